What follows belongs to an exercise in optimizing a design on an open flow for small area, a short achievable clock period and few clock cycles per item; a production flow would make more cautious choices.
At most, simulation tests tie the RTL to the original design; equivalence was not proved.
Order is by start time. A run may have started before the one above it ended, and the first run may already hold edits.
Some runs may be left out. An edit can pass the tests and still lose a function that they never use.
No functional check of the RTL was part of runs 3 to 6, 9 to 13, 17 and 23.
Power figures rest on the tool's default switching activity, not on a simulated workload.

`design/flow/constraint.sdc`:
```
create_clock -name core_clock -period 6.0 [get_ports {clk}]
set_input_delay 1.2000 -clock core_clock [delete_from_list [all_inputs] [get_ports {clk}]]
set_output_delay 1.2000 -clock core_clock [all_outputs]
set_load 0.01 [all_outputs]
```
`design/flow/design.v`:
```
module riscv_alu_div
#(
   parameter C_WIDTH     = 32,
   parameter C_LOG_WIDTH = 6
)
(
    input  logic                    Clk_CI,
    input  logic                    Rst_RBI,
    input  logic [C_WIDTH-1:0]      OpA_DI,
    input  logic [C_WIDTH-1:0]      OpB_DI,
    input  logic [C_LOG_WIDTH-1:0]  OpBShift_DI,
    input  logic                    OpBIsZero_SI,  
    input  logic                    OpBSign_SI,  
    input  logic [1:0]              OpCode_SI,   
    input  logic                    InVld_SI,
    input  logic                    OutRdy_SI,
    output logic                    OutVld_SO,
    output logic [C_WIDTH-1:0]      Res_DO
  );
  logic [C_WIDTH-1:0] ResReg_DP, ResReg_DN;
  logic [C_WIDTH-1:0] ResReg_DP_rev;
  logic [C_WIDTH-1:0] AReg_DP, AReg_DN;
  logic [C_WIDTH-1:0] BReg_DP, BReg_DN;
  logic RemSel_SN, RemSel_SP;
  logic BZero_SN, BZero_SP;
  logic OpBIsZero_S;
  logic CompInv_SN, CompInv_SP;
  logic ResInv_SN, ResInv_SP;
  logic [C_WIDTH-1:0] AddMux_D;
  logic [C_WIDTH-1:0] AddOut_D;
  logic [C_WIDTH-1:0] AddTmp_D;
  logic [C_WIDTH-1:0] BMux_D;
  logic [C_WIDTH-1:0] OutMux_D;
  logic [C_LOG_WIDTH-1:0] Cnt_DP, Cnt_DN;
  logic CntZero_S;
  logic ARegEn_S, BRegEn_S, ResRegEn_S, ABComp_S, PmSel_S, LoadEn_S;
  enum logic [1:0] {IDLE, DIVIDE, FINISH} State_SN, State_SP;
  assign PmSel_S     = LoadEn_S & ~(OpCode_SI[0] & (OpA_DI[$high(OpA_DI)] ^ OpBSign_SI));
  assign AddMux_D    = (LoadEn_S) ? OpA_DI  : BReg_DP;
  assign BMux_D      = (LoadEn_S) ? OpB_DI : {CompInv_SP, (BReg_DP[$high(BReg_DP):1])};
  always_comb begin : p_rev
    for (int i = 0; i < C_WIDTH; i++)
      ResReg_DP_rev[i] = ResReg_DP[C_WIDTH-1-i];
  end
  assign OutMux_D    = (RemSel_SP) ? AReg_DP : ResReg_DP_rev;
  assign Res_DO      = (ResInv_SP) ? -$signed(OutMux_D) : OutMux_D;
  assign OpBIsZero_S = (LoadEn_S) ? OpBIsZero_SI : BZero_SP;
  assign ABComp_S    = ((AReg_DP == BReg_DP) | ((AReg_DP > BReg_DP) ^ CompInv_SP)) & ((|AReg_DP) | OpBIsZero_S);
  assign AddTmp_D    = (LoadEn_S) ? 0 : AReg_DP;
  assign AddOut_D    = (PmSel_S)  ? AddTmp_D + AddMux_D : AddTmp_D - $signed(AddMux_D);
  assign Cnt_DN      = (LoadEn_S)   ? OpBShift_DI :
                       (~CntZero_S) ? Cnt_DP - 1  : Cnt_DP;
  assign CntZero_S   = ~(|Cnt_DP);
  always_comb
  begin : p_fsm
    State_SN       = State_SP;
    OutVld_SO      = 1'b0;
    LoadEn_S       = 1'b0;
    ARegEn_S       = 1'b0;
    BRegEn_S       = 1'b0;
    ResRegEn_S     = 1'b0;
    case (State_SP)
      IDLE: begin
        OutVld_SO    = 1'b1;
        if(InVld_SI) begin
          OutVld_SO  = 1'b0;
          ARegEn_S   = 1'b1;
          BRegEn_S   = 1'b1;
          LoadEn_S   = 1'b1;
          State_SN   = DIVIDE;
        end
      end
      DIVIDE: begin
        ARegEn_S     = ABComp_S;
        BRegEn_S     = 1'b1;
        ResRegEn_S   = 1'b1;
        if (CntZero_S) begin
          State_SN   = FINISH;
        end
      end
      FINISH: begin
        OutVld_SO = 1'b1;
        if(OutRdy_SI) begin
          State_SN  = IDLE;
        end
      end
      default :   ;
    endcase
  end
  assign RemSel_SN  = (LoadEn_S) ? OpCode_SI[1] : RemSel_SP;
  assign CompInv_SN = (LoadEn_S) ? OpBSign_SI   : CompInv_SP;
  assign BZero_SN   = OpBIsZero_S;
  assign ResInv_SN  = (LoadEn_S) ? (~OpBIsZero_SI | OpCode_SI[1]) & OpCode_SI[0] & (OpA_DI[$high(OpA_DI)] ^ OpBSign_SI) : ResInv_SP;
  assign AReg_DN   = (ARegEn_S)   ? AddOut_D : AReg_DP;
  assign BReg_DN   = (BRegEn_S)   ? BMux_D   : BReg_DP;
  assign ResReg_DN = (LoadEn_S)   ? '0       :
                     (ResRegEn_S) ? {ABComp_S, ResReg_DP[$high(ResReg_DP):1]} : ResReg_DP;
  always_ff @(posedge Clk_CI or negedge Rst_RBI) begin : p_regs
    if(~Rst_RBI) begin
       State_SP   <= IDLE;
       AReg_DP    <= '0;
       BReg_DP    <= '0;
       ResReg_DP  <= '0;
       Cnt_DP     <= '0;
       RemSel_SP  <= 1'b0;
       CompInv_SP <= 1'b0;
       ResInv_SP  <= 1'b0;
       BZero_SP   <= 1'b0;
    end else begin
       State_SP   <= State_SN;
       AReg_DP    <= AReg_DN;
       BReg_DP    <= BReg_DN;
       ResReg_DP  <= ResReg_DN;
       Cnt_DP     <= Cnt_DN;
       RemSel_SP  <= RemSel_SN;
       CompInv_SP <= CompInv_SN;
       ResInv_SP  <= ResInv_SN;
       BZero_SP   <= BZero_SN;
    end
  end
endmodule  
module riscv_div (
    input  logic        clk,
    input  logic        rst_n,
    input  logic        in_valid,
    input  logic [31:0] op_a,       
    input  logic [31:0] op_b,       
    input  logic [1:0]  opcode,     
    input  logic        out_ready,
    output logic        out_valid,
    output logic [31:0] result
  );
  logic        b_neg;
  logic [5:0]  lead;
  logic [5:0]  b_shift;
  logic [31:0] b_shifted;
  assign b_neg = opcode[0] & op_b[31];
  always_comb begin : p_lead
    lead = 6'd32;
    for (int i = 0; i < 32; i++)
      if (op_b[i] ^ b_neg)
        lead = 6'(31 - i);
  end
  assign b_shift   = lead - {5'd0, b_neg};
  assign b_shifted = op_b << b_shift[4:0];
  riscv_alu_div #(
    .C_WIDTH     ( 32 ),
    .C_LOG_WIDTH ( 6  )
  ) div_i (
    .Clk_CI       ( clk              ),
    .Rst_RBI      ( rst_n            ),
    .OpA_DI       ( op_a             ),
    .OpB_DI       ( b_shifted        ),
    .OpBShift_DI  ( b_shift          ),
    .OpBIsZero_SI ( op_b == 32'd0    ),
    .OpBSign_SI   ( b_neg            ),
    .OpCode_SI    ( opcode           ),
    .InVld_SI     ( in_valid         ),
    .OutRdy_SI    ( out_ready        ),
    .OutVld_SO    ( out_valid        ),
    .Res_DO       ( result           )
  );
endmodule
```
`design/flow/run.sh`:
```
#!/bin/bash
# synth_recipe.tcl (not shown) runs the flow's synth.tcl, then flattens the netlist and writes it again
# the make line also repeats each setting of config.mk as NAME=value (left out here)
make -C /OpenROAD-flow-scripts/flow DESIGN_CONFIG=/design/flow/config.mk WORK_HOME=/design/flow/orfs CLKGATE_MAP_FILE= SYNTH_SCRIPT=/design/flow/synth_recipe.tcl finish
```
`design/flow/config.mk`:
```
export PLATFORM = sky130hd
export DESIGN_NAME = riscv_div
export DESIGN_NICKNAME = riscv_div
export VERILOG_FILES = /design/flow/design.v
export SDC_FILE = /design/flow/constraint.sdc
export NUM_CORES = 4
export LEC_CHECK = 0
export CAP_MARGIN = 20
export CORE_MARGIN = 2
export CORE_UTILIZATION = 40
export PLACE_DENSITY = 0.6
export SLEW_MARGIN = 20
```
==> reports/results.tsv, run 1 <==
metric	value	unit
crit_path_max_fanout	6	
synth_common_cells	mux2i_1 (168), nor2_1 (115), dfrtp_1 (108), nand2_1 (105), a21oi_1 (83)	
status	finished clean	
portBuffers	102	
synth_edf_count	0	
initial_core_util	40.43	%
hold_buffers	0	
first_iter_violations	744	
ant_nets	0	
die_area	31280	µm²
min_period	5.567	ns
finalClockSkew	0.01232	ns
area_growth	15.99	%
maxCapViolations	0	
setup_viol	0	
tightest_slew	1.030	ns
yosysWarnings	2	
syn_inst	1421	
via_per_inst	5.727	
grt_pass1_wl	56.76	mm
finalMaxSlewViolations	0	
yosysTopAreaCellShare	22.61	%
fin_crit_sh	92.78	%
n_fill_cell	2927	
die-height	176.9	µm
max_stage_delay	0.58	ns
placed_cells	1877	
synthFlopType	dfrtp_1	
wl	35.02	mm
cp-start-kind	input pin	
irDropWorstVdd	0.0002479	V
worst_path_max_delay_cell	clkdlybuf4s50_1	
grt_max_degree	67	
vias	10840	
ys_seq_area_share	22.61	%
min_path_type	flop to flop	
track_usage	22.71	%
firstDrtPassIters	7	
clkTransAtPathRegs	0.07	ns
dp_slack	-0.05803	ns
io_pins	103	
synthTopCellsByArea	dfrtp_1 (23%), mux2i_1 (14%), ha_1 (7.6%)	
grt_pass1_vias	10670	
async_flop_share	100.0	%
gp_congestion	0.8838	
hold_violations	0	
cts_tree	built	
final_net_count	1642	
leakagePower	5.994	nW
num_rows	63	
hpwl	27.34	mm
cts_inserted_buffers	9	
overflow	0	
core_area	29560	µm²
syn_nets	1565	
worstSetupPathType	input pin to flop	
maxSlewHeadroom	31.33	%
seqCellArea	2704	µm²
htree_levels	3	
yosysMostFrequentCell	mux2i_1	
stdcell_count	1893	
layout_setup_ws	0.4334	ns
antenna_cells	0	
p_per_area	629.9	nW/µm²
netlist_area	11950	µm²
clockBufferDepth	2	
multiInputGateArea	8731	µm²
rsz0062_at_grt	false	
ys_ff_latch	108	
clk-insertion-delay-late	0.36	ns
required	6.25	ns
syn_avg_cell_area	8.411	µm²
drcViolationCount	0	
wl_per_cell	18.50	µm
antenna_found_initial	0	
fp.dieW	176.9	µm
crit_arrival	5.81	ns
fmax	179.6	MHz
clock-sinks	108	
synth.distinct_cells	76	
yosysTopAreaCell	dfrtp_1	
cts-root-buf	clkbuf_16	
crit_chain	clkdlybuf4s50_1 > and2_4 > mux2i_1 > ha_1 > o211a_1 > o2111ai_1 > or2_2 > o21ai_0 > xor2_1 > ha_1 > nand3_1 > or2_2 > o221a_2 > o21ai_0 > buf_4 > o211ai_1 > a21oi_1 > a41oi_1 > xnor2_1 > mux2_2	
drive_gt1_share	10.71	%
endpoint_kind	flop	
-- metrics by stage --
stage	util [%]	hold slack (ns)	setup TNS, ns	area [µm²]	power, mW
finish	46.90	0.4820	0	13860	8.732
global route	46.90	0.4964	0	13860	9.554
CTS	46.87	0.4811	0	13850	8.739
detailed placement	45.88	0.4648	-0.05803	13560	8.094
global placement	45.88	0.4531	0	13560	7.999
floorplan	-	0.4350	0	11970	6.086
-- report_power, final --
group / internal, mW / leakage (nW) / total, mW / switching, mW
sequential: 1.03 / 1.36 / 1.55 / 0.517
combinational: 3.29 / 4.50 / 6.57 / 3.29
clock: 0.325 / 0.139 / 0.610 / 0.286
total: 4.64 / 5.99 / 8.73 / 4.09
-- repair_timing --
item / CTS / global route
endpoints found under the setup margin: 0 / 3
buffers inserted: 0 / 0
resized for setup: 0 / 2
-- worst max-delay path: cells and delay by family --
kind / cells / cell delay [ns]
AND/OR/NAND/NOR: 4 / 0.98
AO/OA/AOI/OAI: 8 / 1.65
buffers and inverters: 2 / 0.78
multiplexers: 2 / 0.45
adder cells (fa/ha/maj): 2 / 0.50
XOR/XNOR: 2 / 0.26
-- per-layer routing --
| layer | vias to the layer above | track usage (%) | part of all wire, % |
|---|---|---|---|
| met4 | 0 | 7.713 | 2.7 |
| met2 | 264 | 39.13 | 48 |
| met1 | 5191 | 29.67 | 45 |
| met5 | - | 0 | 0 |
| li1 | 5336 | - | - |
| met3 | 51 | 2.320 | 3.8 |
-- cells in the final DEF, fill, tap and decap left out, types with 6 or more instances in the layout --
| master | count |
|---|---|
| a211o_1 | 6 |
| a211oi_1 | 6 |
| a21o_1 | 30 |
| a21oi_1 | 83 |
| a31oi_1 | 21 |
| and2_1 | 39 |
| and3_1 | 13 |
| buf_4 | 48 |
| clkbuf_16 | 9 |
| clkdlybuf4s50_1 | 101 |
| dfrtp_1 | 107 |
| ha_1 | 72 |
| inv_1 | 56 |
| mux2_2 | 40 |
| mux2i_1 | 168 |
| mux4_2 | 20 |
| nand2_1 | 104 |
| nand2b_1 | 10 |
| nand3_1 | 31 |
| nand4_1 | 18 |
| nor2_1 | 114 |
| nor2b_1 | 16 |
| nor3_1 | 56 |
| nor4_1 | 11 |
| o211a_1 | 9 |
| o211ai_1 | 11 |
| o21ai_0 | 66 |
| o22ai_1 | 12 |
| o31ai_1 | 12 |
| or2_2 | 12 |
| or3_1 | 9 |
| xnor2_1 | 44 |
| xor2_1 | 52 |
-- registers in the layout (all words and copies together), names as in the netlist --
register / flops
div_i.ResReg_DP: 32
div_i.BReg_DP: 32
div_i.BZero_SP: 1
div_i.Cnt_DP: 6
div_i.CompInv_SP: 1
div_i.AReg_DP: 32
div_i.State_SP: 2
div_i.ResInv_SP: 1
div_i.RemSel_SP: 1
-- path summary, 6_finish.rpt --
path	to	startpoint	slack, ns	cells after the start
setup / recovery	div_i.AReg_DP[29]	in_valid	0.43	20
hold / removal	div_i.BZero_SP	div_i.BZero_SP	0.48	2
setup reg to reg	div_i.AReg_DP[29]	div_i.State_SP[1]	0.92	21
hold reg to reg	div_i.BZero_SP	div_i.BZero_SP	0.48	2
max in group asynchronous	div_i.BReg_DP[15]	rst_n	3.92	2
min in group asynchronous	div_i.AReg_DP[2]	rst_n	0.91	1
-- layout make-up --
type,instances,share of cell area (%)
repair buffers,152,10.33
inverters,57,1.552
flip-flops and latches,108,19.51
well taps,390,3.520
clock inverters,6,0.4603
clock buffers,10,1.652
multi-input cells,1170,62.98
-- kinds of logic after synthesis --
group                      after synthesis  share of synthesized area, %
and+or+nand+nor                        457                         18.91
muxes                                  228                         21.61
xor gates and xnor gates                97                         7.109
buffers and inverters                  143                         4.753
AOI/OAI and AO/OA                      314                         17.20
DFF                                    108                         22.61
adders and majority gates               74                         7.810
Testbench counts, summed over its fixed seeds: cycles 46,537, items 3,200.
==> run 2: changes to the inputs <==
==> design/flow/design.v (replaced) <==
module riscv_alu_div (
    input  logic        clk,
    input  logic        rst_n,
    input  logic        in_valid,
    input  logic [31:0] op_a,
    input  logic [31:0] op_b,
    input  logic [1:0]  opcode,    
    input  logic        out_ready,
    output logic        out_valid,
    output logic [31:0] result
  );
  logic st_idle, st_prep, st_step, st_fix, st_done;
  logic [31:0] A, B, Q;
  logic [4:0]  cnt;
  logic [5:0]  lzA;
  logic [4:0]  lzB;
  logic        a_neg, b_neg, rem_op, b_zero, neg_res;
  function automatic logic [5:0] lzc(input logic [31:0] x);
    lzc = 6'd32;
    for (int i = 0; i < 32; i++)
      if (x[i]) lzc = 6'(31 - i);
  endfunction
  logic        in_an, in_bn;
  logic [31:0] in_ax, in_bx;
  logic [5:0]  in_lzb;
  assign in_an  = opcode[0] & op_a[31];
  assign in_bn  = opcode[0] & op_b[31];
  assign in_ax  = op_a ^ {32{in_an}};
  assign in_bx  = op_b ^ {32{in_bn}};
  assign in_lzb = lzc({in_bx[31:1], 1'b1});
  logic signed [6:0] algn;
  logic              quick;
  assign algn  = $signed({2'b0, lzB}) - $signed({1'b0, lzA}) + $signed({6'b0, a_neg});
  assign quick = b_zero | algn[6];
  logic [31:0] neg_in, neg_out;
  assign neg_in  = st_fix ? Q : A;
  assign neg_out = -neg_in;
  logic [31:0] b_al;
  assign b_al = (B << algn[4:0]) | ({32{~b_neg}} & ~({32{1'b1}} << algn[4:0]));
  logic [32:0] sum;
  logic        qbit, last;
  logic [31:0] a_step;
  assign sum    = {1'b0, A} + {1'b0, B} + {32'b0, ~b_neg};
  assign qbit   = sum[32];
  assign a_step = qbit ? sum[31:0] : A;
  assign last   = (cnt == 5'd0);
  always_ff @(posedge clk or negedge rst_n) begin
    if (!rst_n) begin
      st_idle <= 1'b1;
      st_prep <= 1'b0;
      st_step <= 1'b0;
      st_fix  <= 1'b0;
      st_done <= 1'b0;
    end else begin
      st_idle <= (st_idle & ~in_valid) | (st_done & out_ready);
      st_prep <= st_idle & in_valid;
      st_step <= (st_prep & ~quick) | (st_step & ~last);
      st_fix  <= st_step & last & neg_res;
      st_done <= (st_prep & quick) | (st_step & last & ~neg_res) | st_fix | (st_done & ~out_ready);
    end
  end
  always_ff @(posedge clk) begin
    if (st_idle) begin
      A       <= op_a;
      B       <= op_b ^ {32{~in_bn}};
      lzA     <= lzc(in_ax);
      lzB     <= in_lzb[4:0];
      a_neg   <= in_an;
      b_neg   <= in_bn;
      rem_op  <= opcode[1];
      b_zero  <= (op_b == 32'd0);
      neg_res <= opcode[0] & (opcode[1] ? in_an : (in_an ^ in_bn)) & (op_b != 32'd0);
    end
    if (st_prep) begin
      if (quick) begin
        Q <= rem_op ? A : {32{b_zero}};
      end else begin
        A   <= a_neg ? neg_out : A;
        B   <= b_al;
        Q   <= 32'd0;
        cnt <= algn[4:0];
      end
    end
    if (st_step) begin
      A   <= a_step;
      B   <= {1'b1, B[31:1]};
      Q   <= (last & rem_op) ? a_step : {Q[30:0], qbit};
      cnt <= cnt - 5'd1;
    end
    if (st_fix)
      Q <= neg_out;
  end
  assign out_valid = st_done;
  assign result    = Q;
endmodule
module riscv_div (
    input  logic        clk,
    input  logic        rst_n,
    input  logic        in_valid,
    input  logic [31:0] op_a,       
    input  logic [31:0] op_b,       
    input  logic [1:0]  opcode,     
    input  logic        out_ready,
    output logic        out_valid,
    output logic [31:0] result
  );
  riscv_alu_div div_i (
    .clk       ( clk       ),
    .rst_n     ( rst_n     ),
    .in_valid  ( in_valid  ),
    .op_a      ( op_a      ),
    .op_b      ( op_b      ),
    .opcode    ( opcode    ),
    .out_ready ( out_ready ),
    .out_valid ( out_valid ),
    .result    ( result    )
  );
endmodule
==> run 2 against run 1 <==
Effect of this change: power grew 27%; global-route usage rose by 5.0 points; clock skew rose by 0.0021 ns; die area increased by 15%; synthesized cell count grew 27%; worst setup slack improved by 0.95 ns; non-clock buffer count is 27 lower; critical path depth down 6; count of clock-buffer cells in the layout grew 9; register-to-register slack gained 0.46 ns; routed wire length up 45%; combinational power grew 18%.
==> reports/results.tsv, run 2 <==
metric	value	unit
synthTopCellsByArea	edfxtp_1 (18%), mux2i_1 (8.2%), o21ai_0 (6.1%)	
grt_pass1_wl	77.40	mm
async_flop_share	4.098	%
holdWs	0.5262	ns
antenna_cells	0	
crit_family	compound AO/OA/AOI/OAI gates	
yosysWarnings	1	
htree_levels	4	
finalMaxSlewViolations	0	
rsz0062_at_grt	false	
cts_tree	built	
status	finished clean	
syn_nets	1925	
synth.distinct_cells	91	
synthFlopType	edfxtp_1	
fp.dieW	190.1	µm
initial_core_util	40.39	%
netlist_area	13850	µm²
setup_viol	0	
postCtsSetupRepairBufs	0	
area_growth	13.16	%
crit_arrival	4.80	ns
regToRegSetupSlack	1.38	ns
maxCapViolations	0	
yosysTopAreaCellShare	18.43	%
via_per_inst	6.299	
vias	14310	
tightest_slew	1.071	ns
portBuffers	102	
syn_inst	1807	
track_usage	27.68	%
ys_ff_latch	122	
num_rows	68	
min_path_type	flop to flop	
grt_max_degree	84	
synth_common_cells	nand2_1 (225), o21ai_0 (170), a21oi_1 (157), nor2_1 (134), clkbuf_1 (117)	
endpoint_kind	flop	
wl_per_cell	22.35	µm
crit_path_max_fanout	28	
ant_nets	0	
antenna_found_initial	2	
reg.largest.list	div_i.A (32), div_i.B (32), div_i.Q (32)	
firstDrtPassIters	6	
min_period	4.621	ns
max_stage_delay	0.51	ns
placed_cells	2239	
maxSlewHeadroom	28.36	%
stdcell_count	2271	
die_area	36120	µm²
ys_seq_area_share	23.97	%
irDropWorstVdd	0.0004577	V
worstSetupPathType	flop to flop	
fmax	216.4	MHz
die-height	190.1	µm
clock-sinks	122	
drcViolationCount	0	
hold_buffers	0	
path_buf_inv	3	
fin_crit_sh	77.02	%
required	6.17	ns
gp_congestion	0.9429	
drive_gt1_share	7.434	%
final_net_count	1921	
fin_util	45.71	%
clk-insertion-delay-late	0.44	ns
grt_pass1_vias	13120	
core_area	34290	µm²
yosysTopAreaCell	edfxtp_1	
wl	50.76	mm
synth_edf_count	85	
cts_resized	0	
clkTransAtPathRegs	0.06	ns
final_cell_mix	nand2_1 (224), o21ai_0 (169), a21oi_1 (157)	
overflow	0	
finalClockSkew	0.01446	ns
crit_chain	buf_4 > inv_1 > fa_1 > fa_1 > a211o_1 > a2111oi_2 > nor3_2 > o2111ai_2 > a211o_1 > nand3b_1 > buf_4 > mux2i_1 > o21ai_0 > a221o_1	
finalSetupTns	0	ns
p_per_area	706.9	nW/µm²
cts_inserted_buffers	17	
leakagePower	5.782	nW
syn_avg_cell_area	7.664	µm²
cp-start-kind	flop	
clockBufferDepth	2	
first_iter_violations	1769	
hold_violations	0	
io_pins	103	
worst_path_max_delay_cell	fa_1	
cts-root-buf	clkbuf_16	
hpwl	35.95	mm
yosysMostFrequentCell	nand2_1	
mostFrequentLayoutCell	nand2_1	
==> run 2: per-layer routing <==
| layer | share of wire [%] | vias up | global-route usage, % |
|---|---|---|---|
| li1 | - | 6716 | - |
| met1 | 43 | 6782 | 37.80 |
| met2 | 44 | 697 | 42.01 |
| met3 | 10 | 109 | 7.157 |
| met4 | 3.2 | 2 | 10.20 |
| met5 | 0.026 | - | 0 |
==> run 2: tightest hold or removal path: stages, from the launching register on <==
cell and delay [ns]:
dfxtp_1 0.34, nand2_1 0.07, o21ai_0 0.07
==> run 2: cell families (layout without fill, tap and decap cells) <==
kind of cell             after synthesis  count (layout)  share of synthesized area (%)
AND/OR/NAND/NOR                      622             622                          21.09
buffers and inverters                192             201                          5.593
adder cells (fa/ha/maj)               48              48                          4.499
AO/OA/AOI/OAI                        575             575                          25.81
flip-flops                           122             122                          23.97
XOR/XNOR                              91              91                          5.755
multiplexers                         157             157                          13.28
==> run 2: final cells by class <==
type,instances,area (µm²)
Timing Repair Buffer,125,1206
Clock inverter,13,143.9
Sequential cell,122,3328
Tap cell,455,569.3
Multi-Input combinational cell,1493,9816
Fill cell,3442,18620
Inverter,44,165.2
Clock buffer,19,442.9
==> run 2: final timing paths <==
kind | from | endpoint | cells past startpoint
max | div_i.b_neg | div_i.Q[2] | 14
min | div_i.B[30] | div_i.B[29] | 2
max reg2reg | div_i.b_neg | div_i.Q[2] | 14
min reg2reg | div_i.B[30] | div_i.B[29] | 2
max in group asynchronous | rst_n | div_i.st_idle | 1
min in group asynchronous | rst_n | div_i.st_done | 1
==> run 2: through the flow <==
step	total power [mW]	setup slack [ns]	cell area, µm²
floorplan	7.526	1.940	13850
global placement	9.739	1.536	15080
detailed placement	9.799	1.438	15080
CTS	10.90	1.425	15670
global route	11.85	1.114	15670
finish	11.08	1.379	15670
==> run 2: power breakdown <==
part           internal (mW)  total, mW  switching, mW
combinational           3.07       7.72           4.65
clock                  0.625       1.05          0.426
sequential              1.51       2.30          0.793
total                   5.21       11.1           5.87
Testbench counts for the RTL of run 2, summed over its fixed seeds: cycles 28,479, items 3,200.
==> run 3: changes to the inputs <==
==> design/flow/design.v (replaced) <==
module riscv_alu_div (
    input  logic        clk,
    input  logic        rst_n,
    input  logic        in_valid,
    input  logic [31:0] op_a,
    input  logic [31:0] op_b,
    input  logic [1:0]  opcode,    
    input  logic        out_ready,
    output logic        out_valid,
    output logic [31:0] result
  );
  logic st_idle, st_algn, st_step, st_done;
  logic [31:0] A, B, Q;
  logic [4:0]  cnt;
  logic        neg_res, cin, sel_a, n_inv, n_inc, a_inc;
  function automatic logic [5:0] lzc32(input logic [31:0] x);
    logic [15:0] v0; logic [15:0] c0;
    logic [7:0] v1; logic [1:0] c1 [8];
    logic [3:0] v2; logic [2:0] c2 [4];
    logic [1:0] v3; logic [3:0] c3 [2];
    logic v4; logic [4:0] c4;
    for (int i = 0; i < 16; i++) begin
      v0[i] = x[2*i+1] | x[2*i];
      c0[i] = ~x[2*i+1];
    end
    for (int i = 0; i < 8; i++) begin
      v1[i] = v0[2*i+1] | v0[2*i];
      c1[i] = v0[2*i+1] ? {1'b0, c0[2*i+1]} : {1'b1, c0[2*i]};
    end
    for (int i = 0; i < 4; i++) begin
      v2[i] = v1[2*i+1] | v1[2*i];
      c2[i] = v1[2*i+1] ? {1'b0, c1[2*i+1]} : {1'b1, c1[2*i]};
    end
    for (int i = 0; i < 2; i++) begin
      v3[i] = v2[2*i+1] | v2[2*i];
      c3[i] = v2[2*i+1] ? {1'b0, c2[2*i+1]} : {1'b1, c2[2*i]};
    end
    v4 = v3[1] | v3[0];
    c4 = v3[1] ? {1'b0, c3[1]} : {1'b1, c3[0]};
    lzc32 = {~v4, c4 & {5{v4}}};
  endfunction
  logic        in_an, in_bn, in_bz, quick;
  logic [31:0] in_ax, in_bx;
  logic [5:0]  in_lza, in_lzb;
  logic [6:0]  algn;
  assign in_an  = opcode[0] & op_a[31];
  assign in_bn  = opcode[0] & op_b[31];
  assign in_bz  = (op_b == 32'd0);
  assign in_ax  = op_a ^ {32{in_an}};    
  assign in_bx  = op_b ^ {32{in_bn}};    
  assign in_lza = lzc32(in_ax);
  assign in_lzb = lzc32({in_bx[31:1], 1'b1});
  assign algn   = {1'b0, in_lzb} - {1'b0, in_lza} + {6'b0, in_an};
  assign quick  = in_bz | algn[6];
  logic [31:0] n_in, n_out;
  assign n_in  = sel_a ? A : Q;
  logic [31:0] n_x, n_c;
  logic [7:0]  n_g;
  assign n_x = n_in ^ {32{n_inv}};
  always_comb begin : p_inc
    for (int g = 0; g < 8; g++) n_g[g] = &n_x[4*g+3 -: 4];
    for (int k = 0; k < 32; k++) begin
      n_c[k] = n_inc;
      for (int g = 0; g < k/4; g++) n_c[k] = n_c[k] & n_g[g];
      for (int j = (k/4)*4; j < k; j++) n_c[k] = n_c[k] & n_x[j];
    end
  end
  assign n_out = n_x ^ n_c;
  logic [31:0] sum;
  logic        qbit, last;
  wire [31:0] ad_g = A & B;
  wire [31:0] ad_p = A ^ B;
  wire ad_bg0_1 = ad_g[1] | (ad_p[1] & ad_g[0]);
  wire ad_bp0_1 = ad_p[1] & ad_p[0];
  wire ad_bg1_3 = ad_g[3] | (ad_p[3] & ad_g[2]);
  wire ad_bp1_3 = ad_p[3] & ad_p[2];
  wire ad_bg2_5 = ad_g[5] | (ad_p[5] & ad_g[4]);
  wire ad_bp2_5 = ad_p[5] & ad_p[4];
  wire ad_bg3_7 = ad_g[7] | (ad_p[7] & ad_g[6]);
  wire ad_bp3_7 = ad_p[7] & ad_p[6];
  wire ad_bg4_9 = ad_g[9] | (ad_p[9] & ad_g[8]);
  wire ad_bp4_9 = ad_p[9] & ad_p[8];
  wire ad_bg5_11 = ad_g[11] | (ad_p[11] & ad_g[10]);
  wire ad_bp5_11 = ad_p[11] & ad_p[10];
  wire ad_bg6_13 = ad_g[13] | (ad_p[13] & ad_g[12]);
  wire ad_bp6_13 = ad_p[13] & ad_p[12];
  wire ad_bg7_15 = ad_g[15] | (ad_p[15] & ad_g[14]);
  wire ad_bp7_15 = ad_p[15] & ad_p[14];
  wire ad_bg8_17 = ad_g[17] | (ad_p[17] & ad_g[16]);
  wire ad_bp8_17 = ad_p[17] & ad_p[16];
  wire ad_bg9_19 = ad_g[19] | (ad_p[19] & ad_g[18]);
  wire ad_bp9_19 = ad_p[19] & ad_p[18];
  wire ad_bg10_21 = ad_g[21] | (ad_p[21] & ad_g[20]);
  wire ad_bp10_21 = ad_p[21] & ad_p[20];
  wire ad_bg11_23 = ad_g[23] | (ad_p[23] & ad_g[22]);
  wire ad_bp11_23 = ad_p[23] & ad_p[22];
  wire ad_bg12_25 = ad_g[25] | (ad_p[25] & ad_g[24]);
  wire ad_bp12_25 = ad_p[25] & ad_p[24];
  wire ad_bg13_27 = ad_g[27] | (ad_p[27] & ad_g[26]);
  wire ad_bp13_27 = ad_p[27] & ad_p[26];
  wire ad_bg14_29 = ad_g[29] | (ad_p[29] & ad_g[28]);
  wire ad_bp14_29 = ad_p[29] & ad_p[28];
  wire ad_bg15_31 = ad_g[31] | (ad_p[31] & ad_g[30]);
  wire ad_bp15_31 = ad_p[31] & ad_p[30];
  wire adxg0 = ad_bg0_1 | (ad_bp0_1 & cin);
  wire adxp0 = ad_bp0_1 & 1'b0;
  wire adxg1 = ad_bg2_5 | (ad_bp2_5 & ad_bg1_3);
  wire adxp1 = ad_bp2_5 & ad_bp1_3;
  wire adxg2 = ad_bg4_9 | (ad_bp4_9 & ad_bg3_7);
  wire adxp2 = ad_bp4_9 & ad_bp3_7;
  wire adxg3 = ad_bg6_13 | (ad_bp6_13 & ad_bg5_11);
  wire adxp3 = ad_bp6_13 & ad_bp5_11;
  wire adxg4 = ad_bg8_17 | (ad_bp8_17 & ad_bg7_15);
  wire adxp4 = ad_bp8_17 & ad_bp7_15;
  wire adxg5 = ad_bg10_21 | (ad_bp10_21 & ad_bg9_19);
  wire adxp5 = ad_bp10_21 & ad_bp9_19;
  wire adxg6 = ad_bg12_25 | (ad_bp12_25 & ad_bg11_23);
  wire adxp6 = ad_bp12_25 & ad_bp11_23;
  wire adxg7 = ad_bg14_29 | (ad_bp14_29 & ad_bg13_27);
  wire adxp7 = ad_bp14_29 & ad_bp13_27;
  wire adxg8 = adxg1 | (adxp1 & adxg0);
  wire adxp8 = adxp1 & adxp0;
  wire adxg9 = adxg3 | (adxp3 & adxg2);
  wire adxp9 = adxp3 & adxp2;
  wire adxg10 = adxg5 | (adxp5 & adxg4);
  wire adxp10 = adxp5 & adxp4;
  wire adxg11 = adxg7 | (adxp7 & adxg6);
  wire adxp11 = adxp7 & adxp6;
  wire adxg12 = adxg9 | (adxp9 & adxg8);
  wire adxp12 = adxp9 & adxp8;
  wire adxg13 = adxg11 | (adxp11 & adxg10);
  wire adxp13 = adxp11 & adxp10;
  wire adxg14 = adxg13 | (adxp13 & adxg12);
  wire adxp14 = adxp13 & adxp12;
  wire adxg15 = adxg10 | (adxp10 & adxg12);
  wire adxp15 = adxp10 & adxp12;
  wire adxg16 = adxg2 | (adxp2 & adxg8);
  wire adxp16 = adxp2 & adxp8;
  wire adxg17 = adxg4 | (adxp4 & adxg12);
  wire adxp17 = adxp4 & adxp12;
  wire adxg18 = adxg6 | (adxp6 & adxg15);
  wire adxp18 = adxp6 & adxp15;
  wire adxg19 = ad_bg1_3 | (ad_bp1_3 & adxg0);
  wire adxp19 = ad_bp1_3 & adxp0;
  wire adxg20 = ad_bg3_7 | (ad_bp3_7 & adxg8);
  wire adxp20 = ad_bp3_7 & adxp8;
  wire adxg21 = ad_bg5_11 | (ad_bp5_11 & adxg16);
  wire adxp21 = ad_bp5_11 & adxp16;
  wire adxg22 = ad_bg7_15 | (ad_bp7_15 & adxg12);
  wire adxp22 = ad_bp7_15 & adxp12;
  wire adxg23 = ad_bg9_19 | (ad_bp9_19 & adxg17);
  wire adxp23 = ad_bp9_19 & adxp17;
  wire adxg24 = ad_bg11_23 | (ad_bp11_23 & adxg15);
  wire adxp24 = ad_bp11_23 & adxp15;
  wire adxg25 = ad_bg13_27 | (ad_bp13_27 & adxg18);
  wire adxp25 = ad_bp13_27 & adxp18;
  wire adxg26 = ad_bg15_31 | (ad_bp15_31 & adxg14);
  wire adxp26 = ad_bp15_31 & adxp14;
  wire ad_c1 = ad_g[0] | (ad_p[0] & cin);
  wire ad_c3 = ad_g[2] | (ad_p[2] & adxg0);
  wire ad_c5 = ad_g[4] | (ad_p[4] & adxg19);
  wire ad_c7 = ad_g[6] | (ad_p[6] & adxg8);
  wire ad_c9 = ad_g[8] | (ad_p[8] & adxg20);
  wire ad_c11 = ad_g[10] | (ad_p[10] & adxg16);
  wire ad_c13 = ad_g[12] | (ad_p[12] & adxg21);
  wire ad_c15 = ad_g[14] | (ad_p[14] & adxg12);
  wire ad_c17 = ad_g[16] | (ad_p[16] & adxg22);
  wire ad_c19 = ad_g[18] | (ad_p[18] & adxg17);
  wire ad_c21 = ad_g[20] | (ad_p[20] & adxg23);
  wire ad_c23 = ad_g[22] | (ad_p[22] & adxg15);
  wire ad_c25 = ad_g[24] | (ad_p[24] & adxg24);
  wire ad_c27 = ad_g[26] | (ad_p[26] & adxg18);
  wire ad_c29 = ad_g[28] | (ad_p[28] & adxg25);
  wire ad_c31 = ad_g[30] | (ad_p[30] & adxg14);
  assign sum = {ad_p[31] ^ ad_c31, ad_p[30] ^ adxg14, ad_p[29] ^ ad_c29, ad_p[28] ^ adxg25, ad_p[27] ^ ad_c27, ad_p[26] ^ adxg18, ad_p[25] ^ ad_c25, ad_p[24] ^ adxg24, ad_p[23] ^ ad_c23, ad_p[22] ^ adxg15, ad_p[21] ^ ad_c21, ad_p[20] ^ adxg23, ad_p[19] ^ ad_c19, ad_p[18] ^ adxg17, ad_p[17] ^ ad_c17, ad_p[16] ^ adxg22, ad_p[15] ^ ad_c15, ad_p[14] ^ adxg12, ad_p[13] ^ ad_c13, ad_p[12] ^ adxg21, ad_p[11] ^ ad_c11, ad_p[10] ^ adxg16, ad_p[9] ^ ad_c9, ad_p[8] ^ adxg20, ad_p[7] ^ ad_c7, ad_p[6] ^ adxg8, ad_p[5] ^ ad_c5, ad_p[4] ^ adxg19, ad_p[3] ^ ad_c3, ad_p[2] ^ adxg0, ad_p[1] ^ ad_c1, ad_p[0] ^ cin};
  assign qbit = adxg26;
  assign last = (cnt == 5'd0);
  always_ff @(posedge clk or negedge rst_n) begin
    if (!rst_n) begin
      st_idle <= 1'b1;
      st_algn <= 1'b0;
      st_step <= 1'b0;
      st_done <= 1'b0;
    end else begin
      st_idle <= (st_idle & ~in_valid) | (st_done & out_ready);
      st_algn <= st_idle & in_valid & ~quick;
      st_step <= st_algn | (st_step & ~last);
      st_done <= (st_idle & in_valid & quick) | (st_step & last) | (st_done & ~out_ready);
    end
  end
  always_ff @(posedge clk) begin
    if (st_idle) begin
      A       <= in_ax;
      B       <= ~in_bx;
      Q       <= {32{in_bz}};
      cnt     <= algn[4:0];
      neg_res <= opcode[0] & (opcode[1] ? in_an : (in_an ^ in_bn) & ~in_bz);
      cin     <= ~in_bn;
      sel_a   <= opcode[1] | ~quick;
      n_inv   <= quick & opcode[1] & in_an;
      n_inc   <= ~quick & in_an;
      a_inc   <= opcode[1];
    end else if (st_algn) begin
      A       <= n_out;
      B       <= (B << cnt) | ({32{cin}} & ~({32{1'b1}} << cnt));
      sel_a   <= a_inc;
      n_inv   <= neg_res;
      n_inc   <= neg_res;
    end else if (st_step) begin
      if (qbit) A <= sum;
      B   <= {1'b1, B[31:1]};
      Q   <= {Q[30:0], qbit};
      cnt <= cnt - 5'd1;
    end
  end
  assign result    = n_out;
  assign out_valid = st_done;
endmodule
module riscv_div (
    input  logic        clk,
    input  logic        rst_n,
    input  logic        in_valid,
    input  logic [31:0] op_a,       
    input  logic [31:0] op_b,       
    input  logic [1:0]  opcode,     
    input  logic        out_ready,
    output logic        out_valid,
    output logic [31:0] result
  );
  riscv_alu_div div_i (
    .clk       ( clk       ),
    .rst_n     ( rst_n     ),
    .in_valid  ( in_valid  ),
    .op_a      ( op_a      ),
    .op_b      ( op_b      ),
    .opcode    ( opcode    ),
    .out_ready ( out_ready ),
    .out_valid ( out_valid ),
    .result    ( result    )
  );
endmodule
--- a/design/flow/config.mk
+++ b/design/flow/config.mk
@@ -9,4 +9,5 @@
 export CORE_MARGIN = 2
-export CORE_UTILIZATION = 40
-export PLACE_DENSITY = 0.6
+export CORE_UTILIZATION = 65
+export PLACE_DENSITY = 0.75
+export SETUP_SLACK_MARGIN = 1.5
 export SLEW_MARGIN = 20
==> run 3 against run 2 <==
Effect of this change: final area is 11% lower; register-to-register slack better by 0.52 ns; routed wire length is 21% lower; die area is 47% lower; via count is 21% lower; sequential cell count is 11 lower; area after synthesis is 16% lower; hold slack better by 0.073 ns; first-iteration DRC count is 17% lower; sequential share of layout area is 2.5 points higher; power is 17% lower.
==> reports/results.tsv, run 3 <==
metric	value	unit
status	finished clean	
met1Wirelength	15.39	mm
firstDrtPassIters	6	
mostFrequentLayoutCell	edfxtp_1	
synth_xor_area_share	8.919	%
min_path_cells	2	
initial_core_util	65.64	%
netlist_area	11670	µm²
ant_nets	0	
clock-sinks	111	
syn_inst	1290	
synthAdderAreaFrac	10.53	%
min_path_type	flop to flop	
synthFlopType	edfxtp_1	
fin_crit_sh	79.91	%
cts_inserted_buffers	9	
finalMaxSlewViolations	0	
synth_top_family_by_area	compound AO/OA/AOI/OAI gates	
syn_avg_cell_area	9.047	µm²
fmax	208.6	MHz
fp.dieW	138	µm
required	4.80	ns
clockBufferDepth	2	
crit_path_max_fanout	4	
multiInputGateArea	8170	µm²
maxSlewHeadroom	43.27	%
portBuffers	102	
tightest_slew	0.8478	ns
dr.max_layer_used	met4	
synthTopCellsByArea	edfxtp_1 (28%), ha_1 (7.6%), xnor2_1 (7.6%)	
finalSetupTns	0	ns
area_growth	19.93	%
drive_gt1_share	17.17	%
grt_pass1_vias	10580	
grt_max_degree	83	
async_flop_share	3.604	%
die-height	138	µm
maxCapViolations	0	
synth_common_cells	edfxtp_1 (107), xnor2_1 (101), nand2_1 (97), a21oi_1 (82), inv_1 (81)	
num_rows	49	
crit_arrival	3.59	ns
clkTransAtPathRegs	0.08	ns
layout_setup_ws	1.205	ns
clk-insertion-delay-late	0.38	ns
whs_endpoint	div_i.st_idle	
wl	40.11	mm
reg2reg_from	div_i.B[1]	
met2_length	17.49	mm
yosysMostFrequentCell	edfxtp_1	
n_fill_cell	1218	
rr_worst_depth	12	
ys_seq_area_share	28.40	%
vias	11330	
io_pins	103	
route.met3.wl	5.215	mm
antenna_found_initial	1	
syn_nets	1448	
yosysWarnings	7	
ys_ff_latch	111	
die_area	19040	µm²
antenna_cells	0	
yosysTopAreaCell	edfxtp_1	
track_usage	40.58	%
htree_levels	3	
reg.largest.list	div_i.A (32), div_i.B (32), div_i.Q (32)	
cts_tree	built	
endpoint_kind	output pin	
synth_compound_area_share	19.61	%
leakagePower	5.573	nW
seqCellArea	3319	µm²
synth_edf_count	107	
synth.distinct_cells	78	
gp_congestion	1.041	
hold_violations	0	
finalClockSkew	0.01023	ns
cts-root-buf	clkbuf_16	
p_per_area	658.2	nW/µm²
grt_pass1_wl	60.41	mm
worstSetupPathType	flop to output pin	
yosys.area_share.simple	13.46	%
fin_util	78.73	%
muxShareOfSynthArea	13.06	%
rsz0062_at_grt	true	
min_period	4.795	ns
drcViolationCount	0	
via_per_inst	7.017	
cp-start-kind	flop	
wl_per_cell	24.84	µm
core_area	17780	µm²
final_cell_mix	edfxtp_1 (107), xnor2_1 (98), nand2_1 (93)	
hpwl	27.72	mm
worstHoldStart	div_i.st_done	
rr_endpoint	div_i.A[25]	
first_iter_violations	1477	
final_net_count	1539	
power.total	9.213	mW
dp_slack	0.4355	ns
irDropWorstVdd	0.0004866	V
yosysTopAreaCellShare	27.53	%
regToRegSetupSlack	1.90	ns
setup_viol	0	
overflow	0	
run 3: layer usage:
metal / up-vias / GRT usage, %
li1: 4967 / -
met1: 5393 / 56.02
met2: 817 / 60.40
met3: 156 / 10.74
met4: 0 / 18.31
met5: - / 0
run 3: worst max-delay path by stage:
stage                 from           to  slack, ns  depth (start not counted)
2_1_floorplan    opcode[0]  div_i.n_inv       1.51                         19
5_1_grt        div_i.sel_a   result[31]       1.11                         14
3_3_place_gp      op_a[23]  div_i.n_inv       0.58                         18
4_1_cts        div_i.sel_a   result[31]       1.32                         14
6_report       div_i.sel_a   result[11]       1.21                         12
3_5_place_dp     opcode[0]  div_i.n_inv       0.44                         18
run 3: area by class of cell:
type	count	share of cell area, %
multi-input cells	1006	58.37
flip-flops and latches	111	23.71
repair buffers	166	11.31
inverters	87	2.360
well taps	229	2.047
clock buffers	9	1.609
clock inverters	7	0.5900
run 3: kinds of logic (layout without fill, tap and decap cells):
logic type	Yosys count	in the layout
flops	111	111
mux	115	115
buf+inv	175	269
xor+xnor	118	118
fa+ha+maj	88	88
simple gates	318	320
compound gates	365	365
run 3: what timing repair did:
action / 4_1_cts / 5_1_grt
pin swaps: 21 / 24
cloned: 2 / 1
hold buffers: 0 / 0
buffers inserted: 20 / 17
setup endpoints to repair: 30 / 25
gates resized for setup: 102 / 125
run 3: power by group:
part / switching, mW / total [mW] / internal [mW]
Sequential: 0.595 / 2.25 / 1.65
Combinational: 3.55 / 6.31 / 2.76
Clock: 0.320 / 0.650 / 0.331
run 3: worst max-delay path: stages, from the launching register on:
cell             delay, ns
edfxtp_1              0.40
buf_6                 0.16
buf_6                 0.11
mux2i_1               0.12
xor2_1                0.17
or4b_4                0.56
buf_4                 0.16
nor3_1                0.18
ha_1                  0.19
ha_1                  0.15
ha_1                  0.16
xor2_1                0.26
clkdlybuf4s50_1       0.59
run 3: per-stage QoR:
step	hold slack [ns]	instance area [µm²]	cells
2_1_floorplan	0.5345	11680	1290
3_3_place_gp	0.5501	12830	1558
3_5_place_dp	0.5469	12860	1559
4_1_cts	0.5789	13560	1597
5_1_grt	0.5979	14000	1615
6_report	0.5989	14000	1615
==> run 4: changes to the inputs <==
--- a/design/flow/config.mk
+++ b/design/flow/config.mk
@@ -9,4 +9,4 @@
 export CORE_MARGIN = 2
-export CORE_UTILIZATION = 65
-export PLACE_DENSITY = 0.75
+export CORE_UTILIZATION = 40
+export PLACE_DENSITY = 0.6
 export SETUP_SLACK_MARGIN = 1.5
==> run 4 against run 3 <==
Effect of this change: clock skew grew 0.011 ns; largest cell class unchanged; critical endpoint is now result[31]; non-clock buffer count up 11; area after synthesis is the same; global-route usage shrank 15 points.
==> reports/results.tsv, run 4 <==
metric	value	unit
crit_arrival	3.53	ns
final_cell_mix	edfxtp_1 (107), xnor2_1 (97), nand2_1 (92)	
min_path_cells	2	
die-height	174.8	µm
grt_pass1_wl	60.20	mm
endpoint_kind	output pin	
grtUsageMet1	36.20	%
grt_max_degree	73	
clkTransAtPathRegs	0.08	ns
finalSetupTns	0	ns
min_path_type	flop to flop	
seq_power_share	25.2	%
yosysTopAreaCellShare	27.53	%
fmax	211.5	MHz
wl	39.21	mm
rr_worst_depth	16	
netlist_area	11670	µm²
wl_per_cell	22.04	µm
core_area	28700	µm²
ant_nets	0	
cp-start-kind	flop	
portBuffers	102	
clk-insertion-delay-late	0.38	ns
max_stage_delay	0.52	ns
hpwl	28.50	mm
worst_path_max_delay_cell	or4b_4	
hold_violations	0	
finalClockSkew	0.02115	ns
maxSlewHeadroom	25.83	%
clock-sinks	111	
grt_pass1_vias	10310	
first_iter_violations	1122	
setup_viol	0	
crit_path_max_fanout	4	
p_comb_share	67.3	%
finalMaxSlewViolations	0	
overflow	0	
mostFrequentLayoutCell	edfxtp_1	
required	4.80	ns
busiest_layer	met2	
cts-root-buf	clkbuf_16	
reg.largest.list	div_i.A (32), div_i.B (32), div_i.Q (32)	
cts_inserted_buffers	9	
gp_congestion	0.9483	
drcViolationCount	0	
clockBufferDepth	2	
leakagePower	5.565	nW
async_flop_share	3.604	%
swShare	47.47	%
syn_avg_cell_area	9.047	µm²
synth_edf_count	107	
firstDrtPassIters	6	
pwr-share-clk	7.5	%
fp.dieW	174.8	µm
ys_seq_area_share	28.40	%
p_int	4.694	mW
hold_buffers	0	
syn_nets	1448	
drive_gt1_share	17.42	%
track_usage	25.31	%
synth_common_cells	edfxtp_1 (107), xnor2_1 (101), nand2_1 (97), a21oi_1 (82), inv_1 (81)	
area_growth	21.91	%
holdWs	0.5892	ns
fin_util	49.57	%
antenna_cells	0	
worstSetupPathType	flop to output pin	
fin_crit_sh	78.79	%
power.switching	4.241	mW
tightest_slew	1.113	ns
p_per_area	627.9	nW/µm²
initial_core_util	40.66	%
antenna_found_initial	0	
placed_cells	1714	
num_rows	62	
irDropWorstVdd	0.0002652	V
use_met3	3.046	%
yosysWarnings	7	
yosysTopAreaCell	edfxtp_1	
crit_top_cell	ha_4	
vias	10730	
die_area	30560	µm²
synth.distinct_cells	78	
via_per_inst	6.029	
synthFlopType	edfxtp_1	
io_pins	103	
final_net_count	1548	
cts_tree	built	
min_period	4.728	ns
use_met2	40.53	%
stdcell_count	1779	
syn_inst	1290	
rsz0062_at_grt	true	
synthTopCellsByArea	edfxtp_1 (28%), ha_1 (7.6%), xnor2_1 (7.6%)	
ys_ff_latch	111	
status	finished clean	
crit_chain	buf_6 > mux2i_4 > xnor2_2 > or4b_4 > nor4_4 > nand2_2 > nor4_4 > ha_4 > ha_4 > ha_4 > xor2_4 > xnor2_2 > buf_2	
maxCapViolations	0	
htree_levels	3	
yosysMostFrequentCell	edfxtp_1	
-- run 4: layout make-up --
| type | count | area [µm²] |
|---|---|---|
| clock buffers | 9 | 225.2 |
| clock inverters | 7 | 90.09 |
| fillers | 2741 | 14470 |
| inverters | 87 | 332.8 |
| multi-input cells | 1004 | 8165 |
| flip-flops and latches | 111 | 3319 |
| well taps | 384 | 480.5 |
| repair buffers | 177 | 1615 |
-- run 4: per-layer routing --
| layer | up-vias | part of all wire [%] |
|---|---|---|
| met1 | 5190 | 45 |
| li1 | 4984 | - |
| met5 | - | 0 |
| met4 | 0 | 2.0 |
| met3 | 63 | 7.0 |
| met2 | 488 | 46 |
-- run 4: logic make-up after synthesis --
family                     Yosys count  synth area share [%]
AOI/OAI and AO/OA                  365                 19.61
xor gates and xnor gates           118                 8.919
adders and majority gates           88                 10.53
buffers and inverters              175                 6.025
DFF                                111                 28.40
muxes                              115                 13.06
and+or+nand+nor                    318                 13.46
-- run 4: worst paths after layout --
path | slack [ns] | end | startpoint
setup / recovery | 1.27 | result[31] | div_i.sel_a
hold reg to reg | 0.59 | div_i.st_done | div_i.st_done
setup reg to reg | 2.08 | div_i.A[31] | div_i.sel_a
hold / removal | 0.59 | div_i.st_done | div_i.st_done
max in group asynchronous | 4.64 | div_i.st_idle | rst_n
min in group asynchronous | 1.08 | div_i.st_done | rst_n
-- run 4: power groups by stage --
| stage | clock network (mW) | registers, mW | logic (mW) |
|---|---|---|---|
| 2_1_floorplan | 0 | 1.94 | 4.25 |
| 3_3_place_gp | 0 | 2.26 | 5.67 |
| 3_5_place_dp | 0 | 2.26 | 5.76 |
| 4_1_cts | 0.673 | 2.24 | 5.90 |
| 5_1_grt | 0.700 | 2.30 | 6.63 |
| 6_report | 0.668 | 2.25 | 6.01 |
-- run 4: through the flow --
| step | instance area, µm² | setup slack [ns] | total power, mW |
|---|---|---|---|
| 2_1_floorplan | 11680 | 1.507 | 6.192 |
| 3_3_place_gp | 13030 | 0.5493 | 7.928 |
| 3_5_place_dp | 13030 | 0.3329 | 8.018 |
| 4_1_cts | 13940 | 1.264 | 8.817 |
| 5_1_grt | 14230 | 1.134 | 9.633 |
| 6_report | 14230 | 1.272 | 8.934 |
-- run 4: what timing repair did --
action | 4_1_cts | 5_1_grt
buffers inserted | 36 | 11
endpoints found under the setup margin | 30 | 27
resized for setup | 125 | 87
gates cloned | 2 | 0
pin swaps | 27 | 23
-- run 4: critical path, delay by kind of cell, from the launching register on --
| family | cells | cell delay, ns |
|---|---|---|
| simple gates | 4 | 1.18 |
| fa+ha+maj | 3 | 0.49 |
| mux | 1 | 0.18 |
| buf+inv | 2 | 0.35 |
| xor+xnor | 3 | 0.50 |
| flops | 1 | 0.48 |
==> run 5: changes to the inputs <==
--- a/design/flow/design.v
+++ b/design/flow/design.v
@@ -57,11 +57,10 @@
   logic [31:0] n_x, n_c;
-  logic [7:0]  n_g;
+  logic [31:0] n_p [6];
   assign n_x = n_in ^ {32{n_inv}};
   always_comb begin : p_inc
-    for (int g = 0; g < 8; g++) n_g[g] = &n_x[4*g+3 -: 4];
-    for (int k = 0; k < 32; k++) begin
-      n_c[k] = n_inc;
-      for (int g = 0; g < k/4; g++) n_c[k] = n_c[k] & n_g[g];
-      for (int j = (k/4)*4; j < k; j++) n_c[k] = n_c[k] & n_x[j];
-    end
+    n_p[0] = {n_x[30:0], n_inc};
+    for (int l = 0; l < 5; l++)
+      for (int k = 0; k < 32; k++)
+        n_p[l+1][k] = ((k >> l) & 1) ? (n_p[l][k] & n_p[l][((k >> l) << l) - 1]) : n_p[l][k];
+    n_c = n_p[5];
   end
--- a/design/flow/config.mk
+++ b/design/flow/config.mk
@@ -11,3 +11,3 @@
 export PLACE_DENSITY = 0.6
-export SETUP_SLACK_MARGIN = 1.5
+export SETUP_SLACK_MARGIN = 2.0
 export SLEW_MARGIN = 20
==> run 5 against run 4 <==
Effect of this change: still clean; cell count up 10%; non-clock buffer count up 48; clock skew up 0.0018 ns; sequential cell count unchanged; via count up 12%; clock power up 6.9%; worst setup slack better by 0.24 ns; final area up 12%; sequential share of layout area down 2.5 points; critical endpoint is now result[25].
==> reports/results.tsv, run 5 <==
metric	value	unit
min_path_cells	2	
leakagePower	6.223	nW
irDropWorstVdd	0.0002606	V
core_area	30350	µm²
first_iter_violations	1150	
ys_seq_area_share	27.04	%
area_growth	29.95	%
rsz0062_at_grt	true	
reg.largest.list	div_i.A (32), div_i.B (32), div_i.Q (32)	
vias	12040	
required	4.80	ns
maxCapViolations	0	
crit_path_max_fanout	5	
yosysMostFrequentCell	o21ai_0	
portBuffers	102	
synthTopCellsByArea	edfxtp_1 (26%), xnor2_1 (7.8%), o21ai_0 (5.9%)	
clock-sinks	111	
wl	44.66	mm
htree_levels	3	
synth.distinct_cells	84	
mostFrequentLayoutCell	o21ai_0	
p_per_area	583.7	nW/µm²
fmax	222.7	MHz
yosysTopAreaCellShare	26.21	%
syn_avg_cell_area	8.639	µm²
regToRegSetupSlack	2.26	ns
post_dp_cell_area	13690	µm²
whs_endpoint	div_i.st_step	
seq_power_share	24.0	%
worstSetupPathType	flop to output pin	
drcViolationCount	0	
async_flop_share	3.604	%
hold_violations	0	
fp.dieW	179.1	µm
via_per_inst	6.131	
firstDrtPassIters	5	
die-height	179.1	µm
antenna_found_initial	0	
ant_nets	0	
grt_pass1_wl	67.08	mm
clockBufferDepth	2	
hpwl	30.42	mm
hold_buffers	0	
swShare	47.13	%
yosysTopAreaCell	edfxtp_1	
rr_endpoint	div_i.A[31]	
synth_edf_count	107	
endpoint_kind	output pin	
antenna_cells	0	
syn_nets	1558	
clk-insertion-delay-late	0.39	ns
final_cell_mix	o21ai_0 (132), nand2_1 (110), edfxtp_1 (107)	
overflow	0	
status	finished clean	
setup_viol	0	
min_period	4.491	ns
reg2reg_from	div_i.B[2]	
clkTransAtPathRegs	0.08	ns
startpoint	div_i.sel_a	
synth_common_cells	o21ai_0 (145), nand2_1 (119), xnor2_1 (109), edfxtp_1 (107), nor2_1 (101)	
final_net_count	1701	
initial_core_util	40.39	%
wl_per_cell	22.75	µm
crit_arrival	3.29	ns
grt_max_degree	77	
power.switching	4.383	mW
finalClockSkew	0.02296	ns
worstHoldStart	div_i.st_step	
die_area	32060	µm²
cp-start-kind	flop	
yosysWarnings	8	
track_usage	27.46	%
syn_inst	1419	
finalMaxSlewViolations	0	
grt_pass1_vias	11380	
maxSlewHeadroom	36.39	%
synthFlopType	edfxtp_1	
cts_tree	built	
fin_crit_sh	74.85	%
p_comb_share	68.3	%
layout_setup_ws	1.509	ns
netlist_area	12260	µm²
finalSetupTns	0	ns
io_pins	103	
p_int	4.916	mW
gp_congestion	0.9192	
tightest_slew	0.9507	ns
ys_ff_latch	111	
rr_worst_depth	14	
cts_inserted_buffers	9	
design_area	15930	µm²
drive_gt1_share	24.57	%
dp_slack	0.3738	ns
num_rows	64	
min_path_type	flop to flop	
pwr-share-clk	7.7	%
cts-root-buf	clkbuf_16	
-- run 5: cell count changes in the layout (fill, tap and decap cells not counted), moves of 17 or more --
cell / delta
buf_4: +22
buf_2: +17
dlymetal6s2s_1: -18
o21ai_0: +68
nand2_1: +18
o21ai_1: -45
clkdlybuf4s50_1: -27
buf_6: +21
nor2_1: +20
-- run 5: power groups by stage --
stage / Combinational [mW] / Sequential [mW] / Clock, mW
2_1_floorplan: 4.15 / 1.94 / 0
5_1_grt: 6.90 / 2.28 / 0.743
4_1_cts: 6.00 / 2.22 / 0.721
6_report: 6.35 / 2.23 / 0.714
3_3_place_gp: 5.53 / 2.23 / 0
3_5_place_dp: 5.63 / 2.24 / 0
-- run 5: how the worst max path moves through the flow --
stage                       end  slack, ns
global route         result[22]       1.38
CTS                  result[25]       1.49
finish               result[25]       1.51
floorplan           div_i.n_inv       1.51
detailed placement  div_i.n_inv       0.37
global placement    div_i.n_inv       0.45
-- run 5: area by class of cell --
type	instances	area (µm²)
Multi-Input combinational cell	1121	9238
Clock inverter	7	111.4
Sequential cell	111	3319
Tap cell	396	495.5
Inverter	93	391.6
Timing Repair Buffer	225	2141
Clock buffer	9	225.2
Timing Repair inverter	1	8.758
Fill cell	2782	14420
-- run 5: routing by layer --
layer	share of wire (%)	up-vias	global-route usage, %
met4	2.9	0	7.588
met3	7.1	104	3.414
li1	-	5517	-
met2	47	571	44.25
met1	43	5843	38.73
met5	0	-	0
-- run 5: worst max-delay path, stage by stage (launching register included) --
cell	delay, ns
edfxtp_1	0.53
buf_12	0.20
buf_12	0.12
mux2i_1	0.38
o211a_1	0.31
o21ai_2	0.19
or2_4	0.36
or4_4	0.53
xnor2_4	0.15
buf_6	0.14
-- run 5: kinds of logic (layout without fill, tap and decap cells) --
family          count (synthesis)  after routing  synth area share [%]
buf+inv                       189            335                 6.226
mux                            98             98                 10.78
xor+xnor                      135            135                 9.767
compound gates                433            433                 22.91
fa+ha+maj                      69             69                 8.083
flops                         111            111                 27.04
simple gates                  384            386                 15.20
-- run 5: stage by stage --
step	instances	power, mW	hold slack, ns	util [%]
2_1_floorplan	1419	6.092	0.4470	-
3_3_place_gp	1842	7.756	0.4598	45.09
3_5_place_dp	1842	7.871	0.4766	45.10
4_1_cts	1933	8.947	0.4931	50.54
5_1_grt	1963	9.923	0.5138	52.49
6_report	1963	9.299	0.4963	52.49
-- run 5: repair_timing --
item / in CTS / in global routing
pin swaps: 75 / 55
setup buffers: 67 / 29
gates cloned: 8 / 0
setup endpoints to repair: 39 / 35
resized for setup: 354 / 86
endpoints found under the hold margin: 0 / 0
==> run 6: changes to the inputs <==
--- a/design/flow/config.mk
+++ b/design/flow/config.mk
@@ -11,3 +11,3 @@
 export PLACE_DENSITY = 0.6
-export SETUP_SLACK_MARGIN = 2.0
+export SETUP_SLACK_MARGIN = 2.5
 export SLEW_MARGIN = 20
==> run 6 against run 5 <==
Effect of this change: still clean on timing, DRC and antenna; combinational power grew 3.3%; synthesized cell count is the same; register-to-register slack gained 0.28 ns; via count grew 0.47%; maximum frequency grew 0.81%; critical path type unchanged; critical endpoint unchanged; highest routed layer is now met5.
==> reports/results.tsv, run 6 <==
metric	value	unit
holdWs	0.4833	ns
synth_edf_count	107	
synthTopCellsByArea	edfxtp_1 (26%), xnor2_1 (7.8%), o21ai_0 (5.9%)	
worstHoldStart	div_i.st_step	
htree_levels	3	
yosysTopAreaCell	edfxtp_1	
fin_crit_sh	74.25	%
clockBufferDepth	2	
via_per_inst	6.116	
die-height	179.1	µm
syn_avg_cell_area	8.639	µm²
clock-sinks	111	
overflow	0	
reg2reg_from	div_i.A[2]	
num_rows	64	
worst_path_max_delay_cell	or4_4	
hold_buffers	0	
yosysMostFrequentCell	o21ai_0	
ys_ff_latch	111	
netlist_area	12260	µm²
regToRegSetupSlack	2.54	ns
drive_gt1_share	26.94	%
vias	12090	
wl	44.43	mm
cp-start-kind	flop	
io_pins	103	
setup_viol	0	
crit_chain	buf_4 > buf_4 > nand4b_1 > a21oi_1 > o21ai_2 > or2_4 > or4_4 > xnor2_4 > buf_6	
leakagePower	6.226	nW
finalMaxSlewViolations	0	
status	finished clean	
final_net_count	1715	
synthFlopType	edfxtp_1	
maxCapViolations	0	
async_flop_share	3.604	%
whs_endpoint	div_i.st_step	
wl_per_cell	22.47	µm
rr_worst_depth	15	
portBuffers	102	
crit_arrival	3.25	ns
grt_max_degree	78	
clk-insertion-delay-late	0.38	ns
rr_endpoint	div_i.A[29]	
maxSlewHeadroom	34.84	%
endpoint_kind	output pin	
irDropWorstVdd	0.0002877	V
min_path_type	flop to flop	
clkTransAtPathRegs	0.08	ns
ys_seq_area_share	27.04	%
cts_tree	built	
die_area	32060	µm²
yosysWarnings	8	
crit_top_cell	buf_4	
initial_core_util	40.39	%
yosys.area_share.simple	15.20	%
synth_xor_area_share	9.767	%
max_stage_delay	0.53	ns
grt_pass1_vias	11610	
fmax	224.5	MHz
yosysTopAreaCellShare	26.21	%
drcViolationCount	0	
synth.distinct_cells	84	
synth_common_cells	o21ai_0 (145), nand2_1 (119), xnor2_1 (109), edfxtp_1 (107), nor2_1 (101)	
gp_congestion	0.9386	
fp.dieW	179.1	µm
cts_inserted_buffers	9	
min_period	4.455	ns
first_iter_violations	1139	
hold_violations	0	
p_per_area	588.7	nW/µm²
muxShareOfSynthArea	10.78	%
area_growth	30.80	%
ant_nets	0	
synth_top_family_by_area	compound AO/OA/AOI/OAI gates	
rsz0062_at_grt	true	
worstSetupPathType	flop to output pin	
finalSetupTns	0	ns
syn_inst	1419	
grt_pass1_wl	68.19	mm
antenna_cells	0	
reg.largest.list	div_i.A (32), div_i.B (32), div_i.Q (32)	
synth_compound_area_share	22.91	%
firstDrtPassIters	5	
syn_nets	1558	
antenna_found_initial	1	
cts-root-buf	clkbuf_16	
hpwl	30.66	mm
core_area	30350	µm²
required	4.80	ns
track_usage	27.95	%
crit_path_max_fanout	22	
synthAdderAreaFrac	8.083	%
finalClockSkew	0.01443	ns
min_path_cells	2	
mostFrequentLayoutCell	o21ai_0	
final_cell_mix	o21ai_0 (131), nand2_1 (112), edfxtp_1 (107)	
tightest_slew	0.9738	ns
-- run 6: changes by cell type in the layout (fill, tap and decap cells not counted), sizes merged, moves of 3 or more --
cell           before  now
dlymetal6s2s        3    0
clkdlybuf4s15      10   16
clkinv              4    7
inv                93   90
buf               155  169
dlygate4sd2        31   35
clkdlybuf4s50      17   11
-- run 6: area by class of cell --
| type | instances | area [µm²] |
|---|---|---|
| well taps | 396 | 495.5 |
| repair inverters | 1 | 8.758 |
| flip-flops and latches | 111 | 3319 |
| repair buffers | 238 | 2187 |
| multi-input cells | 1122 | 9335 |
| clock inverters | 6 | 68.82 |
| fillers | 2768 | 14310 |
| clock buffers | 10 | 229.0 |
| inverters | 93 | 391.6 |
-- run 6: stage by stage --
stage | std cells | util (%) | area (µm²) | power, mW | worst slack, ns
6_report | 1977 | 52.84 | 16040 | 9.440 | 1.545
5_1_grt | 1977 | 52.84 | 16040 | 10.11 | 1.440
4_1_cts | 1954 | 51.16 | 15530 | 9.030 | 1.517
3_5_place_dp | 1841 | 45.90 | 13930 | 7.932 | 0.3637
3_3_place_gp | 1841 | 45.90 | 13930 | 7.848 | 0.4429
2_1_floorplan | 1419 | - | 12750 | 6.177 | 1.532
-- run 6: power by group --
part / internal (mW) / switching, mW / total [mW]
sequential: 1.62 / 0.609 / 2.23
clock: 0.327 / 0.321 / 0.648
combinational: 3.07 / 3.50 / 6.56
-- run 6: kinds of logic (layout without fill, tap and decap cells) --
kind of cell               Yosys count  count (layout)
AOI/OAI and AO/OA                  433             433
and+or+nand+nor                    384             387
buffers and inverters              189             348
xor gates and xnor gates           135             135
DFF                                111             111
muxes                               98              98
adders and majority gates           69              69
-- run 6: critical path: cells and delay by family (launching register included) --
family          cells  cell delay, ns
simple gates        3            1.17
flops               1            0.50
compound gates      2            0.48
xor+xnor            1            0.15
buf+inv             3            0.58
-- run 6: how the worst max path moves through the flow --
| stage | from | to | slack [ns] |
|---|---|---|---|
| after floorplan | opcode[0] | div_i.n_inv | 1.53 |
| after global placement | opcode[0] | div_i.n_inv | 0.44 |
| after detailed placement | opcode[0] | div_i.n_inv | 0.36 |
| after CTS | div_i.sel_a | result[22] | 1.52 |
| after global routing | div_i.n_inv | result[25] | 1.44 |
| final | div_i.n_inv | result[25] | 1.55 |
-- run 6: what timing repair did --
item,in CTS,in global routing
gates cloned,8,0
setup buffers,89,21
setup endpoints to repair,48,54
pin swaps,76,53
gates resized for setup,353,90
-- run 6: routing by layer --
layer | track usage, % | share of wire [%]
met1 | 38.47 | 43
met2 | 43.89 | 46
met3 | 5.322 | 8.2
met4 | 9.587 | 3.1
met5 | 0 | 0.027
==> run 7: changes to the inputs <==
--- a/design/flow/design.v
+++ b/design/flow/design.v
@@ -11,6 +11,6 @@
   );
-  logic st_idle, st_algn, st_step, st_done;
+  logic st_idle, st_algn, st_step, st_fix, st_done;
   logic [31:0] A, B, Q;
   logic [4:0]  cnt;
-  logic        neg_res, cin, sel_a, n_inv, n_inc, a_inc;
+  logic        neg_res, cin, sel_a, sel_o, n_inv, n_inc, a_inc, q_fix;
   function automatic logic [5:0] lzc32(input logic [31:0] x);
@@ -42,2 +42,3 @@
   logic        in_an, in_bn, in_bz, quick;
+  assign q_fix = opcode[1] & in_an;
   logic [31:0] in_ax, in_bx;
@@ -57,10 +58,11 @@
   logic [31:0] n_x, n_c;
-  logic [31:0] n_p [6];
+  logic [7:0]  n_g;
   assign n_x = n_in ^ {32{n_inv}};
   always_comb begin : p_inc
-    n_p[0] = {n_x[30:0], n_inc};
-    for (int l = 0; l < 5; l++)
-      for (int k = 0; k < 32; k++)
-        n_p[l+1][k] = ((k >> l) & 1) ? (n_p[l][k] & n_p[l][((k >> l) << l) - 1]) : n_p[l][k];
-    n_c = n_p[5];
+    for (int g = 0; g < 8; g++) n_g[g] = &n_x[4*g+3 -: 4];
+    for (int k = 0; k < 32; k++) begin
+      n_c[k] = n_inc;
+      for (int g = 0; g < k/4; g++) n_c[k] = n_c[k] & n_g[g];
+      for (int j = (k/4)*4; j < k; j++) n_c[k] = n_c[k] & n_x[j];
+    end
   end
@@ -181,2 +183,3 @@
       st_step <= 1'b0;
+      st_fix  <= 1'b0;
       st_done <= 1'b0;
@@ -186,3 +189,4 @@
       st_step <= st_algn | (st_step & ~last);
-      st_done <= (st_idle & in_valid & quick) | (st_step & last) | (st_done & ~out_ready);
+      st_fix  <= (st_idle & in_valid & quick & q_fix) | (st_step & last & neg_res);
+      st_done <= (st_idle & in_valid & quick & ~q_fix) | (st_step & last & ~neg_res) | st_fix | (st_done & ~out_ready);
     end
@@ -192,3 +196,2 @@
       A       <= in_ax;
-      B       <= ~in_bx;
       Q       <= {32{in_bz}};
@@ -197,5 +200,6 @@
       cin     <= ~in_bn;
-      sel_a   <= opcode[1] | ~quick;
-      n_inv   <= quick & opcode[1] & in_an;
+      sel_a   <= 1'b1;
+      n_inv   <= quick;
       n_inc   <= ~quick & in_an;
+      sel_o   <= opcode[1];
       a_inc   <= opcode[1];
@@ -203,3 +207,2 @@
       A       <= n_out;
-      B       <= (B << cnt) | ({32{cin}} & ~({32{1'b1}} << cnt));
       sel_a   <= a_inc;
@@ -209,8 +212,18 @@
       if (qbit) A <= sum;
-      B   <= {1'b1, B[31:1]};
       Q   <= {Q[30:0], qbit};
       cnt <= cnt - 5'd1;
-    end
-  end
-  assign result    = n_out;
+    end else if (st_fix) begin
+      Q     <= n_out;
+      sel_o <= 1'b0;
+    end
+  end
+  always_ff @(posedge clk) begin
+    if (st_idle)
+      B <= ~in_bx;
+    else if (st_algn)
+      B <= (B << cnt) | ({32{cin}} & ~({32{1'b1}} << cnt));
+    else
+      B <= {1'b1, B[31:1]};
+  end
+  assign result    = sel_o ? A : Q;
   assign out_valid = st_done;
--- a/design/flow/config.mk
+++ b/design/flow/config.mk
@@ -11,3 +11,3 @@
 export PLACE_DENSITY = 0.6
-export SETUP_SLACK_MARGIN = 2.5
+export SETUP_SLACK_MARGIN = 2.0
 export SLEW_MARGIN = 20
==> run 7 against run 6 <==
Effect of this change: still clean on timing, DRC and antenna; sequential share of layout area shrank 0.23 points; global-route usage fell by 0.25 points; hold slack gained 0.027 ns; critical path type is now input pin to flop.
==> reports/results.tsv, run 7 <==
metric	value	unit
irDropWorstVdd	0.0003285	V
track_usage	27.70	%
clockBufferDepth	2	
synth.distinct_cells	85	
required	6.37	ns
core_area	30430	µm²
worst-path-stages	17	
p_comb_share	65.0	%
clkTransAtPathRegs	0.06	ns
area_growth	21.58	%
grt_max_degree	68	
grt_pass1_wl	67.30	mm
crit_family	compound AO/OA/AOI/OAI gates	
cts-root-buf	clkbuf_16	
cts_tree	built	
synthTopCellsByArea	edfxtp_1 (19%), mux2i_1 (7.9%), xnor2_1 (7.4%)	
n_fill_cell	2932	
pwr-share-clk	11.7	%
status	finished clean	
fin_crit_sh	67.92	%
p_per_area	637.9	nW/µm²
leakagePower	5.894	nW
maxCapViolations	0	
p_int	4.993	mW
swShare	47.62	%
rr_worst_depth	14	
finalSetupTns	0	ns
drcViolationCount	0	
syn_inst	1414	
overflow	0	
worstSetupPathType	input pin to flop	
worst_path_max_delay_cell	clkdlybuf4s50_1	
ys_ff_latch	113	
hpwl	30.97	mm
wl_per_cell	23.01	µm
drive_gt1_share	18.59	%
via_per_inst	6.162	
wl	44.38	mm
power.switching	4.539	mW
tightest_slew	1.102	ns
io_pins	103	
fp.dieW	179.3	µm
finalMaxSlewViolations	0	
power.total	9.532	mW
setup_viol	0	
crit_top_cell	o21ai_1	
max_stage_delay	0.54	ns
layout_setup_ws	1.925	ns
maxSlewHeadroom	26.27	%
reg2reg_from	div_i.n_inv	
placed_cells	1838	
syn_nets	1572	
yosysWarnings	7	
synthFlopType	edfxtp_1	
first_iter_violations	1163	
final_net_count	1678	
gp_congestion	0.9790	
htree_levels	4	
die_area	32140	µm²
syn_avg_cell_area	8.692	µm²
synth_edf_count	76	
endpoint_kind	flop	
async_flop_share	4.425	%
path_buf_inv	3	
vias	11890	
antenna_found_initial	0	
dp_slack	0.5796	ns
seq_power_share	23.4	%
mostFrequentLayoutCell	nand2_1	
fmax	245.4	MHz
hold_violations	0	
stdcell_count	1929	
die-height	179.3	µm
min_path_cells	2	
netlist_area	12290	µm²
ys_seq_area_share	24.81	%
regToRegSetupSlack	2.19	ns
synth_common_cells	nand2_1 (138), a21oi_1 (116), xnor2_1 (104), mux2i_1 (97), o21ai_0 (84)	
initial_core_util	40.39	%
reg.largest.list	div_i.A (32), div_i.B (32), div_i.Q (32)	
yosysTopAreaCell	edfxtp_1	
crit_chain	clkdlybuf4s50_1 > nor2_1 > o311ai_1 > o21a_1 > o22ai_2 > a211oi_2 > nor4_2 > ha_1 > inv_2 > fa_2 > nor2b_1 > o21ai_1 > a21oi_1 > o21ai_1 > a21oi_2 > buf_4 > and3_4	
ant_nets	0	
rsz0062_at_grt	true	
fin_util	49.11	%
num_rows	64	
grt_pass1_vias	11060	
firstDrtPassIters	6	
finalClockSkew	0.01822	ns
clock-sinks	113	
worstHoldStart	div_i.a_inc	
min_period	4.075	ns
crit_arrival	4.44	ns
rr_endpoint	div_i.A[31]	
portBuffers	102	
whs_endpoint	div_i.sel_a	
clk-insertion-delay-late	0.44	ns
final_cell_mix	nand2_1 (132), a21oi_1 (112), xnor2_1 (103)	
min_path_type	flop to flop	
antenna_cells	0	
cp-start-kind	input pin	
crit_path_max_fanout	4	
cts_inserted_buffers	17	
yosysMostFrequentCell	nand2_1	
yosysTopAreaCellShare	18.57	%
==> run 7: cell types whose count changed in the layout (fill, tap and decap cells not counted), moves of 31 or more <==
cell	change
a21oi_1	+33
buf_6	-35
clkdlybuf4s50_1	+33
dfxtp_1	+31
edfxtp_1	-31
inv_1	-37
mux2i_1	+38
o21ai_0	-52
==> run 7: final cells by class <==
cell class | instances | area [µm²] | area share [%]
tap | 396 | 495.5 | 3.316
timing repair buffer | 185 | 1600 | 10.71
clock inverter | 14 | 190.2 | 1.273
inverter | 52 | 197.7 | 1.323
multi-input combinational | 1151 | 8971 | 60.04
clock buffer | 18 | 429.2 | 2.872
sequential | 113 | 3059 | 20.47
==> run 7: how the worst max path moves through the flow <==
stage / from / slack, ns / to
floorplan: opcode[0] / 1.84 / div_i.n_inv
detailed placement: opcode[0] / 0.58 / div_i.n_inv
finish: op_b[2] / 1.92 / div_i.st_algn
global placement: opcode[0] / 0.69 / div_i.n_inv
CTS: op_a[31] / 1.92 / div_i.st_algn
global route: op_b[9] / 1.73 / div_i.st_algn
==> run 7: what timing repair did <==
action                     4_1_cts  5_1_grt
hold buffers                     0        0
cloned                           0        0
setup endpoints to repair       11       17
buffers inserted                51        8
resized for setup              158       53
pin swaps                       38       36
==> run 7: worst register-to-register path: cells and delay by family, from the launching register on <==
kind            cells  cell delay, ns
buf+inv             1            0.47
xor+xnor            3            0.58
fa+ha+maj           3            0.53
simple gates        5            1.18
flops               1            0.56
compound gates      2            0.21
==> run 7: logic make-up (layout without fill, tap and decap cells) <==
family	count (synthesis)	after routing	synth area share, %
AO/OA/AOI/OAI	401	401	20.41
XOR/XNOR	118	118	8.470
adder cells (fa/ha/maj)	88	88	9.997
buffers and inverters	150	269	5.334
flip-flops	113	113	24.81
multiplexers	160	160	15.78
AND/OR/NAND/NOR	384	384	15.20
==> run 7: power groups by stage <==
stage,Clock (mW),Combinational (mW),Sequential [mW]
after floorplan,0,4.56,1.91
after global placement,0,5.95,2.21
after detailed placement,0,6.03,2.23
after CTS,1.12,6.11,2.21
after global routing,1.14,6.82,2.28
final,1.11,6.19,2.23
==> run 7: per-layer routing <==
metal / GRT usage [%] / routed length, µm / vias up / share of wire (%)
met5: 0 / 0 / - / 0
met4: 11.46 / 1646 / 0 / 3.7
li1: - / - / 5467 / -
met1: 39.27 / 19570 / 5786 / 44
met2: 41.67 / 19650 / 536 / 44
met3: 4.411 / 3521 / 98 / 7.9
==> run 7: through the flow <==
| step | hold WS (ns) | instance area [µm²] |
|---|---|---|
| floorplan | 0.4377 | 12350 |
| global placement | 0.4455 | 13590 |
| detailed placement | 0.4966 | 13590 |
| CTS | 0.5115 | 14770 |
| global route | 0.5403 | 14940 |
| finish | 0.5106 | 14940 |
Testbench counts for the RTL of run 7, summed over its fixed seeds: cycles 27,308, items 3,200.
==> run 8: changes to the inputs <==
--- a/design/flow/config.mk
+++ b/design/flow/config.mk
@@ -11,3 +11,3 @@
 export PLACE_DENSITY = 0.6
-export SETUP_SLACK_MARGIN = 2.0
+export SETUP_SLACK_MARGIN = 1.5
 export SLEW_MARGIN = 20
==> run 8 against run 7 <==
Effect of this change: clock skew decreased by 0.0037 ns; global-route usage down 1.1 points; worst setup slack got worse by 0.31 ns; synthesized cell count stayed put; first-iteration DRC count shrank 1.3%; register-to-register slack got worse by 0.30 ns; final area down 3.1%; power is 1.7% lower; critical path type unchanged; critical endpoint is now div_i.n_inv.
==> reports/results.tsv, run 8 <==
metric	value	unit
antenna_cells	0	
maxCapViolations	0	
clkTransAtPathRegs	0.06	ns
crit_path_max_fanout	4	
finalClockSkew	0.01449	ns
synthTopCellsByArea	edfxtp_1 (19%), mux2i_1 (7.9%), xnor2_1 (7.4%)	
die_area	32140	µm²
first_iter_violations	1148	
setup_viol	0	
status	finished clean	
antenna_found_initial	0	
cts_inserted_buffers	17	
synth_common_cells	nand2_1 (138), a21oi_1 (116), xnor2_1 (104), mux2i_1 (97), o21ai_0 (84)	
wl_per_cell	22.56	µm
yosysTopAreaCell	edfxtp_1	
irDropWorstVdd	0.0002900	V
clock-sinks	113	
hpwl	30.42	mm
yosysMostFrequentCell	nand2_1	
required	6.15	ns
firstDrtPassIters	6	
htree_levels	4	
min_period	4.385	ns
reg.largest.list	div_i.A (32), div_i.B (32), div_i.Q (32)	
overflow	0	
stdcell_count	1882	
grt_pass1_vias	10850	
initial_core_util	40.39	%
fmax	228.1	MHz
syn_nets	1572	
placed_cells	1839	
final_net_count	1631	
hold_violations	0	
syn_inst	1414	
mostFrequentLayoutCell	nand2_1	
fin_util	47.59	%
vias	11620	
synth.distinct_cells	85	
synth_edf_count	76	
tightest_slew	1.085	ns
area_growth	17.84	%
netlist_area	12290	µm²
maxSlewHeadroom	27.37	%
yosysTopAreaCellShare	18.57	%
final_cell_mix	nand2_1 (133), a21oi_1 (114), xnor2_1 (104)	
wl	42.45	mm
p_per_area	647.1	nW/µm²
synthFlopType	edfxtp_1	
via_per_inst	6.175	
cp-start-kind	input pin	
fp.dieW	179.3	µm
async_flop_share	4.425	%
ys_seq_area_share	24.81	%
core_area	30430	µm²
cts-root-buf	clkbuf_16	
cts_tree	built	
drive_gt1_share	13.26	%
crit_arrival	4.54	ns
fin_crit_sh	73.08	%
endpoint_kind	flop	
grt_pass1_wl	65.19	mm
io_pins	103	
finalMaxSlewViolations	0	
ys_ff_latch	113	
layout_setup_ws	1.615	ns
clockBufferDepth	2	
drcViolationCount	0	
syn_avg_cell_area	8.692	µm²
track_usage	26.59	%
worstSetupPathType	input pin to flop	
dp_slack	0.5706	ns
clk-insertion-delay-late	0.43	ns
min_path_type	flop to flop	
die-height	179.3	µm
gp_congestion	0.9609	
grt_max_degree	80	
num_rows	64	
ant_nets	0	
leakagePower	5.633	nW
rsz0062_at_grt	false	
finalSetupTns	0	ns
portBuffers	102	
hold_buffers	0	
yosysWarnings	7	
## run 8: cell counts after synthesis
Identical to the previous run, type by type.
## run 8: cell type report
class,instances,area [µm²]
inverter,52,195.2
clock buffer,24,524.3
fill,2923,15950
timing repair buffer,138,1301
multi-input combinational,1151,8836
tap,396,495.5
clock inverter,8,73.82
sequential,113,3057
## run 8: worst paths after layout
kind / from / to / slack [ns] / depth (start not counted)
min: div_i.a_inc / div_i.sel_a / 0.47 / 2
min in group asynchronous: rst_n / div_i.st_done / 1.02 / 1
max in group asynchronous: rst_n / div_i.st_idle / 4.71 / 1
max: op_a[4] / div_i.n_inv / 1.62 / 17
max reg2reg: div_i.n_inv / div_i.A[31] / 1.89 / 14
min reg2reg: div_i.a_inc / div_i.sel_a / 0.47 / 2
## run 8: worst max-delay path, stage by stage
cell	delay, ns
clkdlybuf4s50_1	0.54
nand2_1	0.15
o32ai_4	0.40
o311ai_2	0.17
a21oi_2	0.21
o31ai_2	0.09
ha_1	0.27
inv_1	0.07
ha_2	0.18
inv_2	0.04
fa_2	0.39
nor2b_1	0.12
o21ai_1	0.10
a21oi_1	0.18
o21ai_1	0.11
a21oi_2	0.22
o21bai_1	0.08
## run 8: per-stage QoR
step                power (mW)  instance area (µm²)  hold WS (ns)
floorplan                6.461                12290        0.4377
global placement         8.122                13550        0.4444
detailed placement       8.197                13550        0.4533
CTS                      9.288                14300        0.4672
global route             10.12                14480        0.5101
finish                   9.371                14480        0.4662
## run 8: timing repair
item,in CTS,in global routing
resized for setup,43,62
endpoints found under the setup margin,6,6
cloned,1,0
endpoints found under the hold margin,0,0
setup buffers,6,4
pin swaps,7,19
## run 8: where the power goes
group	internal (mW)	switching, mW	leakage [nW]
Sequential	1.59	0.692	1.07
Combinational	2.67	3.37	4.28
Clock	0.650	0.395	0.282
Total	4.91	4.46	5.63
## run 8: metal layers
layer / GRT usage (%) / up-vias / routed length, µm
met5: 0 / - / 0
met4: 9.341 / 0 / 1431
met3: 5.598 / 100 / 3761
met2: 39.78 / 578 / 18540
met1: 37.69 / 5556 / 18720
li1: - / 5387 / -
## run 8: cells by family after synthesis
logic type	share of synthesized area, %
mux	15.78
compound gates	20.41
simple gates	15.20
fa+ha+maj	9.997
flops	24.81
buf+inv	5.334
xor+xnor	8.470
==> run 9: changes to the inputs <==
--- a/design/flow/design.v
+++ b/design/flow/design.v
@@ -14,3 +14,3 @@
   logic [4:0]  cnt;
-  logic        neg_res, cin, sel_a, sel_o, n_inv, n_inc, a_inc, q_fix;
+  logic        neg_res, cin, sel_a, sel_o, n_inv, n_inc, a_inc;
   function automatic logic [5:0] lzc32(input logic [31:0] x);
@@ -42,6 +42,6 @@
   logic        in_an, in_bn, in_bz, quick;
-  assign q_fix = opcode[1] & in_an;
-  logic [31:0] in_ax, in_bx;
+  logic [31:0] in_bx;
   logic [5:0]  in_lza, in_lzb;
-  logic [6:0]  algn;
+  logic [31:0] in_as;
+  logic [4:0]  algn;
   assign in_an  = opcode[0] & op_a[31];
@@ -49,8 +49,8 @@
   assign in_bz  = (op_b == 32'd0);
-  assign in_ax  = op_a ^ {32{in_an}};    
   assign in_bx  = op_b ^ {32{in_bn}};    
-  assign in_lza = lzc32(in_ax);
+  assign in_as  = in_an ? {~op_a[30:0], 1'b1} : op_a;
+  assign in_lza = lzc32(in_as);
   assign in_lzb = lzc32({in_bx[31:1], 1'b1});
-  assign algn   = {1'b0, in_lzb} - {1'b0, in_lza} + {6'b0, in_an};
-  assign quick  = in_bz | algn[6];
+  assign algn   = in_lzb[4:0] - in_lza[4:0];
+  assign quick  = in_bz | (in_lza > in_lzb);
   logic [31:0] n_in, n_out;
@@ -189,4 +189,4 @@
       st_step <= st_algn | (st_step & ~last);
-      st_fix  <= (st_idle & in_valid & quick & q_fix) | (st_step & last & neg_res);
-      st_done <= (st_idle & in_valid & quick & ~q_fix) | (st_step & last & ~neg_res) | st_fix | (st_done & ~out_ready);
+      st_fix  <= st_step & last & neg_res;
+      st_done <= (st_idle & in_valid & quick) | (st_step & last & ~neg_res) | st_fix | (st_done & ~out_ready);
     end
@@ -195,5 +195,5 @@
     if (st_idle) begin
-      A       <= in_ax;
+      A       <= op_a;
       Q       <= {32{in_bz}};
-      cnt     <= algn[4:0];
+      cnt     <= algn;
       neg_res <= opcode[0] & (opcode[1] ? in_an : (in_an ^ in_bn) & ~in_bz);
@@ -201,4 +201,4 @@
       sel_a   <= 1'b1;
-      n_inv   <= quick;
-      n_inc   <= ~quick & in_an;
+      n_inv   <= in_an;
+      n_inc   <= in_an;
       sel_o   <= opcode[1];
==> run 9 against run 8 <==
Effect of this change: critical path depth shrank 3; area after synthesis down 1.3%; sequential power barely moved; global-route usage down 0.66 points; hold slack gained 0.014 ns; count of clock-buffer cells in the layout shrank 15; clock skew up 0.0010 ns; worst setup slack better by 0.023 ns; synthesized cell count down 2.0%; clock power decreased by 35%; power decreased by 6.4%; sequential share of layout area rose by 0.87 points; largest power group unchanged.
==> reports/results.tsv, run 9 <==
metric	value	unit
synthFlopType	edfxtp_1	
p_int	4.562	mW
rr_endpoint	div_i.Q[31]	
finalMaxSlewViolations	0	
p_per_area	637.1	nW/µm²
async_flop_share	4.464	%
portBuffers	102	
yosysMostFrequentCell	nand2_1	
crit_arrival	4.46	ns
min_period	4.362	ns
holdWs	0.4807	ns
gp_congestion	0.9703	
placed_cells	1806	
clk-insertion-delay-late	0.38	ns
drive_gt1_share	10.59	%
pwr-share-clk	7.8	%
final_cell_mix	nand2_1 (137), a21oi_1 (119), mux2i_1 (109)	
synth_common_cells	nand2_1 (137), a21oi_1 (119), mux2i_1 (109), nor2_1 (93), o21ai_0 (83)	
synth.distinct_cells	87	
synthTopCellsByArea	edfxtp_1 (19%), mux2i_1 (9.0%), ha_1 (7.1%)	
fin_crit_sh	72.69	%
finalClockSkew	0.01550	ns
core_area	29720	µm²
yosysWarnings	7	
cts_tree	built	
htree_levels	3	
hold_violations	0	
clkTransAtPathRegs	0.07	ns
syn_inst	1386	
grt_max_degree	72	
reg.largest.list	div_i.A (32), div_i.B (32), div_i.Q (32)	
final_net_count	1586	
yosysTopAreaCell	edfxtp_1	
ys_ff_latch	112	
netlist_area	12130	µm²
synth_edf_count	75	
num_rows	63	
fin_util	46.34	%
ant_nets	0	
mostFrequentLayoutCell	nand2_1	
tightest_slew	0.8581	ns
grt_pass1_wl	62.97	mm
ys_seq_area_share	24.89	%
via_per_inst	6.209	
io_pins	103	
area_growth	13.53	%
dp_slack	0.8725	ns
required	6.09	ns
cp-start-kind	input pin	
stdcell_count	1825	
first_iter_violations	1275	
syn_nets	1542	
hold_buffers	0	
post_dp_cell_area	13380	µm²
swShare	48.00	%
rr_worst_depth	14	
setup_viol	0	
hpwl	30.67	mm
track_usage	25.93	%
yosysTopAreaCellShare	18.57	%
rsz0062_at_grt	true	
seq_power_share	25.6	%
finalSetupTns	0	ns
min_path_cells	2	
reg2reg_from	div_i.sel_a	
layout_setup_ws	1.638	ns
fmax	229.3	MHz
drcViolationCount	0	
vias	11330	
max_stage_delay	0.57	ns
antenna_found_initial	0	
initial_core_util	40.82	%
n_fill_cell	2885	
wl	41.23	mm
wl_per_cell	22.59	µm
design_area	13770	µm²
regToRegSetupSlack	1.83	ns
power.switching	4.211	mW
clock-sinks	112	
whs_endpoint	div_i.sel_a	
worstHoldStart	div_i.a_inc	
firstDrtPassIters	6	
crit_chain	clkdlybuf4s50_1 > or4_4 > o22ai_4 > nand2_2 > a211o_1 > a211o_1 > o32ai_1 > ha_2 > fa_1 > inv_1 > a21o_1 > a21oi_1 > xor2_1 > a21oi_1	
syn_avg_cell_area	8.751	µm²
clockBufferDepth	2	
min_path_type	flop to flop	
cts-root-buf	clkbuf_16	
overflow	0	
cts_inserted_buffers	9	
startpoint	op_a[26]	
antenna_cells	0	
fp.dieW	178.1	µm
endpoint_kind	flop	
grt_pass1_vias	10490	
leakagePower	5.293	nW
die-height	178.1	µm
worst_path_max_delay_cell	or4_4	
maxSlewHeadroom	42.79	%
p_comb_share	66.6	%
power.total	8.773	mW
irDropWorstVdd	0.0002573	V
worstSetupPathType	input pin to flop	
maxCapViolations	0	
status	finished clean	
die_area	31730	µm²
crit_path_max_fanout	6	
run 9: logic make-up after synthesis:
| family | synth area share [%] |
|---|---|
| AO/OA/AOI/OAI | 20.92 |
| AND/OR/NAND/NOR | 14.20 |
| multiplexers | 18.28 |
| buffers and inverters | 5.426 |
| flip-flops | 24.89 |
| XOR/XNOR | 6.354 |
| adder cells (fa/ha/maj) | 9.924 |
run 9: worst max-delay path by stage:
stage	end	cells after the start
after floorplan	div_i.A[0]	7
after detailed placement	div_i.st_done	14
after CTS	div_i.st_done	14
after global placement	div_i.st_done	13
after global routing	div_i.st_done	14
final	div_i.cnt[4]	14
run 9: repair_timing:
action                                  4_1_cts  5_1_grt
buffers inserted                              0        3
pin swaps                                     0        0
endpoints found under the hold margin         0        0
gates cloned                                  0        0
resized for setup                             5       10
endpoints found under the setup margin        3        5
run 9: critical path: cells and delay by family:
family	cells	cell delay, ns
AND/OR/NAND/NOR	2	0.67
AO/OA/AOI/OAI	7	1.41
buffers and inverters	2	0.55
XOR/XNOR	1	0.16
adder cells (fa/ha/maj)	2	0.47
run 9: per-layer routing:
layer	GRT usage [%]	wire length [µm]	vias up
met1	37.26	18610	5517
met3	3.687	2962	72
li1	-	-	5248
met5	0	0	-
met2	40.25	18470	494
met4	7.787	1190	0
run 9: layout make-up:
cell class / instances / area [µm²] / area share (%)
Multi-Input combinational cell: 1121 / 8493 / 61.68
Sequential cell: 112 / 3027 / 21.98
Timing Repair Buffer: 128 / 1227 / 8.913
Tap cell: 390 / 488.0 / 3.544
Clock buffer: 9 / 225.2 / 1.635
Inverter: 58 / 217.7 / 1.581
Clock inverter: 7 / 92.59 / 0.6724
run 9: power by group through the flow:
| stage | Sequential [mW] | Combinational [mW] | Clock (mW) |
|---|---|---|---|
| final | 2.25 | 5.84 | 0.682 |
| after global routing | 2.29 | 6.46 | 0.716 |
| after CTS | 2.23 | 5.78 | 0.693 |
| after detailed placement | 2.25 | 5.73 | 0 |
| after global placement | 2.24 | 5.67 | 0 |
| after floorplan | 1.88 | 4.40 | 0 |
==> run 10: changes to the inputs <==
--- a/design/flow/design.v
+++ b/design/flow/design.v
@@ -14,3 +14,3 @@
   logic [4:0]  cnt;
-  logic        neg_res, cin, sel_a, sel_o, n_inv, n_inc, a_inc;
+  logic        neg_res, cin, sel_a, n_neg, rem_op;
   function automatic logic [5:0] lzc32(input logic [31:0] x);
@@ -53,18 +53,34 @@
   assign in_lzb = lzc32({in_bx[31:1], 1'b1});
-  assign algn   = in_lzb[4:0] - in_lza[4:0];
-  assign quick  = in_bz | (in_lza > in_lzb);
-  logic [31:0] n_in, n_out;
-  assign n_in  = sel_a ? A : Q;
-  logic [31:0] n_x, n_c;
+  logic [5:0] cp_g [4], cp_p [4];
+  logic [5:0] cp_c;
+  always_comb begin : p_cmp
+    cp_g[0] = in_lzb & ~in_lza;
+    cp_p[0] = in_lzb ^ ~in_lza;
+    for (int l = 0; l < 3; l++)
+      for (int k = 0; k < 6; k++)
+        if (k >= (1 << l)) begin
+          cp_g[l+1][k] = cp_g[l][k] | (cp_p[l][k] & cp_g[l][k - (1 << l)]);
+          cp_p[l+1][k] = cp_p[l][k] & cp_p[l][k - (1 << l)];
+        end else begin
+          cp_g[l+1][k] = cp_g[l][k];
+          cp_p[l+1][k] = cp_p[l][k];
+        end
+    cp_c[0] = 1'b1;
+    for (int k = 1; k < 6; k++) cp_c[k] = cp_g[3][k-1] | cp_p[3][k-1];
+  end
+  assign algn   = cp_p[0][4:0] ^ cp_c[4:0];
+  assign quick  = in_bz | ~(cp_g[3][5] | cp_p[3][5]);
+  logic [31:0] n_in, n_out, n_c;
   logic [7:0]  n_g;
-  assign n_x = n_in ^ {32{n_inv}};
-  always_comb begin : p_inc
-    for (int g = 0; g < 8; g++) n_g[g] = &n_x[4*g+3 -: 4];
+  assign n_in = sel_a ? A : Q;
+  always_comb begin : p_neg
+    for (int g = 0; g < 8; g++) n_g[g] = |n_in[4*g+3 -: 4];
     for (int k = 0; k < 32; k++) begin
-      n_c[k] = n_inc;
-      for (int g = 0; g < k/4; g++) n_c[k] = n_c[k] & n_g[g];
-      for (int j = (k/4)*4; j < k; j++) n_c[k] = n_c[k] & n_x[j];
-    end
-  end
-  assign n_out = n_x ^ n_c;
+      n_c[k] = 1'b0;
+      for (int g = 0; g < k/4; g++) n_c[k] = n_c[k] | n_g[g];
+      for (int j = (k/4)*4; j < k; j++) n_c[k] = n_c[k] | n_in[j];
+      n_c[k] = n_c[k] & n_neg;
+    end
+  end
+  assign n_out = n_in ^ n_c;
   logic [31:0] sum;
@@ -200,12 +216,9 @@
       cin     <= ~in_bn;
-      sel_a   <= 1'b1;
-      n_inv   <= in_an;
-      n_inc   <= in_an;
-      sel_o   <= opcode[1];
-      a_inc   <= opcode[1];
+      rem_op  <= opcode[1];
+      sel_a   <= opcode[1] | ~quick;
+      n_neg   <= in_an;
     end else if (st_algn) begin
       A       <= n_out;
-      sel_a   <= a_inc;
-      n_inv   <= neg_res;
-      n_inc   <= neg_res;
+      sel_a   <= rem_op;
+      n_neg   <= neg_res;
     end else if (st_step) begin
@@ -215,4 +228,4 @@
     end else if (st_fix) begin
-      Q     <= n_out;
-      sel_o <= 1'b0;
+      A     <= n_out;
+      sel_a <= 1'b1;
     end
@@ -227,3 +240,3 @@
   end
-  assign result    = sel_o ? A : Q;
+  assign result    = n_in;
   assign out_valid = st_done;
==> run 10 against run 9 <==
Effect of this change: sequential power fell by 9%; final area decreased by 3.8%; synthesized cell count fell by 2.7%; sequential share of layout area increased by 0.68 points; power is 13% lower; global-route usage increased by 1.3 points; combinational power is 14% lower; critical endpoint is now div_i.sel_a; via count down 2.4%; largest power group unchanged.
==> reports/results.tsv, run 10 <==
metric	value	unit
status	finished clean	
io_pins	103	
regToRegSetupSlack	2.06	ns
design_area	13250	µm²
cts-root-buf	clkbuf_16	
finalSetupTns	0	ns
layout_setup_ws	1.561	ns
worstSetupPathType	input pin to flop	
rr_endpoint	div_i.A[27]	
worstHoldStart	div_i.neg_res	
min_path_type	flop to flop	
mostFrequentLayoutCell	o21ai_0	
syn_inst	1349	
grt_pass1_vias	10260	
drcViolationCount	0	
rsz0062_at_grt	true	
die_area	29040	µm²
synth.distinct_cells	87	
synth_edf_count	75	
yosysTopAreaCellShare	20.33	%
netlist_area	11080	µm²
cp-start-kind	input pin	
dp_slack	0.4661	ns
num_rows	60	
seqCellArea	3003	µm²
leakagePower	5.266	nW
firstDrtPassIters	6	
yosysMostFrequentCell	o21ai_0	
irDropWorstVdd	0.0003383	V
initial_core_util	40.87	%
synthAdderAreaFrac	7.523	%
final_net_count	1563	
hold_buffers	0	
vias	11060	
syn_nets	1476	
reg2reg_from	div_i.A[11]	
final_cell_mix	o21ai_0 (176), nand2_1 (147), inv_1 (96)	
maxCapViolations	0	
synthTopCellsByArea	edfxtp_1 (20%), o21ai_0 (8.1%), dfxtp_1 (5.6%)	
wl_per_cell	21.85	µm
whs_endpoint	div_i.st_done	
rr_worst_depth	11	
track_usage	27.25	%
synth_top_family_by_area	compound AO/OA/AOI/OAI gates	
p_per_area	578.7	nW/µm²
synth_common_cells	o21ai_0 (180), nand2_1 (149), nor2_1 (98), inv_1 (96), a21oi_1 (90)	
grt_pass1_wl	60.55	mm
area_growth	19.65	%
endpoint_kind	flop	
drive_gt1_share	14.24	%
antenna_cells	0	
yosys.area_share.simple	16.30	%
ys_ff_latch	111	
fin_crit_sh	73.98	%
fp.dieW	170.4	µm
ant_nets	0	
multiInputGateArea	7611	µm²
synthFlopType	edfxtp_1	
min_path_cells	1	
clock-sinks	111	
synth_compound_area_share	25.84	%
first_iter_violations	1237	
crit_arrival	4.56	ns
antenna_found_initial	1	
synth_xor_area_share	6.167	%
cts_inserted_buffers	9	
min_period	4.439	ns
required	6.12	ns
clockBufferDepth	2	
finalMaxSlewViolations	0	
stdcell_count	1812	
cts_tree	built	
muxShareOfSynthArea	10.20	%
tightest_slew	1.161	ns
finalClockSkew	0.02516	ns
yosysWarnings	9	
async_flop_share	4.505	%
wl	39.60	mm
clk-insertion-delay-late	0.38	ns
hpwl	29.49	mm
setup_viol	0	
die-height	170.4	µm
crit_path_max_fanout	7	
n_fill_cell	2637	
core_area	27100	µm²
overflow	0	
syn_avg_cell_area	8.211	µm²
fmax	225.3	MHz
gp_congestion	0.9542	
via_per_inst	6.102	
ys_seq_area_share	27.08	%
clkTransAtPathRegs	0.08	ns
grt_max_degree	82	
yosysTopAreaCell	edfxtp_1	
hold_violations	0	
portBuffers	102	
htree_levels	3	
maxSlewHeadroom	22.31	%
placed_cells	1761	
post_dp_cell_area	12470	µm²
reg.largest.list	div_i.A (32), div_i.B (32), div_i.Q (32)	
-- run 10: cell types whose count changed after synthesis, sizes merged, moves of 14 or more --
cell and delta:
buf -22, ha -28, mux2 -35, inv +42
nor3 +17, a21oi -30, o21ai +82, mux2i -74
clkbuf +14
-- run 10: critical path, stage by stage --
cell	delay [ns]
buf_8	0.10
buf_6	0.13
buf_12	0.12
a211o_1	0.33
o32ai_4	0.33
and2_4	0.21
nand4_1	0.13
o41a_1	0.46
ha_1	0.32
o21a_1	0.18
o21a_1	0.21
o21ai_2	0.18
nand3_1	0.10
a22oi_2	0.22
nor2_2	0.06
o32a_1	0.29
-- run 10: layout make-up --
| class | count | share of cell area (%) |
|---|---|---|
| inverter | 102 | 2.898 |
| clock buffer | 9 | 1.699 |
| timing repair buffer | 162 | 11.41 |
| multi-input combinational | 1050 | 57.42 |
| clock inverter | 6 | 0.3965 |
| tap | 372 | 3.512 |
| sequential | 111 | 22.66 |
-- run 10: report_power, final --
group / internal, mW / switching [mW] / leakage, nW / total [mW]
clock network: 0.287 / 0.320 / 0.131 / 0.607
logic: 2.12 / 2.89 / 4.08 / 5.01
registers: 1.46 / 0.594 / 1.06 / 2.05
total: 3.87 / 3.80 / 5.27 / 7.67
-- run 10: metrics by stage --
step                utilization [%]  total power [mW]  hold slack [ns]
floorplan                         -             5.412           0.4677
global placement              46.01             6.909           0.4860
detailed placement            46.01             6.966           0.5195
CTS                           48.25             7.619           0.5175
global route                  48.91             8.284           0.5567
finish                        48.91             7.670           0.5098
-- run 10: cell families (layout without fill, tap and decap cells) --
group | Yosys count | after routing
mux | 75 | 75
xor+xnor | 78 | 78
fa+ha+maj | 57 | 57
compound gates | 452 | 452
flops | 111 | 111
buf+inv | 189 | 279
simple gates | 387 | 388
-- run 10: repair_timing --
action	CTS	global route
endpoints found under the hold margin	0	0
cloned	3	0
gates resized for setup	60	83
buffers inserted	22	11
pin swaps	17	27
endpoints found under the setup margin	6	4
-- run 10: routing by layer --
layer,track usage [%],wire length [µm],vias up
li1,-,-,5132
met1,38.39,17580,5414
met2,43.34,18160,461
met3,3.930,2962,50
met4,8.101,901,0
met5,0,0,-
-- run 10: how the worst max path moves through the flow --
stage,from,endpoint,slack (ns)
finish,opcode[0],div_i.sel_a,1.56
global route,opcode[0],div_i.sel_a,1.41
CTS,opcode[0],div_i.sel_a,1.44
detailed placement,opcode[0],div_i.sel_a,0.47
global placement,opcode[0],div_i.sel_a,0.54
floorplan,op_b[20],div_i.sel_a,1.41
==> run 11: changes to the inputs <==
==> design/flow/flow/run.sh (new file) <==
#!/bin/bash
# Standard layout, with the port buffers made from the smallest buffer cell
# instead of the one buffer_ports picks by default.
set -e
export BUFFER_PORTS_ARGS="-buffer_cell sky130_fd_sc_hd__buf_1"
bash standard.sh > standard.log 2>&1
==> design/flow/standard.sh (new file) <==
#!/bin/bash
# synth_recipe.tcl (not shown) runs the flow's synth.tcl, then flattens the netlist and writes it again
# the make line also repeats each setting of config.mk as NAME=value (left out here)
make -C /OpenROAD-flow-scripts/flow DESIGN_CONFIG=/design/flow/config.mk WORK_HOME=/design/flow/orfs CLKGATE_MAP_FILE= SYNTH_SCRIPT=/design/flow/synth_recipe.tcl "${@:-finish}"
removed: design/flow/run.sh
==> run 11 against run 10 <==
Effect of this change: still clean on timing, DRC and antenna; register-to-register slack better by 0.10 ns; non-clock buffer count decreased by 17; final area is 5.2% lower; count of clock-buffer cells in the layout up 1; routed wire length is 3.8% lower; largest cell class unchanged.
==> reports/results.tsv, run 11 <==
metric	value	unit
yosysTopAreaCellShare	20.33	%
finalSetupTns	0	ns
syn_avg_cell_area	8.211	µm²
yosysMostFrequentCell	o21ai_0	
syn_nets	1476	
p_per_area	600.1	nW/µm²
max_stage_delay	0.64	ns
clock-sinks	111	
crit_family	compound AO/OA/AOI/OAI gates	
worst_path_max_delay_cell	or4_1	
rr_worst_depth	11	
grt_max_degree	80	
met2_length	17.88	mm
yosysWarnings	9	
endpoint_kind	flop	
hold_buffers	0	
num_rows	60	
overflow	0	
die_area	29040	µm²
synthFlopType	edfxtp_1	
worstHoldStart	div_i.neg_res	
required	6.12	ns
dr.max_layer_used	met4	
crit_arrival	4.60	ns
maxCapViolations	0	
worstSetupPathType	input pin to flop	
finalMaxSlewViolations	0	
final_cell_mix	o21ai_0 (176), nand2_1 (147), nor2_1 (97)	
syn_inst	1349	
reg.largest.list	div_i.A (32), div_i.B (32), div_i.Q (32)	
reg2reg_from	div_i.B[13]	
hold_violations	0	
crit_chain	buf_1 > or4_1 > o22ai_4 > nand4b_1 > nor2b_2 > a222oi_1 > ha_1 > o21a_1 > o21a_1 > o21ai_2 > nand3_1 > a22oi_2 > nor2_1 > o32a_1	
min_period	4.485	ns
mostFrequentLayoutCell	o21ai_0	
synth_common_cells	o21ai_0 (180), nand2_1 (149), nor2_1 (98), inv_1 (96), a21oi_1 (90)	
track_usage	26.03	%
die-height	170.4	µm
ant_nets	0	
antenna_found_initial	0	
fin_crit_sh	74.75	%
clk-insertion-delay-late	0.38	ns
final_net_count	1546	
synth.distinct_cells	87	
grt_pass1_wl	58.31	mm
wl	38.11	mm
crit_path_max_fanout	6	
crit_top_cell	o21a_1	
via_per_inst	6.051	
htree_levels	3	
tightest_slew	0.9626	ns
portBuffers	102	
core_area	27100	µm²
area_growth	13.48	%
min_path_cells	1	
clockBufferDepth	2	
synth_edf_count	75	
setup_viol	0	
cp-start-kind	input pin	
whs_endpoint	div_i.st_done	
netlist_area	11080	µm²
rr_endpoint	div_i.A[27]	
grt_pass1_vias	10130	
first_iter_violations	1216	
ys_ff_latch	111	
gp_congestion	0.9404	
regToRegSetupSlack	2.16	ns
async_flop_share	4.505	%
cts-root-buf	clkbuf_16	
synthTopCellsByArea	edfxtp_1 (20%), o21ai_0 (8.1%), dfxtp_1 (5.6%)	
path_buf_inv	1	
cts_tree	built	
io_pins	103	
rsz0062_at_grt	true	
maxSlewHeadroom	35.59	%
vias	10870	
status	finished clean	
clkTransAtPathRegs	0.07	ns
yosysTopAreaCell	edfxtp_1	
met1Wirelength	16.59	mm
fmax	223.0	MHz
route.met3.wl	2.697	mm
drcViolationCount	0	
initial_core_util	40.87	%
wl_per_cell	21.21	µm
cts_inserted_buffers	9	
firstDrtPassIters	5	
ys_seq_area_share	27.08	%
leakagePower	4.761	nW
finalClockSkew	0.01176	ns
drive_gt1_share	11.94	%
fp.dieW	170.4	µm
min_path_type	flop to flop	
irDropWorstVdd	0.0003315	V
hpwl	28.10	mm
fin_util	46.38	%
## run 11: cell counts after synthesis
Identical to the previous run, type by type.
## run 11: repair_timing
| action | CTS | global route |
|---|---|---|
| pin swaps | 14 | 15 |
| gates cloned | 2 | 3 |
| setup buffers | 9 | 14 |
| endpoints found under the setup margin | 5 | 3 |
| gates resized for setup | 17 | 39 |
## run 11: area by class of cell
type | instances | area (µm²)
inverters | 102 | 395.4
repair buffers | 145 | 844.6
fillers | 2691 | 14530
well taps | 372 | 465.4
diodes | 1 | 2.502
clock buffers | 10 | 229.0
clock inverters | 6 | 91.34
multi-input cells | 1050 | 7538
flip-flops and latches | 111 | 3003
## run 11: cell families (layout without fill, tap and decap cells)
group | after synthesis | after routing | share of synthesized area [%]
AOI/OAI and AO/OA | 452 | 452 | 25.84
and+or+nand+nor | 387 | 388 | 16.30
buffers and inverters | 189 | 263 | 6.890
DFF | 111 | 111 | 27.08
xor gates and xnor gates | 78 | 78 | 6.167
muxes | 75 | 75 | 10.20
adders and majority gates | 57 | 57 | 7.523
other | 0 | 1 | 0
## run 11: layer usage
metal	vias to the layer above	track usage [%]
li1	5097	-
met1	5299	35.97
met2	418	41.99
met3	59	4.279
met4	0	7.432
met5	-	0
## run 11: metrics by stage
step                      total power [mW]  area, µm²  hold WS [ns]  std cells  setup slack, ns
final                                7.542      12570        0.5153       1797            1.515
after floorplan                      5.412      11180        0.4677       1349            1.415
after CTS                            7.464      12270        0.5167       1779            1.501
after global placement               6.702      11760        0.4889       1752           0.6145
after global routing                 8.179      12570        0.5790       1796            1.374
after detailed placement             6.737      11760        0.4936       1752           0.5237
## run 11: power breakdown
part / total [mW] / internal [mW] / switching (mW)
clock: 0.680 / 0.370 / 0.310
combinational: 4.82 / 1.96 / 2.86
sequential: 2.04 / 1.46 / 0.581
## run 11: how the worst max path moves through the flow
stage	from	end	slack [ns]	cells past startpoint
6_report	op_a[11]	div_i.sel_a	1.52	14
3_5_place_dp	opcode[0]	div_i.sel_a	0.52	16
3_3_place_gp	opcode[0]	div_i.sel_a	0.61	16
4_1_cts	opcode[0]	div_i.sel_a	1.50	15
5_1_grt	op_a[31]	div_i.sel_a	1.37	14
2_1_floorplan	op_b[20]	div_i.sel_a	1.41	15
==> run 12: changes to the inputs <==
--- a/design/flow/design.v
+++ b/design/flow/design.v
@@ -73,12 +73,10 @@
   logic [31:0] n_in, n_out, n_c;
-  logic [7:0]  n_g;
+  logic [31:0] n_p [6];
   assign n_in = sel_a ? A : Q;
   always_comb begin : p_neg
-    for (int g = 0; g < 8; g++) n_g[g] = |n_in[4*g+3 -: 4];
-    for (int k = 0; k < 32; k++) begin
-      n_c[k] = 1'b0;
-      for (int g = 0; g < k/4; g++) n_c[k] = n_c[k] | n_g[g];
-      for (int j = (k/4)*4; j < k; j++) n_c[k] = n_c[k] | n_in[j];
-      n_c[k] = n_c[k] & n_neg;
-    end
+    n_p[0] = {n_in[30:0], 1'b0};
+    for (int l = 0; l < 5; l++)
+      for (int k = 0; k < 32; k++)
+        n_p[l+1][k] = ((k >> l) & 1) ? (n_p[l][k] | n_p[l][((k >> l) << l) - 1]) : n_p[l][k];
+    n_c = n_p[5] & {32{n_neg}};
   end
==> design/flow/run.sh (new file) <==
#!/bin/bash
# synth_recipe.tcl (not shown) runs the flow's synth.tcl, then flattens the netlist and writes it again
# the make line also repeats each setting of config.mk as NAME=value (left out here)
make -C /OpenROAD-flow-scripts/flow DESIGN_CONFIG=/design/flow/config.mk WORK_HOME=/design/flow/orfs CLKGATE_MAP_FILE= SYNTH_SCRIPT=/design/flow/synth_recipe.tcl finish
removed: design/flow/flow/run.sh
removed: design/flow/standard.sh
==> run 12 against run 11 <==
Effect of this change: die area shrank 2.3%; synthesized cell count grew 0.44%; first-iteration DRC count shrank 9.8%; cell count shrank 1.5%; core utilization grew 1.6 points; hold slack gained 0.035 ns; count of clock-buffer cells in the layout is the same; maximum frequency grew 0.64%; routed wire length shrank 2.9%; area after synthesis shrank 2.4%; register-to-register slack lost 0.29 ns; power shrank 1.8%; critical path type unchanged.
==> reports/results.tsv, run 12 <==
metric	value	unit
fin_crit_sh	74.27	%
cts_inserted_buffers	9	
vias	10650	
cts_tree	built	
initial_core_util	40.46	%
min_period	4.456	ns
num_rows	60	
synth_edf_count	75	
tightest_slew	1.025	ns
irDropWorstVdd	0.0003505	V
fin_util	47.98	%
fmax	224.4	MHz
required	6.08	ns
yosysTopAreaCellShare	20.83	%
grt_pass1_vias	9776	
ys_seq_area_share	27.73	%
wl	37.01	mm
n_fill_cell	2641	
design_area	12820	µm²
holdWs	0.5504	ns
mostFrequentLayoutCell	o21ai_0	
hpwl	26.96	mm
drive_gt1_share	10.93	%
synth_common_cells	o21ai_0 (187), nand2_1 (164), inv_1 (98), a21oi_1 (95), nor2_1 (80)	
portBuffers	102	
gp_congestion	0.9134	
maxSlewHeadroom	31.56	%
syn_inst	1355	
final_net_count	1549	
clk-insertion-delay-late	0.37	ns
post_dp_cell_area	12110	µm²
rsz0062_at_grt	true	
die-height	168.4	µm
core_area	26730	µm²
crit_arrival	4.53	ns
synthTopCellsByArea	edfxtp_1 (21%), o21ai_0 (8.7%), dfxtp_1 (5.7%)	
clkTransAtPathRegs	0.08	ns
setup_viol	0	
seqCellArea	3003	µm²
io_pins	103	
clock-sinks	111	
syn_nets	1482	
ys_ff_latch	111	
maxCapViolations	0	
grt_max_degree	103	
leakagePower	5.061	nW
track_usage	25.68	%
stdcell_count	1770	
netlist_area	10810	µm²
area_growth	18.57	%
overflow	0	
endpoint_kind	flop	
async_flop_share	4.505	%
drcViolationCount	0	
hold_violations	0	
antenna_found_initial	3	
fp.dieW	168.4	µm
final_cell_mix	o21ai_0 (184), nand2_1 (162), inv_1 (96)	
first_iter_violations	1097	
wl_per_cell	20.91	µm
worstSetupPathType	input pin to flop	
min_path_type	flop to flop	
syn_avg_cell_area	7.981	µm²
die_area	28370	µm²
synth.distinct_cells	79	
grt_pass1_wl	57.16	mm
yosysMostFrequentCell	o21ai_0	
yosysTopAreaCell	edfxtp_1	
finalMaxSlewViolations	0	
synthFlopType	edfxtp_1	
cts-root-buf	clkbuf_16	
finalSetupTns	0	ns
crit_path_max_fanout	3	
p_per_area	577.8	nW/µm²
ant_nets	0	
firstDrtPassIters	5	
status	finished clean	
multiInputGateArea	7310	µm²
clockBufferDepth	2	
finalClockSkew	0.01141	ns
via_per_inst	6.015	
cp-start-kind	input pin	
htree_levels	3	
reg.largest.list	div_i.A (32), div_i.B (32), div_i.Q (32)	
yosysWarnings	10	
placed_cells	1726	
## run 12: kinds of logic (layout without fill, tap and decap cells)
kind of cell,Yosys count,count (layout),synth area share (%)
flops,111,111,27.73
mux,73,73,9.025
buf+inv,199,271,7.092
compound gates,459,459,26.08
fa+ha+maj,57,57,7.706
simple gates,379,379,16.13
xor+xnor,77,77,6.236
other cells,0,2,0
## run 12: cell type report
cell class	instances	share of cell area [%]
diodes	2	0.03903
clock buffers	10	1.864
clock inverters	6	0.4294
inverters	103	3.035
multi-input cells	1045	57.01
flip-flops and latches	111	23.42
well taps	341	3.327
repair buffers	152	10.88
## run 12: timing repair
action                                  CTS  global route
resized for setup                        92            35
setup buffers                            22             4
endpoints found under the setup margin    6             6
hold buffers                              0             0
pin swaps                                23            24
## run 12: where the power goes
| group | total [mW] | leakage [nW] | internal [mW] | switching (mW) |
|---|---|---|---|---|
| registers | 1.99 | 1.05 | 1.46 | 0.526 |
| logic | 4.79 | 3.86 | 2.01 | 2.77 |
| clock network | 0.633 | 0.148 | 0.306 | 0.328 |
| total | 7.41 | 5.06 | 3.78 | 3.63 |
## run 12: worst paths after layout
path                          startpoint             to  slack [ns]  cells after the start
min reg2reg                div_i.st_done  div_i.st_idle        0.55                      2
max in group asynchronous          rst_n  div_i.st_idle        4.69                      1
min in group asynchronous          rst_n   div_i.st_fix        1.05                      1
max reg2reg                    div_i.cin    div_i.A[28]        1.87                     12
min                        div_i.st_done  div_i.st_idle        0.55                      2
max                            opcode[0]   div_i.cnt[4]        1.54                     18
## run 12: layer usage
layer / part of all wire, % / track usage, % / vias up
li1: - / - / 5084
met1: 46 / 36.31 / 5120
met2: 45 / 40.04 / 380
met3: 6.1 / 4.419 / 61
met4: 2.7 / 8.021 / 2
met5: 0.035 / 0 / -
## run 12: metrics by stage
stage | worst slack (ns) | total power [mW]
6_report | 1.544 | 7.408
4_1_cts | 1.500 | 7.361
2_1_floorplan | 1.508 | 5.217
3_3_place_gp | 0.5167 | 6.619
5_1_grt | 1.369 | 8.062
3_5_place_dp | 0.4299 | 6.664
## run 12: worst max-delay path, cell delays in order
cell and delay (ns):
buf_6 0.10, and2_4 0.16, or3_4 0.33, o32a_1 0.33, o211ai_1 0.23, a21oi_2 0.10, a211oi_2 0.20, nor2_1 0.09
o41a_1 0.45, ha_4 0.23, o21a_1 0.20, o21a_1 0.21, o21ai_2 0.16, nand2b_1 0.10, xnor2_1 0.14, xnor2_1 0.13
nor2_1 0.11, a31oi_1 0.06
==> run 13: changes to the inputs <==
==> design/flow/flow/run.sh (new file) <==
#!/bin/bash
# Standard layout, with the port buffers made from the smallest buffer cell
# instead of the one buffer_ports picks by default.
set -e
export BUFFER_PORTS_ARGS="-buffer_cell sky130_fd_sc_hd__buf_1"
bash standard.sh > standard.log 2>&1
==> design/flow/standard.sh (new file) <==
#!/bin/bash
# synth_recipe.tcl (not shown) runs the flow's synth.tcl, then flattens the netlist and writes it again
# the make line also repeats each setting of config.mk as NAME=value (left out here)
make -C /OpenROAD-flow-scripts/flow DESIGN_CONFIG=/design/flow/config.mk WORK_HOME=/design/flow/orfs CLKGATE_MAP_FILE= SYNTH_SCRIPT=/design/flow/synth_recipe.tcl "${@:-finish}"
removed: design/flow/run.sh
==> run 13 against run 12 <==
Effect of this change: sequential power increased by 2%; highest routed layer is now met4; via count about the same; die area unchanged; core utilization decreased by 2.9 points; sequential share of layout area increased by 1.5 points; synthesized cell count unchanged; sequential cell count unchanged; combinational power decreased by 4%; first-iteration DRC count decreased by 3.7%.
==> reports/results.tsv, run 13 <==
metric	value	unit
status	finished clean	
pwr-share-clk	9.1	%
fmax	219.2	MHz
cp-start-kind	input pin	
finalMaxSlewViolations	0	
overflow	0	
layout_setup_ws	1.437	ns
reg.largest.list	div_i.A (32), div_i.B (32), div_i.Q (32)	
drive_gt1_share	8.763	%
fin_util	45.13	%
mostFrequentLayoutCell	o21ai_0	
irDropWorstVdd	0.0002970	V
drcViolationCount	0	
syn_inst	1355	
required	6.08	ns
seq_power_share	27.8	%
gp_congestion	0.9149	
antenna_found_initial	0	
grt_pass1_wl	56.59	mm
yosysMostFrequentCell	o21ai_0	
hold_violations	0	
die-height	168.4	µm
yosysWarnings	10	
first_iter_violations	1056	
synth_edf_count	75	
endpoint_kind	flop	
portBuffers	102	
tightest_slew	0.9961	ns
grt_max_degree	74	
hold_buffers	0	
via_per_inst	6.063	
maxCapViolations	0	
clk-insertion-delay-late	0.37	ns
core_area	26730	µm²
leakagePower	4.583	nW
p_comb_share	63.1	%
firstDrtPassIters	8	
synthTopCellsByArea	edfxtp_1 (21%), o21ai_0 (8.7%), dfxtp_1 (5.7%)	
syn_avg_cell_area	7.981	µm²
cts_inserted_buffers	9	
ys_seq_area_share	27.73	%
finalSetupTns	0	ns
worstSetupPathType	input pin to flop	
clock-sinks	111	
wl	36.39	mm
io_pins	103	
netlist_area	10810	µm²
n_fill_cell	2705	
maxSlewHeadroom	33.52	%
cts-root-buf	clkbuf_16	
track_usage	25.30	%
wl_per_cell	20.71	µm
power.total	7.283	mW
synth.distinct_cells	79	
final_cell_mix	o21ai_0 (185), nand2_1 (162), buf_1 (98)	
dp_slack	0.6166	ns
async_flop_share	4.505	%
cts_tree	built	
grt_pass1_vias	10020	
vias	10650	
htree_levels	3	
fin_crit_sh	76.04	%
fp.dieW	168.4	µm
finalClockSkew	0.01127	ns
num_rows	60	
yosysTopAreaCell	edfxtp_1	
rsz0062_at_grt	true	
clkTransAtPathRegs	0.08	ns
ant_nets	0	
min_path_type	flop to flop	
crit_arrival	4.64	ns
initial_core_util	40.46	%
synthFlopType	edfxtp_1	
p_per_area	603.9	nW/µm²
swShare	49.72	%
crit_path_max_fanout	6	
hpwl	26.77	mm
clockBufferDepth	2	
p_int	3.662	mW
area_growth	11.52	%
synth_common_cells	o21ai_0 (187), nand2_1 (164), inv_1 (98), a21oi_1 (95), nor2_1 (80)	
min_period	4.563	ns
yosysTopAreaCellShare	20.83	%
die_area	28370	µm²
final_net_count	1537	
syn_nets	1482	
setup_viol	0	
power.switching	3.621	mW
ys_ff_latch	111	
==> run 13: cell types whose count changed in the layout (fill, tap and decap cells not counted), sizes merged <==
| cell | delta |
|---|---|
| buf | +83 |
| clkbuf | -3 |
| clkdlybuf4s50 | -56 |
| bufinv | +1 |
| dlygate4sd2 | -23 |
| clkinv | -1 |
| clkdlybuf4s15 | -1 |
| diode | -1 |
| dlymetal6s2s | -12 |
==> run 13: final timing paths <==
check | slack, ns | cells past startpoint | endpoint | start
min in group asynchronous | 0.68 | 1 | div_i.st_done | rst_n
setup / recovery | 1.44 | 17 | div_i.cnt[4] | op_a[31]
hold / removal | 0.53 | 2 | div_i.st_idle | div_i.st_done
max in group asynchronous | 5.05 | 1 | div_i.st_idle | rst_n
setup reg to reg | 1.76 | 9 | div_i.A[14] | div_i.cin
hold reg to reg | 0.53 | 2 | div_i.st_idle | div_i.st_done
==> run 13: cell families after synthesis <==
logic type / Yosys count / share of synthesized area, %
AO/OA/AOI/OAI: 459 / 26.08
XOR/XNOR: 77 / 6.236
adder cells (fa/ha/maj): 57 / 7.706
buffers and inverters: 199 / 7.092
flip-flops: 111 / 27.73
multiplexers: 73 / 9.025
AND/OR/NAND/NOR: 379 / 16.13
==> run 13: what timing repair did <==
action	CTS	global route
setup buffers	5	10
endpoints found under the setup margin	5	4
pin swaps	9	21
gates resized for setup	15	24
==> run 13: layer usage <==
| metal | vias up | track usage [%] | part of all wire (%) |
|---|---|---|---|
| li1 | 5065 | - | - |
| met1 | 5071 | 34.92 | 45 |
| met2 | 450 | 40.08 | 45 |
| met3 | 66 | 4.278 | 6.7 |
| met4 | 0 | 8.846 | 3.3 |
| met5 | - | 0 | 0 |
==> run 13: final cells by class <==
type                    count  area (µm²)  area share, %
repair buffers            140       738.2          6.121
inverters                 103       386.6          3.206
flip-flops and latches    111        3003          24.90
clock inverters             6       73.82         0.6121
multi-input cells        1045        7201          59.71
well taps                 341       426.7          3.538
clock buffers              10       229.0          1.899
diodes                      1       2.502        0.02075
==> run 13: through the flow <==
stage / instances / hold slack (ns) / cell area [µm²]
after floorplan: 1355 / 0.4720 / 10830
after global placement: 1723 / 0.5210 / 11430
after detailed placement: 1723 / 0.5207 / 11430
after CTS: 1744 / 0.5365 / 11840
after global routing: 1756 / 0.5604 / 12060
final: 1757 / 0.5305 / 12060
==> run 13: power groups by stage <==
stage	Sequential [mW]	Combinational, mW	Clock, mW
6_report	2.03	4.60	0.661
3_5_place_dp	2.04	4.43	0
4_1_cts	2.03	4.47	0.666
3_3_place_gp	2.04	4.37	0
2_1_floorplan	1.73	3.49	0
5_1_grt	2.07	5.16	0.688
==> run 13: critical path, stage by stage <==
cell      delay (ns)
buf_6           0.10
and2_4          0.17
or3_1           0.38
o32ai_4         0.32
nand2_2         0.14
nor3b_4         0.25
inv_1           0.09
o41a_1          0.44
ha_1            0.32
o21a_1          0.22
o21a_1          0.23
o21ai_2         0.19
nand2b_1        0.16
xnor2_2         0.18
xnor2_1         0.13
nor2_1          0.08
a31oi_1         0.05
==> run 14: changes to the inputs <==
--- a/design/flow/design.v
+++ b/design/flow/design.v
@@ -13,3 +13,4 @@
   logic [31:0] A, B, Q;
-  logic [4:0]  cnt;
+  logic [4:0]  cnt, lzb_r;
+  logic [5:0]  lza_r;
   logic        neg_res, cin, sel_a, n_neg, rem_op;
@@ -53,21 +54,13 @@
   assign in_lzb = lzc32({in_bx[31:1], 1'b1});
-  logic [5:0] cp_g [4], cp_p [4];
-  logic [5:0] cp_c;
-  always_comb begin : p_cmp
-    cp_g[0] = in_lzb & ~in_lza;
-    cp_p[0] = in_lzb ^ ~in_lza;
-    for (int l = 0; l < 3; l++)
-      for (int k = 0; k < 6; k++)
-        if (k >= (1 << l)) begin
-          cp_g[l+1][k] = cp_g[l][k] | (cp_p[l][k] & cp_g[l][k - (1 << l)]);
-          cp_p[l+1][k] = cp_p[l][k] & cp_p[l][k - (1 << l)];
-        end else begin
-          cp_g[l+1][k] = cp_g[l][k];
-          cp_p[l+1][k] = cp_p[l][k];
-        end
-    cp_c[0] = 1'b1;
-    for (int k = 1; k < 6; k++) cp_c[k] = cp_g[3][k-1] | cp_p[3][k-1];
-  end
-  assign algn   = cp_p[0][4:0] ^ cp_c[4:0];
-  assign quick  = in_bz | ~(cp_g[3][5] | cp_p[3][5]);
+  logic [31:0] m_r [6];
+  logic [31:0] m_b;
+  always_comb begin : p_msk
+    for (int k = 0; k < 32; k++) m_r[0][k] = (k == 31) ? 1'b1 : in_bx[31 - k];
+    for (int l = 0; l < 5; l++)
+      for (int k = 0; k < 32; k++)
+        m_r[l+1][k] = ((k >> l) & 1) ? (m_r[l][k] | m_r[l][((k >> l) << l) - 1]) : m_r[l][k];
+    for (int k = 0; k < 32; k++) m_b[k] = m_r[5][31 - k];
+  end
+  assign quick  = in_bz | ((in_as & ~{1'b0, m_b[31:1]}) == 32'd0);
+  assign algn   = lzb_r - lza_r[4:0];
   logic [31:0] n_in, n_out, n_c;
@@ -211,3 +204,4 @@
       Q       <= {32{in_bz}};
-      cnt     <= algn;
+      lza_r   <= in_lza;
+      lzb_r   <= in_lzb[4:0];
       neg_res <= opcode[0] & (opcode[1] ? in_an : (in_an ^ in_bn) & ~in_bz);
@@ -219,2 +213,3 @@
       A       <= n_out;
+      cnt     <= algn;
       sel_a   <= rem_op;
@@ -234,3 +229,3 @@
     else if (st_algn)
-      B <= (B << cnt) | ({32{cin}} & ~({32{1'b1}} << cnt));
+      B <= (B << algn) | ({32{cin}} & ~({32{1'b1}} << algn));
     else
==> run 14 against run 13 <==
Effect of this change: still clean; sequential share of layout area is 0.40 points higher; power is 7.0% higher; synthesized cell count is 8.3% higher; die area is 8.6% higher; hold slack better by 0.023 ns; clock skew is 0.0098 ns higher; combinational power hardly changed; final area is 8.3% higher; clock power is 68% higher; area after synthesis is 8.8% higher; worst setup slack better by 0.52 ns; maximum frequency is 13% higher; critical endpoint is now div_i.A[28]; largest cell class unchanged; largest power group unchanged; highest routed layer unchanged.
==> reports/results.tsv, run 14 <==
metric	value	unit
hold_violations	0	
rsz0062_at_grt	false	
yosysWarnings	9	
firstDrtPassIters	6	
hpwl	32.25	mm
wl_per_cell	22.46	µm
status	finished clean	
ys_seq_area_share	28.04	%
ys_ff_latch	121	
gp_congestion	1.000	
fmax	247.6	MHz
syn_nets	1592	
pwr-share-clk	14.2	%
n_fill_cell	2919	
cp-start-kind	flop	
worst_path_max_delay_cell	edfxtp_1	
dp_slack	1.767	ns
cts-root-buf	clkbuf_16	
leakagePower	5.051	nW
clk-insertion-delay-late	0.45	ns
drive_gt1_share	7.232	%
antenna_found_initial	0	
cts_resized	0	
area_growth	10.97	%
synth_edf_count	85	
portBuffers	102	
maxSlewHeadroom	39.49	%
synth_common_cells	nand2_1 (168), o21ai_0 (155), nor2_1 (131), inv_1 (95), a21oi_1 (93)	
swShare	47.59	%
clock-sinks	121	
num_rows	62	
min_path_type	flop to flop	
power.switching	3.709	mW
synthFlopType	edfxtp_1	
grt_pass1_vias	11060	
io_pins	103	
synth.distinct_cells	82	
worstSetupPathType	flop to flop	
layout_setup_ws	1.962	ns
min_period	4.038	ns
drcViolationCount	0	
ant_nets	0	
yosysTopAreaCellShare	21.69	%
first_iter_violations	1606	
grt_pass1_wl	65.81	mm
required	6.19	ns
synthTopCellsByArea	edfxtp_1 (22%), o21ai_0 (6.6%), nand2_1 (5.4%)	
postCtsSetupRepairBufs	0	
yosysTopAreaCell	edfxtp_1	
cts_tree	built	
finalMaxSlewViolations	0	
fin_crit_sh	67.30	%
via_per_inst	6.190	
crit_arrival	4.23	ns
p_int	4.084	mW
initial_core_util	40.78	%
syn_inst	1467	
fin_util	45.26	%
vias	11790	
track_usage	27.75	%
max_stage_delay	0.44	ns
holdWs	0.5535	ns
min_path_cells	2	
fp.dieW	175.5	µm
die-height	175.5	µm
crit_path_max_fanout	4	
wl	42.79	mm
final_cell_mix	nand2_1 (168), o21ai_0 (155), nor2_1 (131)	
syn_avg_cell_area	8.022	µm²
mostFrequentLayoutCell	nand2_1	
rr_worst_depth	13	
setup_viol	0	
clkTransAtPathRegs	0.07	ns
hold_buffers	0	
overflow	0	
p_comb_share	59.1	%
grt_max_degree	82	
maxCapViolations	0	
cts_inserted_buffers	17	
irDropWorstVdd	0.0002572	V
antenna_cells	0	
power.total	7.793	mW
yosysMostFrequentCell	nand2_1	
crit_chain	ha_1 > a21oi_1 > o21ai_0 > a2111o_1 > a41o_1 > a211o_1 > a211o_1 > a21oi_1 > o21bai_1 > fa_1 > nor2_1 > a21oi_1 > mux2_2	
htree_levels	4	
core_area	28860	µm²
seq_power_share	26.7	%
final_net_count	1633	
endpoint_kind	flop	
crit_top_cell	a21oi_1	
finalSetupTns	0	ns
die_area	30810	µm²
finalClockSkew	0.02108	ns
clockBufferDepth	2	
p_per_area	596.7	nW/µm²
netlist_area	11770	µm²
async_flop_share	4.132	%
tightest_slew	0.9077	ns
reg.largest.list	div_i.A (32), div_i.B (32), div_i.Q (32)	
run 14: cell count changes after synthesis, sizes merged, moves of 10 or more:
cell	before	now
nor2	80	131
o21ai	188	164
nor2b	2	16
a211o	0	12
edfxtp	75	85
xor2	18	28
run 14: path summary, 6_finish.rpt:
check	startpoint	end	slack (ns)
setup reg to reg	div_i.A[7]	div_i.A[28]	1.96
max in group asynchronous	rst_n	div_i.st_idle	5.12
min in group asynchronous	rst_n	div_i.st_step	0.61
hold reg to reg	div_i.st_done	div_i.st_idle	0.55
setup / recovery	div_i.A[7]	div_i.A[28]	1.96
hold / removal	div_i.st_done	div_i.st_idle	0.55
run 14: final cells by class:
class                           instances  area [µm²]  share of cell area [%]
Multi-Input combinational cell       1145        7714                   59.06
Sequential cell                       121        3304                   25.30
Timing Repair Buffer                  126       583.1                   4.464
Tap cell                              384       480.5                   3.679
Clock buffer                           17       425.4                   3.257
Inverter                               97       364.1                   2.788
Clock inverter                         15       188.9                   1.447
run 14: through the flow:
step	cell area, µm²	instances
global route	13060	1905
finish	13060	1905
floorplan	11770	1467
global placement	12420	1872
CTS	13060	1905
detailed placement	12450	1873
run 14: power by group through the flow:
stage	Clock [mW]	Combinational (mW)	Sequential [mW]
CTS	1.11	4.56	2.07
global placement	0	4.45	2.08
global route	1.14	5.18	2.13
finish	1.11	4.61	2.08
floorplan	0	3.48	1.82
detailed placement	0	4.51	2.09
run 14: layer usage:
layer  global-route usage, %  wire length (µm)
met5                       0                 0
met4                   9.332              1205
met3                   5.325              3833
met2                   43.01             19120
met1                   38.84             18620
run 14: cells by family (layout without fill, tap and decap cells):
| group | count (synthesis) | after routing | synth area share, % |
|---|---|---|---|
| AOI/OAI and AO/OA | 483 | 483 | 26.67 |
| xor gates and xnor gates | 90 | 90 | 6.698 |
| adders and majority gates | 55 | 55 | 6.932 |
| buffers and inverters | 201 | 255 | 6.666 |
| DFF | 121 | 121 | 28.04 |
| muxes | 75 | 75 | 7.814 |
| and+or+nand+nor | 442 | 442 | 17.18 |
run 14: critical path, delay by kind of cell, from the launching register on:
kind                       cells  cell delay [ns]
adders and majority gates      2             0.80
DFF                            1             0.44
and+or+nand+nor                1             0.12
AOI/OAI and AO/OA              9             2.16
muxes                          1             0.27
Testbench counts for the RTL of run 14, summed over its fixed seeds: cycles 27,127, items 3,200.
==> run 15: changes to the inputs <==
--- a/design/flow/config.mk
+++ b/design/flow/config.mk
@@ -11,3 +11,3 @@
 export PLACE_DENSITY = 0.6
-export SETUP_SLACK_MARGIN = 1.5
+export SETUP_SLACK_MARGIN = 2.0
 export SLEW_MARGIN = 20
==> run 15 against run 14 <==
Effect of this change: sequential share of layout area is 0.065 points lower; largest cell class unchanged; count of clock-buffer cells in the layout stayed put; routed wire length about the same; critical endpoint is now div_i.A[24]; combinational power grew 1%; still clean on timing, DRC and antenna; core utilization increased by 0.15 points; area after synthesis unchanged.
==> reports/results.tsv, run 15 <==
metric	value	unit
status	finished clean	
final_net_count	1634	
grt_max_degree	82	
endpoint_kind	flop	
htree_levels	4	
clock-sinks	121	
syn_nets	1592	
final_cell_mix	nand2_1 (168), o21ai_0 (154), nor2_1 (131)	
fmax	258.3	MHz
cts-root-buf	clkbuf_16	
n_fill_cell	2911	
crit_arrival	4.07	ns
via_per_inst	6.174	
mostFrequentLayoutCell	nand2_1	
ys_ff_latch	121	
rr_endpoint	div_i.A[24]	
multiInputGateArea	7744	µm²
tightest_slew	0.8245	ns
synthTopCellsByArea	edfxtp_1 (22%), o21ai_0 (6.6%), nand2_1 (5.4%)	
syn_inst	1467	
finalClockSkew	0.02034	ns
die-height	175.5	µm
irDropWorstVdd	0.0002598	V
dr.max_layer_used	met4	
wl	42.82	mm
yosysWarnings	9	
maxSlewHeadroom	44.76	%
track_usage	27.76	%
met1Wirelength	18.92	mm
stdcell_count	1906	
finalMaxSlewViolations	0	
cts_tree	built	
min_path_type	flop to flop	
setup_viol	0	
seq_power_share	26.5	%
min_period	3.872	ns
antenna_cells	0	
reg2reg_from	div_i.A[11]	
route.met3.wl	3.545	mm
fin_crit_sh	64.53	%
netlist_area	11770	µm²
power.switching	3.736	mW
worstSetupPathType	flop to flop	
p_comb_share	59.4	%
min_path_cells	2	
seqCellArea	3307	µm²
met2_length	19.05	mm
vias	11770	
drive_gt1_share	7.753	%
yosysMostFrequentCell	nand2_1	
grt_pass1_vias	11060	
startpoint	div_i.A[11]	
overflow	0	
rsz0062_at_grt	false	
maxCapViolations	0	
synth_common_cells	nand2_1 (168), o21ai_0 (155), nor2_1 (131), inv_1 (95), a21oi_1 (93)	
cp-start-kind	flop	
yosysTopAreaCell	edfxtp_1	
core_area	28860	µm²
io_pins	103	
regToRegSetupSlack	2.13	ns
ys_seq_area_share	28.04	%
crit_path_max_fanout	4	
portBuffers	102	
required	6.19	ns
leakagePower	5.061	nW
p_per_area	598.6	nW/µm²
reg.largest.list	div_i.A (32), div_i.B (32), div_i.Q (32)	
wl_per_cell	22.46	µm
swShare	47.62	%
synth_edf_count	85	
pwr-share-clk	14.1	%
synth.distinct_cells	82	
firstDrtPassIters	6	
grt_pass1_wl	65.82	mm
cts_inserted_buffers	17	
num_rows	62	
drcViolationCount	0	
first_iter_violations	1613	
rr_worst_depth	12	
crit_end	div_i.A[24]	
antenna_found_initial	0	
hpwl	32.25	mm
placed_cells	1873	
initial_core_util	40.78	%
p_int	4.108	mW
async_flop_share	4.132	%
synthFlopType	edfxtp_1	
yosysTopAreaCellShare	21.69	%
hold_buffers	0	
gp_congestion	1.000	
die_area	30810	µm²
syn_avg_cell_area	8.022	µm²
clk-insertion-delay-late	0.45	ns
finalSetupTns	0	ns
ant_nets	0	
clockBufferDepth	2	
hold_violations	0	
fp.dieW	175.5	µm
clkTransAtPathRegs	0.07	ns
area_growth	11.34	%
[run 15: cell types whose count changed in the layout (fill, tap and decap cells not counted), sizes merged]
| cell | delta |
|---|---|
| buf | +1 |
[run 15: stage by stage]
| step | area, µm² | util (%) | setup WS [ns] | hold WS [ns] | power, mW |
|---|---|---|---|---|---|
| 2_1_floorplan | 11770 | - | 2.263 | 0.5045 | 5.299 |
| 3_3_place_gp | 12420 | 43.03 | 1.818 | 0.5328 | 6.536 |
| 3_5_place_dp | 12450 | 43.13 | 1.767 | 0.5411 | 6.598 |
| 4_1_cts | 13060 | 45.27 | 2.042 | 0.5708 | 7.744 |
| 5_1_grt | 13100 | 45.41 | 2.000 | 0.6034 | 8.493 |
| 6_report | 13100 | 45.41 | 2.128 | 0.5526 | 7.844 |
[run 15: worst min path at each step]
stage / start / to / slack (ns)
6_report: div_i.st_done / div_i.st_idle / 0.55
5_1_grt: div_i.st_done / div_i.st_idle / 0.60
4_1_cts: div_i.st_done / div_i.st_idle / 0.57
3_5_place_dp: div_i.st_done / div_i.st_idle / 0.54
3_3_place_gp: div_i.st_done / div_i.st_idle / 0.53
2_1_floorplan: div_i.neg_res / div_i.st_fix / 0.50
[run 15: repair_timing]
item	CTS	global route
setup endpoints to repair	1	16
gates resized for setup	1	9
pin swaps	0	2
buffers inserted	0	1
[run 15: cells by family (layout without fill, tap and decap cells)]
logic type                 after synthesis  count (layout)  share of synthesized area (%)
AOI/OAI and AO/OA                      483             483                          26.67
xor gates and xnor gates                90              90                          6.698
adders and majority gates               55              55                          6.932
buffers and inverters                  201             256                          6.666
DFF                                    121             121                          28.04
muxes                                   75              75                          7.814
and+or+nand+nor                        442             442                          17.18
[run 15: per-layer routing]
layer	vias to the layer above	global-route usage (%)
met5	-	0
met4	0	9.332
met3	93	5.325
met2	581	43.03
met1	5634	38.84
li1	5459	-
[run 15: critical path, stage by stage (launching register included)]
cell	delay, ns
edfxtp_1	0.43
ha_1	0.36
a211oi_1	0.29
nor2_1	0.09
a2111o_1	0.29
a41o_1	0.26
a211o_1	0.33
a211o_4	0.38
a31o_2	0.26
fa_1	0.42
nor2_1	0.13
a21oi_1	0.08
mux2_2	0.29
[run 15: power by group through the flow]
stage	registers (mW)	logic (mW)	clock network (mW)
final	2.08	4.66	1.11
after global placement	2.08	4.45	0
after global routing	2.13	5.22	1.14
after floorplan	1.82	3.48	0
after detailed placement	2.09	4.51	0
after CTS	2.07	4.56	1.11
[run 15: area by class of cell]
| type | count | share of cell area (%) |
|---|---|---|
| inverter | 97 | 2.779 |
| sequential | 121 | 25.24 |
| timing repair buffer | 127 | 4.535 |
| tap | 384 | 3.667 |
| clock inverter | 15 | 1.442 |
| multi-input combinational | 1145 | 59.09 |
| clock buffer | 17 | 3.246 |
==> run 16: changes to the inputs <==
--- a/design/flow/design.v
+++ b/design/flow/design.v
@@ -13,4 +13,3 @@
   logic [31:0] A, B, Q;
-  logic [4:0]  cnt, lzb_r;
-  logic [5:0]  lza_r;
+  logic [4:0]  cnt, lza_r;
   logic        neg_res, cin, sel_a, n_neg, rem_op;
@@ -64,3 +63,3 @@
   assign quick  = in_bz | ((in_as & ~{1'b0, m_b[31:1]}) == 32'd0);
-  assign algn   = lzb_r - lza_r[4:0];
+  assign algn   = cnt - lza_r;
   logic [31:0] n_in, n_out, n_c;
@@ -204,4 +203,4 @@
       Q       <= {32{in_bz}};
-      lza_r   <= in_lza;
-      lzb_r   <= in_lzb[4:0];
+      lza_r   <= in_lza[4:0];
+      cnt     <= in_lzb[4:0];
       neg_res <= opcode[0] & (opcode[1] ? in_an : (in_an ^ in_bn) & ~in_bz);
--- a/design/flow/config.mk
+++ b/design/flow/config.mk
@@ -11,3 +11,3 @@
 export PLACE_DENSITY = 0.6
-export SETUP_SLACK_MARGIN = 2.0
+export SETUP_SLACK_MARGIN = 3.0
 export SLEW_MARGIN = 20
==> run 16 against run 15 <==
Effect of this change: non-clock buffer count increased by 72; largest power group unchanged; still clean on timing, DRC and antenna; first-iteration DRC count increased by 1.8%; sequential cell count decreased by 5; core utilization increased by 5.7 points.
==> reports/results.tsv, run 16 <==
metric	value	unit
cts-root-buf	clkbuf_16	
vias	12570	
synthFlopType	edfxtp_1	
yosysTopAreaCellShare	20.52	%
dr.max_layer_used	met4	
maxCapViolations	0	
p_per_area	741.6	nW/µm²
fin_crit_sh	55.13	%
initial_core_util	40.67	%
reg.largest.list	div_i.A (32), div_i.B (32), div_i.Q (32)	
antenna_found_initial	0	
wl_per_cell	23.58	µm
via_per_inst	6.350	
gp_congestion	0.9467	
finalMaxSlewViolations	0	
num_rows	62	
synth_edf_count	80	
async_flop_share	4.310	%
wl	46.67	mm
syn_nets	1596	
ant_nets	0	
htree_levels	4	
grt_pass1_wl	69.59	mm
multiInputGateArea	8556	µm²
irDropWorstVdd	0.0003746	V
finalClockSkew	0.01683	ns
area_growth	25.57	%
grt_pass1_vias	11470	
clkTransAtPathRegs	0.06	ns
ys_ff_latch	116	
min_period	3.308	ns
synth_common_cells	o21ai_0 (182), nand2_1 (144), nor2_1 (110), a21oi_1 (102), inv_1 (97)	
io_pins	103	
firstDrtPassIters	5	
maxSlewHeadroom	26.72	%
yosysTopAreaCell	edfxtp_1	
grt_max_degree	86	
hpwl	32.96	mm
crit_arrival	3.49	ns
status	finished clean	
drcViolationCount	0	
rsz0062_at_grt	true	
layout_setup_ws	2.692	ns
syn_inst	1471	
overflow	0	
route.met3.wl	4.807	mm
ys_seq_area_share	26.91	%
setup_viol	0	
cp-start-kind	flop	
worstSetupPathType	flop to flop	
crit_path_max_fanout	3	
dp_slack	1.414	ns
yosysMostFrequentCell	o21ai_0	
syn_avg_cell_area	7.957	µm²
die-height	175.1	µm
synthTopCellsByArea	edfxtp_1 (21%), o21ai_0 (7.8%), dfxtp_1 (5.3%)	
final_net_count	1707	
yosysWarnings	9	
first_iter_violations	1642	
min_path_type	flop to flop	
required	6.19	ns
core_area	28780	µm²
tightest_slew	1.099	ns
clockBufferDepth	2	
antenna_cells	0	
met2_length	20.97	mm
die_area	30650	µm²
track_usage	29.62	%
netlist_area	11700	µm²
seqCellArea	3167	µm²
fp.dieW	175.1	µm
endpoint_kind	flop	
clock-sinks	116	
cts_tree	built	
hold_buffers	0	
clk-insertion-delay-late	0.44	ns
portBuffers	102	
cts_inserted_buffers	17	
mostFrequentLayoutCell	o21ai_0	
synth.distinct_cells	88	
hold_violations	0	
leakagePower	5.627	nW
n_fill_cell	2737	
drive_gt1_share	21.13	%
final_cell_mix	o21ai_0 (151), nand2_1 (136), nor2_1 (107)	
fmax	302.3	MHz
met1Wirelength	19.10	mm
finalSetupTns	0	ns
## run 16: changes by cell type after synthesis, sizes merged, moves of 6 or more
cell	delta
o21ai	+25
a22oi	+16
a21oi	+9
nand2	-24
nand3	+11
xnor2	-12
nand4	+8
nor2	-21
o32ai	-8
mux2i	+8
o221ai	-6
a311oi	-8
nor3	+6
## run 16: power breakdown
part	total [mW]	internal (mW)	switching [mW]	leakage (nW)
clock	1.11	0.666	0.447	0.299
sequential	2.11	1.55	0.562	1.11
combinational	7.68	3.31	4.36	4.22
total	10.9	5.53	5.37	5.63
## run 16: final timing paths
| path | start | endpoint | slack, ns | cells after the start |
|---|---|---|---|---|
| min | div_i.st_done | div_i.st_idle | 0.53 | 2 |
| max | div_i.A[13] | div_i.A[28] | 2.69 | 13 |
| min reg2reg | div_i.st_done | div_i.st_idle | 0.53 | 2 |
| max reg2reg | div_i.A[13] | div_i.A[28] | 2.69 | 13 |
| min in group asynchronous | rst_n | div_i.st_fix | 0.61 | 1 |
| max in group asynchronous | rst_n | div_i.st_idle | 5.12 | 1 |
## run 16: cell families after synthesis
family,synth area share (%)
simple gates,17.66
compound gates,26.93
buf+inv,6.969
mux,8.733
fa+ha+maj,6.970
flops,26.91
xor+xnor,5.836
## run 16: layout make-up
type	instances	area share [%]
clock buffer	17	2.894
clock inverter	15	1.319
inverter	99	2.545
multi-input combinational	1149	58.21
sequential	116	21.55
tap	384	3.269
timing repair buffer	199	10.22
## run 16: worst max-delay path, stage by stage (launching register included)
cell and delay [ns]:
edfxtp_1 0.45, ha_4 0.31, and4_4 0.24, nand3_2 0.07
a211o_1 0.30, a21oi_2 0.20, or2_4 0.15, a41o_1 0.22
a21boi_2 0.08, o21bai_1 0.19, fa_2 0.46, nor2_1 0.09
a21oi_1 0.05, mux2_4 0.27
## run 16: routing by layer
layer | vias up | global-route usage [%]
met5 | - | 1.282
met4 | 0 | 10.28
met3 | 152 | 6.397
met2 | 761 | 46.20
met1 | 6006 | 40.47
li1 | 5647 | -
## run 16: timing repair
item,4_1_cts,5_1_grt
pin swaps,34,32
endpoints found under the setup margin,127,89
resized for setup,130,103
setup buffers,39,25
gates cloned,5,3
## run 16: metrics by stage
stage / cell area (µm²) / cells / total power [mW] / util (%) / hold WS (ns)
after floorplan: 11840 / 1471 / 6.440 / - / 0.4590
after global placement: 12420 / 1875 / 8.089 / 43.17 / 0.5164
after detailed placement: 12430 / 1875 / 8.165 / 43.19 / 0.5196
after CTS: 14020 / 1951 / 10.09 / 48.73 / 0.5278
after global routing: 14700 / 1979 / 11.60 / 51.07 / 0.5765
final: 14700 / 1979 / 10.90 / 51.07 / 0.5282
Testbench counts for the RTL of run 16, summed over its fixed seeds: cycles 27,127, items 3,200.
==> run 17: changes to the inputs <==
--- a/design/flow/design.v
+++ b/design/flow/design.v
@@ -62,3 +62,8 @@
   end
-  assign quick  = in_bz | ((in_as & ~{1'b0, m_b[31:1]}) == 32'd0);
+  logic [31:0] m_hi;
+  logic        qk_p, qk_n;
+  assign m_hi   = ~{1'b0, m_b[31:1]};
+  assign qk_p   = ((op_a & m_hi) == 32'd0);
+  assign qk_n   = (({~op_a[30:0], 1'b1} & m_hi) == 32'd0);
+  assign quick  = in_bz | (in_an ? qk_n : qk_p);
   assign algn   = cnt - lza_r;
==> run 17 against run 16 <==
Effect of this change: routed wire length rose by 7.6%; synthesized cell count is 0.34% higher; combinational power up 19%; first-iteration DRC count rose by 0.67%; worst setup slack got worse by 0.026 ns; final area up 7.0%; clock power decreased by 4%; highest routed layer unchanged.
==> reports/results.tsv, run 17 <==
metric	value	unit
htree_levels	4	
crit_arrival	3.51	ns
cp-start-kind	flop	
rr_worst_depth	14	
crit_path_max_fanout	4	
grt_pass1_wl	73.33	mm
syn_avg_cell_area	7.993	µm²
grt_max_degree	88	
gp_congestion	0.9823	
io_pins	103	
min_path_type	flop to flop	
rr_endpoint	div_i.A[26]	
hpwl	33.99	mm
drive_gt1_share	27.82	%
crit_family	compound AO/OA/AOI/OAI gates	
synth.distinct_cells	91	
crit_chain	ha_4 > and4_4 > nor2b_1 > o21ai_1 > o211ai_1 > a21oi_4 > inv_2 > a21o_1 > a21o_1 > a221o_1 > fa_2 > and3_1 > a21oi_2 > o21ai_1	
core_area	28860	µm²
die_area	30880	µm²
clkTransAtPathRegs	0.07	ns
clockBufferDepth	2	
finalSetupTns	0	ns
setup_viol	0	
final_cell_mix	nand2_1 (142), o21ai_0 (124), buf_4 (115)	
cts-root-buf	clkbuf_16	
worstSetupPathType	flop to flop	
ant_nets	0	
endpoint_kind	flop	
worst_path_max_delay_cell	edfxtp_1	
mostFrequentLayoutCell	nand2_1	
portBuffers	102	
maxSlewHeadroom	31.28	%
wl_per_cell	24.45	µm
track_usage	31.05	%
finalClockSkew	0.01563	ns
min_path_cells	1	
rsz0062_at_grt	true	
synth_common_cells	o21ai_0 (167), nand2_1 (157), nor2_1 (116), a21oi_1 (114), inv_1 (105)	
whs_endpoint	div_i.st_fix	
die-height	175.7	µm
antenna_found_initial	3	
fp.dieW	175.7	µm
fmax	300.0	MHz
maxCapViolations	0	
wl	50.23	mm
leakagePower	5.975	nW
max_stage_delay	0.44	ns
irDropWorstVdd	0.0003877	V
clock-sinks	116	
area_growth	33.28	%
path_buf_inv	1	
overflow	0	
fin_crit_sh	55.56	%
drcViolationCount	0	
ys_ff_latch	116	
cts_inserted_buffers	17	
yosysTopAreaCellShare	20.36	%
finalMaxSlewViolations	0	
first_iter_violations	1653	
min_period	3.334	ns
tightest_slew	1.028	ns
num_rows	62	
p_per_area	783.5	nW/µm²
reg.largest.list	div_i.A (32), div_i.B (32), div_i.Q (32)	
via_per_inst	6.402	
final_net_count	1780	
regToRegSetupSlack	2.67	ns
synthTopCellsByArea	edfxtp_1 (20%), o21ai_0 (7.1%), dfxtp_1 (5.3%)	
clk-insertion-delay-late	0.44	ns
async_flop_share	4.310	%
ys_seq_area_share	26.69	%
cts_tree	built	
yosysWarnings	9	
status	finished clean	
netlist_area	11800	µm²
hold_violations	0	
yosysTopAreaCell	edfxtp_1	
syn_inst	1476	
syn_nets	1601	
fin_util	54.49	%
worstHoldStart	div_i.neg_res	
synthFlopType	edfxtp_1	
vias	13150	
synth_edf_count	80	
required	6.18	ns
grt_pass1_vias	12280	
initial_core_util	40.88	%
firstDrtPassIters	7	
yosysMostFrequentCell	o21ai_0	
reg2reg_from	div_i.A[15]	
==> run 17: cell count changes in the layout (fill, tap and decap cells not counted), moves of 7 or more <==
cell      change
a221oi_1      -9
a22oi_1      -14
buf_4        +47
buf_6        +21
dfxtp_1       -7
mux2i_1      -13
nand2b_1      +7
nor3_1       -11
nor3_2       +10
o21ai_0      -27
o21ai_1      +11
o221ai_1     +12
==> run 17: timing repair <==
item	4_1_cts	5_1_grt
endpoints found under the setup margin	158	104
gates resized for setup	179	142
gates cloned	5	3
buffers inserted	95	40
hold buffers	0	0
pin swaps	60	64
==> run 17: report_power, final <==
part | leakage, nW | internal [mW] | switching (mW)
Clock | 0.286 | 0.623 | 0.449
Sequential | 1.11 | 1.54 | 0.573
Combinational | 4.58 | 4.13 | 5.00
==> run 17: worst max path at each step <==
stage | startpoint | endpoint | cells after the start
finish | div_i.A[15] | div_i.A[26] | 14
global route | div_i.A[15] | div_i.A[26] | 14
CTS | div_i.A[2] | div_i.A[26] | 14
detailed placement | op_b[31] | div_i.sel_a | 11
global placement | op_b[31] | div_i.sel_a | 11
floorplan | op_b[31] | div_i.sel_a | 9
==> run 17: per-layer routing <==
layer	wire (µm)	part of all wire [%]	track usage (%)	vias up
li1	-	-	-	5797
met1	20050	40	41.88	6283
met2	22300	44	47.60	865
met3	5193	10	5.952	204
met4	2690	5.4	15.43	0
met5	0	0	0	-
==> run 17: worst reg2reg max path, stage by stage (launching register included) <==
cell and delay [ns]:
edfxtp_1 0.44, ha_4 0.28, and4_4 0.19, nor2b_1 0.12
o21ai_1 0.17, o211ai_1 0.19, a21oi_4 0.21, inv_2 0.05
a21o_1 0.15, a21o_1 0.17, a221o_1 0.32, fa_2 0.40
and3_1 0.18, a21oi_2 0.12, o21ai_1 0.08
==> run 17: logic make-up (layout without fill, tap and decap cells) <==
family | count (synthesis) | after routing | share of synthesized area [%]
adders and majority gates | 55 | 55 | 6.915
AOI/OAI and AO/OA | 503 | 504 | 27.12
other | 0 | 2 | 0
and+or+nand+nor | 436 | 439 | 17.68
DFF | 116 | 116 | 26.69
buffers and inverters | 213 | 401 | 7.148
xor gates and xnor gates | 81 | 81 | 6.013
muxes | 72 | 72 | 8.431
==> run 17: metrics by stage <==
stage	power [mW]	hold WS, ns	cells	instance area [µm²]	setup WS [ns]
floorplan	6.466	0.4865	1476	12090	2.819
CTS	11.10	0.5669	2009	14800	2.686
global route	13.00	0.5990	2052	15720	2.535
global placement	8.152	0.5353	1877	12640	1.680
finish	12.32	0.5633	2054	15720	2.666
detailed placement	8.220	0.5430	1877	12640	1.620
==> run 17: cell type report <==
| type | count | area [µm²] |
|---|---|---|
| clock inverter | 15 | 168.9 |
| sequential | 116 | 3178 |
| fill | 2650 | 13130 |
| multi-input combinational | 1151 | 9117 |
| timing repair buffer | 262 | 1928 |
| inverter | 107 | 420.4 |
| antenna | 2 | 5.005 |
| clock buffer | 17 | 425.4 |
| tap | 384 | 480.5 |
==> run 18: changes to the inputs <==
--- a/design/flow/design.v
+++ b/design/flow/design.v
@@ -62,8 +62,3 @@
   end
-  logic [31:0] m_hi;
-  logic        qk_p, qk_n;
-  assign m_hi   = ~{1'b0, m_b[31:1]};
-  assign qk_p   = ((op_a & m_hi) == 32'd0);
-  assign qk_n   = (({~op_a[30:0], 1'b1} & m_hi) == 32'd0);
-  assign quick  = in_bz | (in_an ? qk_n : qk_p);
+  assign quick  = in_bz | ((in_as & ~{1'b0, m_b[31:1]}) == 32'd0);
   assign algn   = cnt - lza_r;
--- a/design/flow/config.mk
+++ b/design/flow/config.mk
@@ -11,3 +11,3 @@
 export PLACE_DENSITY = 0.6
-export SETUP_SLACK_MARGIN = 3.0
+export SETUP_SLACK_MARGIN = 2.5
 export SLEW_MARGIN = 20
==> run 18 against run 17 <==
Effect of this change: critical endpoint is now div_i.sel_a; maximum frequency fell by 5.1%; via count is 7.6% lower; first-iteration DRC count fell by 14%; largest cell class unchanged; core utilization decreased by 7.8 points; sequential cell count unchanged; area after synthesis is 0.78% lower; routed wire length down 8.5%; register-to-register slack lost 0.08 ns; hold slack worse by 0.051 ns.
==> reports/results.tsv, run 18 <==
metric	value	unit
worst_path_max_delay_cell	o21bai_2	
io_pins	103	
power.total	9.842	mW
fp.dieW	175.1	µm
synthFlopType	edfxtp_1	
ys_ff_latch	116	
initial_core_util	40.67	%
die_area	30650	µm²
maxCapViolations	0	
finalClockSkew	0.01739	ns
clk-insertion-delay-late	0.44	ns
layout_setup_ws	2.488	ns
drive_gt1_share	11.81	%
endpoint_kind	flop	
firstDrtPassIters	8	
num_rows	62	
track_usage	29.50	%
die-height	175.1	µm
first_iter_violations	1424	
min_path_type	flop to flop	
finalSetupTns	0	ns
overflow	0	
gp_congestion	0.9912	
final_cell_mix	o21ai_0 (182), nand2_1 (143), nor2_1 (110)	
worstHoldStart	div_i.st_done	
required	6.13	ns
grt_max_degree	79	
clock-sinks	116	
min_period	3.512	ns
yosysWarnings	9	
holdWs	0.5118	ns
crit_chain	buf_1 > buf_6 > and2_4 > inv_2 > a32oi_2 > nand2b_1 > nor2_1 > a21oi_1 > a31oi_1 > o21bai_2 > a31oi_1	
reg.largest.list	div_i.A (32), div_i.B (32), div_i.Q (32)	
area_growth	14.69	%
core_area	28780	µm²
regToRegSetupSlack	2.59	ns
vias	12150	
antenna_cells	0	
design_area	13420	µm²
final_net_count	1662	
async_flop_share	4.310	%
cts_inserted_buffers	17	
via_per_inst	6.282	
cts-root-buf	clkbuf_16	
hold_violations	0	
worstSetupPathType	input pin to flop	
yosysTopAreaCell	edfxtp_1	
htree_levels	4	
cp-start-kind	input pin	
setup_viol	0	
leakagePower	5.099	nW
synth_edf_count	80	
yosysMostFrequentCell	o21ai_0	
synth_common_cells	o21ai_0 (182), nand2_1 (144), nor2_1 (110), a21oi_1 (102), inv_1 (97)	
rr_worst_depth	13	
rr_endpoint	div_i.A[28]	
fin_crit_sh	58.53	%
clkTransAtPathRegs	0.06	ns
dp_slack	1.466	ns
rsz0062_at_grt	true	
maxSlewHeadroom	34.72	%
n_fill_cell	2923	
ant_nets	0	
reg2reg_from	div_i.A[11]	
crit_arrival	3.64	ns
clockBufferDepth	2	
mostFrequentLayoutCell	o21ai_0	
min_path_cells	2	
tightest_slew	0.9755	ns
portBuffers	102	
syn_avg_cell_area	7.957	µm²
grt_pass1_wl	68.79	mm
max_stage_delay	0.33	ns
syn_inst	1471	
startpoint	opcode[0]	
irDropWorstVdd	0.0005597	V
drcViolationCount	0	
crit_path_max_fanout	36	
p_per_area	733.2	nW/µm²
crit_top_cell	a31oi_1	
hpwl	33.94	mm
status	finished clean	
wl_per_cell	23.76	µm
fmax	284.8	MHz
post_dp_cell_area	12390	µm²
grt_pass1_vias	11360	
antenna_found_initial	1	
syn_nets	1596	
whs_endpoint	div_i.st_idle	
netlist_area	11700	µm²
synth.distinct_cells	88	
synthTopCellsByArea	edfxtp_1 (21%), o21ai_0 (7.8%), dfxtp_1 (5.3%)	
yosysTopAreaCellShare	20.52	%
wl	45.96	mm
ys_seq_area_share	26.91	%
cts_tree	built	
finalMaxSlewViolations	0	
-- run 18: cell count changes in the layout (fill, tap and decap cells not counted), sizes merged, moves of 7 or more --
cell,previous run,this run
xnor2,58,50
a22oi,13,24
mux2i,39,50
inv,112,100
a221oi,3,10
clkbuf,25,18
nand2,157,144
o221ai,17,5
buf,252,154
a21oi,114,102
-- run 18: area by class of cell --
class	instances	area, µm²	share of cell area, %
Timing Repair Buffer	154	822.0	6.124
Sequential cell	116	3167	23.59
Multi-Input combinational cell	1149	7975	59.41
Inverter	99	371.6	2.768
Clock buffer	18	429.2	3.197
Clock inverter	14	178.9	1.333
Tap cell	384	480.5	3.579
-- run 18: per-stage QoR --
| stage | utilization, % | instances |
|---|---|---|
| after floorplan | - | 1471 |
| after global placement | 43.04 | 1878 |
| after detailed placement | 43.04 | 1878 |
| after CTS | 45.84 | 1923 |
| after global routing | 46.64 | 1934 |
| final | 46.64 | 1934 |
-- run 18: worst max path at each step --
| stage | end | slack [ns] |
|---|---|---|
| after floorplan | div_i.A[28] | 2.65 |
| after global placement | div_i.sel_a | 1.58 |
| after detailed placement | div_i.sel_a | 1.47 |
| after CTS | div_i.sel_a | 2.41 |
| after global routing | div_i.sel_a | 2.32 |
| final | div_i.sel_a | 2.49 |
-- run 18: worst max-delay path: cells and delay by family --
family                 cells  cell delay, ns
AOI/OAI and AO/OA          5            1.13
and+or+nand+nor            3            0.64
buffers and inverters      3            0.64
-- run 18: timing repair --
item / in CTS / in global routing
hold buffers: 0 / 0
resized for setup: 17 / 30
pin swaps: 5 / 9
endpoints found under the setup margin: 40 / 30
cloned: 0 / 0
buffers inserted: 13 / 11
-- run 18: cells by family after synthesis --
logic type	after synthesis	share of synthesized area [%]
flops	116	26.91
mux	81	8.733
simple gates	431	17.66
fa+ha+maj	55	6.970
xor+xnor	78	5.836
buf+inv	206	6.969
compound gates	504	26.93
-- run 18: metal layers --
| metal | track usage [%] | vias up | wire length (µm) |
|---|---|---|---|
| li1 | - | 5546 | - |
| met3 | 4.809 | 130 | 4060 |
| met4 | 12.53 | 0 | 1942 |
| met2 | 45.21 | 669 | 20190 |
| met1 | 41.16 | 5804 | 19770 |
| met5 | 0 | - | 0 |
-- run 18: power breakdown --
group	leakage (nW)	total (mW)	internal (mW)	switching, mW
combinational	3.70	6.64	2.66	3.99
clock	0.287	1.10	0.658	0.439
sequential	1.11	2.10	1.55	0.555
Testbench counts for the RTL of run 18, summed over its fixed seeds: cycles 27,127, items 3,200.
==> run 19: changes to the inputs <==
--- a/design/flow/config.mk
+++ b/design/flow/config.mk
@@ -11,3 +11,3 @@
 export PLACE_DENSITY = 0.6
-export SETUP_SLACK_MARGIN = 2.5
+export SETUP_SLACK_MARGIN = 2.7
 export SLEW_MARGIN = 20
==> run 19 against run 18 <==
Effect of this change: global-route usage decreased by 0.25 points; via count increased by 0.56%; routed wire length increased by 0.86%; maximum frequency is 4.4% higher; sequential share of layout area fell by 0.47 points; clock power up 8%.
==> reports/results.tsv, run 19 <==
metric	value	unit
status	finished clean	
syn_avg_cell_area	7.957	µm²
clock-sinks	116	
path_buf_inv	3	
final_net_count	1668	
die_area	30650	µm²
syn_nets	1596	
ys_ff_latch	116	
drcViolationCount	0	
multiInputGateArea	8104	µm²
leakagePower	5.190	nW
fp.dieW	175.1	µm
grt_max_degree	82	
n_fill_cell	2874	
crit_chain	inv_2 > ha_4 > inv_2 > fa_2 > buf_12 > mux4_2 > mux2i_1 > mux2i_1 > o311ai_0 > a22oi_1	
grt_pass1_wl	68.84	mm
min_path_type	flop to flop	
hold_violations	0	
antenna_found_initial	0	
p_per_area	741.5	nW/µm²
yosysTopAreaCellShare	20.52	%
antenna_cells	0	
ys_seq_area_share	26.91	%
fmax	297.3	MHz
p_int	5.074	mW
synth.distinct_cells	88	
die-height	175.1	µm
ant_nets	0	
yosysTopAreaCell	edfxtp_1	
clockBufferDepth	2	
wl	46.35	mm
maxCapViolations	0	
dp_slack	1.634	ns
hpwl	33.48	mm
htree_levels	4	
initial_core_util	40.67	%
min_period	3.363	ns
area_growth	17.01	%
vias	12220	
crit_arrival	3.62	ns
pwr-share-clk	11.7	%
reg.largest.list	div_i.A (32), div_i.B (32), div_i.Q (32)	
yosysMostFrequentCell	o21ai_0	
final_cell_mix	o21ai_0 (174), nand2_1 (142), nor2_1 (109)	
swShare	50.03	%
synth_common_cells	o21ai_0 (182), nand2_1 (144), nor2_1 (110), a21oi_1 (102), inv_1 (97)	
yosysWarnings	9	
mostFrequentLayoutCell	o21ai_0	
max_stage_delay	0.68	ns
cp-start-kind	flop	
clk-insertion-delay-late	0.43	ns
grt_pass1_vias	11530	
async_flop_share	4.310	%
cts-root-buf	clkbuf_16	
synth_edf_count	80	
irDropWorstVdd	0.0003330	V
firstDrtPassIters	8	
num_rows	62	
finalMaxSlewViolations	0	
io_pins	103	
drive_gt1_share	13.43	%
synthTopCellsByArea	edfxtp_1 (21%), o21ai_0 (7.8%), dfxtp_1 (5.3%)	
rsz0062_at_grt	true	
clkTransAtPathRegs	0.07	ns
netlist_area	11700	µm²
syn_inst	1471	
worst_path_max_delay_cell	fa_2	
maxSlewHeadroom	34.21	%
cts_inserted_buffers	17	
power.total	10.16	mW
track_usage	29.25	%
crit_path_max_fanout	5	
gp_congestion	0.9773	
seq_power_share	20.7	%
portBuffers	102	
wl_per_cell	23.89	µm
synthFlopType	edfxtp_1	
finalClockSkew	0.01443	ns
overflow	0	
seqCellArea	3167	µm²
p_comb_share	67.6	%
core_area	28780	µm²
fin_crit_sh	56.05	%
first_iter_violations	1270	
tightest_slew	0.9785	ns
layout_setup_ws	2.637	ns
worstSetupPathType	flop to flop	
power.switching	5.081	mW
via_per_inst	6.297	
finalSetupTns	0	ns
cts_tree	built	
endpoint_kind	flop	
setup_viol	0	
crit_family	multiplexers	
required	6.25	ns
## run 19: worst paths after layout
kind | startpoint | slack [ns] | depth (start not counted) | endpoint
setup / recovery | div_i.cnt[0] | 2.64 | 10 | div_i.B[25]
hold / removal | div_i.st_done | 0.51 | 2 | div_i.st_idle
setup reg to reg | div_i.cnt[0] | 2.64 | 10 | div_i.B[25]
hold reg to reg | div_i.st_done | 0.51 | 2 | div_i.st_idle
max in group asynchronous | rst_n | 5.10 | 1 | div_i.st_idle
min in group asynchronous | rst_n | 0.62 | 1 | div_i.st_algn
## run 19: worst reg2reg max path: stages, from the launching register on
cell and delay (ns):
edfxtp_1 0.44, inv_2 0.12, ha_4 0.14, inv_2 0.04, fa_2 0.68, buf_12 0.16
mux4_2 0.59, mux2i_1 0.21, mux2i_1 0.14, o311ai_0 0.51, a22oi_1 0.15
## run 19: what timing repair did
item,in CTS,in global routing
setup buffers,21,9
pin swaps,16,20
gates resized for setup,46,47
endpoints found under the setup margin,56,31
hold buffers,0,0
gates cloned,0,3
## run 19: logic make-up (layout without fill, tap and decap cells)
family,after synthesis,count (layout),share of synthesized area (%)
AO/OA/AOI/OAI,504,504,26.93
XOR/XNOR,78,79,5.836
adder cells (fa/ha/maj),55,55,6.970
buffers and inverters,206,290,6.969
flip-flops,116,116,26.91
multiplexers,81,81,8.733
AND/OR/NAND/NOR,431,431,17.66
## run 19: area by class of cell
cell class | instances | area share (%)
Tap cell | 384 | 3.508
Clock buffer | 18 | 3.134
Clock inverter | 14 | 1.644
Multi-Input combinational cell | 1150 | 59.17
Timing Repair Buffer | 159 | 6.706
Inverter | 99 | 2.713
Sequential cell | 116 | 23.12
## run 19: metrics by stage
step	instance area, µm²	cells	hold slack, ns	util, %
after floorplan	11710	1471	0.4590	-
after global placement	12350	1875	0.5009	42.91
after detailed placement	12350	1875	0.5154	42.91
after CTS	13360	1928	0.5168	46.44
after global routing	13700	1940	0.5647	47.59
final	13700	1940	0.5124	47.59
## run 19: routing by layer
layer | up-vias | wire length, µm | GRT usage, %
met5 | - | 0 | 0
met4 | 0 | 2010 | 12.26
met3 | 120 | 4076 | 5.026
met2 | 658 | 20840 | 46.26
met1 | 5876 | 19430 | 39.53
li1 | 5563 | - | -
## run 19: power by group through the flow
stage | combinational [mW] | sequential [mW] | clock [mW]
2_1_floorplan | 4.56 | 1.82 | 0
3_3_place_gp | 6.02 | 2.08 | 0
3_5_place_dp | 6.06 | 2.08 | 0
4_1_cts | 6.41 | 2.07 | 1.19
5_1_grt | 7.43 | 2.15 | 1.22
6_report | 6.86 | 2.10 | 1.19
==> run 20: changes to the inputs <==
--- a/design/flow/config.mk
+++ b/design/flow/config.mk
@@ -9,5 +9,5 @@
 export CORE_MARGIN = 2
-export CORE_UTILIZATION = 40
-export PLACE_DENSITY = 0.6
-export SETUP_SLACK_MARGIN = 2.7
+export CORE_UTILIZATION = 50
+export PLACE_DENSITY = 0.7
+export SETUP_SLACK_MARGIN = 2.5
 export SLEW_MARGIN = 20
==> run 20 against run 19 <==
Effect of this change: die area fell by 20%; routed wire length is 6.6% lower; worst setup slack got worse by 0.12 ns; still clean; cell count fell by 4.7%; clock power decreased by 12%; largest power group unchanged; maximum frequency shrank 3.5%; largest cell class unchanged; critical path depth down 2; sequential share of layout area up 1.0 points; register-to-register slack lost 0.097 ns.
==> reports/results.tsv, run 20 <==
metric	value	unit
wl_per_cell	23.42	µm
fin_crit_sh	58.06	%
power.total	9.443	mW
io_pins	103	
ant_nets	0	
cp-start-kind	input pin	
async_flop_share	4.310	%
pwr-share-clk	11.1	%
power.switching	4.780	mW
p_comb_share	66.4	%
maxSlewHeadroom	27.25	%
drcViolationCount	0	
vias	12250	
firstDrtPassIters	7	
p_per_area	720.8	nW/µm²
worst_path_max_delay_cell	buf_1	
drive_gt1_share	10.35	%
crit_family	simple AND/OR/NAND/NOR gates	
htree_levels	4	
worst-path-stages	8	
seq_power_share	22.5	%
synth.distinct_cells	88	
core_area	22780	µm²
grt_max_degree	84	
track_usage	34.98	%
min_period	3.484	ns
first_iter_violations	1446	
grt_pass1_vias	11440	
ys_ff_latch	116	
die-height	157.0	µm
design_area	13100	µm²
hold_buffers	0	
swShare	50.62	%
crit_path_max_fanout	10	
wl	43.31	mm
rr_worst_depth	13	
tightest_slew	1.087	ns
finalSetupTns	0	ns
die_area	24650	µm²
leakagePower	5.005	nW
post_dp_cell_area	12250	µm²
hold_violations	0	
path_buf_inv	1	
syn_nets	1596	
initial_core_util	51.39	%
startpoint	op_b[27]	
crit_end	div_i.cnt[1]	
worstSetupPathType	input pin to flop	
reg2reg_from	div_i.B[7]	
max_stage_delay	0.46	ns
fmax	287.1	MHz
num_rows	55	
synth_common_cells	o21ai_0 (182), nand2_1 (144), nor2_1 (110), a21oi_1 (102), inv_1 (97)	
irDropWorstVdd	0.0005079	V
synth_edf_count	80	
yosysTopAreaCellShare	20.52	%
endpoint_kind	flop	
portBuffers	102	
grt_pass1_wl	65.74	mm
via_per_inst	6.622	
gp_congestion	1.007	
fp.dieW	157.0	µm
crit_chain	buf_1 > and4_1 > a32oi_1 > nor2_1 > nand2_1 > or3_1 > o311ai_1 > o21ai_0	
regToRegSetupSlack	2.54	ns
syn_avg_cell_area	7.957	µm²
finalMaxSlewViolations	0	
clock-sinks	116	
p_int	4.663	mW
clk-insertion-delay-late	0.43	ns
netlist_area	11700	µm²
hpwl	31.57	mm
cts_tree	built	
reg.largest.list	div_i.A (32), div_i.B (32), div_i.Q (32)	
crit_arrival	3.62	ns
setup_viol	0	
area_growth	11.92	%
final_cell_mix	o21ai_0 (182), nand2_1 (141), nor2_1 (110)	
yosysMostFrequentCell	o21ai_0	
cts_inserted_buffers	17	
maxCapViolations	0	
required	6.14	ns
synthFlopType	edfxtp_1	
final_net_count	1648	
antenna_found_initial	0	
finalClockSkew	0.02017	ns
antenna_cells	0	
mostFrequentLayoutCell	o21ai_0	
clockBufferDepth	2	
yosysTopAreaCell	edfxtp_1	
min_path_type	flop to flop	
syn_inst	1471	
overflow	0	
rr_endpoint	div_i.A[23]	
ys_seq_area_share	26.91	%
cts-root-buf	clkbuf_16	
synthTopCellsByArea	edfxtp_1 (21%), o21ai_0 (7.8%), dfxtp_1 (5.3%)	
status	finished clean	
rsz0062_at_grt	true	
clkTransAtPathRegs	0.06	ns
fin_util	57.51	%
yosysWarnings	9	
run 20: cell counts after synthesis:
No cell type changed its count.
run 20: worst register-to-register path, cell delays in order (launching register included):
cell and delay [ns]:
dfxtp_2 0.47, ha_4 0.27, and4_4 0.20, nor2b_1 0.15, o31ai_2 0.32, a21oi_2 0.12
or2_2 0.32, a41o_1 0.22, buf_4 0.14, buf_4 0.12, fa_1 0.37, xor2_1 0.17
a22oi_1 0.18, o21ai_0 0.13
run 20: cell families after synthesis:
family / synth area share (%)
muxes: 8.733
DFF: 26.91
buffers and inverters: 6.969
and+or+nand+nor: 17.66
xor gates and xnor gates: 5.836
AOI/OAI and AO/OA: 26.93
adders and majority gates: 6.970
run 20: repair_timing:
item                                    4_1_cts  5_1_grt
resized for setup                            15       27
buffers inserted                              6        7
pin swaps                                     6        6
endpoints found under the setup margin       34       56
run 20: power by group through the flow:
stage               logic (mW)  clock network (mW)  registers [mW]
global placement          5.76                   0            2.09
detailed placement        5.88                   0            2.10
CTS                       6.02                1.05            2.09
global route              6.91                1.08            2.15
finish                    6.27                1.05            2.12
floorplan                 4.56                   0            1.82
run 20: final cells by class:
cell class / instances / area [µm²]
sequential: 116 / 3166
timing repair buffer: 140 / 704.4
clock buffer: 17 / 425.4
inverter: 99 / 371.6
fill: 2115 / 9678
clock inverter: 15 / 171.4
tap: 313 / 391.6
multi-input combinational: 1149 / 7870
run 20: how the worst min path moves through the flow:
stage	startpoint	end	slack [ns]	cells after the start
final	div_i.neg_res	div_i.st_fix	0.58	1
after global routing	div_i.st_done	div_i.st_idle	0.62	2
after CTS	div_i.neg_res	div_i.st_fix	0.58	1
after detailed placement	div_i.neg_res	div_i.st_fix	0.56	1
after global placement	div_i.neg_res	div_i.st_fix	0.55	1
after floorplan	div_i.B[31]	div_i.B[30]	0.46	2
run 20: stage by stage:
stage / setup WS, ns / hold WS (ns) / std cells
floorplan: 2.648 / 0.4590 / 1471
detailed placement: 1.758 / 0.5604 / 1804
global route: 2.397 / 0.6166 / 1849
finish: 2.516 / 0.5841 / 1849
global placement: 1.693 / 0.5520 / 1804
CTS: 2.472 / 0.5791 / 1842
run 20: routing by layer:
metal / up-vias / track usage, % / part of all wire, %
li1: 5512 / - / -
met5: - / 0 / 0
met2: 801 / 54.01 / 44
met3: 142 / 8.866 / 12
met1: 5790 / 46.34 / 40
met4: 0 / 15.51 / 4.3
==> run 21: changes to the inputs <==
--- a/design/flow/design.v
+++ b/design/flow/design.v
@@ -62,3 +62,8 @@
   end
-  assign quick  = in_bz | ((in_as & ~{1'b0, m_b[31:1]}) == 32'd0);
+  logic [31:0] m_hi;
+  logic        qk_p, qk_n;
+  assign m_hi   = ~{1'b0, m_b[31:1]};
+  assign qk_p   = ((op_a & m_hi) == 32'd0);
+  assign qk_n   = (({~op_a[30:0], 1'b1} & m_hi) == 32'd0);
+  assign quick  = in_bz | (in_an ? qk_n : qk_p);
   assign algn   = cnt - lza_r;
@@ -201,3 +206,2 @@
     if (st_idle) begin
-      A       <= op_a;
       Q       <= {32{in_bz}};
@@ -211,3 +215,2 @@
     end else if (st_algn) begin
-      A       <= n_out;
       cnt     <= algn;
@@ -216,3 +219,2 @@
     end else if (st_step) begin
-      if (qbit) A <= sum;
       Q   <= {Q[30:0], qbit};
@@ -220,3 +222,2 @@
     end else if (st_fix) begin
-      A     <= n_out;
       sel_a <= 1'b1;
@@ -224,2 +225,6 @@
   end
+  logic [31:0] a_hold;
+  assign a_hold = st_idle ? op_a : ((st_algn | st_fix) ? n_out : A);
+  always_ff @(posedge clk)
+    A <= (st_step & qbit) ? sum : a_hold;
   always_ff @(posedge clk) begin
--- a/design/flow/config.mk
+++ b/design/flow/config.mk
@@ -9,4 +9,4 @@
 export CORE_MARGIN = 2
-export CORE_UTILIZATION = 50
-export PLACE_DENSITY = 0.7
+export CORE_UTILIZATION = 40
+export PLACE_DENSITY = 0.6
 export SETUP_SLACK_MARGIN = 2.5
==> run 21 against run 20 <==
Effect of this change: clock power barely moved; register-to-register slack improved by 0.04 ns; power rose by 1.0%; maximum frequency rose by 1.5%; synthesized cell count rose by 2.2%; critical path depth rose by 3; still clean; sequential power barely moved; clock skew fell by 0.0048 ns; cell count rose by 5.1%; sequential cell count did not move; global-route usage fell by 6.1 points.
==> reports/results.tsv, run 21 <==
metric	value	unit
mostFrequentLayoutCell	nand2_1	
portBuffers	102	
fmax	291.2	MHz
netlist_area	11990	µm²
final_cell_mix	nand2_1 (187), o21ai_0 (167), a21oi_1 (110)	
synth_xor_area_share	5.478	%
overflow	0	
htree_levels	4	
required	6.13	ns
busiest_layer	met2	
hold_violations	0	
yosysWarnings	9	
irDropWorstVdd	0.0003805	V
cts_inserted_buffers	17	
area_growth	11.32	%
wl	45.57	mm
ys_seq_area_share	26.26	%
cts_tree	built	
multiInputGateArea	8090	µm²
stdcell_count	1944	
dp_slack	1.441	ns
startpoint	opcode[0]	
synth.distinct_cells	96	
initial_core_util	40.57	%
min_period	3.434	ns
max_stage_delay	0.50	ns
crit_arrival	3.57	ns
reg2reg_from	div_i.B[9]	
crit_path_max_fanout	39	
finalSetupTns	0	ns
syn_inst	1504	
placed_cells	1900	
clkTransAtPathRegs	0.06	ns
io_pins	103	
crit_top_cell	a31oi_1	
synth_top_family_by_area	compound AO/OA/AOI/OAI gates	
grtUsageMet1	38.89	%
status	finished clean	
worst_path_max_delay_cell	a2111oi_1	
muxShareOfSynthArea	8.900	%
use_met3	7.023	%
hpwl	34.08	mm
syn_avg_cell_area	7.973	µm²
maxCapViolations	0	
wl_per_cell	23.44	µm
worstHoldStart	div_i.B[31]	
final_net_count	1666	
design_area	13350	µm²
synthTopCellsByArea	edfxtp_1 (20%), o21ai_0 (7.1%), nand2_1 (5.9%)	
cp-start-kind	input pin	
synth_compound_area_share	27.42	%
tightest_slew	1.089	ns
n_fill_cell	2991	
die_area	31380	µm²
crit_family	compound AO/OA/AOI/OAI gates	
ys_ff_latch	116	
clockBufferDepth	2	
cts-root-buf	clkbuf_16	
grt_pass1_wl	68.18	mm
layout_setup_ws	2.566	ns
crit_chain	clkbuf_2 > buf_6 > and2_2 > buf_12 > a31oi_1 > nor2b_1 > a2111oi_1 > nand4_1 > o31a_1 > o21ai_2 > a31oi_1	
fin_crit_sh	57.23	%
antenna_cells	0	
first_iter_violations	1642	
min_path_type	flop to flop	
grt_max_degree	85	
syn_nets	1629	
endpoint_kind	flop	
yosysTopAreaCellShare	20.03	%
gp_congestion	0.9489	
reg.largest.list	div_i.A (32), div_i.B (32), div_i.Q (32)	
grt_pass1_vias	11220	
finalMaxSlewViolations	0	
vias	12240	
fp.dieW	177.1	µm
worstSetupPathType	input pin to flop	
synthFlopType	edfxtp_1	
holdWs	0.5915	ns
drcViolationCount	0	
track_usage	28.88	%
use_met2	44.20	%
yosysTopAreaCell	edfxtp_1	
antenna_found_initial	0	
async_flop_share	4.310	%
synth_common_cells	nand2_1 (187), o21ai_0 (170), a21oi_1 (110), nor2_1 (94), inv_1 (93)	
num_rows	63	
core_area	29560	µm²
yosysMostFrequentCell	nand2_1	
rsz0062_at_grt	true	
synth_edf_count	80	
seqCellArea	3153	µm²
clk-insertion-delay-late	0.44	ns
p_per_area	714.8	nW/µm²
path_buf_inv	3	
leakagePower	5.060	nW
die-height	177.1	µm
power.total	9.541	mW
firstDrtPassIters	8	
synthAdderAreaFrac	6.803	%
fin_util	45.16	%
drive_gt1_share	8.945	%
clock-sinks	116	
maxSlewHeadroom	27.42	%
post_dp_cell_area	12570	µm²
yosys.area_share.simple	17.88	%
setup_viol	0	
ant_nets	0	
via_per_inst	6.294	
hold_buffers	0	
finalClockSkew	0.01533	ns
==> run 21: changes by cell type after synthesis, sizes merged, moves of 8 or more <==
cell / delta
nand2: +43
o211ai: +9
nor2: -16
o21ai: -8
a21oi: +9
mux2: -10
a22oi: -15
buf: +16
==> run 21: per-layer routing <==
metal	wire (µm)	up-vias
li1	-	5639
met1	18940	5868
met2	20130	626
met3	4552	103
met4	1945	0
met5	0	-
==> run 21: final timing paths <==
check / to / slack [ns] / depth (start not counted)
setup reg to reg: div_i.A[27] / 2.58 / 12
min in group asynchronous: div_i.st_done / 0.68 / 1
hold reg to reg: div_i.B[30] / 0.59 / 2
setup / recovery: div_i.sel_a / 2.57 / 11
hold / removal: div_i.B[30] / 0.59 / 2
max in group asynchronous: div_i.st_idle / 5.00 / 1
==> run 21: cell families after synthesis <==
group | after synthesis
AND/OR/NAND/NOR | 447
buffers and inverters | 214
XOR/XNOR | 75
AO/OA/AOI/OAI | 517
flip-flops | 116
multiplexers | 80
adder cells (fa/ha/maj) | 55
==> run 21: layout make-up <==
| class | instances | share of cell area (%) |
|---|---|---|
| Inverter | 97 | 2.746 |
| Clock buffer | 17 | 3.187 |
| Clock inverter | 15 | 1.097 |
| Multi-Input combinational cell | 1174 | 60.61 |
| Tap cell | 390 | 3.655 |
| Timing Repair Buffer | 135 | 5.089 |
| Sequential cell | 116 | 23.62 |
==> run 21: where the power goes <==
group          switching (mW)  total [mW]  internal (mW)
Clock                   0.445        1.03          0.581
Sequential              0.589        2.14           1.55
Combinational            3.83        6.37           2.55
==> run 21: worst register-to-register path, stage by stage (launching register included) <==
cell and delay [ns]:
dfxtp_1 0.55, ha_1 0.35, a21oi_1 0.18, o21ai_0 0.17
a221oi_2 0.42, a21o_1 0.21, o21ba_2 0.16, o21bai_2 0.11
a221o_1 0.35, fa_1 0.38, xor2_1 0.16, nor2_1 0.09
a21oi_1 0.05
==> run 21: repair_timing <==
item                       in CTS  in global routing
cloned                          0                  0
hold endpoints to repair        0                  0
setup endpoints to repair      89                 48
pin swaps                       1                  3
gates resized for setup         9                 20
setup buffers                   6                  6
Testbench counts for the RTL of run 21, summed over its fixed seeds: cycles 27,127, items 3,200.
==> run 22: changes to the inputs <==
--- a/design/flow/config.mk
+++ b/design/flow/config.mk
@@ -9,4 +9,4 @@
 export CORE_MARGIN = 2
-export CORE_UTILIZATION = 40
-export PLACE_DENSITY = 0.6
+export CORE_UTILIZATION = 50
+export PLACE_DENSITY = 0.7
 export SETUP_SLACK_MARGIN = 2.5
==> run 22 against run 21 <==
Effect of this change: die area is 20% lower; worst setup slack better by 0.030 ns; cell count is 3.8% lower; clock power hardly changed; power is 1.1% lower; combinational power is 1% lower; hold slack worse by 0.022 ns; area after synthesis stayed put; largest power group unchanged.
==> reports/results.tsv, run 22 <==
metric	value	unit
portBuffers	102	
synth_compound_area_share	27.42	%
synthAdderAreaFrac	6.803	%
finalMaxSlewViolations	0	
via_per_inst	6.654	
clockBufferDepth	2	
whs_endpoint	div_i.st_idle	
netlist_area	11990	µm²
p_per_area	713.9	nW/µm²
rr_endpoint	div_i.B[31]	
vias	12450	
rr_worst_depth	9	
crit_chain	buf_1 > buf_4 > a2111oi_1 > o2bb2ai_1 > nand3_1 > o21ai_0 > o31a_1 > o21ai_2 > a31o_1	
synthFlopType	edfxtp_1	
cp-start-kind	input pin	
maxSlewHeadroom	37.31	%
synth_top_family_by_area	compound AO/OA/AOI/OAI gates	
yosysTopAreaCellShare	20.03	%
clkTransAtPathRegs	0.06	ns
firstDrtPassIters	7	
syn_inst	1504	
first_iter_violations	1691	
hpwl	33.07	mm
gp_congestion	0.9912	
grt_pass1_wl	66.92	mm
muxShareOfSynthArea	8.900	%
grt_max_degree	57	
synth_xor_area_share	5.478	%
fmax	293.8	MHz
fp.dieW	158.9	µm
htree_levels	4	
final_cell_mix	nand2_1 (187), o21ai_0 (169), a21oi_1 (110)	
regToRegSetupSlack	2.62	ns
min_path_type	flop to flop	
reg.largest.list	div_i.A (32), div_i.B (32), div_i.Q (32)	
worst_path_max_delay_cell	a2111oi_1	
ys_seq_area_share	26.26	%
synth_common_cells	nand2_1 (187), o21ai_0 (170), a21oi_1 (110), nor2_1 (94), inv_1 (93)	
worstSetupPathType	input pin to flop	
design_area	13220	µm²
rsz0062_at_grt	false	
synth.distinct_cells	96	
max_stage_delay	0.76	ns
mostFrequentLayoutCell	nand2_1	
stdcell_count	1871	
clock-sinks	116	
n_fill_cell	2220	
yosys.area_share.simple	17.88	%
initial_core_util	50.94	%
cts-root-buf	clkbuf_16	
maxCapViolations	0	
area_growth	10.28	%
setup_viol	0	
min_path_cells	2	
drive_gt1_share	8.827	%
hold_violations	0	
seqCellArea	3154	µm²
worstHoldStart	div_i.st_done	
wl_per_cell	23.42	µm
ys_ff_latch	116	
cts_tree	built	
overflow	0	
finalSetupTns	0	ns
yosysMostFrequentCell	nand2_1	
multiInputGateArea	8088	µm²
fin_crit_sh	56.72	%
track_usage	33.89	%
grt_pass1_vias	11420	
num_rows	56	
core_area	23540	µm²
syn_nets	1629	
leakagePower	5.045	nW
synth_edf_count	80	
min_period	3.403	ns
cts_inserted_buffers	17	
reg2reg_from	div_i.lza_r[0]	
io_pins	103	
crit_path_max_fanout	24	
clk-insertion-delay-late	0.42	ns
required	6.31	ns
antenna_cells	0	
ant_nets	0	
crit_arrival	3.71	ns
placed_cells	1833	
syn_avg_cell_area	7.973	µm²
post_dp_cell_area	12510	µm²
yosysTopAreaCell	edfxtp_1	
synthTopCellsByArea	edfxtp_1 (20%), o21ai_0 (7.1%), nand2_1 (5.9%)	
finalClockSkew	0.01166	ns
final_net_count	1664	
tightest_slew	0.9345	ns
wl	43.83	mm
holdWs	0.5697	ns
die-height	158.9	µm
die_area	25240	µm²
drcViolationCount	0	
antenna_found_initial	0	
status	finished clean	
async_flop_share	4.310	%
endpoint_kind	flop	
yosysWarnings	9	
irDropWorstVdd	0.0003746	V
==> run 22: cell counts after synthesis <==
No cell type changed its count.
==> run 22: critical path: cells and delay by family <==
family / cells / cell delay [ns]
AO/OA/AOI/OAI: 6 / 1.96
buffers and inverters: 2 / 0.31
AND/OR/NAND/NOR: 1 / 0.23
==> run 22: kinds of logic after synthesis <==
group                    count (synthesis)
AO/OA/AOI/OAI                          517
AND/OR/NAND/NOR                        447
buffers and inverters                  214
flip-flops                             116
multiplexers                            80
XOR/XNOR                                75
adder cells (fa/ha/maj)                 55
==> run 22: power breakdown <==
group | total [mW] | internal [mW] | switching, mW
Combinational | 6.30 | 2.50 | 3.80
Clock | 1.00 | 0.580 | 0.420
Sequential | 2.14 | 1.55 | 0.584
Total | 9.44 | 4.63 | 4.81
==> run 22: layout make-up <==
class | instances | area share, %
Multi-Input combinational cell | 1174 | 61.16
Timing Repair Buffer | 133 | 4.873
Tap cell | 319 | 3.018
Clock inverter | 15 | 1.107
Sequential cell | 116 | 23.85
Clock buffer | 17 | 3.217
Inverter | 97 | 2.772
==> run 22: worst max path at each step <==
stage           startpoint             to  slack (ns)
2_1_floorplan  div_i.A[23]     div_i.A[0]        2.71
3_3_place_gp      op_b[31]    div_i.sel_a        1.85
3_5_place_dp      op_b[31]    div_i.sel_a        1.76
4_1_cts           op_b[31]    div_i.sel_a        2.43
5_1_grt         div_i.A[5]    div_i.A[24]        2.51
6_report         opcode[0]  div_i.st_done        2.60
==> run 22: routing by layer <==
metal / GRT usage, % / routed length [µm] / part of all wire (%)
met4: 15.25 / 1914 / 4.4
met2: 52.90 / 19420 / 44
met5: 0 / 0 / 0
met1: 46.63 / 17840 / 41
met3: 5.042 / 4656 / 11
==> run 22: what timing repair did <==
action | in CTS | in global routing
pin swaps | 1 | 2
setup endpoints to repair | 46 | 49
hold buffers | 0 | 0
resized for setup | 10 | 14
buffers inserted | 1 | 5
==> run 22: per-stage QoR <==
step | setup WS, ns | util, % | power, mW
floorplan | 2.708 | - | 6.488
global placement | 1.851 | 53.13 | 8.020
detailed placement | 1.758 | 53.13 | 8.120
CTS | 2.434 | 55.80 | 9.219
global route | 2.506 | 56.17 | 10.09
finish | 2.597 | 56.17 | 9.440
==> run 23: changes to the inputs <==
--- a/design/flow/design.v
+++ b/design/flow/design.v
@@ -71,3 +71,3 @@
   logic [31:0] n_p [6];
-  assign n_in = sel_a ? A : Q;
+  assign n_in = (sel_a | st_algn) ? A : Q;
   always_comb begin : p_neg
@@ -212,3 +212,3 @@
       rem_op  <= opcode[1];
-      sel_a   <= opcode[1] | ~quick;
+      sel_a   <= opcode[1];
       n_neg   <= in_an;
--- a/design/flow/config.mk
+++ b/design/flow/config.mk
@@ -9,4 +9,4 @@
 export CORE_MARGIN = 2
-export CORE_UTILIZATION = 50
-export PLACE_DENSITY = 0.7
+export CORE_UTILIZATION = 40
+export PLACE_DENSITY = 0.6
 export SETUP_SLACK_MARGIN = 2.5
==> run 23 against run 22 <==
Effect of this change: critical endpoint is now result[0]; cell count is 10% higher; global-route usage shrank 2.4 points; area after synthesis is 2.2% higher; still clean on timing, DRC and antenna; highest routed layer unchanged; final area grew 6.1%; critical path depth decreased by 4; non-clock buffer count rose by 28; power rose by 9.6%; critical path type is now flop to output pin; combinational power is 15% higher; count of clock-buffer cells in the layout is 4 higher.
==> reports/results.tsv, run 23 <==
metric	value	unit
power.total	10.34	mW
fmax	289.6	MHz
regToRegSetupSlack	2.59	ns
clkTransAtPathRegs	0.06	ns
portBuffers	102	
initial_core_util	40.38	%
p_per_area	737.4	nW/µm²
leakagePower	5.480	nW
vias	13200	
wl	50.59	mm
track_usage	31.51	%
mostFrequentLayoutCell	nand2_1	
synth.distinct_cells	89	
yosysTopAreaCellShare	19.60	%
clk-insertion-delay-late	0.44	ns
io_pins	103	
maxSlewHeadroom	32.96	%
drive_gt1_share	10.82	%
post_dp_cell_area	12910	µm²
clockBufferDepth	2	
core_area	30350	µm²
syn_avg_cell_area	7.727	µm²
wl_per_cell	24.57	µm
yosysTopAreaCell	edfxtp_1	
synth_edf_count	80	
syn_inst	1586	
path_buf_inv	3	
finalMaxSlewViolations	0	
fin_crit_sh	57.55	%
synthFlopType	edfxtp_1	
yosysWarnings	9	
clock-sinks	116	
yosysMostFrequentCell	o21ai_0	
dp_slack	1.725	ns
crit_chain	buf_4 > nor2_4 > buf_12 > o21ai_0 > buf_1	
rr_worst_depth	13	
holdWs	0.5805	ns
whs_endpoint	div_i.sel_a	
fin_util	46.22	%
setup_viol	0	
first_iter_violations	1668	
min_period	3.453	ns
die_area	32060	µm²
ant_nets	0	
final_cell_mix	nand2_1 (183), o21ai_0 (181), a21oi_1 (113)	
maxCapViolations	0	
antenna_found_initial	0	
finalSetupTns	0	ns
reg.largest.list	div_i.A (32), div_i.B (32), div_i.Q (32)	
max_stage_delay	0.73	ns
required	4.80	ns
hold_violations	0	
crit_family	compound AO/OA/AOI/OAI gates	
min_path_cells	1	
worstSetupPathType	flop to output pin	
rr_endpoint	div_i.A[29]	
htree_levels	4	
hpwl	38.07	mm
reg2reg_from	div_i.A[5]	
via_per_inst	6.411	
crit_path_max_fanout	14	
grt_pass1_wl	75.61	mm
crit_arrival	2.25	ns
stdcell_count	2059	
num_rows	64	
ys_ff_latch	116	
hold_buffers	0	
drcViolationCount	0	
cp-start-kind	flop	
final_net_count	1775	
worst_path_max_delay_cell	o21ai_0	
die-height	179.0	µm
grt_max_degree	68	
finalClockSkew	0.01684	ns
placed_cells	1992	
antenna_cells	0	
min_path_type	flop to flop	
syn_nets	1711	
layout_setup_ws	2.547	ns
overflow	0	
design_area	14030	µm²
ys_seq_area_share	25.70	%
grt_pass1_vias	12490	
gp_congestion	1.003	
irDropWorstVdd	0.0003722	V
cts_tree	built	
synth_common_cells	o21ai_0 (186), nand2_1 (185), a21oi_1 (119), inv_1 (109), nor2_1 (109)	
status	finished clean	
cts_inserted_buffers	17	
tightest_slew	1.006	ns
rsz0062_at_grt	true	
worstHoldStart	div_i.rem_op	
fp.dieW	179.0	µm
firstDrtPassIters	7	
synthTopCellsByArea	edfxtp_1 (20%), o21ai_0 (7.6%), nand2_1 (5.7%)	
netlist_area	12260	µm²
endpoint_kind	output pin	
cts-root-buf	clkbuf_16	
async_flop_share	4.310	%
area_growth	14.45	%
## run 23: cell count changes after synthesis, moves of 13 or more
cell | before | now
a221oi_1 | 6 | 31
and2_1 | 5 | 23
buf_2 | 29 | 11
mux2i_1 | 51 | 68
inv_1 | 93 | 109
o21ai_0 | 170 | 186
nor2_1 | 94 | 109
mux4_2 | 20 | 6
xnor2_1 | 47 | 61
clkbuf_1 | 75 | 88
## run 23: repair_timing
item	4_1_cts	5_1_grt
buffers inserted	16	19
pin swaps	8	10
gates resized for setup	26	37
cloned	0	0
setup endpoints to repair	147	89
## run 23: worst max path at each step
stage | start | endpoint | slack, ns | cells past startpoint
after floorplan | div_i.A[1] | div_i.A[0] | 2.68 | 9
after global placement | opcode[0] | div_i.st_done | 1.73 | 9
after detailed placement | opcode[0] | div_i.st_done | 1.72 | 9
after CTS | opcode[0] | div_i.lza_r[0] | 2.51 | 9
after global routing | div_i.A[1] | div_i.A[29] | 2.45 | 14
final | div_i.st_algn | result[0] | 2.55 | 5
## run 23: worst reg2reg max path, delay by kind of cell, from the launching register on
kind,cells,cell delay [ns]
compound gates,7,1.38
fa+ha+maj,2,0.76
flops,1,0.43
simple gates,3,0.32
xor+xnor,1,0.20
## run 23: report_power, final
part | leakage (nW) | internal (mW) | switching [mW]
Clock | 0.268 | 0.606 | 0.400
Combinational | 4.11 | 2.75 | 4.50
Sequential | 1.11 | 1.55 | 0.537
Total | 5.48 | 4.90 | 5.44
## run 23: area by class of cell
| cell class | instances | area, µm² |
|---|---|---|
| sequential | 116 | 3169 |
| fill | 3047 | 16320 |
| inverter | 112 | 424.2 |
| clock inverter | 11 | 112.6 |
| tap | 396 | 495.5 |
| multi-input combinational | 1242 | 8504 |
| clock buffer | 21 | 440.4 |
| timing repair buffer | 161 | 879.6 |
## run 23: kinds of logic (layout without fill, tap and decap cells)
kind of cell | Yosys count | after routing | synth area share [%]
multiplexers | 87 | 87 | 7.851
AND/OR/NAND/NOR | 475 | 475 | 18.24
adder cells (fa/ha/maj) | 55 | 55 | 6.657
flip-flops | 116 | 116 | 25.70
XOR/XNOR | 77 | 77 | 5.503
buffers and inverters | 228 | 305 | 7.228
AO/OA/AOI/OAI | 548 | 548 | 28.82
## run 23: layer usage
layer,global-route usage [%],vias up,share of wire [%]
met5,0,-,0
met4,13.65,0,3.9
met3,4.665,111,8.6
met2,50.30,751,45
met1,42.24,6355,42
li1,-,5984,-
==> run 24: changes to the inputs <==
--- a/design/flow/design.v
+++ b/design/flow/design.v
@@ -71,3 +71,3 @@
   logic [31:0] n_p [6];
-  assign n_in = (sel_a | st_algn) ? A : Q;
+  assign n_in = sel_a ? A : Q;
   always_comb begin : p_neg
@@ -212,3 +212,3 @@
       rem_op  <= opcode[1];
-      sel_a   <= opcode[1];
+      sel_a   <= opcode[1] | ~quick;
       n_neg   <= in_an;
--- a/design/flow/config.mk
+++ b/design/flow/config.mk
@@ -9,5 +9,5 @@
 export CORE_MARGIN = 2
-export CORE_UTILIZATION = 40
-export PLACE_DENSITY = 0.6
-export SETUP_SLACK_MARGIN = 2.5
+export CORE_UTILIZATION = 50
+export PLACE_DENSITY = 0.7
+export SETUP_SLACK_MARGIN = 2.7
 export SLEW_MARGIN = 20
==> run 24 against run 23 <==
Effect of this change: clock skew is 0.0039 ns lower; cell count decreased by 8.5%; maximum frequency is 4.2% higher; sequential cell count unchanged; critical path type is now input pin to flop; largest cell class unchanged; still clean on timing, DRC and antenna; first-iteration DRC count rose by 10%; core utilization rose by 11 points; sequential share of layout area grew 0.85 points.
==> reports/results.tsv, run 24 <==
metric	value	unit
grt_max_degree	57	
whs_endpoint	div_i.st_idle	
min_path_cells	2	
area_growth	12.25	%
gp_congestion	0.9912	
met1Wirelength	17.69	mm
route.met3.wl	5.050	mm
vias	12590	
regToRegSetupSlack	2.72	ns
min_path_type	flop to flop	
wl_per_cell	23.67	µm
yosysTopAreaCellShare	20.03	%
num_rows	56	
firstDrtPassIters	6	
antenna_cells	0	
clkTransAtPathRegs	0.06	ns
finalMaxSlewViolations	0	
reg2reg_from	div_i.lza_r[0]	
netlist_area	11990	µm²
first_iter_violations	1843	
core_area	23540	µm²
die_area	25240	µm²
cts_tree	built	
via_per_inst	6.683	
layout_setup_ws	2.687	ns
io_pins	103	
wl	44.57	mm
irDropWorstVdd	0.0003980	V
synth_common_cells	nand2_1 (187), o21ai_0 (170), a21oi_1 (110), nor2_1 (94), inv_1 (93)	
initial_core_util	50.94	%
leakagePower	5.119	nW
final_net_count	1676	
syn_nets	1629	
mostFrequentLayoutCell	nand2_1	
seq_power_share	22.0	%
power.switching	4.937	mW
hold_violations	0	
ys_ff_latch	116	
grt_pass1_wl	67.29	mm
finalClockSkew	0.01298	ns
endpoint_kind	flop	
portBuffers	102	
holdWs	0.5739	ns
cp-start-kind	input pin	
ys_seq_area_share	26.26	%
design_area	13460	µm²
fin_crit_sh	55.21	%
status	finished clean	
met2_length	19.78	mm
synthTopCellsByArea	edfxtp_1 (20%), o21ai_0 (7.1%), nand2_1 (5.9%)	
required	6.15	ns
yosysTopAreaCell	edfxtp_1	
antenna_found_initial	0	
clk-insertion-delay-late	0.43	ns
rr_worst_depth	9	
cts_inserted_buffers	17	
worstHoldStart	div_i.st_done	
yosysMostFrequentCell	nand2_1	
tightest_slew	0.9515	ns
crit_path_max_fanout	28	
hpwl	33.07	mm
maxSlewHeadroom	35.90	%
dp_slack	1.758	ns
post_dp_cell_area	12510	µm²
drive_gt1_share	10.42	%
dr.max_layer_used	met4	
swShare	50.95	%
clock-sinks	116	
p_int	4.753	mW
clockBufferDepth	2	
crit_arrival	3.46	ns
rsz0062_at_grt	true	
track_usage	34.10	%
overflow	0	
pwr-share-clk	10.4	%
grt_pass1_vias	11470	
fin_util	57.17	%
synthFlopType	edfxtp_1	
syn_inst	1504	
worstSetupPathType	input pin to flop	
ant_nets	0	
yosysWarnings	9	
fp.dieW	158.9	µm
min_period	3.313	ns
fmax	301.9	MHz
p_per_area	719.9	nW/µm²
htree_levels	4	
final_cell_mix	nand2_1 (187), o21ai_0 (165), a21oi_1 (110)	
syn_avg_cell_area	7.973	µm²
setup_viol	0	
maxCapViolations	0	
finalSetupTns	0	ns
synth_edf_count	80	
n_fill_cell	2196	
async_flop_share	4.310	%
rr_endpoint	div_i.B[12]	
die-height	158.9	µm
reg.largest.list	div_i.A (32), div_i.B (32), div_i.Q (32)	
hold_buffers	0	
drcViolationCount	0	
cts-root-buf	clkbuf_16	
synth.distinct_cells	96	
p_comb_share	67.6	%
## run 24: cell count changes after synthesis, sizes merged, moves of 12 or more
cell,delta
a221oi,-25
o211ai,+13
mux2i,-15
mux4,+14
xor2,+12
nor2,-16
inv,-17
clkbuf,-14
and2,-19
buf,+15
xnor2,-14
## run 24: timing repair
action | CTS | global route
endpoints found under the setup margin | 121 | 82
gates cloned | 0 | 3
setup buffers | 5 | 10
resized for setup | 23 | 28
pin swaps | 2 | 7
## run 24: kinds of logic after synthesis
logic type	Yosys count	share of synthesized area (%)
fa+ha+maj	55	6.803
buf+inv	214	7.252
mux	80	8.900
xor+xnor	75	5.478
flops	116	26.26
simple gates	447	17.88
compound gates	517	27.42
## run 24: metal layers
metal | track usage (%) | vias up
met3 | 5.251 | 139
met5 | 0 | -
met2 | 53.49 | 806
li1 | - | 5646
met1 | 46.65 | 5994
met4 | 15.12 | 0
## run 24: worst max-delay path, cell delays in order
cell      delay (ns)
buf_1           0.09
buf_6           0.23
and2_4          0.25
clkinv_4        0.14
buf_4           0.22
a32o_1          0.25
nand3_1         0.14
a31oi_1         0.08
nor4_2          0.39
a21oi_2         0.10
o21ai_2         0.24
a31oi_1         0.11
## run 24: area by class of cell
class,instances,area [µm²],share of cell area [%]
clock buffer,17,425.4,3.160
clock inverter,15,146.4,1.088
inverter,97,372.9,2.770
multi-input combinational,1176,8212,61.01
sequential,116,3156,23.44
tap,319,399.1,2.965
timing repair buffer,143,749.5,5.568
## run 24: how the worst max path moves through the flow
stage | cells after the start | to | start | slack (ns)
finish | 12 | div_i.sel_a | op_b[31] | 2.69
global route | 9 | div_i.sel_a | op_b[19] | 2.62
CTS | 11 | div_i.sel_a | op_b[31] | 2.62
detailed placement | 12 | div_i.sel_a | op_b[31] | 1.76
global placement | 12 | div_i.sel_a | op_b[31] | 1.85
floorplan | 10 | div_i.A[0] | div_i.A[23] | 2.71
## run 24: per-stage QoR
step	cells	total power [mW]
after CTS	1870	9.283
after global placement	1833	8.020
final	1883	9.690
after detailed placement	1833	8.120
after floorplan	1504	6.488
after global routing	1883	10.33
## run 24: power groups by stage
stage	clock network [mW]	logic [mW]	registers, mW
2_1_floorplan	0	4.64	1.85
3_3_place_gp	0	5.89	2.13
3_5_place_dp	0	5.98	2.14
4_1_cts	1.01	6.16	2.12
5_1_grt	1.04	7.12	2.17
6_report	1.00	6.55	2.13
Testbench counts for the RTL of run 24, summed over its fixed seeds: cycles 27,127, items 3,200.
==> run 25: changes to the inputs <==
--- a/design/flow/config.mk
+++ b/design/flow/config.mk
@@ -11,3 +11,3 @@
 export PLACE_DENSITY = 0.7
-export SETUP_SLACK_MARGIN = 2.7
+export SETUP_SLACK_MARGIN = 2.9
 export SLEW_MARGIN = 20
==> run 25 against run 24 <==
Effect of this change: die area did not move; maximum frequency rose by 5.3%; critical path depth did not move.
==> reports/results.tsv, run 25 <==
metric	value	unit
status	finished clean	
min_path_type	flop to flop	
overflow	0	
synth_edf_count	80	
initial_core_util	50.94	%
clkTransAtPathRegs	0.06	ns
drive_gt1_share	18.96	%
num_rows	56	
maxSlewHeadroom	45.47	%
leakagePower	5.659	nW
synth.distinct_cells	96	
hold_buffers	0	
cts_inserted_buffers	17	
gp_congestion	0.9989	
clock-sinks	116	
n_fill_cell	2090	
area_growth	22.99	%
first_iter_violations	1688	
track_usage	34.72	%
final_net_count	1742	
rsz0062_at_grt	true	
final_cell_mix	nand2_1 (180), o21ai_0 (145), a21oi_1 (105)	
irDropWorstVdd	0.0003879	V
power.total	11.05	mW
mostFrequentLayoutCell	nand2_1	
yosysMostFrequentCell	nand2_1	
syn_nets	1629	
seqCellArea	3174	µm²
cts-root-buf	clkbuf_16	
antenna_found_initial	0	
design_area	14750	µm²
netlist_area	11990	µm²
holdWs	0.5182	ns
crit_path_max_fanout	3	
portBuffers	102	
die_area	25240	µm²
syn_avg_cell_area	7.973	µm²
multiInputGateArea	8686	µm²
setup_viol	0	
hold_violations	0	
hpwl	32.28	mm
core_area	23540	µm²
yosysTopAreaCell	edfxtp_1	
crit_arrival	3.44	ns
max_stage_delay	0.57	ns
fin_util	62.64	%
via_per_inst	6.658	
maxCapViolations	0	
fmax	317.8	MHz
firstDrtPassIters	9	
wl_per_cell	24.25	µm
clockBufferDepth	2	
p_per_area	749.6	nW/µm²
finalClockSkew	0.01667	ns
fin_crit_sh	52.44	%
grt_pass1_wl	68.80	mm
use_met3	7.785	%
finalSetupTns	0	ns
synthTopCellsByArea	edfxtp_1 (20%), o21ai_0 (7.1%), nand2_1 (5.9%)	
min_period	3.147	ns
antenna_cells	0	
io_pins	103	
yosysTopAreaCellShare	20.03	%
reg.largest.list	div_i.A (32), div_i.B (32), div_i.Q (32)	
yosysWarnings	9	
required	6.30	ns
synth_common_cells	nand2_1 (187), o21ai_0 (170), a21oi_1 (110), nor2_1 (94), inv_1 (93)	
grt_max_degree	79	
ys_ff_latch	116	
use_met2	54.55	%
grt_pass1_vias	11770	
regToRegSetupSlack	2.85	ns
ys_seq_area_share	26.26	%
synthFlopType	edfxtp_1	
cts_tree	built	
post_dp_cell_area	12590	µm²
wl	47.27	mm
crit_chain	inv_2 > ha_4 > inv_2 > fa_2 > buf_6 > buf_6 > mux4_2 > mux2i_2 > mux2i_1 > a221o_1 > o211ai_1 > o21ai_1	
drcViolationCount	0	
die-height	158.9	µm
htree_levels	4	
fp.dieW	158.9	µm
finalMaxSlewViolations	0	
busiest_layer	met2	
tightest_slew	0.8179	ns
endpoint_kind	flop	
clk-insertion-delay-late	0.44	ns
ant_nets	0	
syn_inst	1504	
cp-start-kind	flop	
async_flop_share	4.310	%
worst_path_max_delay_cell	fa_2	
vias	12980	
worstSetupPathType	flop to flop	
grtUsageMet1	45.78	%
run 25: cell counts after synthesis:
Identical to the previous run, type by type.
run 25: final timing paths:
| path | startpoint | endpoint | depth (start not counted) |
|---|---|---|---|
| min in group asynchronous | rst_n | div_i.st_fix | 1 |
| max in group asynchronous | rst_n | div_i.st_idle | 1 |
| worst max register to register | div_i.cnt[0] | div_i.B[13] | 12 |
| worst min-delay path | div_i.st_done | div_i.st_idle | 2 |
| worst min register to register | div_i.st_done | div_i.st_idle | 2 |
| worst max-delay path | div_i.cnt[0] | div_i.B[13] | 12 |
run 25: cells by family (layout without fill, tap and decap cells):
group           Yosys count  after routing  share of synthesized area [%]
mux                      80             80                          8.900
simple gates            447            449                          17.88
xor+xnor                 75             76                          5.478
compound gates          517            517                          27.42
buf+inv                 214            337                          7.252
fa+ha+maj                55             55                          6.803
flops                   116            116                          26.26
run 25: timing repair:
action | in CTS | in global routing
setup endpoints to repair | 139 | 114
gates cloned | 3 | 11
setup buffers | 27 | 46
pin swaps | 18 | 35
gates resized for setup | 84 | 91
run 25: metal layers:
metal	part of all wire [%]	vias to the layer above
li1	-	5764
met1	38	6159
met2	45	882
met3	11	171
met4	5.1	0
met5	0	-
run 25: metrics by stage:
stage                     std cells  setup WS, ns
after floorplan                1504         2.893
after global placement         1830         1.662
after detailed placement       1830         1.567
after CTS                      1892         2.809
after global routing           1949         2.810
final                          1949         2.853
run 25: cell type report:
class / instances / area share [%]
clock buffers: 18 / 2.910
clock inverters: 14 / 0.8145
inverters: 97 / 2.554
multi-input cells: 1177 / 58.90
flip-flops and latches: 116 / 21.52
well taps: 319 / 2.706
repair buffers: 207 / 10.54
repair inverters: 1 / 0.05939
run 25: worst max-delay path: cells and delay by family, from the launching register on:
| family | cells | cell delay (ns) |
|---|---|---|
| AOI/OAI and AO/OA | 3 | 0.59 |
| DFF | 1 | 0.41 |
| muxes | 3 | 0.86 |
| adders and majority gates | 2 | 0.71 |
| buffers and inverters | 4 | 0.42 |
run 25: where the power goes:
group          internal [mW]  switching, mW
logic                   3.41           4.52
clock network          0.539          0.447
registers               1.56          0.573
total                   5.51           5.54
==> run 26: changes to the inputs <==
--- a/design/flow/config.mk
+++ b/design/flow/config.mk
@@ -9,5 +9,5 @@
 export CORE_MARGIN = 2
-export CORE_UTILIZATION = 50
-export PLACE_DENSITY = 0.7
-export SETUP_SLACK_MARGIN = 2.9
+export CORE_UTILIZATION = 60
+export PLACE_DENSITY = 0.75
+export SETUP_SLACK_MARGIN = 2.7
 export SLEW_MARGIN = 20
==> run 26 against run 25 <==
Effect of this change: still clean on timing, DRC and antenna; sequential cell count unchanged; clock power up 0.8%; via count down 1.7%; non-clock buffer count down 58; hold slack better by 0.055 ns; power down 9.0%; die area down 16%; worst setup slack worse by 0.25 ns; clock skew down 0.0032 ns; cell count down 5.9%; critical path type is now input pin to flop; critical endpoint is now div_i.sel_a.
==> reports/results.tsv, run 26 <==
metric	value	unit
core_area	19530	µm²
clk-insertion-delay-late	0.43	ns
max_stage_delay	0.50	ns
required	6.14	ns
reg.largest.list	div_i.A (32), div_i.B (32), div_i.Q (32)	
crit_end	div_i.sel_a	
endpoint_kind	flop	
cts_tree	built	
overflow	0	
setup_viol	0	
fin_util	69.66	%
synth.distinct_cells	96	
crit_top_cell	a31oi_1	
firstDrtPassIters	10	
design_area	13600	µm²
finalClockSkew	0.01344	ns
cts-root-buf	clkbuf_16	
crit_arrival	3.54	ns
ant_nets	0	
drcViolationCount	0	
regToRegSetupSlack	2.68	ns
netlist_area	11990	µm²
leakagePower	5.188	nW
first_iter_violations	1939	
rr_worst_depth	10	
final_net_count	1681	
worst-path-stages	11	
synth_edf_count	80	
grt_max_degree	95	
maxCapViolations	0	
dp_slack	1.534	ns
cts_inserted_buffers	17	
num_rows	51	
hold_buffers	0	
yosysTopAreaCell	edfxtp_1	
holdWs	0.5729	ns
drive_gt1_share	11.98	%
placed_cells	1774	
yosysMostFrequentCell	nand2_1	
area_growth	13.43	%
finalMaxSlewViolations	0	
reg2reg_from	div_i.B[23]	
hold_violations	0	
crit_path_max_fanout	28	
syn_avg_cell_area	7.973	µm²
worst_path_max_delay_cell	a2111oi_0	
die-height	145.4	µm
ys_ff_latch	116	
tightest_slew	0.9784	ns
async_flop_share	4.310	%
hpwl	31.80	mm
fmax	294.3	MHz
layout_setup_ws	2.602	ns
grt_pass1_vias	11490	
portBuffers	102	
worstSetupPathType	input pin to flop	
irDropWorstVdd	0.0003670	V
clock-sinks	116	
ys_seq_area_share	26.26	%
finalSetupTns	0	ns
fin_crit_sh	56.63	%
clockBufferDepth	2	
synthTopCellsByArea	edfxtp_1 (20%), o21ai_0 (7.1%), nand2_1 (5.9%)	
crit_chain	buf_1 > buf_8 > and2_4 > buf_12 > a31oi_1 > nor2b_1 > a2111oi_0 > nand4_1 > o31a_1 > o21ai_4 > a31oi_1	
yosysTopAreaCellShare	20.03	%
gp_congestion	1.027	
rsz0062_at_grt	true	
syn_inst	1504	
antenna_cells	0	
wl_per_cell	24.18	µm
via_per_inst	6.952	
final_cell_mix	nand2_1 (186), o21ai_0 (163), a21oi_1 (108)	
post_dp_cell_area	12410	µm²
path_buf_inv	3	
status	finished clean	
clkTransAtPathRegs	0.06	ns
maxSlewHeadroom	34.78	%
cp-start-kind	input pin	
die_area	21130	µm²
syn_nets	1629	
mostFrequentLayoutCell	nand2_1	
io_pins	103	
vias	12750	
track_usage	40.46	%
stdcell_count	1834	
grt_pass1_wl	66.99	mm
wl	44.35	mm
antenna_found_initial	0	
initial_core_util	61.41	%
crit_family	compound AO/OA/AOI/OAI gates	
htree_levels	4	
power.total	10.06	mW
fp.dieW	145.4	µm
synth_common_cells	nand2_1 (187), o21ai_0 (170), a21oi_1 (110), nor2_1 (94), inv_1 (93)	
min_path_type	flop to flop	
startpoint	op_b[31]	
min_period	3.398	ns
p_per_area	739.6	nW/µm²
yosysWarnings	9	
rr_endpoint	div_i.A[3]	
synthFlopType	edfxtp_1	
[run 26: cell counts after synthesis]
Identical to the previous run, type by type.
[run 26: how the worst min path moves through the flow]
stage | startpoint | end | slack (ns) | depth (start not counted)
2_1_floorplan | div_i.B[23] | div_i.B[22] | 0.48 | 2
3_3_place_gp | div_i.st_done | div_i.st_idle | 0.54 | 2
3_5_place_dp | div_i.st_done | div_i.st_idle | 0.55 | 2
4_1_cts | div_i.st_done | div_i.st_idle | 0.56 | 2
5_1_grt | div_i.B[13] | div_i.B[12] | 0.61 | 2
6_report | div_i.st_done | div_i.st_idle | 0.57 | 2
[run 26: cell families (layout without fill, tap and decap cells)]
family	after synthesis	count (layout)	synth area share, %
mux	80	80	8.900
flops	116	116	26.26
compound gates	517	517	27.42
xor+xnor	75	75	5.478
fa+ha+maj	55	55	6.803
simple gates	447	448	17.88
buf+inv	214	278	7.252
[run 26: area by class of cell]
type | count | area [µm²]
fillers | 1649 | 5924
well taps | 265 | 331.6
multi-input cells | 1175 | 8339
inverters | 97 | 365.4
repair buffers | 149 | 839.6
clock inverters | 14 | 128.9
clock buffers | 18 | 429.2
flip-flops and latches | 116 | 3168
[run 26: metal layers]
metal	GRT usage, %	up-vias	wire length, µm
li1	-	5660	-
met1	55.39	5932	17180
met2	62.18	971	19340
met3	9.498	187	5613
met4	16.37	0	2216
met5	0	-	0
[run 26: power by group]
part	switching, mW	internal, mW	leakage (nW)
combinational	4.13	2.78	3.82
clock	0.421	0.573	0.269
sequential	0.590	1.56	1.10
[run 26: worst reg2reg max path, cell delays in order, from the launching register on]
cell      delay, ns
dfxtp_1        0.46
ha_1           0.35
a21o_1         0.19
a21o_1         0.19
a221o_1        0.38
a221oi_2       0.27
o21ai_2        0.16
a41oi_4        0.39
buf_12         0.30
o211ai_1       0.22
o21a_1         0.17
[run 26: timing repair]
item,in CTS,in global routing
setup buffers,6,20
endpoints found under the setup margin,141,122
pin swaps,4,12
endpoints found under the hold margin,0,0
cloned,0,1
resized for setup,28,60
==> run 27: changes to the inputs <==
--- a/design/flow/config.mk
+++ b/design/flow/config.mk
@@ -9,4 +9,5 @@
 export CORE_MARGIN = 2
-export CORE_UTILIZATION = 60
-export PLACE_DENSITY = 0.75
+export CORE_UTILIZATION = 50
+export CTS_BUF_LIST = sky130_fd_sc_hd__clkbuf_4 sky130_fd_sc_hd__clkbuf_8
+export PLACE_DENSITY = 0.7
 export SETUP_SLACK_MARGIN = 2.7
==> run 27 against run 26 <==
Effect of this change: non-clock buffer count is 5 lower; routed wire length grew 0.47%; clock power shrank 27%; maximum frequency grew 2.5%; combinational power decreased by 4.8%; synthesized cell count did not move; worst setup slack better by 0.083 ns; register-to-register slack is essentially flat; cell count up 2.7%; first-iteration DRC count decreased by 14%; critical path depth unchanged; critical path type is now flop to flop.
==> reports/results.tsv, run 27 <==
metric	value	unit
cp-start-kind	flop	
async_flop_share	4.310	%
rsz0062_at_grt	true	
cts-root-buf	clkbuf_8	
drcViolationCount	0	
wl_per_cell	23.65	µm
syn_nets	1629	
via_per_inst	6.622	
holdWs	0.5752	ns
first_iter_violations	1668	
syn_inst	1504	
min_path_type	flop to flop	
clk-insertion-delay-late	0.47	ns
die_area	25240	µm²
hold_violations	0	
yosysMostFrequentCell	nand2_1	
whs_endpoint	div_i.st_idle	
irDropWorstVdd	0.0003831	V
num_rows	56	
yosysWarnings	9	
netlist_area	11990	µm²
crit_path_max_fanout	5	
synthTopCellsByArea	edfxtp_1 (20%), o21ai_0 (7.1%), nand2_1 (5.9%)	
synth_common_cells	nand2_1 (187), o21ai_0 (170), a21oi_1 (110), nor2_1 (94), inv_1 (93)	
yosysTopAreaCell	edfxtp_1	
finalMaxSlewViolations	0	
crit_arrival	3.65	ns
track_usage	34.10	%
cts_tree	built	
leakagePower	5.031	nW
synth.distinct_cells	96	
hpwl	33.07	mm
maxSlewHeadroom	37.91	%
initial_core_util	50.94	%
min_period	3.315	ns
ys_seq_area_share	26.26	%
worstSetupPathType	flop to flop	
fin_util	56.37	%
core_area	23540	µm²
ys_ff_latch	116	
worst_path_max_delay_cell	fa_2	
synthFlopType	edfxtp_1	
setup_viol	0	
vias	12480	
fp.dieW	158.9	µm
clockBufferDepth	2	
wl	44.56	mm
clock-sinks	116	
rr_worst_depth	11	
rr_endpoint	div_i.B[12]	
firstDrtPassIters	6	
fmax	301.7	MHz
ant_nets	0	
p_per_area	711.7	nW/µm²
gp_congestion	0.9912	
grt_pass1_vias	11440	
status	finished clean	
hold_buffers	0	
overflow	0	
grt_max_degree	57	
syn_avg_cell_area	7.973	µm²
yosysTopAreaCellShare	20.03	%
final_cell_mix	nand2_1 (187), o21ai_0 (164), a21oi_1 (108)	
io_pins	103	
regToRegSetupSlack	2.69	ns
grt_pass1_wl	67.03	mm
die-height	158.9	µm
finalClockSkew	0.01592	ns
worstHoldStart	div_i.st_done	
crit_top_cell	o31ai_1	
mostFrequentLayoutCell	nand2_1	
endpoint_kind	flop	
placed_cells	1833	
drive_gt1_share	10.73	%
finalSetupTns	0	ns
tightest_slew	0.9216	ns
min_path_cells	2	
required	6.34	ns
maxCapViolations	0	
htree_levels	4	
synth_edf_count	80	
antenna_found_initial	0	
antenna_cells	0	
cts_inserted_buffers	17	
final_net_count	1677	
area_growth	10.66	%
clkTransAtPathRegs	0.08	ns
portBuffers	102	
crit_chain	ha_4 > inv_1 > fa_2 > buf_4 > mux4_2 > nand2_1 > o31ai_1 > nor2_1 > a31oi_1 > a221oi_1 > o31ai_1	
reg2reg_from	div_i.lza_r[0]	
fin_crit_sh	55.25	%
reg.largest.list	div_i.A (32), div_i.B (32), div_i.Q (32)	
max_stage_delay	0.62	ns
stdcell_count	1884	
[run 27: cell counts after synthesis]
No cell type changed its count.
[run 27: how the worst max path moves through the flow]
stage,to,slack (ns),startpoint,depth (start not counted)
floorplan,div_i.A[0],2.71,div_i.A[23],10
finish,div_i.B[12],2.69,div_i.lza_r[0],11
global route,div_i.sel_a,2.58,op_b[31],12
detailed placement,div_i.sel_a,1.76,op_b[31],12
CTS,div_i.sel_a,2.58,op_b[31],12
global placement,div_i.sel_a,1.85,op_b[31],12
[run 27: per-layer routing]
metal / part of all wire [%] / routed length [µm] / global-route usage [%] / up-vias
li1: - / - / - / 5652
met1: 40 / 17760 / 46.37 / 5899
met2: 44 / 19790 / 53.06 / 784
met3: 11 / 4796 / 6.034 / 141
met4: 5.0 / 2219 / 15.50 / 0
met5: 0 / 0 / 0 / -
[run 27: where the power goes]
part / internal (mW) / switching (mW)
registers: 1.55 / 0.572
logic: 2.65 / 3.95
clock network: 0.338 / 0.390
total: 4.53 / 4.91
[run 27: layout make-up]
type | count | area [µm²]
fill | 2225 | 10270
tap | 319 | 399.1
inverter | 97 | 370.4
multi-input combinational | 1176 | 8227
clock buffer | 17 | 234.0
sequential | 116 | 3158
timing repair buffer | 144 | 735.7
clock inverter | 15 | 146.4
[run 27: critical path, delay by kind of cell, from the launching register on]
kind	cells	cell delay, ns
mux	1	0.52
compound gates	4	0.90
buf+inv	2	0.21
fa+ha+maj	2	0.81
flops	1	0.54
simple gates	2	0.21
[run 27: stage by stage]
stage	total power, mW	worst slack (ns)	cell area [µm²]
after CTS	8.998	2.580	13010
after global routing	10.10	2.582	13270
after floorplan	6.488	2.708	12000
after global placement	8.020	1.851	12510
final	9.444	2.685	13270
after detailed placement	8.120	1.758	12510
[run 27: what timing repair did]
action / CTS / global route
gates cloned: 0 / 2
gates resized for setup: 19 / 36
endpoints found under the setup margin: 117 / 110
setup buffers: 5 / 12
pin swaps: 2 / 7
[run 27: logic make-up after synthesis]
group / Yosys count / synth area share [%]
AO/OA/AOI/OAI: 517 / 27.42
buffers and inverters: 214 / 7.252
flip-flops: 116 / 26.26
AND/OR/NAND/NOR: 447 / 17.88
multiplexers: 80 / 8.900
adder cells (fa/ha/maj): 55 / 6.803
XOR/XNOR: 75 / 5.478

-- static timing again, ports no longer ideal --
No port has a modelled driver above. Below, the same layouts with a new extraction and two added sets of constraints. Step 1 sets driving cells, clkbuf_16 on the clock port and buf_2 on the other inputs (assumed; they add their load-dependent delay and slew). Step 2 also shifts input and output timing later by t, the mid clock arrival at the registers, as if the neighbouring blocks saw the same clock. Slacks: no drivers / after step 1 / after step 2; pairs: no drivers / after step 1.
run	t, ns	setup WS [ns]	latest minus earliest clock arrival (ns)	worst data-port slew with drivers (ns)	pins driven straight from the clock port
run 1	0.400	0.433 / 0.453 / 0.053	0.012 / 0.013	0.04	1
run 2	0.485	1.379 / 1.379 / 1.379	0.014 / 0.014	0.04	1
run 3	0.419	1.205 / 1.158 / 1.050	0.010 / 0.010	0.04	1
run 4	0.414	1.272 / 1.222 / 1.205	0.021 / 0.021	0.04	1
run 5	0.422	1.509 / 1.463 / 1.174	0.023 / 0.023	0.06	1
run 6	0.423	1.545 / 1.498 / 1.337	0.014 / 0.015	0.06	1
run 7	0.484	1.925 / 1.946 / 1.462	0.018 / 0.018	0.04	1
run 8	0.469	1.615 / 1.634 / 1.165	0.014 / 0.014	0.04	1
run 9	0.418	1.638 / 1.665 / 1.247	0.016 / 0.015	0.04	1
run 10	0.412	1.561 / 1.571 / 1.158	0.025 / 0.025	0.05	1
run 11	0.417	1.515 / 1.534 / 1.117	0.014 / 0.014	0.05	1
run 12	0.412	1.544 / 1.562 / 1.149	0.012 / 0.013	0.07	1
run 13	0.411	1.437 / 1.439 / 1.028	0.013 / 0.013	0.07	1
run 14	0.486	1.962 / 1.962 / 1.623	0.021 / 0.021	0.05	1
run 15	0.487	2.128 / 2.128 / 1.853	0.021 / 0.021	0.05	1
run 16	0.480	2.692 / 2.692 / 2.580	0.017 / 0.017	0.06	1
run 17	0.478	2.666 / 2.666 / 2.258	0.016 / 0.016	0.05	1
run 18	0.482	2.488 / 2.519 / 2.037	0.017 / 0.018	0.11	1
run 19	0.477	2.637 / 2.637 / 2.268	0.016 / 0.015	0.09	1
run 20	0.472	2.516 / 2.538 / 2.067	0.020 / 0.020	0.04	1
run 21	0.481	2.566 / 2.577 / 2.112	0.016 / 0.017	0.04	1
run 22	0.470	2.597 / 2.622 / 2.154	0.012 / 0.012	0.04	1
run 23	0.471	2.547 / 2.503 / 2.209	0.017 / 0.017	0.05	1
run 24	0.469	2.687 / 2.710 / 2.242	0.013 / 0.013	0.04	1
run 25	0.479	2.853 / 2.853 / 2.499	0.016 / 0.017	0.04	1
run 26	0.474	2.602 / 2.630 / 2.156	0.014 / 0.013	0.04	1
run 27	0.508	2.685 / 2.685 / 2.224	0.017 / 0.017	0.04	1
After both steps every run listed still meets setup and hold. For run 7, which loses most, drivers alone change the setup slack by +0.021 ns; drivers and shift together by -0.463 ns.
